Source: an optimization exercise on an open RTL-to-GDS flow (aim: small area). Production flows keep margins and buffers that such runs may drop. At most, simulation tests tie the RTL to the original design; equivalence was not proved. The runs stand in the order in which they began. Some may have run side by side, so a run need not build on the results above it, and the first need not be the original design. Some runs may be left out. An edit can pass the tests and still lose a function that they never use. Only the layout flow was run in run 1; the RTL was not checked for function there. Power figures rest on the tool's default switching activity, not on a simulated workload.

<file path="design.v">
module Timer (clk,rst,en,T,Flag);
	input clk,en;
	input rst;
	input T;
	output reg Flag;
	reg [8:0] counter;  
	reg Ignore_T,T_temp;  
	always @(posedge clk or negedge rst) begin
		if (!rst) begin
			Flag <= 0;
			counter <= 0;
			Ignore_T <= 0;
			T_temp <= 0;
		end 
		else begin
			if(~en) begin
				Flag <= 0;  
				counter <= 0;
				Ignore_T <= 0;
				T_temp <= 0;
			end
			else begin
				if(Ignore_T == 0)
					T_temp <= T;
				if (T_temp==0 && counter==90) begin
					Flag<= 1;
					counter <= 0;
					Ignore_T <= 0;
				end
				else if (T_temp==1 && counter==150) begin
					Flag <= 1;
				    counter <= 0;
				    Ignore_T <= 0;
				end
				else begin
					Flag <= 0;
					Ignore_T <= 1;
					counter <= counter+1;
				end
			end
		end		
	end
endmodule 
module Pulse_Gen (clk,rst,in,out);
	parameter WIDTH=8;
	input clk,rst;
	input [WIDTH-1:0] in;
	output [WIDTH-1:0]out;
	reg [WIDTH-1:0] q;
	always @(posedge clk or negedge rst) begin
		if(!rst) begin
			q<=0;
		end
		else begin
			q<=in;
		end
	end
	assign out=(~q)&in;
endmodule
module Pulse_Gen_2_Edges (clk,rst,in,out);
	parameter WIDTH=8;
	input clk,rst;
	input [WIDTH-1:0] in;
	output [WIDTH-1:0]out;
	reg [WIDTH-1:0] q;
	always @(posedge clk or negedge rst) begin
		if(!rst) begin
			q <= 0;
		end
		else begin
			q <= in;
		end
	end
	assign out = q ^ in;
endmodule
module UCIE_ctl_CNTL_FSM (
	input 				i_clk,
	input 				i_rst_n,
	input 		[3:0] 	i_fdi_lp_state_req,
	input 				i_fdi_lp_rx_active_sts,
	input				i_fdi_lp_linkerror,
	input 				i_fdi_pl_error,
	input 		[3:0] 	i_rdi_pl_state_sts,
	input 				i_rdi_pl_inband_pres,
	input 		[2:0] 	i_rdi_pl_speedmode,
	input 		[2:0] 	i_rdi_pl_lnk_cfg,
	input  			 	i_csr_UCIe_Link_Control_Retrain,
	input 		[31:0] 	i_csr_ADVCAP,
	input 				i_tx_overflow,
	input 				i_rx_overflow,
	input 				i_sb_busy_flag,
	input 		[4:0] 	i_sb_pl_decode,
	input 				i_sb_pl_valid,
	input 		[31:0] 	i_sb_pl_adv_cap_val,
	input 				i_sb_src_error,
	input 				i_sb_dst_error,
	input 				i_sb_opcode_error,
	input 				i_sb_unsupported_message,
	input 				i_sb_parity_error,
	output reg  [3:0] 	o_fdi_pl_state_sts,
	output reg 			o_fdi_pl_inband_pres,
	output reg 			o_fdi_pl_rx_active_req,
	output reg 	[2:0] 	o_fdi_pl_protocol,
	output reg 	[3:0] 	o_fdi_pl_protocol_flitfmt,
	output reg 			o_fdi_pl_protocol_vld,
	output reg 	[2:0]	o_fdi_pl_speedmode,
	output reg 	[2:0]	o_fdi_pl_lnk_cfg,
	output reg 			o_pl_phyinrecenter_i, 	 
	output reg 			o_pl_trainerror_i, 		 
	output reg 	[3:0] 	o_rdi_lp_state_req,
	output reg 			o_rdi_lp_linkerror,
	output reg 	[4:0]	o_sb_lp_decode,
	output reg 			o_sb_lp_valid,
	output reg 	[31:0]	o_sb_lp_adv_cap_val,
	output reg			o_log_parameter_exchange_timeout,
	output reg			o_log_state_status_transition_timeout,
	output reg			o_log_adapter_timeout,
	output reg	[3:0]	o_log_enabled_caps
	);
	localparam  GLOBAL_RESET 					= 5'b00000;
	localparam	RESET 							= 5'b00001;
	localparam	REQ_ACTIVE_STATE_ON_PHY			= 5'b00011;
	localparam	SEE_CAPS						= 5'b00010;
	localparam	PARAMETER_NEGOTIATION_FALIED	= 5'b00110;
	localparam	PARAMETER_NEGOTIATION_DONE		= 5'b00111;
	localparam	SEND_SB_ACTIVE_REQ				= 5'b00101;
	localparam	SB_ACTIVE_RSP_RECEIVED			= 5'b00100;
	localparam	WAIT_RX_STATE					= 5'b01100;
	localparam	OPEN_RX							= 5'b01101;
	localparam	SEND_SB_ACTIVE_RSP				= 5'b01111;
	localparam	ACTIVE							= 5'b01110;
	localparam	PROPAGATE_RETRAIN_REQ_TO_PHY	= 5'b01010;
	localparam	RETRAIN							= 5'b01011;
	localparam	PROPAGATE_LINKERROR_TO_PHY		= 5'b01001;
	localparam	LINKERROR 						= 5'b01000;
	localparam	SEND_SB_LINKRESET_REQ			= 5'b11000;
	localparam	SEND_SB_LINKRESET_RSP			= 5'b11001;
	localparam	PROPAGATE_LINKRESET_REQ_TO_PHY	= 5'b11011;
	localparam	LINKRESET 						= 5'b11010;
	localparam	PROPAGATE_ACTIVE_REQ_TO_PHY		= 5'b11110;
	localparam  NOP_REQ 						= 4'b0000;
	localparam  ACTIVE_REQ 						= 4'b0001;
	localparam 	LINKRESET_REQ 					= 4'b1001;
	localparam 	RETRAIN_REQ 					= 4'b1011;
	localparam  RESET_STS 						= 4'b0000;
	localparam  ACTIVE_STS 						= 4'b0001;
	localparam 	LINKRESET_STS 					= 4'b1001;
	localparam  LINKERROR_STS 					= 4'b1010;
	localparam 	RETRAIN_STS 					= 4'b1011;
	localparam  SB_ADV_CAP_ADAPTER 				= 5'b00000;
	localparam	SB_ADAPTER_REQ_ACTIVE 			= 5'b10101;
	localparam	SB_ADAPTER_RSP_ACTIVE 			= 5'b11001;
	localparam 	SB_ADAPTER_REQ_LINKRESET 		= 5'b10111;
	localparam 	SB_ADAPTER_RSP_LINKRESET 		= 5'b11011;
	localparam  RAW_FORMAT						= 4'b0001;
	localparam  STREAMING_PROTOCOL				= 3'b111;
	localparam  PCIE_PROTOCOL 					= 3'b000;
	localparam  CXL_1_PROTOCOL					= 3'b011;
	reg [4:0] cs, ns;
	reg r_IS_NOP_SENT_flag;
	reg r_transitioned_from_NOP_flag;
	reg r_RX_done_flag, r_TX_done_flag;
	wire r_linkreset_req_sent_flag = 1'b0;
	reg w_en_transition_after_sb_busy_detected_flag;
	reg [3:0] r_negotiated_caps;
	reg r_en_timer, r_mode_timer;
	wire w_timeout_flag;
	wire w_link_down_signal;
	wire w_sb_busy_detected_flag;
	reg	[3:0]   r_fdi_pl_state_sts_temp;
	reg 		r_fdi_pl_inband_pres_temp;
	reg 		r_fdi_pl_rx_active_req_temp;
	reg [2:0] 	r_fdi_pl_protocol_temp;
	reg [3:0] 	r_fdi_pl_protocol_flitfmt_temp;	
	reg 		r_fdi_pl_protocol_vld_temp;
	reg [2:0] 	r_fdi_pl_speedmode_temp;
	reg [2:0]	r_fdi_pl_lnk_cfg_temp;
	reg 		r_sb_busy_flag_temp;
	reg [4:0]	r_sb_lp_decode_temp;
	reg 		r_sb_lp_valid_temp;
	reg [31:0]	o_sb_lp_adv_cap_val_temp;
	reg [3:0] 	r_rdi_lp_state_req_temp;
	reg 		r_rdi_lp_linkerror_temp;
	reg 		r_pl_phyinrecenter_i_temp;
	reg 		r_pl_trainerror_i_temp;
	reg 		r_TX_done_flag_temp;
	reg 		r_RX_done_flag_temp;
	reg 		r_IS_NOP_SENT_temp;
	reg 		r_transitioned_from_NOP_flag_temp;
	reg 		r_en_transition_after_sb_busy_detected_flag_temp;
	reg [3:0] 	r_log_enabled_caps_temp;
	reg [3:0] 	r_negotiated_caps_temp;
	Timer  timer (.clk(i_clk), .rst(i_rst_n), .en(r_en_timer), .T(r_mode_timer), .Flag(w_timeout_flag));
	assign w_link_down_signal = ((o_fdi_pl_state_sts == ACTIVE_STS) && (i_tx_overflow || i_rx_overflow))   ||
								i_fdi_lp_linkerror || o_pl_trainerror_i || 
								i_sb_src_error 	   || i_sb_dst_error 	|| i_sb_opcode_error || i_sb_parity_error ||
								i_sb_unsupported_message;
	assign w_sb_busy_detected_flag = i_sb_busy_flag & ~r_sb_busy_flag_temp;  
	always @(*) begin
		r_transitioned_from_NOP_flag = r_transitioned_from_NOP_flag_temp;
		case(cs)
			GLOBAL_RESET: begin
				if(!i_rst_n) begin
					ns = GLOBAL_RESET;
				end
				else begin
					ns = RESET;
				end
			end
			RESET : begin
				if (i_rdi_pl_state_sts == LINKERROR_STS) begin
					ns = LINKERROR;
				end
				else if (w_link_down_signal) begin
					ns = PROPAGATE_LINKERROR_TO_PHY;
				end
				else if (i_sb_pl_valid && (i_sb_pl_decode == SB_ADAPTER_REQ_LINKRESET)) begin
					ns = SEND_SB_LINKRESET_RSP;
				end
				else if ((i_fdi_lp_state_req == LINKRESET_REQ) && r_transitioned_from_NOP_flag_temp) begin
					ns = SEND_SB_LINKRESET_REQ;
				end
				else begin
					if(	i_rdi_pl_inband_pres || ((i_fdi_lp_state_req == ACTIVE_REQ) && r_transitioned_from_NOP_flag_temp)) begin
						ns = REQ_ACTIVE_STATE_ON_PHY;
						r_transitioned_from_NOP_flag = 0;
					end
					else if(i_fdi_lp_state_req == NOP_REQ) begin
						r_transitioned_from_NOP_flag = 1;
						ns = RESET;
					end
					else begin
						r_transitioned_from_NOP_flag = 0;
						ns = RESET;
					end
				end			
			end
			REQ_ACTIVE_STATE_ON_PHY : begin
				if (i_rdi_pl_state_sts == LINKERROR_STS) begin
					ns = LINKERROR;
				end
				else if (w_link_down_signal || w_timeout_flag) begin
					ns = PROPAGATE_LINKERROR_TO_PHY;
				end
				else if (i_sb_pl_valid && (i_sb_pl_decode == SB_ADAPTER_REQ_LINKRESET)) begin
					ns = SEND_SB_LINKRESET_RSP;
				end
				else if (i_fdi_lp_state_req == LINKRESET_REQ) begin
					ns = SEND_SB_LINKRESET_REQ;
				end
				else begin
					if (i_rdi_pl_state_sts == ACTIVE_STS) begin
						if (o_fdi_pl_inband_pres) begin
							ns = SEND_SB_ACTIVE_REQ;
						end
						else begin
							ns = SEE_CAPS;
						end
					end
					else begin
						ns = REQ_ACTIVE_STATE_ON_PHY;
					end
				end
			end
			SEE_CAPS : begin
				if (i_rdi_pl_state_sts == LINKERROR_STS) begin
					ns = LINKERROR;
				end
				else if (w_link_down_signal || w_timeout_flag) begin
					ns = PROPAGATE_LINKERROR_TO_PHY;
				end
				else if (i_sb_pl_valid && (i_sb_pl_decode == SB_ADAPTER_REQ_LINKRESET)) begin
					ns = SEND_SB_LINKRESET_RSP;
				end
				else if (i_fdi_lp_state_req == LINKRESET_REQ) begin
					ns = SEND_SB_LINKRESET_REQ;
				end
				else begin
					if (i_sb_pl_valid && (i_sb_pl_decode == SB_ADV_CAP_ADAPTER) && w_en_transition_after_sb_busy_detected_flag) begin
						if (i_csr_ADVCAP == i_sb_pl_adv_cap_val) begin
							ns = PARAMETER_NEGOTIATION_DONE;
						end
						else begin
							ns = PARAMETER_NEGOTIATION_FALIED;
						end
					end
					else begin
						ns = SEE_CAPS;
					end
				end
			end
			PARAMETER_NEGOTIATION_FALIED : begin
				ns = PROPAGATE_LINKERROR_TO_PHY;
			end
			PARAMETER_NEGOTIATION_DONE : begin
				if (i_rdi_pl_state_sts == LINKERROR_STS) begin
					ns = LINKERROR;
				end
				else if (w_link_down_signal) begin
					ns = PROPAGATE_LINKERROR_TO_PHY;
				end
				else if (i_sb_pl_valid && (i_sb_pl_decode == SB_ADAPTER_REQ_LINKRESET)) begin
					ns = SEND_SB_LINKRESET_RSP;
				end
				else if (i_fdi_lp_state_req == LINKRESET_REQ) begin
					ns = SEND_SB_LINKRESET_REQ;
				end
				else begin
					if (i_fdi_lp_state_req == ACTIVE_REQ) begin
						ns = SEND_SB_ACTIVE_REQ;
					end
					else begin
						ns = WAIT_RX_STATE;
					end
				end
			end
			SEND_SB_ACTIVE_REQ : begin
				if (i_rdi_pl_state_sts == LINKERROR_STS) begin
					ns = LINKERROR;
				end
				else if (w_link_down_signal || w_timeout_flag) begin
					ns = PROPAGATE_LINKERROR_TO_PHY;
				end
				else if (i_sb_pl_valid && (i_sb_pl_decode == SB_ADAPTER_REQ_LINKRESET)) begin
					ns = SEND_SB_LINKRESET_RSP;
				end
				else if (i_fdi_lp_state_req == LINKRESET_REQ) begin
					ns = SEND_SB_LINKRESET_REQ;
				end
				else begin
					if (i_sb_pl_valid && w_en_transition_after_sb_busy_detected_flag) begin
						if ((i_sb_pl_decode == SB_ADAPTER_REQ_ACTIVE) && !r_RX_done_flag) begin
							ns = OPEN_RX;
						end
						else if (i_sb_pl_decode == SB_ADAPTER_RSP_ACTIVE) begin
							ns = SB_ACTIVE_RSP_RECEIVED;
						end
						else begin
							ns = SEND_SB_ACTIVE_REQ;
						end
					end
					else begin
						ns = SEND_SB_ACTIVE_REQ;
					end
				end
			end
			SB_ACTIVE_RSP_RECEIVED : begin
				if (i_rdi_pl_state_sts == LINKERROR_STS) begin
					ns = LINKERROR;
				end
				else if (w_link_down_signal) begin
					ns = PROPAGATE_LINKERROR_TO_PHY;
				end
				else if (i_sb_pl_valid && (i_sb_pl_decode == SB_ADAPTER_REQ_LINKRESET)) begin
					ns = SEND_SB_LINKRESET_RSP;
				end
				else if (i_fdi_lp_state_req == LINKRESET_REQ) begin
					ns = SEND_SB_LINKRESET_REQ;
				end
				else begin
					if (r_RX_done_flag) begin
						ns = ACTIVE;
					end
					else begin
						ns = WAIT_RX_STATE;
					end
				end
			end
			WAIT_RX_STATE : begin
				if (i_rdi_pl_state_sts == LINKERROR_STS) begin
					ns = LINKERROR;
				end
				else if (w_link_down_signal || w_timeout_flag) begin
					ns = PROPAGATE_LINKERROR_TO_PHY;
				end
				else if (i_sb_pl_valid && (i_sb_pl_decode == SB_ADAPTER_REQ_LINKRESET)) begin
					ns = SEND_SB_LINKRESET_RSP;
				end
				else if (i_fdi_lp_state_req == LINKRESET_REQ) begin
					ns = SEND_SB_LINKRESET_REQ;
				end
				else begin
					if (i_sb_pl_valid && (i_sb_pl_decode == SB_ADAPTER_REQ_ACTIVE)) begin
						ns = OPEN_RX;
					end
					else if (i_fdi_lp_state_req == ACTIVE_REQ && !r_TX_done_flag) begin
						ns = SEND_SB_ACTIVE_REQ;
					end
					else begin
						ns = WAIT_RX_STATE;
					end
				end
			end
			OPEN_RX : begin
				if (i_rdi_pl_state_sts == LINKERROR_STS) begin
					ns = LINKERROR;
				end
				else if (w_link_down_signal || w_timeout_flag) begin
					ns = PROPAGATE_LINKERROR_TO_PHY;
				end
				else if (i_sb_pl_valid && (i_sb_pl_decode == SB_ADAPTER_REQ_LINKRESET)) begin
					ns = SEND_SB_LINKRESET_RSP;
				end
				else if (i_fdi_lp_state_req == LINKRESET_REQ) begin
					ns = SEND_SB_LINKRESET_REQ;
				end
				else begin
					if (i_fdi_lp_rx_active_sts) begin
						ns = SEND_SB_ACTIVE_RSP;
					end
					else begin
						ns = OPEN_RX;
					end
				end
			end
			SEND_SB_ACTIVE_RSP : begin
				if (i_rdi_pl_state_sts == LINKERROR_STS) begin
					ns = LINKERROR;
				end
				else if (w_link_down_signal) begin
					ns = PROPAGATE_LINKERROR_TO_PHY;
				end
				else if (i_sb_pl_valid && (i_sb_pl_decode == SB_ADAPTER_REQ_LINKRESET)) begin
					ns = SEND_SB_LINKRESET_RSP;
				end
				else if (i_fdi_lp_state_req == LINKRESET_REQ) begin
					ns = SEND_SB_LINKRESET_REQ;
				end
				else begin
					if (w_en_transition_after_sb_busy_detected_flag) begin
						if (r_TX_done_flag) begin
							ns = ACTIVE;
						end
						else begin
							if (i_sb_pl_valid && (i_sb_pl_decode == SB_ADAPTER_RSP_ACTIVE)) begin
								ns = SB_ACTIVE_RSP_RECEIVED;
							end
							else if (i_fdi_lp_state_req == ACTIVE_REQ) begin
								ns = SEND_SB_ACTIVE_REQ;
							end
							else begin
								ns = SEND_SB_ACTIVE_RSP;
							end
						end
					end
					else begin
						ns = SEND_SB_ACTIVE_RSP;
					end
				end
			end
			ACTIVE : begin
				if (i_rdi_pl_state_sts == LINKERROR_STS) begin
					ns = LINKERROR;
				end
				else if (w_link_down_signal) begin
					ns = PROPAGATE_LINKERROR_TO_PHY;
				end
				else if (i_sb_pl_valid && (i_sb_pl_decode == SB_ADAPTER_REQ_LINKRESET)) begin
					ns = SEND_SB_LINKRESET_RSP;
				end
				else if (i_fdi_lp_state_req == LINKRESET_REQ) begin
					ns = SEND_SB_LINKRESET_REQ;
				end
				else begin
					if (i_rdi_pl_state_sts == RETRAIN_STS) begin
						ns = RETRAIN;
					end
					else if (i_fdi_lp_state_req == RETRAIN_REQ 	||
							i_csr_UCIe_Link_Control_Retrain 	||
							i_fdi_pl_error) begin
						ns = PROPAGATE_RETRAIN_REQ_TO_PHY;
					end
					else begin
						ns = ACTIVE;
					end
				end
			end
			PROPAGATE_RETRAIN_REQ_TO_PHY : begin
				if (i_rdi_pl_state_sts == LINKERROR_STS) begin
					ns = LINKERROR;
				end
				else if (w_link_down_signal || w_timeout_flag) begin
					ns = PROPAGATE_LINKERROR_TO_PHY;
				end
				else if (i_sb_pl_valid && (i_sb_pl_decode == SB_ADAPTER_REQ_LINKRESET)) begin
					ns = SEND_SB_LINKRESET_RSP;
				end
				else if (i_fdi_lp_state_req == LINKRESET_REQ) begin
					ns = SEND_SB_LINKRESET_REQ;
				end
				else begin
					if (i_rdi_pl_state_sts == RETRAIN_STS) begin
						ns = RETRAIN;
					end
					else begin
						ns = PROPAGATE_RETRAIN_REQ_TO_PHY;
					end
				end
			end
			RETRAIN : begin
				if (i_rdi_pl_state_sts == LINKERROR_STS) begin
					ns = LINKERROR;
				end
				else if (w_link_down_signal) begin
					ns = PROPAGATE_LINKERROR_TO_PHY;
				end
				else if (i_sb_pl_valid && (i_sb_pl_decode == SB_ADAPTER_REQ_LINKRESET)) begin
					ns = SEND_SB_LINKRESET_RSP;
				end
				else if (i_fdi_lp_state_req == LINKRESET_REQ) begin
					ns = SEND_SB_LINKRESET_REQ;
				end
				else begin
					if((i_fdi_lp_state_req == ACTIVE_REQ) && r_transitioned_from_NOP_flag_temp) begin
						ns = REQ_ACTIVE_STATE_ON_PHY;
						r_transitioned_from_NOP_flag = 0;
					end
					else if(i_fdi_lp_state_req == NOP_REQ) begin
						r_transitioned_from_NOP_flag = 1;
						ns = RETRAIN;
					end
					else begin
						r_transitioned_from_NOP_flag = 0;
						ns = RETRAIN;
					end
				end
			end
			PROPAGATE_LINKERROR_TO_PHY : begin
				if (i_rdi_pl_state_sts == LINKERROR_STS) begin
					ns = LINKERROR;
				end
				else begin
					ns = PROPAGATE_LINKERROR_TO_PHY;
				end
			end
			LINKERROR : begin
				if (i_rdi_pl_state_sts == RESET_STS) begin
					ns = RESET;
				end
				else if (!w_timeout_flag) begin
					ns = LINKERROR;
				end
				else begin
					if (w_link_down_signal) begin
						ns = LINKERROR;
					end
					else if (i_fdi_lp_state_req == ACTIVE_REQ) begin
						ns = PROPAGATE_ACTIVE_REQ_TO_PHY;
					end
					else begin
						ns = LINKERROR;
					end
				end
			end
			SEND_SB_LINKRESET_REQ : begin
				if (i_rdi_pl_state_sts == LINKERROR_STS) begin
					ns = LINKERROR;
				end
				else if (w_link_down_signal || w_timeout_flag) begin
					ns = PROPAGATE_LINKERROR_TO_PHY;
				end
				else begin
					if (i_sb_pl_valid && w_en_transition_after_sb_busy_detected_flag) begin
						if (i_sb_pl_decode == SB_ADAPTER_RSP_LINKRESET) begin
							ns = PROPAGATE_LINKRESET_REQ_TO_PHY;
						end
						else if (i_sb_pl_decode == SB_ADAPTER_REQ_LINKRESET) begin
							ns = SEND_SB_LINKRESET_RSP;
						end
						else begin
							ns = SEND_SB_LINKRESET_REQ;
						end
					end
					else begin
						ns = SEND_SB_LINKRESET_REQ;
					end
				end
			end
			SEND_SB_LINKRESET_RSP : begin
				if (i_rdi_pl_state_sts == LINKERROR_STS) begin
					ns = LINKERROR;
				end
				else if (w_link_down_signal) begin
					ns = PROPAGATE_LINKERROR_TO_PHY;
				end
				else begin
					if (w_en_transition_after_sb_busy_detected_flag) begin
						if (r_linkreset_req_sent_flag) begin
							ns = PROPAGATE_LINKRESET_REQ_TO_PHY;
						end
						else if (i_rdi_pl_state_sts == LINKRESET_STS) begin
							ns = LINKRESET;
						end
						else begin
							ns = SEND_SB_LINKRESET_RSP;
						end
					end
					else begin
						ns = SEND_SB_LINKRESET_RSP;
					end
				end
			end
			PROPAGATE_LINKRESET_REQ_TO_PHY : begin
				if (i_rdi_pl_state_sts == LINKERROR_STS) begin
					ns = LINKERROR;
				end
				else if (w_link_down_signal || w_timeout_flag) begin
					ns = PROPAGATE_LINKERROR_TO_PHY;
				end
				else begin
					if (i_rdi_pl_state_sts == LINKRESET_STS) begin
						ns = LINKRESET;
					end
					else begin
						ns = PROPAGATE_LINKRESET_REQ_TO_PHY;
					end
				end
			end
			LINKRESET : begin
				if (i_rdi_pl_state_sts == LINKERROR_STS) begin
					ns = LINKERROR;
				end
				else if (w_link_down_signal) begin
					ns = PROPAGATE_LINKERROR_TO_PHY;
				end
				else begin
					if (i_rdi_pl_state_sts == RESET_STS) begin
						ns = RESET;
					end
					else if (i_fdi_lp_state_req == ACTIVE_REQ) begin
						ns = PROPAGATE_ACTIVE_REQ_TO_PHY;
					end
					else begin
						ns = LINKRESET;
					end
				end
			end
			PROPAGATE_ACTIVE_REQ_TO_PHY : begin
				if (w_link_down_signal || w_timeout_flag) begin
					ns = PROPAGATE_LINKERROR_TO_PHY;
				end
				else if (i_sb_pl_valid && (i_sb_pl_decode == SB_ADAPTER_REQ_LINKRESET)) begin
					ns = SEND_SB_LINKRESET_RSP;
				end
				else if (i_fdi_lp_state_req == LINKRESET_REQ) begin
					ns = SEND_SB_LINKRESET_REQ;
				end
				else begin
					if (i_rdi_pl_state_sts == RESET_STS) begin
						ns = RESET;
					end
					else begin
						ns = PROPAGATE_ACTIVE_REQ_TO_PHY;
					end
				end
			end
			default : begin
				ns = GLOBAL_RESET;
			end
		endcase
	end
	always @(posedge i_clk or negedge i_rst_n) begin
		if(!i_rst_n) begin
			cs <= GLOBAL_RESET;
		end
		else begin
			cs <= ns;
		end
	end
	always @(*) begin
		o_fdi_pl_state_sts  		= r_fdi_pl_state_sts_temp;
		o_fdi_pl_inband_pres    	= r_fdi_pl_inband_pres_temp;
		o_pl_trainerror_i 			= r_pl_trainerror_i_temp;
		o_fdi_pl_rx_active_req 		= r_fdi_pl_rx_active_req_temp;
		o_fdi_pl_protocol 			= r_fdi_pl_protocol_temp;
		o_fdi_pl_protocol_flitfmt 	= r_fdi_pl_protocol_flitfmt_temp;
		o_fdi_pl_protocol_vld 		= r_fdi_pl_protocol_vld_temp;
		o_fdi_pl_speedmode 			= r_fdi_pl_speedmode_temp;
		o_fdi_pl_lnk_cfg 			= r_fdi_pl_lnk_cfg_temp;
		o_pl_phyinrecenter_i 		= r_pl_phyinrecenter_i_temp;
		o_rdi_lp_state_req  		= r_rdi_lp_state_req_temp;
		o_rdi_lp_linkerror 			= r_rdi_lp_linkerror_temp;
		o_sb_lp_decode 				= r_sb_lp_decode_temp;
		o_sb_lp_valid  				= r_sb_lp_valid_temp;
		o_sb_lp_adv_cap_val 		= o_sb_lp_adv_cap_val_temp;
		r_IS_NOP_SENT_flag 			= r_IS_NOP_SENT_temp;
		r_en_timer 					= 0;
		r_mode_timer 				= 0;
		r_TX_done_flag				= r_TX_done_flag_temp;
		r_RX_done_flag				= r_RX_done_flag_temp;
		w_en_transition_after_sb_busy_detected_flag = r_en_transition_after_sb_busy_detected_flag_temp;
		r_negotiated_caps 			= r_negotiated_caps_temp;
		o_log_parameter_exchange_timeout 		= 0;
		o_log_state_status_transition_timeout 	= 0;
		o_log_adapter_timeout 					= 0;
		o_log_enabled_caps 						= r_log_enabled_caps_temp;
		case(cs)
			GLOBAL_RESET: begin
				o_fdi_pl_state_sts 		=  RESET_STS;
				o_fdi_pl_inband_pres 	=  0;
				o_pl_trainerror_i 		=  0;
				o_fdi_pl_rx_active_req 	=  0;
				if (i_csr_ADVCAP[4]) begin
					o_fdi_pl_protocol 	=  STREAMING_PROTOCOL;
				end
				else if (i_csr_ADVCAP[3]) begin
					o_fdi_pl_protocol 	=  PCIE_PROTOCOL;
				end
				else if (i_csr_ADVCAP[1] || i_csr_ADVCAP[2] ) begin
					o_fdi_pl_protocol 	=  CXL_1_PROTOCOL;
				end
				o_fdi_pl_protocol_flitfmt 	=  RAW_FORMAT;
				o_fdi_pl_protocol_vld 		=  0;
				o_fdi_pl_speedmode 			=  3'b000;
				o_fdi_pl_lnk_cfg 			=  3'b001;
				o_pl_phyinrecenter_i 		=  0;
				o_rdi_lp_state_req 			=  NOP_REQ;
				o_rdi_lp_linkerror 			=  0;
				o_sb_lp_decode  			=  0;
				o_sb_lp_valid 				=  0;
				o_sb_lp_adv_cap_val 		=  0;
				r_TX_done_flag 				=  0;
				r_RX_done_flag 				=  0;
				w_en_transition_after_sb_busy_detected_flag = 0;
				r_IS_NOP_SENT_flag 			=  0;
				o_log_enabled_caps 			=  0;
			end
			RESET : begin
				o_fdi_pl_state_sts 			=  RESET_STS;
				o_fdi_pl_inband_pres 		=  0;
				o_pl_trainerror_i 			=  0;
				o_fdi_pl_rx_active_req 		=  0;
				o_fdi_pl_protocol_vld 		=  0;
				o_pl_phyinrecenter_i 		=  0;
				o_rdi_lp_state_req 			=  NOP_REQ;
				o_rdi_lp_linkerror 			=  0;
				o_sb_lp_decode 				=  0;
				o_sb_lp_valid 				=  0;
				o_sb_lp_adv_cap_val 		=  0;
				w_en_transition_after_sb_busy_detected_flag = 0;
				r_IS_NOP_SENT_flag 			=  0;
				r_TX_done_flag 				=  0;
				r_RX_done_flag 				=  0;
			end
			REQ_ACTIVE_STATE_ON_PHY : begin
				if(w_timeout_flag) begin
					r_en_timer 		=  0;
				end 
				else begin
					r_en_timer 		=  1;
					r_mode_timer 	=  0;
				end
				o_pl_trainerror_i 		=  0;
				o_fdi_pl_rx_active_req 	=  0;
				o_pl_phyinrecenter_i 	=  1;
				if ( (o_fdi_pl_state_sts== RESET_STS) && i_rdi_pl_inband_pres) begin
					o_rdi_lp_state_req 	=  ACTIVE_REQ;
				end
				else if(r_IS_NOP_SENT_temp) begin
					o_rdi_lp_state_req 	=  ACTIVE_REQ;
				end
				else begin
					o_rdi_lp_state_req 	=  NOP_REQ;
					r_IS_NOP_SENT_flag 	=  1;
				end
				o_rdi_lp_linkerror 		=  0;
				o_sb_lp_decode 			=  0;
				o_sb_lp_valid 			=  0;
				o_sb_lp_adv_cap_val 	=  0;
				w_en_transition_after_sb_busy_detected_flag = 0;
			end
			SEE_CAPS : begin
				if (w_sb_busy_detected_flag) begin
					w_en_transition_after_sb_busy_detected_flag = 1;
				end
				if(w_timeout_flag) begin
					o_log_parameter_exchange_timeout = 1;
					r_en_timer 		=  0;
				end 
				else begin
					r_en_timer 		=  1;
					r_mode_timer 	=  0;
				end
				o_fdi_pl_state_sts 		=  RESET_STS;
				o_fdi_pl_inband_pres 	=  0;
				o_pl_trainerror_i 		=  0;
				o_fdi_pl_rx_active_req 	=  0;
				if ( (i_csr_ADVCAP == i_sb_pl_adv_cap_val )
				 && (i_sb_pl_valid && i_sb_pl_decode ==  SB_ADV_CAP_ADAPTER) && i_csr_ADVCAP[4]  ) begin 
					o_fdi_pl_protocol 	=  STREAMING_PROTOCOL;
				end
				else if (  (i_csr_ADVCAP ==  i_sb_pl_adv_cap_val )
				 && (i_sb_pl_valid && i_sb_pl_decode ==  SB_ADV_CAP_ADAPTER) && i_csr_ADVCAP[3]) begin
					o_fdi_pl_protocol 	=  PCIE_PROTOCOL;
				end
				else if ((i_csr_ADVCAP ==  i_sb_pl_adv_cap_val )
				 && (i_sb_pl_valid && i_sb_pl_decode ==  SB_ADV_CAP_ADAPTER) && (i_csr_ADVCAP[1] || i_csr_ADVCAP[2]) ) begin
					o_fdi_pl_protocol 	=  CXL_1_PROTOCOL;
				end
				o_fdi_pl_protocol_flitfmt 	=  RAW_FORMAT;
				o_fdi_pl_protocol_vld 		=  0;
				o_pl_phyinrecenter_i 		=  1;
				o_rdi_lp_state_req 			=  NOP_REQ;
				o_rdi_lp_linkerror 			=  0;
				o_sb_lp_decode 				=  SB_ADV_CAP_ADAPTER;
				o_sb_lp_valid 				=  1;
				o_sb_lp_adv_cap_val 		=  i_csr_ADVCAP;
				r_IS_NOP_SENT_flag 			=  0;
				o_fdi_pl_speedmode 			=  i_rdi_pl_speedmode;
				o_fdi_pl_lnk_cfg 			=  i_rdi_pl_lnk_cfg;
				r_negotiated_caps 			=  i_csr_ADVCAP[3:0];
			end
			PARAMETER_NEGOTIATION_FALIED : begin
				o_fdi_pl_state_sts 			=  RESET_STS;
				o_fdi_pl_inband_pres 		=  0;
				o_pl_trainerror_i 			=  1;
				o_fdi_pl_rx_active_req 		=  0;
				o_fdi_pl_protocol 			=  0;
				o_fdi_pl_protocol_flitfmt 	=  0;
				o_fdi_pl_protocol_vld 		=  0;
				o_pl_phyinrecenter_i 		=  1;
				o_rdi_lp_state_req 			=  NOP_REQ;
				o_rdi_lp_linkerror 			=  0;
				o_sb_lp_decode 				=  0;
				o_sb_lp_valid 				=  0;
				o_sb_lp_adv_cap_val 		=  0;
				w_en_transition_after_sb_busy_detected_flag = 0;
				r_IS_NOP_SENT_flag 			=  0;
			end
			PARAMETER_NEGOTIATION_DONE : begin
				o_fdi_pl_state_sts 			=  RESET_STS;
				o_fdi_pl_inband_pres 		=  1;
				o_pl_trainerror_i 			=  0;
				o_fdi_pl_rx_active_req 		=  0;
				o_fdi_pl_protocol_vld 		=  1;
				o_pl_phyinrecenter_i 		=  1;
				o_rdi_lp_state_req 			=  NOP_REQ;
				o_rdi_lp_linkerror 			=  0;
				o_sb_lp_decode 				=  0;
				o_sb_lp_valid 				=  0;
				o_sb_lp_adv_cap_val 		=  0;
				w_en_transition_after_sb_busy_detected_flag = 0;
				r_IS_NOP_SENT_flag 			=  0;
				o_log_enabled_caps 			= r_negotiated_caps;
			end
			SEND_SB_ACTIVE_REQ : begin
				if (w_sb_busy_detected_flag) begin
					w_en_transition_after_sb_busy_detected_flag = 1;
				end
				if(w_timeout_flag) begin
					o_log_adapter_timeout = 1;
					r_en_timer 		=  0;
				end 
				else begin
					r_en_timer 		=  1;
					r_mode_timer 	=  0;
				end
				o_fdi_pl_inband_pres 	=  1;
				o_pl_trainerror_i 		=  0;
				o_fdi_pl_rx_active_req 	=  0;
				o_fdi_pl_protocol_vld 	=  1;
				o_pl_phyinrecenter_i 	=  1;
				o_rdi_lp_state_req 		=  NOP_REQ;
				o_rdi_lp_linkerror 		=  0;
				o_sb_lp_decode 			=  SB_ADAPTER_REQ_ACTIVE;
				o_sb_lp_valid 			=  1;
				o_sb_lp_adv_cap_val 	=  0;
				r_IS_NOP_SENT_flag 		=  0;
			end
			SB_ACTIVE_RSP_RECEIVED : begin
				o_fdi_pl_inband_pres 	=  1;
				o_pl_trainerror_i 		=  0;
				o_fdi_pl_rx_active_req 	=  0;
				o_fdi_pl_protocol_vld 	=  1;
				o_pl_phyinrecenter_i 	=  1;
				o_rdi_lp_state_req 		=  NOP_REQ;
				o_rdi_lp_linkerror 		=  0;
				o_sb_lp_decode 			=  0;
				o_sb_lp_valid 			=  0;
				o_sb_lp_adv_cap_val 	=  0;
				r_TX_done_flag 			=  1;
				w_en_transition_after_sb_busy_detected_flag = 0;
				r_IS_NOP_SENT_flag 		=  0;
			end
			WAIT_RX_STATE : begin
				if(w_timeout_flag) begin
					o_log_adapter_timeout = 1;
					r_en_timer 		=  0;
				end 
				else begin
					r_en_timer 		=  1;
					r_mode_timer 	=  0;
				end
				o_fdi_pl_inband_pres 	=  1;
				o_pl_trainerror_i 		=  0;
				o_fdi_pl_rx_active_req 	=  0;
				o_fdi_pl_protocol_vld 	=  1;
				o_pl_phyinrecenter_i 	=  1;
				o_rdi_lp_state_req 		=  NOP_REQ;
				o_rdi_lp_linkerror 		=  0;
				o_sb_lp_decode 			=  0;
				o_sb_lp_valid 			=  0;
				o_sb_lp_adv_cap_val 	=  0;
				w_en_transition_after_sb_busy_detected_flag = 0;
				r_IS_NOP_SENT_flag 		=  0;
			end
			OPEN_RX : begin
				if(w_timeout_flag) begin
					o_log_adapter_timeout = 1;
					r_en_timer 		=  0;
				end 
				else begin
					r_en_timer 		=  1;
					r_mode_timer 	=  0;
				end
				o_fdi_pl_inband_pres 	=  1;
				o_pl_trainerror_i 		=  0;
				o_fdi_pl_rx_active_req 	=  1;
				o_fdi_pl_protocol_vld 	=  1;
				o_pl_phyinrecenter_i 	=  1;
				o_rdi_lp_state_req 		=  NOP_REQ;
				o_rdi_lp_linkerror 		=  0;
				o_sb_lp_decode 			=  0;
				o_sb_lp_valid 			=  0;
				o_sb_lp_adv_cap_val 	=  0;
				w_en_transition_after_sb_busy_detected_flag = 0;
				r_IS_NOP_SENT_flag 		=  0;
			end
			SEND_SB_ACTIVE_RSP : begin
				if (w_sb_busy_detected_flag) begin
					w_en_transition_after_sb_busy_detected_flag = 1;
				end
				o_fdi_pl_inband_pres 	=  1;
				o_pl_trainerror_i 		=  0;
				o_fdi_pl_rx_active_req 	=  1;  
				o_fdi_pl_protocol_vld 	=  1;
				o_pl_phyinrecenter_i 	=  1;
				o_rdi_lp_state_req 		=  NOP_REQ;
				o_rdi_lp_linkerror 		=  0;
				o_sb_lp_decode 			=  SB_ADAPTER_RSP_ACTIVE;
				o_sb_lp_valid 			=  1;
				o_sb_lp_adv_cap_val 	=  0;
				r_RX_done_flag 			=  1;
				r_IS_NOP_SENT_flag 		=  0;
			end
			ACTIVE : begin
				o_fdi_pl_state_sts 		=  ACTIVE_STS;
				o_fdi_pl_inband_pres 	=  1;
				o_pl_trainerror_i 		=  0;
				o_fdi_pl_rx_active_req 	=  1;
				o_fdi_pl_protocol_vld 	=  1;
				o_pl_phyinrecenter_i 	=  0;
				o_rdi_lp_state_req 		=  NOP_REQ;
				o_rdi_lp_linkerror 		=  0;
				o_sb_lp_decode 			=  0;
				o_sb_lp_valid 			=  0;
				o_sb_lp_adv_cap_val 	=  0;
				r_TX_done_flag 			=  0;
				r_RX_done_flag 			=  0;
				w_en_transition_after_sb_busy_detected_flag = 0;
				r_IS_NOP_SENT_flag 		=  0;
				o_fdi_pl_speedmode 		=  i_rdi_pl_speedmode;
				o_fdi_pl_lnk_cfg 		=  i_rdi_pl_lnk_cfg;
			end
			PROPAGATE_RETRAIN_REQ_TO_PHY : begin
				if(w_timeout_flag) begin
					o_log_state_status_transition_timeout = 1;
					r_en_timer 		=  0;
				end 
				else begin
					r_en_timer 		=  1;
					r_mode_timer 	=  0;
				end
				o_fdi_pl_state_sts 		=  ACTIVE_STS;
				o_fdi_pl_inband_pres 	=  1;
				o_pl_trainerror_i 		=  0;
				o_fdi_pl_rx_active_req 	=  0;  
				o_fdi_pl_protocol_vld 	=  0;
				o_pl_phyinrecenter_i 	=  1;
				o_rdi_lp_state_req 		=  RETRAIN_REQ;
				o_rdi_lp_linkerror 		=  0;
				o_sb_lp_decode 			=  0;
				o_sb_lp_valid 			=  0;
				o_sb_lp_adv_cap_val 	=  0;
				w_en_transition_after_sb_busy_detected_flag = 0;
				r_IS_NOP_SENT_flag 		=  0;
				o_fdi_pl_speedmode 		=  i_rdi_pl_speedmode;
				o_fdi_pl_lnk_cfg 		=  i_rdi_pl_lnk_cfg;
			end
			RETRAIN : begin
				o_fdi_pl_state_sts 		=  RETRAIN_STS;
				o_fdi_pl_inband_pres 	=  1;
				o_pl_trainerror_i 		=  0;
				o_fdi_pl_rx_active_req 	=  0;
				o_fdi_pl_protocol_vld 	=  1;
				o_pl_phyinrecenter_i 	=  1;
				o_rdi_lp_linkerror 		=  0;
				o_sb_lp_decode 			=  0;
				o_sb_lp_valid 			=  0;
				o_sb_lp_adv_cap_val 	=  0;
				w_en_transition_after_sb_busy_detected_flag = 0;
				r_IS_NOP_SENT_flag 		=  0;
				o_fdi_pl_speedmode 		=  i_rdi_pl_speedmode;
				o_fdi_pl_lnk_cfg 		=  i_rdi_pl_lnk_cfg;
				o_fdi_pl_speedmode 		=  i_rdi_pl_speedmode;
				o_fdi_pl_lnk_cfg 		=  i_rdi_pl_lnk_cfg;
			end
			PROPAGATE_LINKERROR_TO_PHY : begin
				o_fdi_pl_rx_active_req 	=  0;
				o_fdi_pl_protocol_vld 	=  0;
				o_pl_phyinrecenter_i 	=  0;
				o_rdi_lp_state_req 		=  NOP_REQ;
				o_rdi_lp_linkerror 		=  1;
				o_sb_lp_decode 			=  0;
				o_sb_lp_valid 			=  0;
				o_sb_lp_adv_cap_val 	=  0;
				w_en_transition_after_sb_busy_detected_flag = 0;
				r_IS_NOP_SENT_flag 		=  0;
			end
			LINKERROR : begin
				if(w_timeout_flag) begin
					r_en_timer 		=  0;
				end 
				else begin
					r_en_timer 		=  1;
					r_mode_timer 	=  1;
				end
				o_fdi_pl_state_sts 		=  LINKERROR_STS;
				o_fdi_pl_inband_pres 	=  0;
				o_pl_trainerror_i 		=  0;
				o_fdi_pl_rx_active_req 	=  0;
				o_fdi_pl_protocol_vld 	=  0;
				o_pl_phyinrecenter_i 	=  0;
				o_rdi_lp_state_req 		=  NOP_REQ;
				o_sb_lp_decode 			=  0;
				o_sb_lp_valid 			=  0;
				o_sb_lp_adv_cap_val 	=  0;
				w_en_transition_after_sb_busy_detected_flag = 0;
				r_IS_NOP_SENT_flag 		=  0;
			end
			SEND_SB_LINKRESET_REQ : begin
				if (w_sb_busy_detected_flag) begin
					w_en_transition_after_sb_busy_detected_flag = 1;
				end
				if(w_timeout_flag) begin
					o_log_adapter_timeout = 1;
					r_en_timer 		=  0;
				end 
				else begin
					r_en_timer 		=  1;
					r_mode_timer 	=  0;
				end
				o_fdi_pl_inband_pres 	=  0;
				o_pl_trainerror_i 		=  0;
				o_fdi_pl_rx_active_req 	=  0;
				o_fdi_pl_protocol_vld 	=  0;
				o_pl_phyinrecenter_i 	=  0;
				o_rdi_lp_state_req 		=  NOP_REQ;
				o_rdi_lp_linkerror 		=  0;
				o_sb_lp_decode 			=  SB_ADAPTER_REQ_LINKRESET;
				o_sb_lp_valid 			=  1;
				o_sb_lp_adv_cap_val 	=  0;
				r_IS_NOP_SENT_flag 		=  0;
			end
			SEND_SB_LINKRESET_RSP : begin
				if (w_sb_busy_detected_flag) begin
					w_en_transition_after_sb_busy_detected_flag=1;
				end
				o_fdi_pl_state_sts 		=  LINKRESET_STS;
				o_fdi_pl_inband_pres 	=  0;
				o_pl_trainerror_i 		=  0;
				o_fdi_pl_rx_active_req 	=  0;
				o_fdi_pl_protocol_vld 	=  0;
				o_pl_phyinrecenter_i 	=  0;
				o_rdi_lp_state_req 		=  NOP_REQ;
				o_rdi_lp_linkerror 		=  0;
				o_sb_lp_decode 			=  SB_ADAPTER_RSP_LINKRESET;
				o_sb_lp_valid 			=  1;
				o_sb_lp_adv_cap_val 	=  0;
				r_IS_NOP_SENT_flag 		=  0;
			end
			PROPAGATE_LINKRESET_REQ_TO_PHY : begin
				if(w_timeout_flag) begin
					o_log_state_status_transition_timeout = 1;
					r_en_timer 		=  0;
				end 
				else begin
					r_en_timer 		=  1;
					r_mode_timer 	=  0;
				end
				o_fdi_pl_state_sts 		=  LINKRESET_STS;
				o_fdi_pl_inband_pres 	=  0;
				o_pl_trainerror_i 		=  0;
				o_fdi_pl_rx_active_req 	=  0;
				o_fdi_pl_protocol_vld 	=  0;
				o_pl_phyinrecenter_i 	=  0;
				o_rdi_lp_state_req 		=  LINKRESET_REQ;
				o_rdi_lp_linkerror 		=  0;
				o_sb_lp_decode 			=  0;
				o_sb_lp_valid 			=  0;
				o_sb_lp_adv_cap_val 	=  0;
				w_en_transition_after_sb_busy_detected_flag = 0;
				r_IS_NOP_SENT_flag 		=  0;
			end
			LINKRESET : begin
				o_fdi_pl_state_sts 		=  LINKRESET_STS;
				o_fdi_pl_inband_pres 	=  0;
				o_pl_trainerror_i 		=  0;
				o_fdi_pl_rx_active_req 	=  0;
				o_fdi_pl_protocol_vld 	=  0;
				o_pl_phyinrecenter_i 	=  0;
				o_rdi_lp_linkerror 		=  0;
				o_sb_lp_decode 			=  0;
				o_sb_lp_valid 			=  0;
				o_sb_lp_adv_cap_val 	=  0;
				w_en_transition_after_sb_busy_detected_flag = 0;
				r_IS_NOP_SENT_flag 		=  0;
			end
			PROPAGATE_ACTIVE_REQ_TO_PHY : begin
				if(w_timeout_flag) begin
					o_log_state_status_transition_timeout = 1;
					r_en_timer 		=  0;
				end 
				else begin
					r_en_timer 		=  1;
					r_mode_timer 	=  0;
				end
				o_fdi_pl_inband_pres 		=  0;
				o_pl_trainerror_i 			=  0;
				o_fdi_pl_rx_active_req 		=  0;
				o_fdi_pl_protocol_vld 		=  0;
				o_pl_phyinrecenter_i 		=  0;
				o_rdi_lp_state_req 			=  ACTIVE_REQ;
				o_rdi_lp_linkerror 			=  0;
				o_sb_lp_decode 				=  0;
				o_sb_lp_valid 				=  0;
				o_sb_lp_adv_cap_val 		=  0;
				w_en_transition_after_sb_busy_detected_flag = 0;
				r_IS_NOP_SENT_flag 			=  0;
			end
			default : begin
				o_fdi_pl_state_sts 			=  RESET_STS;
				o_fdi_pl_inband_pres 		=  0;
				o_pl_trainerror_i 			=  0;
				o_fdi_pl_rx_active_req 		=  0;
				o_fdi_pl_protocol 			=  0;
				o_fdi_pl_protocol_flitfmt 	=  0;
				o_fdi_pl_protocol_vld 		=  0;
				o_pl_phyinrecenter_i 		=  0;
				o_rdi_lp_state_req 			=  NOP_REQ;
				o_rdi_lp_linkerror 			=  0;
				o_sb_lp_decode 				=  0;
				o_sb_lp_valid 				=  0;
				o_sb_lp_adv_cap_val 		=  0;
				w_en_transition_after_sb_busy_detected_flag = 0;
				r_IS_NOP_SENT_flag 			=  0;
			end
		endcase
	end
	always @(posedge i_clk or negedge i_rst_n) begin
		if(!i_rst_n) begin
			r_fdi_pl_state_sts_temp			<= 0;
			r_fdi_pl_inband_pres_temp		<= 0;
			r_pl_trainerror_i_temp			<= 0;
			r_fdi_pl_rx_active_req_temp		<= 0;
			r_fdi_pl_protocol_temp  		<= 0;
			r_fdi_pl_protocol_flitfmt_temp	<= 0;
			r_fdi_pl_protocol_vld_temp		<= 0;
			r_fdi_pl_speedmode_temp			<= 0;
			r_fdi_pl_lnk_cfg_temp			<= 0;
			r_pl_phyinrecenter_i_temp		<= 0;
			r_rdi_lp_state_req_temp			<= 0;
			r_rdi_lp_linkerror_temp			<= 0;
			r_sb_lp_decode_temp				<= 0;
			r_sb_lp_valid_temp				<= 0;
			o_sb_lp_adv_cap_val_temp		<= 0;
			r_IS_NOP_SENT_temp 				<= 0;
			r_TX_done_flag_temp				<= 0;
			r_RX_done_flag_temp				<= 0;
			r_transitioned_from_NOP_flag_temp	<= 0;
			r_sb_busy_flag_temp 				<= 0;
			r_en_transition_after_sb_busy_detected_flag_temp <= 0;
			r_log_enabled_caps_temp 		<= 0;
			r_negotiated_caps_temp 			<= 0;
		end
		else begin
			r_fdi_pl_state_sts_temp 		<= o_fdi_pl_state_sts;
			r_fdi_pl_inband_pres_temp 		<= o_fdi_pl_inband_pres;
			r_pl_trainerror_i_temp 			<= o_pl_trainerror_i;
			r_fdi_pl_rx_active_req_temp 	<= o_fdi_pl_rx_active_req;
			r_fdi_pl_protocol_temp 			<= o_fdi_pl_protocol;
			r_fdi_pl_protocol_flitfmt_temp 	<= o_fdi_pl_protocol_flitfmt;
			r_fdi_pl_protocol_vld_temp 		<= o_fdi_pl_protocol_vld;
			r_fdi_pl_speedmode_temp  		<= o_fdi_pl_speedmode;
			r_fdi_pl_lnk_cfg_temp  			<= o_fdi_pl_lnk_cfg;
			r_pl_phyinrecenter_i_temp  		<= o_pl_phyinrecenter_i;
			r_rdi_lp_state_req_temp  		<= o_rdi_lp_state_req;
			r_rdi_lp_linkerror_temp  		<= o_rdi_lp_linkerror;
			r_sb_lp_decode_temp  			<= o_sb_lp_decode;
			r_sb_lp_valid_temp  			<= o_sb_lp_valid;
			o_sb_lp_adv_cap_val_temp   		<= o_sb_lp_adv_cap_val;
			r_IS_NOP_SENT_temp 				<= r_IS_NOP_SENT_flag;
			r_TX_done_flag_temp				<= r_TX_done_flag;
			r_RX_done_flag_temp				<= r_RX_done_flag;
			r_transitioned_from_NOP_flag_temp	<= r_transitioned_from_NOP_flag;
			r_sb_busy_flag_temp 				<= i_sb_busy_flag;
			r_en_transition_after_sb_busy_detected_flag_temp <= w_en_transition_after_sb_busy_detected_flag;
			r_log_enabled_caps_temp 		<= o_log_enabled_caps;
			r_negotiated_caps_temp 			<= r_negotiated_caps;
		end
	end
endmodule
module UCIE_ctl_Logging_FSM(
  input         i_clk,
  input         i_rst,
  input [3:0]   i_cntl_pl_state_sts,
  input         i_cntl_phyinrecenter,
  input         i_cntl_invalid_parameter_exchange,
  input         i_cntl_parameter_exchange_timeout,
  input         i_cntl_state_status_transition_timeout,
  input         i_cntl_adapter_timeout,
  input [2:0]   i_cntl_pl_speedmode,
  input [2:0]   i_cntl_pl_lnk_cfg,
  input [3:0]   i_cntl_enabled_caps,
  input         i_rdi_pl_error,
  input         i_rdi_pl_cerror,
  input         i_rdi_pl_nferror,
  input         i_rdi_pl_trainerror,
  input         i_rdi_pl_phyinrecenter,
  input         i_sb_pl_valid,
  input [4:0]   i_sb_pl_decode,
  input         i_sb_src_error,
  input         i_sb_dst_error,
  input         i_sb_parity_error,
  input         i_sb_opcode_error,
  input         i_sb_unsupported_message,
  input         i_tx_over_flow,
  input         i_rx_over_flow,
  output            o_fdi_pl_error,
  output            o_fdi_pl_cerror,
  output            o_fdi_pl_nferror,
  output            o_fdi_pl_phyinrecenter,
  output            o_fdi_pl_trainerror,
  output reg        o_csr_wr,
  output reg [7:0]  o_csr_addr,
  output reg [31:0] o_csr_wdata
);
localparam SB_MSG_ERROR_CORRECTABLE      = 5'b11100;
localparam SB_MSG_ERROR_NON_FATAL        = 5'b11101;
localparam SB_MSG_ERROR_FATAL            = 5'b11110;
localparam LINK_STATUS_ACTIVE            = 4'b0001;
localparam LINK_STATUS_RETRAIN           = 4'b1011;
localparam STATE_IDLE                    = 3'b000;
localparam STATE_LINK_STATUS             = 3'b001;    
localparam STATE_INTERNAL_ERROR_STATUS   = 3'b010;
localparam STATE_ADAPTER_ERROR_STATUS    = 3'b011;
localparam STATE_UNCORR_ERROR_STATUS     = 3'b100;
localparam STATE_CLEAR_RETRAIN           = 3'b101;
localparam REG_LINK_CONTROL              = 8'h10;
localparam REG_LINK_STATUS               = 8'h14;
localparam REG_INTERNAL_ERROR_STATUS     = 8'h24;
localparam REG_ADAPTER_ERROR_STATUS      = 8'h2c;
localparam REG_UNCORR_ERROR_STATUS       = 8'h34;
wire w_fdi_pl_error_p, w_fdi_pl_cerror_p, w_fdi_pl_nferror_p,
     w_invalid_parameter_exchange_p, w_fdi_pl_trainerror_p,
     w_fdi_pl_phyinrecenter_p, 
     w_sb_correctable, w_sb_nonfatal, w_sb_fatal,
     w_sb_correctable_p, w_sb_nonfatal_p, w_sb_fatal_p,
     w_sb_src_error_p, w_sb_dst_error_p, w_sb_opcode_error_p, w_sb_unsupported_message_p, w_sb_parity_error_p, 
     w_state_status_transition_timeout_p, w_adapter_timeout_p, w_parameter_exchange_timeout_p,
     w_tx_over_flow_p, w_rx_over_flow_p,
     w_link_status, w_link_status_p,
     w_entered_retrain, w_entered_retrain_p;
wire [2:0]  w_fdi_pl_speedmode_p,
            w_fdi_pl_lnk_cfg_p;
wire [3:0]  w_enabled_caps_p;
reg [2:0]   r_current_state, r_next_state;
reg [31:0]  r_link_status_log_data, r_internal_error_status_log_data, r_uncorr_error_status_log_data, r_adapter_error_status_log_data,
            r_link_status_log_data_temp, r_internal_error_status_log_data_temp, r_uncorr_error_status_log_data_temp, r_adapter_error_status_log_data_temp;
reg [16:0]  r_link_status_log_updates_flag, r_link_status_log_updates_flag_temp;
reg         r_entered_retrain, r_entered_retrain_temp;
Pulse_Gen #(19) PG_RISING_EDGE (
    .clk(i_clk),
    .rst(i_rst),
    .in ({o_fdi_pl_error,   o_fdi_pl_cerror,   o_fdi_pl_nferror,   i_cntl_invalid_parameter_exchange,   o_fdi_pl_trainerror,
          w_sb_correctable, w_sb_nonfatal,     w_sb_fatal,
          i_sb_src_error,   i_sb_dst_error,    i_sb_opcode_error,   i_sb_unsupported_message,   i_sb_parity_error,
          i_cntl_state_status_transition_timeout,   i_cntl_adapter_timeout,   i_cntl_parameter_exchange_timeout,
          i_tx_over_flow,   i_rx_over_flow,
          w_entered_retrain}
          ),
    .out({w_fdi_pl_error_p, w_fdi_pl_cerror_p, w_fdi_pl_nferror_p, w_invalid_parameter_exchange_p, w_fdi_pl_trainerror_p,
          w_sb_correctable_p, w_sb_nonfatal_p, w_sb_fatal_p,
          w_sb_src_error_p, w_sb_dst_error_p,  w_sb_opcode_error_p, w_sb_unsupported_message_p, w_sb_parity_error_p,
          w_state_status_transition_timeout_p, w_adapter_timeout_p, w_parameter_exchange_timeout_p,
          w_tx_over_flow_p, w_rx_over_flow_p,
          w_entered_retrain_p}
          )
    );
Pulse_Gen_2_Edges #(12) PG_BOTH_EDGES (
    .clk(i_clk),
    .rst(i_rst),
    .in ({w_link_status,        o_fdi_pl_phyinrecenter,
          i_cntl_pl_speedmode,   i_cntl_pl_lnk_cfg,
          i_cntl_enabled_caps}
          ),
    .out({w_link_status_p,      w_fdi_pl_phyinrecenter_p,
          w_fdi_pl_speedmode_p, w_fdi_pl_lnk_cfg_p,
          w_enabled_caps_p}
          )
    );
assign o_fdi_pl_error           = i_rdi_pl_error;
assign o_fdi_pl_cerror          = i_rdi_pl_cerror;
assign o_fdi_pl_nferror         = i_rdi_pl_nferror;
assign o_fdi_pl_trainerror      = i_rdi_pl_trainerror    | i_cntl_invalid_parameter_exchange;
assign o_fdi_pl_phyinrecenter   = i_rdi_pl_phyinrecenter | i_cntl_phyinrecenter;
assign w_sb_correctable = (i_sb_pl_decode == SB_MSG_ERROR_CORRECTABLE && i_sb_pl_valid) ? 1'b1 : 1'b0;
assign w_sb_nonfatal    = (i_sb_pl_decode == SB_MSG_ERROR_NON_FATAL   && i_sb_pl_valid) ? 1'b1 : 1'b0;
assign w_sb_fatal       = (i_sb_pl_decode == SB_MSG_ERROR_FATAL       && i_sb_pl_valid) ? 1'b1 : 1'b0;
assign w_link_status     = (i_cntl_pl_state_sts == LINK_STATUS_ACTIVE || i_cntl_pl_state_sts == LINK_STATUS_RETRAIN) ? 1'b1 : 1'b0;
assign w_entered_retrain = (i_cntl_pl_state_sts == LINK_STATUS_RETRAIN) ? 1'b1 : 1'b0;
always @(*) begin
    case (r_current_state)
        STATE_IDLE: begin
            if (r_link_status_log_updates_flag || r_link_status_log_data[31:17])
                r_next_state = STATE_LINK_STATUS;
            else if (r_internal_error_status_log_data)
                r_next_state = STATE_INTERNAL_ERROR_STATUS;  
            else if (r_uncorr_error_status_log_data)
                r_next_state = STATE_UNCORR_ERROR_STATUS;
            else if (r_adapter_error_status_log_data)
                r_next_state = STATE_ADAPTER_ERROR_STATUS;
            else if (r_entered_retrain)
                r_next_state = STATE_CLEAR_RETRAIN;
            else
                r_next_state = STATE_IDLE;
        end
        STATE_CLEAR_RETRAIN: begin
            r_next_state = STATE_IDLE;
        end
        STATE_LINK_STATUS: begin
            if (r_internal_error_status_log_data)
                r_next_state = STATE_INTERNAL_ERROR_STATUS;
            else if (r_uncorr_error_status_log_data)
                r_next_state = STATE_UNCORR_ERROR_STATUS;
            else if (r_adapter_error_status_log_data)
                r_next_state = STATE_ADAPTER_ERROR_STATUS;
            else
                r_next_state = STATE_IDLE;
        end
        STATE_INTERNAL_ERROR_STATUS: begin
            if (r_link_status_log_updates_flag || r_link_status_log_data[31:17])
                r_next_state = STATE_LINK_STATUS;
            else if (r_uncorr_error_status_log_data)
                r_next_state = STATE_UNCORR_ERROR_STATUS;
            else if (r_adapter_error_status_log_data)
                r_next_state = STATE_ADAPTER_ERROR_STATUS;
            else
                r_next_state = STATE_IDLE;
        end
        STATE_UNCORR_ERROR_STATUS: begin
            if (r_link_status_log_updates_flag || r_link_status_log_data[31:17])
                r_next_state = STATE_LINK_STATUS;
            else if (r_internal_error_status_log_data)
                r_next_state = STATE_INTERNAL_ERROR_STATUS;  
            else if (r_adapter_error_status_log_data)
                r_next_state = STATE_ADAPTER_ERROR_STATUS;
            else
                r_next_state = STATE_IDLE;
        end
        STATE_ADAPTER_ERROR_STATUS: begin
            if (r_link_status_log_updates_flag || r_link_status_log_data[31:17])
                r_next_state = STATE_LINK_STATUS;
            else if (r_internal_error_status_log_data)
                r_next_state = STATE_INTERNAL_ERROR_STATUS;  
            else if (r_uncorr_error_status_log_data)
                r_next_state = STATE_UNCORR_ERROR_STATUS;
            else
                r_next_state = STATE_IDLE;
        end
        default : r_next_state = STATE_IDLE;
    endcase
end
always @(posedge i_clk or negedge i_rst) begin
  if (!i_rst) begin
    r_current_state <= STATE_IDLE;
  end else begin
    r_current_state <= r_next_state;
  end
end
always @ (*) begin
    o_csr_wr    = 0;
    o_csr_addr  = 0;
    o_csr_wdata = 0;
    r_link_status_log_updates_flag   = r_link_status_log_updates_flag_temp;
    r_link_status_log_data           = r_link_status_log_data_temp;
    r_internal_error_status_log_data = r_internal_error_status_log_data_temp;
    r_uncorr_error_status_log_data   = r_uncorr_error_status_log_data_temp;
    r_adapter_error_status_log_data  = r_adapter_error_status_log_data_temp;
    if (w_enabled_caps_p && (i_cntl_enabled_caps != 0))
        r_link_status_log_updates_flag[3:0]     = {4{(w_enabled_caps_p && (i_cntl_enabled_caps != 0))}};
    if (w_link_status && w_fdi_pl_lnk_cfg_p)
        r_link_status_log_updates_flag[10:7]    = 4'b1111;
    if (w_link_status  && w_fdi_pl_speedmode_p)
        r_link_status_log_updates_flag[14:11]   = 4'b1111;
    if (w_link_status_p)
        r_link_status_log_updates_flag[15]      = 1'b1;
    if (w_fdi_pl_phyinrecenter_p)
        r_link_status_log_updates_flag[16]      = 1'b1;
    if (w_enabled_caps_p)           r_link_status_log_data[3:0]   = i_cntl_enabled_caps;
    if (w_link_status)              begin
        if (w_fdi_pl_lnk_cfg_p)     r_link_status_log_data[10:7]  = i_cntl_pl_lnk_cfg;
        if (w_fdi_pl_speedmode_p)   r_link_status_log_data[14:11] = i_cntl_pl_speedmode;
    end
    if (w_link_status_p)            begin
        r_link_status_log_data[15]   = w_link_status;
        r_link_status_log_data[17]   = 1'b1;
    end
    if (w_fdi_pl_phyinrecenter_p)   r_link_status_log_data[16]   = o_fdi_pl_phyinrecenter;
    if (w_fdi_pl_error_p || w_fdi_pl_cerror_p || w_sb_correctable_p) begin
        r_link_status_log_data[19]   = 1'b1;
    end
    if (w_fdi_pl_nferror_p)         r_link_status_log_data[20]   = 1'b1;
    if (w_fdi_pl_trainerror_p)      r_link_status_log_data[21]   = 1'b1;
    if (w_sb_src_error_p)           r_internal_error_status_log_data[0] = 1'b1;
    if (w_sb_dst_error_p)           r_internal_error_status_log_data[1] = 1'b1;
    if (w_sb_opcode_error_p)        r_internal_error_status_log_data[2] = 1'b1;
    if (w_sb_unsupported_message_p) r_internal_error_status_log_data[3] = 1'b1;
    if (w_sb_parity_error_p)        r_internal_error_status_log_data[4] = 1'b1;
    if (w_tx_over_flow_p)           r_internal_error_status_log_data[6] = 1'b1;
    if (w_rx_over_flow_p)           r_internal_error_status_log_data[7] = 1'b1;
    if (w_parameter_exchange_timeout_p)         r_adapter_error_status_log_data[0]  = 1'b1;
    if (w_state_status_transition_timeout_p)    r_adapter_error_status_log_data[1]  = 1'b1;
    if (w_adapter_timeout_p)        r_uncorr_error_status_log_data[0] = 1'b1;
    if (w_rx_over_flow_p)           r_uncorr_error_status_log_data[1] = 1'b1;
    if (w_sb_src_error_p     || w_sb_dst_error_p       || w_sb_opcode_error_p
     || w_sb_parity_error_p  || w_sb_unsupported_message_p
     || w_tx_over_flow_p     || w_rx_over_flow_p) begin
        r_uncorr_error_status_log_data[2] = 1'b1;
    end
    if (w_sb_fatal_p)                   r_uncorr_error_status_log_data[3] = 1'b1;
    if (w_sb_nonfatal_p)                r_uncorr_error_status_log_data[4] = 1'b1;
    if (w_invalid_parameter_exchange_p) r_uncorr_error_status_log_data[5] = 1'b1;
    r_entered_retrain         = r_entered_retrain_temp;
    if (w_entered_retrain_p)    r_entered_retrain = 1;
    case (r_current_state)
        STATE_CLEAR_RETRAIN: begin
            o_csr_wr    = 1;
            o_csr_addr  = REG_LINK_CONTROL;
            o_csr_wdata = 'h0000_0000;
            r_entered_retrain = 0;
        end
        STATE_LINK_STATUS: begin
            o_csr_wr    = 1;
            o_csr_addr  = REG_LINK_STATUS;
            o_csr_wdata = r_link_status_log_data;
            r_link_status_log_data[31:17] = 0;
            r_link_status_log_updates_flag = 0;
        end
        STATE_INTERNAL_ERROR_STATUS: begin
            o_csr_wr    = 1;
            o_csr_addr  = REG_INTERNAL_ERROR_STATUS;
            o_csr_wdata = r_internal_error_status_log_data;
            r_internal_error_status_log_data = 0;
        end
        STATE_UNCORR_ERROR_STATUS: begin
            o_csr_wr    = 1;
            o_csr_addr  = REG_UNCORR_ERROR_STATUS;
            o_csr_wdata = r_uncorr_error_status_log_data;
            r_uncorr_error_status_log_data = 0;
        end
        STATE_ADAPTER_ERROR_STATUS: begin
            o_csr_wr    = 1;
            o_csr_addr  = REG_ADAPTER_ERROR_STATUS;
            o_csr_wdata = r_adapter_error_status_log_data;
            r_adapter_error_status_log_data = 0;
        end
        default : begin
            o_csr_wr    = 0;
            o_csr_addr  = 0;
            o_csr_wdata = 0;
        end
    endcase
end
always @(posedge i_clk or negedge i_rst) begin
    if (!i_rst) begin
        r_link_status_log_updates_flag_temp      <= 0;
        r_link_status_log_data_temp              <= 0;
        r_internal_error_status_log_data_temp    <= 0;
        r_uncorr_error_status_log_data_temp      <= 0;
        r_adapter_error_status_log_data_temp     <= 0;
        r_entered_retrain_temp                   <= 0;
    end
    else begin
        r_link_status_log_updates_flag_temp      <= r_link_status_log_updates_flag;
        r_link_status_log_data_temp              <= r_link_status_log_data;
        r_internal_error_status_log_data_temp    <= r_internal_error_status_log_data;
        r_uncorr_error_status_log_data_temp      <= r_uncorr_error_status_log_data;
        r_adapter_error_status_log_data_temp     <= r_adapter_error_status_log_data;
        r_entered_retrain_temp                   <= r_entered_retrain;
    end
end
endmodule
module UCIE_ctl_CNTL (
	input 				i_rst_n,
	input 				i_fdi_lclk,
	input 		[3:0] 	i_fdi_lp_state_req,
	input 				i_fdi_lp_rx_active_sts,
	input				i_fdi_lp_linkerror,
	input 		[3:0] 	i_rdi_pl_state_sts,
	input 				i_rdi_pl_inband_pres,
	input 		[2:0] 	i_rdi_pl_speedmode,
	input 		[2:0] 	i_rdi_pl_lnk_cfg,
	input 				i_rdi_pl_phyinrecenter,
	input 				i_rdi_pl_error,
	input 				i_rdi_pl_cerror,
	input 				i_rdi_pl_nferror,
	input 				i_rdi_pl_trainerror,
	input  			 	i_csr_UCIe_Link_Control_Retrain,
	input 		[31:0] 	i_csr_ADVCAP,
	input 				i_tx_overflow,
	input 				i_rx_overflow,
	input 				i_sb_busy_flag,
	input 				i_sb_pl_valid,
	input 		[4:0] 	i_sb_pl_decode,
	input 		[31:0] 	i_sb_pl_adv_cap_val,
	input 				i_sb_src_error,
	input 				i_sb_dst_error,
	input 				i_sb_opcode_error,
	input 				i_sb_unsupported_message,
	input 				i_sb_parity_error,
	output 	  	[3:0] 	o_fdi_pl_state_sts,
	output 	 			o_fdi_pl_inband_pres,
	output 	 			o_fdi_pl_rx_active_req,
	output 	 	[2:0] 	o_fdi_pl_protocol,
	output 	 	[3:0] 	o_fdi_pl_protocol_flitfmt,
	output 	 			o_fdi_pl_protocol_vld,
	output 	 	[2:0]	o_fdi_pl_speedmode,
	output 	 	[2:0]	o_fdi_pl_lnk_cfg,
	output 				o_fdi_pl_error,
	output 				o_fdi_pl_cerror,
	output 				o_fdi_pl_nferror,
	output 				o_fdi_pl_phyinrecenter,
	output 				o_fdi_pl_trainerror,
	output 	 	[3:0] 	o_rdi_lp_state_req,
	output 	 			o_rdi_lp_linkerror,
	output 	 	[4:0]	o_sb_lp_decode,
	output 	 			o_sb_lp_valid,
	output 	 	[31:0]	o_sb_lp_adv_cap_val,
	output 				o_csr_wr,
	output [7:0]	 	o_csr_addr,
	output [31:0] 		o_csr_wdata
);
	wire 		w_pl_phyinrecenter_i;
	wire 		w_pl_trainerror_i;
	wire 		w_parameter_exchange_timeout;
	wire 		w_state_status_transition_timeout;
	wire 		w_adapter_timeout;
	wire [3:0]  w_enabled_caps;
	UCIE_ctl_CNTL_FSM CNTL_FSM (
		.i_clk 									(i_fdi_lclk),
		.i_rst_n 								(i_rst_n),
	 	.i_fdi_lp_state_req 					(i_fdi_lp_state_req),
		.i_fdi_lp_rx_active_sts 				(i_fdi_lp_rx_active_sts),
		.i_fdi_lp_linkerror 					(i_fdi_lp_linkerror),
		.i_fdi_pl_error 						(o_fdi_pl_error),
	 	.o_fdi_pl_state_sts 					(o_fdi_pl_state_sts),
		.o_fdi_pl_inband_pres 					(o_fdi_pl_inband_pres),
		.o_fdi_pl_rx_active_req 				(o_fdi_pl_rx_active_req),
	 	.o_fdi_pl_protocol 						(o_fdi_pl_protocol),
	 	.o_fdi_pl_protocol_flitfmt 				(o_fdi_pl_protocol_flitfmt),
		.o_fdi_pl_protocol_vld 					(o_fdi_pl_protocol_vld),
		.o_fdi_pl_speedmode 					(o_fdi_pl_speedmode),
		.o_fdi_pl_lnk_cfg 						(o_fdi_pl_lnk_cfg),
		.o_pl_phyinrecenter_i 					(w_pl_phyinrecenter_i),
		.o_pl_trainerror_i 						(w_pl_trainerror_i),
	 	.i_rdi_pl_state_sts 					(i_rdi_pl_state_sts),
		.i_rdi_pl_inband_pres 					(i_rdi_pl_inband_pres),
	 	.i_rdi_pl_speedmode 					(i_rdi_pl_speedmode),
	 	.i_rdi_pl_lnk_cfg 						(i_rdi_pl_lnk_cfg),
		.o_rdi_lp_state_req 					(o_rdi_lp_state_req),
		.o_rdi_lp_linkerror 					(o_rdi_lp_linkerror),
	  	.i_csr_UCIe_Link_Control_Retrain 		(i_csr_UCIe_Link_Control_Retrain),
	 	.i_csr_ADVCAP 							(i_csr_ADVCAP),
	 	.i_tx_overflow 							(i_tx_overflow),
	 	.i_rx_overflow 							(i_rx_overflow),
	 	.i_sb_src_error 						(i_sb_src_error),
		.i_sb_dst_error 						(i_sb_dst_error),
		.i_sb_opcode_error 						(i_sb_opcode_error),
		.i_sb_unsupported_message 				(i_sb_unsupported_message),
		.i_sb_parity_error 						(i_sb_parity_error),
	 	.i_sb_busy_flag 						(i_sb_busy_flag),
	 	.i_sb_pl_decode 						(i_sb_pl_decode),
		.i_sb_pl_valid 							(i_sb_pl_valid),
	 	.i_sb_pl_adv_cap_val 					(i_sb_pl_adv_cap_val),
	 	.o_sb_lp_decode 						(o_sb_lp_decode),
		.o_sb_lp_valid 							(o_sb_lp_valid),
		.o_sb_lp_adv_cap_val 					(o_sb_lp_adv_cap_val),
		.o_log_parameter_exchange_timeout 		(w_parameter_exchange_timeout),
		.o_log_state_status_transition_timeout 	(w_state_status_transition_timeout),
		.o_log_adapter_timeout 					(w_adapter_timeout),
		.o_log_enabled_caps                    	(w_enabled_caps)
	);
	UCIE_ctl_Logging_FSM LOG_FSM (
		.i_clk 									(i_fdi_lclk),
		.i_rst 									(i_rst_n),
		.i_cntl_pl_state_sts 					(o_fdi_pl_state_sts),
		.i_cntl_pl_speedmode 					(o_fdi_pl_speedmode),
		.i_cntl_pl_lnk_cfg 						(o_fdi_pl_lnk_cfg),
		.i_cntl_phyinrecenter 					(w_pl_phyinrecenter_i),
		.i_cntl_invalid_parameter_exchange 		(w_pl_trainerror_i),
		.i_cntl_parameter_exchange_timeout 		(w_parameter_exchange_timeout),
		.i_cntl_state_status_transition_timeout (w_state_status_transition_timeout),
		.i_cntl_adapter_timeout 				(w_adapter_timeout),
		.i_cntl_enabled_caps                    (w_enabled_caps),
		.i_rdi_pl_error 						(i_rdi_pl_error),
		.i_rdi_pl_cerror 						(i_rdi_pl_cerror),
		.i_rdi_pl_nferror 						(i_rdi_pl_nferror),
		.i_rdi_pl_trainerror 					(i_rdi_pl_trainerror),
		.i_rdi_pl_phyinrecenter 				(i_rdi_pl_phyinrecenter),
		.i_sb_pl_valid 							(i_sb_pl_valid),
		.i_sb_pl_decode 						(i_sb_pl_decode),
		.i_sb_src_error 						(i_sb_src_error),
		.i_sb_dst_error 						(i_sb_dst_error),
		.i_sb_opcode_error 						(i_sb_opcode_error),
		.i_sb_unsupported_message 				(i_sb_unsupported_message),
		.i_sb_parity_error 						(i_sb_parity_error),
		.i_tx_over_flow 						(i_tx_overflow),
		.i_rx_over_flow 						(i_rx_overflow),
		.o_fdi_pl_error 						(o_fdi_pl_error),
		.o_fdi_pl_cerror 						(o_fdi_pl_cerror),
		.o_fdi_pl_nferror 						(o_fdi_pl_nferror),
		.o_fdi_pl_phyinrecenter 				(o_fdi_pl_phyinrecenter),
		.o_fdi_pl_trainerror 					(o_fdi_pl_trainerror),
		.o_csr_wr 								(o_csr_wr),
		.o_csr_addr 							(o_csr_addr),
		.o_csr_wdata 							(o_csr_wdata)
	);
endmodule
</file>
<file path="run.sh">
#!/bin/bash
# synth_recipe.tcl (not shown) runs the flow's synth.tcl, then flattens the netlist and writes it again
# the make line also repeats each setting of config.mk as NAME=value (left out here)
make -C /OpenROAD-flow-scripts/flow DESIGN_CONFIG=/design/flow/config.mk WORK_HOME=/design/flow/orfs CLKGATE_MAP_FILE= SYNTH_SCRIPT=/design/flow/synth_recipe.tcl finish
</file>
<file path="config.mk">
export PLATFORM = sky130hd
export DESIGN_NAME = UCIE_ctl_CNTL
export DESIGN_NICKNAME = UCIE_ctl_CNTL
export VERILOG_FILES = /design/flow/design.v
export SDC_FILE = /design/flow/constraint.sdc
export NUM_CORES = 4
export LEC_CHECK = 0
export CAP_MARGIN = 20
export CORE_MARGIN = 2
export CORE_UTILIZATION = 40
export SLEW_MARGIN = 20
</file>
<file path="constraint.sdc">
create_clock -name core_clock -period 6.0 [get_ports {i_fdi_lclk}]
set_input_delay 1.2000 -clock core_clock [delete_from_list [all_inputs] [get_ports {i_fdi_lclk}]]
set_output_delay 1.2000 -clock core_clock [all_outputs]
set_load 0.01 [all_outputs]
</file>
==> results of run 1 <==
kinds of logic (layout without fill, tap and decap cells):
family,after synthesis,in the layout,synth area share
AOI/OAI and AO/OA,263,263,0.155
xor gates and xnor gates,48,48,0.0364
adders and majority gates,5,5,0.00477
buffers and inverters,112,319,0.0436
DFF,222,222,0.482
muxes,13,13,0.0125
other,1,4,0.000325
and+or+nand+nor,574,574,0.266
power groups by stage:
stage	Clock, mW	Sequential (mW)	Combinational [mW]
final	1.52	1.72	1.31
after global routing	1.62	1.74	1.41
after CTS	1.56	1.72	1.31
after detailed placement	0	1.75	1.30
after global placement	0	1.75	1.30
after floorplan	0	1.69	0.738
worst max-delay path, cell delays in order, from the launching register on:
cell	delay (ns)
dfrtp_1	0.75
buf_4	0.29
nor4bb_1	0.37
o21a_1	0.16
a21oi_1	0.08
or2_2	0.37
a21oi_2	0.42
mux2_2	0.43
a221o_1	0.36
clkdlybuf4s50_1	0.50
per-stage QoR:
step	utilization	total power, mW	hold WS, ns	cells
finish	0.519	4.56	0.475	1832
global route	0.519	4.78	0.506	1832
CTS	0.519	4.59	0.482	1832
detailed placement	0.490	3.05	0.468	1786
global placement	0.490	3.05	0.459	1786
floorplan	-	2.42	0.448	1241
cell type report:
cell class,instances,area [um^2]
Inverter,33,124
Multi-Input combinational cell,907,5510
Clock buffer,34,689
Clock inverter,12,128
Sequential cell,222,5560
Tap cell,384,480
Fill cell,2670,13700
Timing Repair Buffer,240,2320
cell usage after synthesis, types with 30 or more instances:
cell type    n  area, um^2
and2_1      91         569
a21oi_1     49         245
xor2_1      41         359
nor2_1     136         510
clkbuf_1    52         195
dfrtp_1    222        5560
inv_1       30         113
nand2_1     95         357
o21ai_0     61         305
nor4_1      43         269
nor2b_1     39         244
a22oi_1     32         240
and3_1      36         225
how the worst min path moves through the flow:
stage	cells past startpoint	slack, ns	start	end
floorplan	2	0.45	LOG_FSM.r_link_status_log_updates_flag_temp[10]	LOG_FSM.r_link_status_log_updates_flag_temp[10]
global placement	2	0.46	LOG_FSM.r_link_status_log_updates_flag_temp[10]	LOG_FSM.r_link_status_log_updates_flag_temp[10]
detailed placement	1	0.47	CNTL_FSM.r_fdi_pl_protocol_flitfmt_temp[1]	CNTL_FSM.r_fdi_pl_protocol_flitfmt_temp[1]
CTS	1	0.48	CNTL_FSM.r_fdi_pl_protocol_flitfmt_temp[1]	CNTL_FSM.r_fdi_pl_protocol_flitfmt_temp[1]
global route	1	0.51	CNTL_FSM.r_fdi_pl_protocol_flitfmt_temp[1]	CNTL_FSM.r_fdi_pl_protocol_flitfmt_temp[1]
finish	1	0.47	CNTL_FSM.r_fdi_pl_protocol_flitfmt_temp[1]	CNTL_FSM.r_fdi_pl_protocol_flitfmt_temp[1]
registers in the layout, indices dropped and copies added (netlist names), 5 cells and up:
signal                                         flops
LOG_FSM.r_adapter_error_status_log_data_temp      32
LOG_FSM.r_link_status_log_updates_flag_temp       17
LOG_FSM.PG_RISING_EDGE.q                          19
LOG_FSM.r_uncorr_error_status_log_data_temp       32
LOG_FSM.r_internal_error_status_log_data_temp     32
CNTL_FSM.timer.counter                             9
LOG_FSM.PG_BOTH_EDGES.q                           12
LOG_FSM.r_link_status_log_data_temp               29
CNTL_FSM.cs                                        5
per-layer routing:
layer,GRT usage,share of wire
met3,0.0450,0.064
met1,0.381,0.48
met5,0,0
met2,0.369,0.44
met4,0.0571,0.019
==> results.yml, run 1 <==
run_status:
  status: "timing/DRC/antenna clean"
global_routing:
  grtUsageTotal: 0.250
  grt_overflow: 0
  grt_pass1_wl_um: 59800
  grt_max_degree: 76
  antenna_found_initial: 0
  grt_pass1_vias: 10021
floorplanning:
  die_h_um: 174
  rows: 62
  core-area_mm2: 0.0285
  die_w_um: 174
  io_pins: 212
  dieArea_mm2: 0.0302
  start_util: 0.404
clock_network:
  cts_sinks: 222
  hold_buffers: 0
  cts_max_level: 1
  path_clk_slew_ns: 0.06
  clk_path_buf_depth: 3
  cts_tree: "built"
  post_cts_buffers: 0
  numCtsBuffers: 25
  clkLatencyLatePin_ns: 0.52
  cts_resized: 0
  root_buffer: "clkbuf_16"
worst_setup_path:
  arrival_ns: 4.24
  worstPathMaxFanout: 18
  start_kind: "register"
  worstSetupPathType: "reg2out"
  critical_path.endpoint: "o_csr_wdata[11]"
  end_kind: "output pin"
  regToRegSetupSlack_ns: 2.10
  reg2reg_depth: 9
  crit_required_ns: 4.80
  startpoint: "CNTL_FSM.cs[1]"
  r2r_end: "LOG_FSM.r_current_state[2]"
  reg2reg_from: "CNTL_FSM.cs[2]"
route:
  drtPass1Iterations: 5
  drt-total-wl_um: 38000
  wl_per_cell_um: 20.7
  dr_total_vias: 10242
  drc: 0
  drt_iter0_markers: 808
  vias_per_cell: 5.59
  antenna_left: 0
cells_and_area:
  num_antenna_cells: 0
  synthToLayoutAreaGrowth_pct: 28.4
  final_area_mm2: 0.0148
  layout_common_cells: "dfrtp_1 (222), clkdlybuf4s50_1 (206), nor2_1 (135)"
  nets: 1534
  layout_commonest_cell: "dfrtp_1"
  drive_above_1_share: 0.0746
min_path:
  hold_path_class: "reg2reg"
sta:
  rsz0062_at_grt: "false"
  layout_min_cycle_time_ns: 5.44
  worst_pin_slew_ns: 1.19
  worst_slew_margin_rel: 0.208
  slew_viol_final: 0
  setup_violations: 0
  setup_ws_ns: 0.559
  finalCritPeriodShare: 0.907
  fin_setup_tns_ns: 0
  fmax_mhz: 184
  clock_skew_ns: 0.0134
  hold_viol: 0
placement:
  placed_cell_area_mm2: 0.0140
  place.gp.congestion: 0.938
  place_hpwl_um: 28000
  io_buffers: 207
  dp_worst_setup_slack_ns: 0.775
pwr:
  p_seq_frac: 0.378
  ir_worst_vdd_v: 0.000271
  p_switching_mw: 1.52
  p_comb_frac: 0.288
  pwr-share-clk: 0.334
  p_leak_nw: 6.49
  sw_frac_of_total: 0.333
  p_int_mw: 3.04
  power_density_mw_per_mm2: 308
yosys:
  synth_edf_count: 0
  synth_area_mm2: 0.0115
  synth_ff_type: "dfrtp_1"
  yosysSeqAreaShare: 0.482
  synth_cells: 1238
  synth.avg_cell_area_um2: 9.32
  ys_seq_elements: 222
  synth_cell_types: 82
  ys_warn_count: 5
  synthArstFlopShare: 1.00
job:
  maxCapViolations: 0
==> run 2: changes to the inputs <==
==> design.v (replaced) <==
module UCIE_ctl_CNTL (
	input 				i_rst_n,
	input 				i_fdi_lclk,
	input 		[3:0] 	i_fdi_lp_state_req,
	input 				i_fdi_lp_rx_active_sts,
	input				i_fdi_lp_linkerror,
	input 		[3:0] 	i_rdi_pl_state_sts,
	input 				i_rdi_pl_inband_pres,
	input 		[2:0] 	i_rdi_pl_speedmode,
	input 		[2:0] 	i_rdi_pl_lnk_cfg,
	input 				i_rdi_pl_phyinrecenter,
	input 				i_rdi_pl_error,
	input 				i_rdi_pl_cerror,
	input 				i_rdi_pl_nferror,
	input 				i_rdi_pl_trainerror,
	input  			 	i_csr_UCIe_Link_Control_Retrain,
	input 		[31:0] 	i_csr_ADVCAP,
	input 				i_tx_overflow,
	input 				i_rx_overflow,
	input 				i_sb_busy_flag,
	input 				i_sb_pl_valid,
	input 		[4:0] 	i_sb_pl_decode,
	input 		[31:0] 	i_sb_pl_adv_cap_val,
	input 				i_sb_src_error,
	input 				i_sb_dst_error,
	input 				i_sb_opcode_error,
	input 				i_sb_unsupported_message,
	input 				i_sb_parity_error,
	output reg 	[3:0] 	o_fdi_pl_state_sts,
	output reg 			o_fdi_pl_inband_pres,
	output 	 			o_fdi_pl_rx_active_req,
	output 	 	[2:0] 	o_fdi_pl_protocol,
	output 	 	[3:0] 	o_fdi_pl_protocol_flitfmt,
	output 	 			o_fdi_pl_protocol_vld,
	output 	 	[2:0]	o_fdi_pl_speedmode,
	output 	 	[2:0]	o_fdi_pl_lnk_cfg,
	output 				o_fdi_pl_error,
	output 				o_fdi_pl_cerror,
	output 				o_fdi_pl_nferror,
	output 				o_fdi_pl_phyinrecenter,
	output 				o_fdi_pl_trainerror,
	output reg 	[3:0] 	o_rdi_lp_state_req,
	output 	 			o_rdi_lp_linkerror,
	output reg 	[4:0]	o_sb_lp_decode,
	output 	 			o_sb_lp_valid,
	output 	 	[31:0]	o_sb_lp_adv_cap_val,
	output reg			o_csr_wr,
	output reg [7:0]	o_csr_addr,
	output reg [31:0] 	o_csr_wdata
);
	localparam [4:0] GR   = 5'b00000;	 
	localparam [4:0] RST  = 5'b00001;	 
	localparam [4:0] REQ  = 5'b00011;	 
	localparam [4:0] SEE  = 5'b00010;	 
	localparam [4:0] NF   = 5'b00110;	 
	localparam [4:0] ND   = 5'b00111;	 
	localparam [4:0] SSAR = 5'b00101;	 
	localparam [4:0] SARR = 5'b00100;	 
	localparam [4:0] WRX  = 5'b01100;	 
	localparam [4:0] ORX  = 5'b01101;	 
	localparam [4:0] SSAP = 5'b01111;	 
	localparam [4:0] ACT  = 5'b01110;	 
	localparam [4:0] PRR  = 5'b01010;	 
	localparam [4:0] RTR  = 5'b01011;	 
	localparam [4:0] PLE  = 5'b01001;	 
	localparam [4:0] LE   = 5'b01000;	 
	localparam [4:0] SLQ  = 5'b11000;	 
	localparam [4:0] SLP  = 5'b11001;	 
	localparam [4:0] PLR  = 5'b11011;	 
	localparam [4:0] LR   = 5'b11010;	 
	localparam [4:0] PAR  = 5'b11110;	 
	reg [4:0] cs, ns;
	wire s_gr   = (cs == GR);
	wire s_rst  = (cs == RST);
	wire s_req  = (cs == REQ);
	wire s_see  = (cs == SEE);
	wire s_nf   = (cs == NF);
	wire s_nd   = (cs == ND);
	wire s_ssar = (cs == SSAR);
	wire s_sarr = (cs == SARR);
	wire s_wrx  = (cs == WRX);
	wire s_orx  = (cs == ORX);
	wire s_ssap = (cs == SSAP);
	wire s_act  = (cs == ACT);
	wire s_prr  = (cs == PRR);
	wire s_rtr  = (cs == RTR);
	wire s_ple  = (cs == PLE);
	wire s_le   = (cs == LE);
	wire s_slq  = (cs == SLQ);
	wire s_slp  = (cs == SLP);
	wire s_plr  = (cs == PLR);
	wire s_lr   = (cs == LR);
	wire s_par  = (cs == PAR);
	reg [2:0] sts_q;		 
	reg       inb_q;		 
	reg       te_q;			 
	reg [1:0] prot_q;		 
	reg       fmt_q;		 
	reg [2:0] spd_q, cfg_q;	 
	reg       lpr_q;		 
	reg       lerr_q;		 
	reg       nop_q;		 
	reg       tx_q, rx_q;	 
	reg       tnop_q;		 
	reg       busy_q;		 
	reg       ent_q;		 
	reg [3:0] caps_q;		 
	reg [3:0] neg_q;		 
	reg [7:0] tcnt;			 
	reg       tflag;		 
	wire les     = (i_rdi_pl_state_sts == 4'b1010);
	wire pl_rst  = (i_rdi_pl_state_sts == 4'b0000);
	wire pl_act  = (i_rdi_pl_state_sts == 4'b0001);
	wire pl_lr   = (i_rdi_pl_state_sts == 4'b1001);
	wire pl_rtr  = (i_rdi_pl_state_sts == 4'b1011);
	wire lp_nop  = (i_fdi_lp_state_req == 4'b0000);
	wire lp_act  = (i_fdi_lp_state_req == 4'b0001);
	wire lp_lr   = (i_fdi_lp_state_req == 4'b1001);
	wire lp_rtr  = (i_fdi_lp_state_req == 4'b1011);
	wire sb_cap  = i_sb_pl_valid & (i_sb_pl_decode == 5'b00000);
	wire sb_areq = i_sb_pl_valid & (i_sb_pl_decode == 5'b10101);
	wire sb_arsp = i_sb_pl_valid & (i_sb_pl_decode == 5'b11001);
	wire sb_lreq = i_sb_pl_valid & (i_sb_pl_decode == 5'b10111);
	wire sb_lrsp = i_sb_pl_valid & (i_sb_pl_decode == 5'b11011);
	wire cap_eq  = (i_csr_ADVCAP == i_sb_pl_adv_cap_val);
	wire sb_err  = i_sb_src_error | i_sb_dst_error | i_sb_opcode_error |
	               i_sb_parity_error | i_sb_unsupported_message;
	wire to      = tflag;
	wire sts_hold = s_req | s_ssar | s_sarr | s_wrx | s_orx | s_ssap | s_ple | s_slq | s_par;
	always @(*) begin
		if (sts_hold)               o_fdi_pl_state_sts = {sts_q[2], 1'b0, sts_q[1], sts_q[0]};
		else if (s_act | s_prr)     o_fdi_pl_state_sts = 4'b0001;
		else if (s_rtr)             o_fdi_pl_state_sts = 4'b1011;
		else if (s_le)              o_fdi_pl_state_sts = 4'b1010;
		else if (s_slp | s_plr | s_lr) o_fdi_pl_state_sts = 4'b1001;
		else                        o_fdi_pl_state_sts = 4'b0000;
	end
	always @(*) begin
		if (s_req | s_ple)
			o_fdi_pl_inband_pres = inb_q;
		else
			o_fdi_pl_inband_pres = s_nd | s_ssar | s_sarr | s_wrx | s_orx | s_ssap | s_act | s_prr | s_rtr;
	end
	wire te_i = s_nf | (s_ple & te_q);
	assign o_fdi_pl_rx_active_req = s_orx | s_ssap | s_act;
	assign o_fdi_pl_protocol_vld  = s_nd | s_ssar | s_sarr | s_wrx | s_orx | s_ssap | s_act | s_rtr | (s_req & sts_q[2]);
	wire phy_i = s_req | s_see | s_nf | s_nd | s_ssar | s_sarr | s_wrx | s_orx | s_ssap | s_prr | s_rtr;
	wire see_ok = s_see & cap_eq & sb_cap;
	wire [2:0] prot_sel = i_csr_ADVCAP[4] ? 3'b111 : i_csr_ADVCAP[3] ? 3'b100 : (i_csr_ADVCAP[1] | i_csr_ADVCAP[2]) ? 3'b101 : 3'b000;
	wire [1:0] prot_d = ((s_gr | see_ok) & prot_sel[2]) ? prot_sel[1:0] : s_nf ? 2'b00 : prot_q;
	assign o_fdi_pl_protocol = {prot_d[1], prot_d[0], prot_d[0]};
	wire fmt_d = (s_gr | s_see) ? 1'b1 : s_nf ? 1'b0 : fmt_q;
	assign o_fdi_pl_protocol_flitfmt = {3'b000, fmt_d};
	wire lnk_upd = s_see | s_act | s_prr | s_rtr;
	assign o_fdi_pl_speedmode = s_gr ? 3'b000 : lnk_upd ? i_rdi_pl_speedmode : spd_q;
	assign o_fdi_pl_lnk_cfg   = s_gr ? 3'b001 : lnk_upd ? i_rdi_pl_lnk_cfg   : cfg_q;
	wire req_act = s_req & (nop_q | (~sts_q[2] & ~sts_q[0] & i_rdi_pl_inband_pres));
	always @(*) begin
		if (s_prr | (s_rtr & lpr_q))     o_rdi_lp_state_req = 4'b1011;
		else if (s_plr | (s_lr & lpr_q)) o_rdi_lp_state_req = 4'b1001;
		else if (s_par | req_act)        o_rdi_lp_state_req = 4'b0001;
		else                             o_rdi_lp_state_req = 4'b0000;
	end
	assign o_rdi_lp_linkerror = s_ple | (s_le & lerr_q);
	always @(*) begin
		case (1'b1)
			s_ssar:  o_sb_lp_decode = 5'b10101;
			s_ssap:  o_sb_lp_decode = 5'b11001;
			s_slq:   o_sb_lp_decode = 5'b10111;
			s_slp:   o_sb_lp_decode = 5'b11011;
			default: o_sb_lp_decode = 5'b00000;
		endcase
	end
	assign o_sb_lp_valid = s_see | s_ssar | s_ssap | s_slq | s_slp;
	assign o_sb_lp_adv_cap_val = s_see ? i_csr_ADVCAP : 32'd0;
	wire busy_edge = i_sb_busy_flag & ~busy_q;
	wire ent = (s_see | s_ssar | s_ssap | s_slq | s_slp) & (ent_q | busy_edge);
	wire [3:0] caps = s_gr ? 4'd0 : s_nd ? neg_q : caps_q;
	wire sts_is_act = (~sts_q[2] & sts_q[0] & s_slq) | s_act | s_prr;
	wire ld = (sts_is_act & (i_tx_overflow | i_rx_overflow)) | i_fdi_lp_linkerror | sb_err;
	wire to_par_exch = s_see & to;
	wire to_adapter  = (s_ssar | s_wrx | s_orx | s_slq) & to;
	wire to_sst      = (s_prr | s_plr | s_par) & to;
	reg tnop_d;
	always @(*) begin
		tnop_d = tnop_q;
		ns = cs;
		case (cs)
			GR: ns = RST;
			RST: begin
				if (les) ns = LE;
				else if (ld) ns = PLE;
				else if (sb_lreq) ns = SLP;
				else if (lp_lr & tnop_q) ns = SLQ;
				else begin
					if (i_rdi_pl_inband_pres | (lp_act & tnop_q)) ns = REQ;
					tnop_d = lp_nop & ~i_rdi_pl_inband_pres;
				end
			end
			REQ, SEE, SSAR, WRX, ORX, PRR, ND, SARR, SSAP, ACT, RTR: begin
				if (les) ns = LE;
				else if (ld | (to & (s_req | s_see | s_ssar | s_wrx | s_orx | s_prr))) ns = PLE;
				else if (sb_lreq) ns = SLP;
				else if (lp_lr) ns = SLQ;
				else case (cs)
					REQ:  if (pl_act) ns = inb_q ? SSAR : SEE;
					SEE:  if (sb_cap & ent_q | sb_cap & busy_edge) ns = cap_eq ? ND : NF;
					ND:   ns = lp_act ? SSAR : WRX;
					SSAR: if (i_sb_pl_valid & ent) begin
					          if (sb_areq & ~rx_q) ns = ORX;
					          else if (sb_arsp) ns = SARR;
					      end
					SARR: ns = rx_q ? ACT : WRX;
					WRX:  if (sb_areq) ns = ORX;
					      else if (lp_act & ~tx_q) ns = SSAR;
					ORX:  if (i_fdi_lp_rx_active_sts) ns = SSAP;
					SSAP: if (ent) begin
					          if (tx_q) ns = ACT;
					          else if (sb_arsp) ns = SARR;
					          else if (lp_act) ns = SSAR;
					      end
					ACT:  if (pl_rtr) ns = RTR;
					      else if (lp_rtr | i_csr_UCIe_Link_Control_Retrain | i_rdi_pl_error) ns = PRR;
					PRR:  if (pl_rtr) ns = RTR;
					RTR:  begin
					          if (lp_act & tnop_q) ns = REQ;
					          tnop_d = lp_nop;
					      end
					default: ;
				endcase
			end
			NF: ns = PLE;
			PLE: if (les) ns = LE;
			LE: begin
				if (pl_rst) ns = RST;
				else if (to & ~ld & lp_act) ns = PAR;
			end
			SLQ: begin
				if (les) ns = LE;
				else if (ld | to) ns = PLE;
				else if (ent) begin
					if (sb_lrsp) ns = PLR;
					else if (sb_lreq) ns = SLP;
				end
			end
			SLP: begin
				if (les) ns = LE;
				else if (ld) ns = PLE;
				else if (ent & pl_lr) ns = LR;
			end
			PLR: begin
				if (les) ns = LE;
				else if (ld | to) ns = PLE;
				else if (pl_lr) ns = LR;
			end
			LR: begin
				if (les) ns = LE;
				else if (ld) ns = PLE;
				else if (pl_rst) ns = RST;
				else if (lp_act) ns = PAR;
			end
			PAR: begin
				if (ld | to) ns = PLE;
				else if (sb_lreq) ns = SLP;
				else if (lp_lr) ns = SLQ;
				else if (pl_rst) ns = RST;
			end
			default: ns = GR;
		endcase
	end
	wire t_en = (s_req | s_see | s_ssar | s_wrx | s_orx | s_prr | s_le | s_slq | s_plr | s_par) & ~tflag;
	wire t_fire = (tcnt == 8'd150);
	wire t_zero = (tcnt == 8'd0);
	wire [7:0] t_inc = tcnt + 8'd1;
	always @(posedge i_fdi_lclk or negedge i_rst_n) begin
		if (!i_rst_n) begin
			cs <= GR;
			sts_q <= 3'b000; inb_q <= 1'b0; te_q <= 1'b0; prot_q <= 2'b00; fmt_q <= 1'b0;
			spd_q <= 3'b000; cfg_q <= 3'b000; lpr_q <= 1'b0; lerr_q <= 1'b0; nop_q <= 1'b0;
			tx_q <= 1'b0; rx_q <= 1'b0; tnop_q <= 1'b0; busy_q <= 1'b0; ent_q <= 1'b0;
			caps_q <= 4'd0; neg_q <= 4'd0; tcnt <= 8'd0; tflag <= 1'b0;
		end else begin
			cs <= ns;
			sts_q <= {o_fdi_pl_state_sts[3], o_fdi_pl_state_sts[1], o_fdi_pl_state_sts[0]};
			inb_q <= o_fdi_pl_inband_pres;
			te_q <= te_i;
			prot_q <= prot_d;
			fmt_q <= fmt_d;
			spd_q <= o_fdi_pl_speedmode;
			cfg_q <= o_fdi_pl_lnk_cfg;
			lpr_q <= |o_rdi_lp_state_req;
			lerr_q <= o_rdi_lp_linkerror;
			nop_q <= s_req & (nop_q | ~(~sts_q[2] & ~sts_q[0] & i_rdi_pl_inband_pres));
			tx_q <= s_sarr | (tx_q & ~(s_gr | s_rst | s_act));
			rx_q <= s_ssap | (rx_q & ~(s_gr | s_rst | s_act));
			tnop_q <= tnop_d;
			busy_q <= i_sb_busy_flag;
			ent_q <= ent;
			caps_q <= caps;
			if (s_see) neg_q <= i_csr_ADVCAP[3:0];
			if (!t_en) begin
				tcnt <= 8'd0; tflag <= 1'b0;
			end else if (t_fire) begin
				tcnt <= 8'd0; tflag <= 1'b1;
			end else begin
				tcnt <= (t_zero & ~s_le) ? 8'd61 : t_inc;
				tflag <= 1'b0;
			end
		end
	end
	assign o_fdi_pl_error         = i_rdi_pl_error;
	assign o_fdi_pl_cerror        = i_rdi_pl_cerror;
	assign o_fdi_pl_nferror       = i_rdi_pl_nferror;
	assign o_fdi_pl_trainerror    = i_rdi_pl_trainerror | te_i;
	assign o_fdi_pl_phyinrecenter = i_rdi_pl_phyinrecenter | phy_i;
	localparam [2:0] L_IDLE = 3'd0, L_LINK = 3'd1, L_INT = 3'd2, L_ADP = 3'd3, L_UNC = 3'd4, L_CLR = 3'd5;
	reg [2:0] ls, lns;
	reg q_err, q_cerr, q_nferr, q_trerr, q_corr, q_nfat, q_fat;
	reg q_src, q_dst, q_opc, q_uns, q_par, q_tx, q_rx, q_phy;
	reg [2:0] l_cfg, l_spd;			 
	reg l_b17, l_b19, l_b20, l_b21, l_upd;
	reg [6:0] l_int;				 
	reg [5:0] l_unc;
	reg [1:0] l_adp;
	reg l_ertr;
	wire sb_corr = i_sb_pl_valid & (i_sb_pl_decode == 5'b11100);
	wire sb_nfat = i_sb_pl_valid & (i_sb_pl_decode == 5'b11101);
	wire sb_fat  = i_sb_pl_valid & (i_sb_pl_decode == 5'b11110);
	wire p_err   = i_rdi_pl_error   & ~q_err;
	wire p_cerr  = i_rdi_pl_cerror  & ~q_cerr;
	wire p_nferr = i_rdi_pl_nferror & ~q_nferr;
	wire p_inv   = te_i & ~te_q;
	wire p_trerr = o_fdi_pl_trainerror & ~q_trerr;
	wire p_corr  = sb_corr & ~q_corr;
	wire p_nfat  = sb_nfat & ~q_nfat;
	wire p_fat   = sb_fat  & ~q_fat;
	wire p_src   = i_sb_src_error & ~q_src;
	wire p_dst   = i_sb_dst_error & ~q_dst;
	wire p_opc   = i_sb_opcode_error & ~q_opc;
	wire p_uns   = i_sb_unsupported_message & ~q_uns;
	wire p_par   = i_sb_parity_error & ~q_par;
	wire p_tx    = i_tx_overflow & ~q_tx;
	wire p_rx    = i_rx_overflow & ~q_rx;
	wire link_st   = (o_fdi_pl_state_sts == 4'b0001) | (o_fdi_pl_state_sts == 4'b1011);
	wire link_st_q = sts_q[0] & (~sts_q[2] | sts_q[1]);
	wire ertr      = (o_fdi_pl_state_sts == 4'b1011);
	wire ertr_q    = sts_q[2] & sts_q[1] & sts_q[0];
	wire p_link    = link_st ^ link_st_q;
	wire p_ertr    = ertr & ~ertr_q;
	wire p_phy     = o_fdi_pl_phyinrecenter ^ q_phy;
	wire p_caps    = (caps != caps_q);
	wire p_cfg     = (o_fdi_pl_lnk_cfg != cfg_q);
	wire p_spd     = (o_fdi_pl_speedmode != spd_q);
	wire       u_upd = l_upd | (p_caps & (caps != 4'd0)) | (link_st & (p_cfg | p_spd)) | p_link | p_phy;
	wire [2:0] u_cfg = (link_st & p_cfg) ? o_fdi_pl_lnk_cfg : l_cfg;
	wire [2:0] u_spd = (link_st & p_spd) ? o_fdi_pl_speedmode : l_spd;
	wire       u_b17 = l_b17 | p_link;
	wire       u_b19 = l_b19 | p_err | p_cerr | p_corr;
	wire       u_b20 = l_b20 | p_nferr;
	wire       u_b21 = l_b21 | p_trerr;
	wire [6:0] u_int = l_int | {p_rx, p_tx, p_par, p_uns, p_opc, p_dst, p_src};
	wire [5:0] u_unc = l_unc | {p_inv, p_nfat, p_fat, (p_src | p_dst | p_opc | p_par | p_uns | p_tx | p_rx), p_rx, to_adapter};
	wire [1:0] u_adp = l_adp | {to_sst, to_par_exch};
	wire       u_ertr = l_ertr | p_ertr;
	wire link_pend = u_upd | u_b19 | u_b20 | u_b21;
	wire int_pend  = |u_int;
	wire unc_pend  = |u_unc;
	wire adp_pend  = |u_adp;
	always @(*) begin
		case (ls)
			L_IDLE: lns = link_pend ? L_LINK : int_pend ? L_INT : unc_pend ? L_UNC : adp_pend ? L_ADP : u_ertr ? L_CLR : L_IDLE;
			L_LINK: lns = int_pend ? L_INT : unc_pend ? L_UNC : adp_pend ? L_ADP : L_IDLE;
			L_INT:  lns = link_pend ? L_LINK : unc_pend ? L_UNC : adp_pend ? L_ADP : L_IDLE;
			L_UNC:  lns = link_pend ? L_LINK : int_pend ? L_INT : adp_pend ? L_ADP : L_IDLE;
			L_ADP:  lns = link_pend ? L_LINK : int_pend ? L_INT : unc_pend ? L_UNC : L_IDLE;
			default: lns = L_IDLE;
		endcase
	end
	always @(*) begin
		o_csr_wr = 1'b1;
		o_csr_addr = 8'h00;
		o_csr_wdata = 32'd0;
		case (ls)
			L_CLR:  o_csr_addr = 8'h10;
			L_LINK: begin
				o_csr_addr = 8'h14;
				o_csr_wdata = {10'd0, u_b21, u_b20, u_b19, 1'b0, u_b17, o_fdi_pl_phyinrecenter, link_st,
				               1'b0, u_spd, 1'b0, u_cfg, 3'b000, caps};
			end
			L_INT: begin o_csr_addr = 8'h24; o_csr_wdata = {24'd0, u_int[6:5], 1'b0, u_int[4:0]}; end
			L_UNC: begin o_csr_addr = 8'h34; o_csr_wdata = {26'd0, u_unc}; end
			L_ADP: begin o_csr_addr = 8'h2c; o_csr_wdata = {30'd0, u_adp}; end
			default: o_csr_wr = 1'b0;
		endcase
	end
	always @(posedge i_fdi_lclk or negedge i_rst_n) begin
		if (!i_rst_n) begin
			ls <= L_IDLE;
			q_err <= 1'b0; q_cerr <= 1'b0; q_nferr <= 1'b0; q_trerr <= 1'b0;
			q_corr <= 1'b0; q_nfat <= 1'b0; q_fat <= 1'b0;
			q_src <= 1'b0; q_dst <= 1'b0; q_opc <= 1'b0; q_uns <= 1'b0; q_par <= 1'b0;
			q_tx <= 1'b0; q_rx <= 1'b0; q_phy <= 1'b0;
			l_cfg <= 3'd0; l_spd <= 3'd0;
			l_b17 <= 1'b0; l_b19 <= 1'b0; l_b20 <= 1'b0; l_b21 <= 1'b0; l_upd <= 1'b0;
			l_int <= 7'd0; l_unc <= 6'd0; l_adp <= 2'd0; l_ertr <= 1'b0;
		end else begin
			ls <= lns;
			q_err <= i_rdi_pl_error; q_cerr <= i_rdi_pl_cerror; q_nferr <= i_rdi_pl_nferror;
			q_trerr <= o_fdi_pl_trainerror;
			q_corr <= sb_corr; q_nfat <= sb_nfat; q_fat <= sb_fat;
			q_src <= i_sb_src_error; q_dst <= i_sb_dst_error; q_opc <= i_sb_opcode_error;
			q_uns <= i_sb_unsupported_message; q_par <= i_sb_parity_error;
			q_tx <= i_tx_overflow; q_rx <= i_rx_overflow;
			q_phy <= o_fdi_pl_phyinrecenter;
			l_cfg <= u_cfg; l_spd <= u_spd;
			l_b17 <= u_b17 & (ls != L_LINK);
			l_b19 <= u_b19 & (ls != L_LINK);
			l_b20 <= u_b20 & (ls != L_LINK);
			l_b21 <= u_b21 & (ls != L_LINK);
			l_upd <= u_upd & (ls != L_LINK);
			l_int <= u_int & {7{ls != L_INT}};
			l_unc <= u_unc & {6{ls != L_UNC}};
			l_adp <= u_adp & {2{ls != L_ADP}};
			l_ertr <= u_ertr & (ls != L_CLR);
		end
	end
endmodule
==> run 2 against run 1 <==
Effect of this change: clock skew shrank 0.0057 ns; sequential power shrank 46%; final cell count shrank 35%; critical path depth grew 1; critical endpoint is now o_fdi_pl_protocol[1]; non-clock buffer count shrank 38; first-iteration DRC count shrank 17%; sequential cell count shrank 133.
==> results.yml, run 2 <==
run_status:
  status: "timing/DRC/antenna clean"
sta:
  setup_violations: 0
  finalCritPeriodShare: 0.889
  setup_ws_ns: 0.666
  layout_min_cycle_time_ns: 5.33
  fin_setup_tns_ns: 0
  slew_viol_final: 0
  hold_viol: 0
  rsz0062_at_grt: "false"
  fmax_mhz: 187
  worst_pin_slew_ns: 0.959
  clock_skew_ns: 0.00768
  hold_ws_ns: 0.484
  worst_slew_margin_rel: 0.356
worst_setup_path:
  crit_required_ns: 4.80
  regToRegSetupSlack_ns: 2.53
  start_kind: "input pin"
  worstPathMaxFanout: 5
  crit_buf_inv: 2
  max_stage_delay_ns: 0.63
  arrival_ns: 4.13
  r2r_end: "cs[0]"
  worstSetupPathType: "in2out"
  reg2reg_depth: 8
  reg2reg_from: "cs[2]"
  cpLargestDelayFamily: "buffers and inverters"
  worstPathCellList: "clkdlybuf4s50_1 -> xor2_1 -> nor4_1 -> nand4_1 -> nor3_1 -> nand2_1 -> nand2_1 -> a21oi_1 -> a311oi_1 -> clkdlybuf4s50_1"
  end_kind: "output pin"
  cpMaxStageDelayCell: "clkdlybuf4s50_1"
cells_and_area:
  top_regs: "tcnt (8), l_int (7), l_unc (6)"
  top_register: "tcnt"
  layout_common_cells: "clkdlybuf4s50_1 (188), nor2_1 (107), dfrtp_1 (89)"
  layout_commonest_cell: "clkdlybuf4s50_1"
  fin_util: 0.551
  final_area_mm2: 0.00878
  fin_cells: 1186
  synthToLayoutAreaGrowth_pct: 33.9
  drive_above_1_share: 0.0660
  num_antenna_cells: 0
  nets: 1071
  largest_reg_flops: 8
pwr:
  power_density_mw_per_mm2: 407
  p_leak_nw: 3.69
  power_mw: 3.58
  ir_worst_vdd_v: 0.000207
floorplanning:
  io_pins: 212
  dieArea_mm2: 0.0174
  start_util: 0.411
  rows: 46
  core-area_mm2: 0.0159
  die_h_um: 132
  die_w_um: 132
route:
  drt-total-wl_um: 23600
  antenna_left: 0
  drt_iter0_markers: 672
  wl_per_cell_um: 19.9
  dr_total_vias: 6714
  drtPass1Iterations: 7
  drc: 0
  vias_per_cell: 5.66
clock_network:
  cts_tree: "built"
  path_clk_slew_ns: 0.07
  numCtsBuffers: 9
  post_cts_buffers: 0
  clkLatencyLatePin_ns: 0.35
  cts_max_level: 3
  cts_resized: 0
  root_buffer: "clkbuf_16"
  hold_buffers: 0
  clk_path_buf_depth: 2
  cts_sinks: 89
yosys:
  ys_warn_count: 1
  synth_edf_count: 0
  yosys.area.top_type: "dfrtp_1"
  synth_area_leaders: "dfrtp_1 (34%), nor2_1 (6.1%), xor2_1 (5.6%)"
  synth_commonest_cells: "nor2_1 (107), dfrtp_1 (89), nand2_1 (63), a21oi_1 (50), xor2_1 (42)"
  yosysSeqAreaShare: 0.340
  synth_cells: 798
  synthArstFlopShare: 1.00
  yosys.area.top_type_share: 0.340
  yosysMostFrequentCell: "nor2_1"
  ys_seq_elements: 89
  synth_cell_types: 86
  synth_area_mm2: 0.00656
  synth.avg_cell_area_um2: 8.22
  synth_ff_type: "dfrtp_1"
global_routing:
  grt_pass1_vias: 6495
  antenna_found_initial: 0
  grt_overflow: 0
  grtUsageTotal: 0.271
  grt_pass1_wl_um: 37500
  grt_max_degree: 55
placement:
  dp_cells: 1170
  place_hpwl_um: 18400
  placed_cell_area_mm2: 0.00846
  place.gp.congestion: 1.02
  dp_worst_setup_slack_ns: 0.661
  io_buffers: 189
min_path:
  min_path_cells: 1
  hold_path_class: "reg2reg"
  min_to: "l_spd[2]"
  hp-start: "l_spd[2]"
job:
  maxCapViolations: 0
run 2: cell count changes in the layout (fill, tap and decap cells not counted), sizes merged, moves of 22 or more:
cell	change
nor2	-31
a22oi	-30
nand2	-31
nor4	-22
dfrtp	-133
clkbuf	-25
and2	-81
o21ai	-28
run 2: cell type report:
class / count / area, um^2
timing repair buffer: 202 / 1990
fill: 1475 / 7160
sequential: 89 / 2230
multi-input combinational: 634 / 3860
clock buffer: 9 / 225
clock inverter: 7 / 98.8
tap: 216 / 270
inverter: 29 / 109
run 2: routing by layer:
metal	vias to the layer above	wire [um]	track usage
li1	3139	-	-
met1	3293	10600	0.380
met2	258	11500	0.442
met3	24	1330	0.0477
met4	0	194	0.0525
met5	-	0	0
run 2: worst max path at each step:
stage | startpoint | cells after the start | end | slack (ns)
final | i_csr_ADVCAP[3] | 10 | o_fdi_pl_protocol[1] | 0.67
after global routing | i_csr_ADVCAP[3] | 10 | o_fdi_pl_protocol[0] | 0.42
after CTS | i_csr_ADVCAP[3] | 10 | o_fdi_pl_protocol[1] | 0.67
after detailed placement | i_csr_ADVCAP[3] | 10 | o_fdi_pl_protocol[1] | 0.66
after global placement | i_csr_ADVCAP[3] | 10 | o_fdi_pl_protocol[0] | 0.80
after floorplan | i_csr_ADVCAP[21] | 9 | o_fdi_pl_protocol[1] | 1.97
run 2: power by group:
part	internal, mW	leakage, nW	total (mW)	switching, mW
clock	0.369	0.162	0.627	0.258
sequential	0.767	1.12	0.932	0.165
combinational	0.852	2.41	2.02	1.17
total	1.99	3.69	3.58	1.59
run 2: cells by family after synthesis:
| logic type | after synthesis | synth area share |
|---|---|---|
| xor gates and xnor gates | 48 | 0.0641 |
| buffers and inverters | 96 | 0.0844 |
| AOI/OAI and AO/OA | 172 | 0.176 |
| muxes | 22 | 0.0365 |
| DFF | 89 | 0.340 |
| adders and majority gates | 3 | 0.00573 |
| other | 1 | 0.000572 |
| and+or+nand+nor | 367 | 0.293 |
==> run 3: changes to the inputs <==
--- a/config.mk
+++ b/config.mk
@@ -8,4 +8,5 @@
 export CAP_MARGIN = 20
 export CORE_MARGIN = 2
 export CORE_UTILIZATION = 40
+export CTS_BUF_LIST = sky130_fd_sc_hd__clkbuf_8
 export SLEW_MARGIN = 20
==> run 3 against run 2 <==
Effect of this change: hold slack gained 0.0063 ns; routed wire length fell by 0.19%; worst setup slack worse by 0.042 ns; register-to-register slack got worse by 0.05 ns; maximum frequency down 0.78%; critical path type unchanged; still clean on timing, DRC and antenna; area after synthesis did not move; largest power group unchanged; sequential share of layout area increased by 0.30 points; count of clock-buffer cells in the layout stayed put.
==> results.yml, run 3 <==
run_status:
  status: "timing/DRC/antenna clean"
route:
  drt_iter0_markers: 691
  drtPass1Iterations: 5
  dr_total_vias: 6689
  drc: 0
  drt-total-wl_um: 23600
  antenna_left: 0
  vias_per_cell: 5.64
  wl_per_cell_um: 19.9
clock_network:
  cts_resized: 0
  cts_max_level: 3
  clkLatencyLatePin_ns: 0.38
  root_buffer: "clkbuf_8"
  numCtsBuffers: 9
  cts_sinks: 89
  clk_path_buf_depth: 2
  post_cts_buffers: 0
  cts_tree: "built"
  hold_buffers: 0
  path_clk_slew_ns: 0.09
cells_and_area:
  layout_common_cells: "clkdlybuf4s50_1 (188), nor2_1 (107), dfrtp_1 (89)"
  top_register: "tcnt"
  nets: 1071
  fin_util: 0.544
  layout_commonest_cell: "clkdlybuf4s50_1"
  top_regs: "tcnt (8), l_int (7), l_unc (6)"
  multi_input_area_mm2: 0.00386
  num_antenna_cells: 0
  largest_reg_flops: 8
  regArea_mm2: 0.00223
  synthToLayoutAreaGrowth_pct: 32.4
  drive_above_1_share: 0.0660
  fillerInstances: 1494
sta:
  worst_slew_margin_rel: 0.339
  fin_setup_tns_ns: 0
  setup_violations: 0
  fmax_mhz: 186
  rsz0062_at_grt: "false"
  clock_skew_ns: 0.00570
  worst_pin_slew_ns: 0.984
  finalCritPeriodShare: 0.896
  layout_min_cycle_time_ns: 5.38
  hold_viol: 0
  slew_viol_final: 0
global_routing:
  grt_pass1_wl_um: 37300
  grt_max_degree: 55
  antenna_found_initial: 0
  grtUsageTotal: 0.269
  grt_pass1_vias: 6496
  grt_overflow: 0
pwr:
  ir_worst_vdd_v: 0.000191
  power_density_mw_per_mm2: 395
  power_mw: 3.43
  p_leak_nw: 3.65
worst_setup_path:
  start_kind: "input pin"
  r2r_end: "cs[0]"
  worstSetupPathType: "in2out"
  crit_required_ns: 4.80
  max_stage_delay_ns: 0.63
  critical_path.endpoint: "o_fdi_pl_protocol[1]"
  end_kind: "output pin"
  arrival_ns: 4.18
  reg2reg_depth: 8
  worstPathCellList: "clkdlybuf4s50_1 -> xor2_1 -> nor4_1 -> nand4_1 -> nor3_1 -> nand2_1 -> nand2_1 -> a21oi_1 -> a311oi_1 -> clkdlybuf4s50_1"
  startpoint: "i_csr_ADVCAP[3]"
  worstPathMaxFanout: 5
  cpMaxStageDelayCell: "clkdlybuf4s50_1"
  reg2reg_from: "cs[2]"
  regToRegSetupSlack_ns: 2.48
floorplanning:
  core-area_mm2: 0.0159
  die_w_um: 132
  rows: 46
  dieArea_mm2: 0.0174
  io_pins: 212
  start_util: 0.411
  die_h_um: 132
min_path:
  hold_path_class: "reg2reg"
  hp-start: "l_spd[2]"
yosys:
  synth_area_leaders: "dfrtp_1 (34%), nor2_1 (6.1%), xor2_1 (5.6%)"
  synth_cells: 798
  synth_cell_types: 86
  yosysMostFrequentCell: "nor2_1"
  yosysSeqAreaShare: 0.340
  yosys.area.top_type: "dfrtp_1"
  ys_seq_elements: 89
  yosys.area.top_type_share: 0.340
  synth_ff_type: "dfrtp_1"
  ys_warn_count: 1
  synth_area_mm2: 0.00656
  synth.avg_cell_area_um2: 8.22
  synth_commonest_cells: "nor2_1 (107), dfrtp_1 (89), nand2_1 (63), a21oi_1 (50), xor2_1 (42)"
  synthArstFlopShare: 1.00
  synth_edf_count: 0
placement:
  place.gp.congestion: 1.02
  io_buffers: 189
  place_hpwl_um: 18400
job:
  maxCapViolations: 0
-- run 3: cell counts after synthesis --
No cell type changed its count.
-- run 3: metal layers --
metal,share of wire,vias to the layer above,global-route usage
met3,0.064,21,0.0450
met2,0.49,280,0.440
met1,0.44,3250,0.380
met5,0,-,0
met4,0.0093,0,0.0465
li1,-,3138,-
-- run 3: worst min path at each step --
stage | end | slack (ns) | depth (start not counted)
floorplan | l_b17 | 0.45 | 2
global placement | l_spd[0] | 0.46 | 1
detailed placement | l_spd[2] | 0.47 | 1
CTS | l_spd[2] | 0.49 | 1
global route | l_cfg[1] | 0.51 | 1
finish | l_spd[2] | 0.49 | 1
-- run 3: where the power goes --
group          internal, mW  switching (mW)
Combinational         0.852            1.16
Sequential            0.766           0.166
Clock                 0.239           0.238
Total                  1.86            1.57
-- run 3: cells by family after synthesis --
family / count (synthesis) / synth area share
xor+xnor: 48 / 0.0641
flops: 89 / 0.340
mux: 22 / 0.0365
fa+ha+maj: 3 / 0.00573
simple gates: 367 / 0.293
buf+inv: 96 / 0.0844
other cells: 1 / 0.000572
compound gates: 172 / 0.176
-- run 3: layout make-up --
cell class / count / area share
Timing Repair Buffer: 202 / 0.229
Tap cell: 216 / 0.0311
Multi-Input combinational cell: 634 / 0.445
Inverter: 29 / 0.0125
Sequential cell: 89 / 0.257
Clock inverter: 7 / 0.0114
Clock buffer: 9 / 0.0143
-- run 3: critical path, delay by kind of cell --
kind	cells	cell delay [ns]
simple gates	5	1.13
buf+inv	2	1.15
compound gates	2	0.49
xor+xnor	1	0.21
-- run 3: through the flow --
stage               cells  worst slack [ns]  area [um^2]  hold slack [ns]
floorplan             819              1.97         6640            0.452
global placement     1170             0.802         8460            0.464
detailed placement   1170             0.661         8460            0.471
CTS                  1186             0.667         8680            0.493
global route         1186             0.420         8680            0.513
finish               1186             0.624         8680            0.490
==> run 4: changes to the inputs <==
==> flow/run.sh (new file) <==
#!/bin/bash
set -euo pipefail
bash standard.sh finish "BUFFER_PORTS_ARGS=-buffer_cell sky130_fd_sc_hd__buf_1" > standard_flow.log 2>&1
==> standard.sh (new file) <==
#!/bin/bash
# synth_recipe.tcl (not shown) runs the flow's synth.tcl, then flattens the netlist and writes it again
# the make line also repeats each setting of config.mk as NAME=value (left out here)
make -C /OpenROAD-flow-scripts/flow DESIGN_CONFIG=/design/flow/config.mk WORK_HOME=/design/flow/orfs CLKGATE_MAP_FILE= SYNTH_SCRIPT=/design/flow/synth_recipe.tcl "${@:-finish}"
--- a/config.mk
+++ b/config.mk
@@ -8,5 +8,4 @@
 export CAP_MARGIN = 20
 export CORE_MARGIN = 2
 export CORE_UTILIZATION = 40
-export CTS_BUF_LIST = sky130_fd_sc_hd__clkbuf_8
 export SLEW_MARGIN = 20
removed: run.sh
==> run 4 against run 3 <==
Effect of this change: area after synthesis stayed put; final cell count shrank 0.25%; critical path depth is 2 lower; utilization decreased by 7.0 points; sequential power rose by 2%; maximum frequency is 9.8% higher; critical path type is now reg2out; largest cell class unchanged.
==> results.yml, run 4 <==
global_routing:
  met2_usage: 0.371
  grt_overflow: 0
  grtUsageTotal: 0.241
  grt_pass1_vias: 6173
  antenna_found_initial: 0
  grt.busiest_layer: "met2"
  use_met1: 0.345
  grt_use_met3: 0.0392
  grt_pass1_wl_um: 33600
  grt_max_degree: 49
sta:
  worst_slew_margin_rel: 0.372
  clock_skew_ns: 0.0107
  layout_min_cycle_time_ns: 4.89
  hold_ws_ns: 0.483
  fin_setup_tns_ns: 0
  setup_ws_ns: 1.11
  slew_viol_final: 0
  hold_viol: 0
  setup_violations: 0
  finalCritPeriodShare: 0.816
  fmax_mhz: 204
  rsz0062_at_grt: "false"
  worst_pin_slew_ns: 0.934
yosys:
  synthMuxAreaShare: 0.0365
  yosysMostFrequentCell: "nor2_1"
  yosysSeqAreaShare: 0.340
  synthXorXnorAreaFrac: 0.0641
  synth_cell_types: 86
  synth_top_family_by_area: "simple AND/OR/NAND/NOR gates"
  synth_cells: 798
  synth_ff_type: "dfrtp_1"
  synth_area_leaders: "dfrtp_1 (34%), nor2_1 (6.1%), xor2_1 (5.6%)"
  synth_area_mm2: 0.00656
  synth_edf_count: 0
  ys_warn_count: 1
  synth-compound-area-share: 0.176
  synthAdderAreaFrac: 0.00573
  synthArstFlopShare: 1.00
  ys_seq_elements: 89
  yosys.area.top_type_share: 0.340
  synth_commonest_cells: "nor2_1 (107), dfrtp_1 (89), nand2_1 (63), a21oi_1 (50), xor2_1 (42)"
  synth.avg_cell_area_um2: 8.22
  synthSimpleGateAreaFrac: 0.293
  yosys.area.top_type: "dfrtp_1"
placement:
  place.gp.congestion: 0.958
  place_hpwl_um: 16200
  io_buffers: 189
  dp_worst_setup_slack_ns: 1.49
  dp_cells: 1167
  placed_cell_area_mm2: 0.00725
worst_setup_path:
  crit_required_ns: 4.80
  worstPathCellList: "or3_1 -> nor3_4 -> nor3_1 -> a211oi_1 -> or2_1 -> mux2_1 -> and2_1 -> buf_1"
  regToRegSetupSlack_ns: 2.42
  cpMaxStageDelayCell: "dfrtp_1"
  arrival_ns: 3.69
  end_kind: "output pin"
  start_kind: "register"
  worstSetupPathType: "reg2out"
  cpLargestDelayFamily: "simple AND/OR/NAND/NOR gates"
  max_stage_delay_ns: 0.68
  worstPathMaxFanout: 22
  crit_buf_inv: 1
clock_network:
  cts_tree: "built"
  numCtsBuffers: 9
  cts_sinks: 89
  clkLatencyLatePin_ns: 0.36
  cts_max_level: 3
  hold_buffers: 0
  path_clk_slew_ns: 0.07
  clk_path_buf_depth: 2
  root_buffer: "clkbuf_16"
  post_cts_buffers: 0
  cts_resized: 0
cells_and_area:
  fin_cells: 1183
  fin_util: 0.474
  top_register: "tcnt"
  layout_commonest_cell: "buf_1"
  largest_reg_flops: 8
  nets: 1068
  synthToLayoutAreaGrowth_pct: 15.3
  top_regs: "tcnt (8), l_int (7), l_unc (6)"
  num_antenna_cells: 0
  layout_common_cells: "buf_1 (188), nor2_1 (107), dfrtp_1 (89)"
  final_area_mm2: 0.00756
  drive_above_1_share: 0.0620
run_status:
  status: "timing/DRC/antenna clean"
pwr:
  ir_worst_vdd_v: 0.000214
  power_mw: 3.24
  p_leak_nw: 3.19
  power_density_mw_per_mm2: 429
route:
  dr_total_vias: 6523
  wl_per_cell_um: 17.8
  drc: 0
  drt-total-wl_um: 21100
  drt_iter0_markers: 526
  antenna_left: 0
  vias_per_cell: 5.51
  drtPass1Iterations: 5
floorplanning:
  start_util: 0.411
  die_h_um: 132
  die_w_um: 132
  io_pins: 212
  rows: 46
  dieArea_mm2: 0.0174
  core-area_mm2: 0.0159
min_path:
  hold_path_class: "reg2reg"
job:
  maxCapViolations: 0
-- run 4: path summary, 6_finish.rpt --
| kind | startpoint | end | cells after the start |
|---|---|---|---|
| hold / removal | l_spd[0] | l_spd[0] | 1 |
| setup reg to reg | cs[4] | cs[3] | 8 |
| hold reg to reg | l_spd[0] | l_spd[0] | 1 |
| min in group asynchronous | i_rst_n | tnop_q | 1 |
| max in group asynchronous | i_rst_n | tcnt[2] | 2 |
| setup / recovery | cs[4] | o_csr_wdata[11] | 8 |
-- run 4: final cells by class --
class / count / area (um^2)
Fill cell: 1646 / 8380
Multi-Input combinational cell: 634 / 3860
Sequential cell: 89 / 2230
Timing Repair Buffer: 199 / 788
Tap cell: 216 / 270
Clock buffer: 9 / 225
Inverter: 29 / 109
Clock inverter: 7 / 83.8
-- run 4: kinds of logic after synthesis --
kind of cell             after synthesis
AND/OR/NAND/NOR                      367
AO/OA/AOI/OAI                        172
buffers and inverters                 96
flip-flops                            89
XOR/XNOR                              48
multiplexers                          22
adder cells (fa/ha/maj)                3
other                                  1
-- run 4: worst register-to-register path: cells and delay by family, from the launching register on --
kind	cells	cell delay [ns]
AOI/OAI and AO/OA	2	0.40
DFF	1	0.87
buffers and inverters	1	0.35
muxes	1	0.38
and+or+nand+nor	4	1.46
-- run 4: per-layer routing --
layer / routed length, um / up-vias
li1: - / 3144
met1: 9840 / 3092
met2: 9530 / 246
met3: 1150 / 41
met4: 559 / 0
met5: 0 / -
-- run 4: power breakdown --
group	internal, mW	leakage [nW]	switching, mW
combinational	0.579	1.91	1.12
clock	0.332	0.154	0.268
sequential	0.767	1.12	0.180
total	1.68	3.19	1.57
==> run 5: changes to the inputs <==
==> flow/run.sh (replaced) <==
#!/bin/bash
set -euo pipefail
bash standard.sh finish \
  "BUFFER_PORTS_ARGS=-buffer_cell sky130_fd_sc_hd__buf_1" \
  "CTS_ARGS=-sink_clustering_enable -repair_clock_nets -buf_list sky130_fd_sc_hd__clkbuf_8 -dont_use_dummy_load" \
  > standard_flow.log 2>&1
==> run 5 against run 4 <==
Effect of this change: clock power down 43%; utilization down 1.2 points; area after synthesis unchanged; die area unchanged; routed wire length down 0.20%; final cell count down 0.59%; sequential power about the same; first-iteration DRC count up 14%; sequential cell count unchanged; highest routed layer unchanged.
==> results.yml, run 5 <==
yosys:
  yosysMostFrequentCell: "nor2_1"
  synth_cells: 798
  synth_area_leaders: "dfrtp_1 (34%), nor2_1 (6.1%), xor2_1 (5.6%)"
  ys_seq_elements: 89
  yosys.area.top_type_share: 0.340
  ys_warn_count: 1
  synth_area_mm2: 0.00656
  synthArstFlopShare: 1.00
  synth_ff_type: "dfrtp_1"
  synth.avg_cell_area_um2: 8.22
  synth_commonest_cells: "nor2_1 (107), dfrtp_1 (89), nand2_1 (63), a21oi_1 (50), xor2_1 (42)"
  yosys.area.top_type: "dfrtp_1"
  yosysSeqAreaShare: 0.340
  synth_cell_types: 86
  synth_edf_count: 0
pwr:
  power_mw: 2.98
  p_leak_nw: 3.10
  ir_worst_vdd_v: 0.000184
  power_density_mw_per_mm2: 405
floorplanning:
  io_pins: 212
  die_w_um: 132
  dieArea_mm2: 0.0174
  rows: 46
  die_h_um: 132
  core-area_mm2: 0.0159
  start_util: 0.411
sta:
  fmax_mhz: 204
  slew_viol_final: 0
  setup_violations: 0
  layout_min_cycle_time_ns: 4.89
  clock_skew_ns: 0.0352
  worst_slew_margin_rel: 0.383
  worst_pin_slew_ns: 0.918
  rsz0062_at_grt: "false"
  fin_setup_tns_ns: 0
  hold_ws_ns: 0.482
  hold_viol: 0
  finalCritPeriodShare: 0.816
cells_and_area:
  num_antenna_cells: 0
  top_regs: "tcnt (8), l_int (7), l_unc (6)"
  layout_common_cells: "buf_1 (188), nor2_1 (107), dfrtp_1 (89)"
  layout_commonest_cell: "buf_1"
  regArea_mm2: 0.00223
  nets: 1068
  drive_above_1_share: 0.0552
  top_register: "tcnt"
  fillerInstances: 1669
  final_area_mm2: 0.00738
  fin_util: 0.463
  largest_reg_flops: 8
  synthToLayoutAreaGrowth_pct: 12.5
  multi_input_area_mm2: 0.00386
clock_network:
  cts_max_level: 3
  hold_buffers: 0
  cts_tree: "built"
  cts_resized: 0
  clk_path_buf_depth: 2
  post_cts_buffers: 0
  cts_sinks: 89
  numCtsBuffers: 9
  path_clk_slew_ns: 0.07
  clkLatencyLatePin_ns: 0.39
  root_buffer: "clkbuf_8"
worst_setup_path:
  reg2reg_from: "cs[4]"
  reg2reg_depth: 8
  regToRegSetupSlack_ns: 2.39
  start_kind: "register"
  end_kind: "output pin"
  arrival_ns: 3.69
  worstPathMaxFanout: 22
  r2r_end: "cs[3]"
  worstSetupPathType: "reg2out"
  crit_required_ns: 4.80
placement:
  place.gp.congestion: 0.958
  io_buffers: 189
  place_hpwl_um: 16200
  placed_cell_area_mm2: 0.00725
route:
  drtPass1Iterations: 5
  antenna_left: 0
  drc: 0
  drt_iter0_markers: 602
  dr_total_vias: 6483
  wl_per_cell_um: 17.9
  drt-total-wl_um: 21000
  vias_per_cell: 5.51
global_routing:
  grt_pass1_vias: 6147
  grt_overflow: 0
  grt_max_degree: 49
  grtUsageTotal: 0.240
  grt_pass1_wl_um: 33500
  antenna_found_initial: 0
min_path:
  min_path_cells: 1
  min_to: "l_spd[0]"
  hp-start: "l_spd[0]"
  hold_path_class: "reg2reg"
job:
  maxCapViolations: 0
run_status:
  status: "timing/DRC/antenna clean"
-- run 5: cell counts after synthesis --
Identical to the previous run, type by type.
-- run 5: routing by layer --
layer,global-route usage,vias up,wire length (um)
met5,0,-,0
met4,0.0803,0,574
met3,0.0361,38,1080
met2,0.370,237,9480
met1,0.344,3084,9900
li1,-,3124,-
-- run 5: logic make-up (layout without fill, tap and decap cells) --
group                    after synthesis  after routing  share of synthesized area
AND/OR/NAND/NOR                      367            367                      0.293
AO/OA/AOI/OAI                        172            172                      0.176
buffers and inverters                 96            237                     0.0844
flip-flops                            89             89                      0.340
XOR/XNOR                              48             48                     0.0641
multiplexers                          22             22                     0.0365
adder cells (fa/ha/maj)                3              3                    0.00573
other                                  1             22                   0.000572
-- run 5: layout make-up --
type,instances,share of cell area
multi-input cells,634,0.523
flip-flops and latches,89,0.302
repair buffers,199,0.107
well taps,216,0.0366
clock buffers,9,0.0168
inverters,29,0.0148
-- run 5: worst max-delay path by stage --
stage	startpoint	endpoint	slack, ns	cells past startpoint
after detailed placement	cs[4]	o_csr_wdata[12]	1.49	8
final	cs[4]	o_csr_wdata[11]	1.11	8
after floorplan	i_csr_ADVCAP[21]	o_fdi_pl_protocol[1]	1.97	9
after global placement	cs[4]	o_csr_wdata[11]	1.54	8
after global routing	cs[4]	o_csr_wdata[11]	0.87	8
after CTS	cs[4]	o_csr_wdata[12]	1.08	8
-- run 5: stage by stage --
step	instances	setup WS (ns)
3_5_place_dp	1167	1.49
4_1_cts	1176	1.08
6_report	1176	1.11
3_3_place_gp	1167	1.54
5_1_grt	1176	0.867
2_1_floorplan	819	1.97
-- run 5: critical path: stages, from the launching register on --
cell and delay, ns:
dfrtp_1 0.68, or3_1 0.64, nor3_4 0.60, nor3_1 0.13, a211oi_1 0.41, or2_1 0.23, mux2_1 0.35, and2_1 0.16
buf_1 0.12
-- run 5: where the power goes --
| group | internal [mW] | switching (mW) |
|---|---|---|
| clock network | 0.135 | 0.205 |
| logic | 0.579 | 1.12 |
| registers | 0.766 | 0.178 |
| total | 1.48 | 1.50 |
==> run 6: changes to the inputs <==
--- a/design.v
+++ b/design.v
@@ -97,9 +97,7 @@
 	reg [1:0] prot_q;		 
 	reg       fmt_q;		 
 	reg [2:0] spd_q, cfg_q;	 
-	reg       lpr_q;		 
-	reg       lerr_q;		 
-	reg       nop_q;		 
+	reg       aux_q;		 
 	reg       tx_q, rx_q;	 
 	reg       tnop_q;		 
 	reg       busy_q;		 
@@ -107,7 +105,6 @@
 	reg [3:0] caps_q;		 
 	reg [3:0] neg_q;		 
 	reg [7:0] tcnt;			 
-	reg       tflag;		 
 	wire les     = (i_rdi_pl_state_sts == 4'b1010);
 	wire pl_rst  = (i_rdi_pl_state_sts == 4'b0000);
 	wire pl_act  = (i_rdi_pl_state_sts == 4'b0001);
@@ -125,6 +122,8 @@
 	wire cap_eq  = (i_csr_ADVCAP == i_sb_pl_adv_cap_val);
 	wire sb_err  = i_sb_src_error | i_sb_dst_error | i_sb_opcode_error |
 	               i_sb_parity_error | i_sb_unsupported_message;
+	wire t_pre   = (tcnt[7:1] == 7'b1001011);
+	wire tflag   = t_pre & tcnt[0];
 	wire to      = tflag;
 	wire sts_hold = s_req | s_ssar | s_sarr | s_wrx | s_orx | s_ssap | s_ple | s_slq | s_par;
 	always @(*) begin
@@ -154,14 +153,14 @@
 	wire lnk_upd = s_see | s_act | s_prr | s_rtr;
 	assign o_fdi_pl_speedmode = s_gr ? 3'b000 : lnk_upd ? i_rdi_pl_speedmode : spd_q;
 	assign o_fdi_pl_lnk_cfg   = s_gr ? 3'b001 : lnk_upd ? i_rdi_pl_lnk_cfg   : cfg_q;
-	wire req_act = s_req & (nop_q | (~sts_q[2] & ~sts_q[0] & i_rdi_pl_inband_pres));
+	wire req_act = s_req & (aux_q | (~sts_q[2] & ~sts_q[0] & i_rdi_pl_inband_pres));
 	always @(*) begin
-		if (s_prr | (s_rtr & lpr_q))     o_rdi_lp_state_req = 4'b1011;
-		else if (s_plr | (s_lr & lpr_q)) o_rdi_lp_state_req = 4'b1001;
+		if (s_prr | (s_rtr & aux_q))     o_rdi_lp_state_req = 4'b1011;
+		else if (s_plr | (s_lr & aux_q)) o_rdi_lp_state_req = 4'b1001;
 		else if (s_par | req_act)        o_rdi_lp_state_req = 4'b0001;
 		else                             o_rdi_lp_state_req = 4'b0000;
 	end
-	assign o_rdi_lp_linkerror = s_ple | (s_le & lerr_q);
+	assign o_rdi_lp_linkerror = s_ple | (s_le & aux_q);
 	always @(*) begin
 		case (1'b1)
 			s_ssar:  o_sb_lp_decode = 5'b10101;
@@ -269,44 +268,39 @@
 		endcase
 	end
 	wire t_en = (s_req | s_see | s_ssar | s_wrx | s_orx | s_prr | s_le | s_slq | s_plr | s_par) & ~tflag;
-	wire t_fire = (tcnt == 8'd150);
+	wire t_fire = t_pre & ~tcnt[0];
 	wire t_zero = (tcnt == 8'd0);
 	wire [7:0] t_inc = tcnt + 8'd1;
 	always @(posedge i_fdi_lclk or negedge i_rst_n) begin
 		if (!i_rst_n) begin
 			cs <= GR;
-			sts_q <= 3'b000; inb_q <= 1'b0; te_q <= 1'b0; prot_q <= 2'b00; fmt_q <= 1'b0;
-			spd_q <= 3'b000; cfg_q <= 3'b000; lpr_q <= 1'b0; lerr_q <= 1'b0; nop_q <= 1'b0;
-			tx_q <= 1'b0; rx_q <= 1'b0; tnop_q <= 1'b0; busy_q <= 1'b0; ent_q <= 1'b0;
-			caps_q <= 4'd0; neg_q <= 4'd0; tcnt <= 8'd0; tflag <= 1'b0;
+			sts_q <= 3'b000; prot_q <= 2'b00; tnop_q <= 1'b0;
 		end else begin
 			cs <= ns;
 			sts_q <= {o_fdi_pl_state_sts[3], o_fdi_pl_state_sts[1], o_fdi_pl_state_sts[0]};
+			prot_q <= prot_d;
+			tnop_q <= tnop_d;
+		end
+	end
+	always @(posedge i_fdi_lclk) begin
 			inb_q <= o_fdi_pl_inband_pres;
 			te_q <= te_i;
-			prot_q <= prot_d;
 			fmt_q <= fmt_d;
 			spd_q <= o_fdi_pl_speedmode;
 			cfg_q <= o_fdi_pl_lnk_cfg;
-			lpr_q <= |o_rdi_lp_state_req;
-			lerr_q <= o_rdi_lp_linkerror;
-			nop_q <= s_req & (nop_q | ~(~sts_q[2] & ~sts_q[0] & i_rdi_pl_inband_pres));
+			aux_q <= (~les & (s_prr | s_plr | (s_rtr & aux_q & ~(lp_act & tnop_q)) | (s_lr & aux_q) |
+			                  (s_req & (aux_q | ~(~sts_q[2] & ~sts_q[0] & i_rdi_pl_inband_pres))))) |
+			         s_ple | (s_le & aux_q);
 			tx_q <= s_sarr | (tx_q & ~(s_gr | s_rst | s_act));
 			rx_q <= s_ssap | (rx_q & ~(s_gr | s_rst | s_act));
-			tnop_q <= tnop_d;
 			busy_q <= i_sb_busy_flag;
 			ent_q <= ent;
 			caps_q <= caps;
 			if (s_see) neg_q <= i_csr_ADVCAP[3:0];
-			if (!t_en) begin
-				tcnt <= 8'd0; tflag <= 1'b0;
-			end else if (t_fire) begin
-				tcnt <= 8'd0; tflag <= 1'b1;
-			end else begin
+			if (!t_en)
+				tcnt <= 8'd0;
+			else
 				tcnt <= (t_zero & ~s_le) ? 8'd61 : t_inc;
-				tflag <= 1'b0;
-			end
-		end
 	end
 	assign o_fdi_pl_error         = i_rdi_pl_error;
 	assign o_fdi_pl_cerror        = i_rdi_pl_cerror;
@@ -315,7 +309,8 @@
 	assign o_fdi_pl_phyinrecenter = i_rdi_pl_phyinrecenter | phy_i;
 	localparam [2:0] L_IDLE = 3'd0, L_LINK = 3'd1, L_INT = 3'd2, L_ADP = 3'd3, L_UNC = 3'd4, L_CLR = 3'd5;
 	reg [2:0] ls, lns;
-	reg q_err, q_cerr, q_nferr, q_trerr, q_corr, q_nfat, q_fat;
+	reg q_err, q_cerr, q_nferr, q_trerr;
+	reg [1:0] q_sbe;
 	reg q_src, q_dst, q_opc, q_uns, q_par, q_tx, q_rx, q_phy;
 	reg [2:0] l_cfg, l_spd;			 
 	reg l_b17, l_b19, l_b20, l_b21, l_upd;
@@ -331,9 +326,9 @@
 	wire p_nferr = i_rdi_pl_nferror & ~q_nferr;
 	wire p_inv   = te_i & ~te_q;
 	wire p_trerr = o_fdi_pl_trainerror & ~q_trerr;
-	wire p_corr  = sb_corr & ~q_corr;
-	wire p_nfat  = sb_nfat & ~q_nfat;
-	wire p_fat   = sb_fat  & ~q_fat;
+	wire p_corr  = sb_corr & ~(q_sbe == 2'b11);
+	wire p_nfat  = sb_nfat & ~(q_sbe == 2'b01);
+	wire p_fat   = sb_fat  & ~(q_sbe == 2'b10);
 	wire p_src   = i_sb_src_error & ~q_src;
 	wire p_dst   = i_sb_dst_error & ~q_dst;
 	wire p_opc   = i_sb_opcode_error & ~q_opc;
@@ -341,19 +336,20 @@
 	wire p_par   = i_sb_parity_error & ~q_par;
 	wire p_tx    = i_tx_overflow & ~q_tx;
 	wire p_rx    = i_rx_overflow & ~q_rx;
-	wire link_st   = (o_fdi_pl_state_sts == 4'b0001) | (o_fdi_pl_state_sts == 4'b1011);
+	wire lnk_act   = s_act | s_prr | s_rtr;		 
+	wire link_st   = lnk_act | (sts_hold & sts_q[0] & (~sts_q[2] | sts_q[1]));
 	wire link_st_q = sts_q[0] & (~sts_q[2] | sts_q[1]);
-	wire ertr      = (o_fdi_pl_state_sts == 4'b1011);
+	wire ertr      = s_rtr | (sts_hold & sts_q[2] & sts_q[1] & sts_q[0]);
 	wire ertr_q    = sts_q[2] & sts_q[1] & sts_q[0];
 	wire p_link    = link_st ^ link_st_q;
 	wire p_ertr    = ertr & ~ertr_q;
 	wire p_phy     = o_fdi_pl_phyinrecenter ^ q_phy;
-	wire p_caps    = (caps != caps_q);
-	wire p_cfg     = (o_fdi_pl_lnk_cfg != cfg_q);
-	wire p_spd     = (o_fdi_pl_speedmode != spd_q);
-	wire       u_upd = l_upd | (p_caps & (caps != 4'd0)) | (link_st & (p_cfg | p_spd)) | p_link | p_phy;
-	wire [2:0] u_cfg = (link_st & p_cfg) ? o_fdi_pl_lnk_cfg : l_cfg;
-	wire [2:0] u_spd = (link_st & p_spd) ? o_fdi_pl_speedmode : l_spd;
+	wire n_caps    = s_nd & (neg_q != caps_q) & (neg_q != 4'd0);	 
+	wire n_cfg     = lnk_act & (i_rdi_pl_lnk_cfg != cfg_q);		 
+	wire n_spd     = lnk_act & (i_rdi_pl_speedmode != spd_q);	 
+	wire       u_upd = l_upd | n_caps | n_cfg | n_spd | p_link | p_phy;
+	wire [2:0] u_cfg = n_cfg ? i_rdi_pl_lnk_cfg : l_cfg;
+	wire [2:0] u_spd = n_spd ? i_rdi_pl_speedmode : l_spd;
 	wire       u_b17 = l_b17 | p_link;
 	wire       u_b19 = l_b19 | p_err | p_cerr | p_corr;
 	wire       u_b20 = l_b20 | p_nferr;
@@ -397,7 +393,7 @@
 		if (!i_rst_n) begin
 			ls <= L_IDLE;
 			q_err <= 1'b0; q_cerr <= 1'b0; q_nferr <= 1'b0; q_trerr <= 1'b0;
-			q_corr <= 1'b0; q_nfat <= 1'b0; q_fat <= 1'b0;
+			q_sbe <= 2'b00;
 			q_src <= 1'b0; q_dst <= 1'b0; q_opc <= 1'b0; q_uns <= 1'b0; q_par <= 1'b0;
 			q_tx <= 1'b0; q_rx <= 1'b0; q_phy <= 1'b0;
 			l_cfg <= 3'd0; l_spd <= 3'd0;
@@ -407,7 +403,7 @@
 			ls <= lns;
 			q_err <= i_rdi_pl_error; q_cerr <= i_rdi_pl_cerror; q_nferr <= i_rdi_pl_nferror;
 			q_trerr <= o_fdi_pl_trainerror;
-			q_corr <= sb_corr; q_nfat <= sb_nfat; q_fat <= sb_fat;
+			q_sbe <= {sb_corr | sb_fat, sb_corr | sb_nfat};
 			q_src <= i_sb_src_error; q_dst <= i_sb_dst_error; q_opc <= i_sb_opcode_error;
 			q_uns <= i_sb_unsupported_message; q_par <= i_sb_parity_error;
 			q_tx <= i_tx_overflow; q_rx <= i_rx_overflow;
==> run 6 against run 5 <==
Effect of this change: routed wire length is 1.7% lower; first-iteration DRC count decreased by 34%; hold slack better by 0.0049 ns; sequential power decreased by 1%; design area down 2.4%; via count is 1.4% lower; clock skew is 0.016 ns lower; largest cell class unchanged; highest routed layer unchanged.
==> results.yml, run 6 <==
yosys:
  synth_area_leaders: "dfrtp_1 (22%), dfxtp_1 (8.2%), nor2_1 (5.9%)"
  synthArstFlopShare: 0.647
  ys_seq_elements: 85
  synth_cells: 795
  yosys.area.top_type: "dfrtp_1"
  synth_ff_type: "dfrtp_1"
  synth_edf_count: 4
  yosys.area.top_type_share: 0.217
  synth_area_mm2: 0.00634
  yosysMostFrequentCell: "nor2_1"
  yosysSeqAreaShare: 0.318
  ys_warn_count: 1
  synth.avg_cell_area_um2: 7.98
  synth_cell_types: 84
  synth_commonest_cells: "nor2_1 (99), nand2_1 (62), dfrtp_1 (55), xor2_1 (42)"
sta:
  layout_min_cycle_time_ns: 4.52
  hold_viol: 0
  worst_slew_margin_rel: 0.400
  rsz0062_at_grt: "false"
  hold_ws_ns: 0.487
  slew_viol_final: 0
  clock_skew_ns: 0.0196
  fmax_mhz: 221
  setup_violations: 0
  worst_pin_slew_ns: 0.894
  fin_setup_tns_ns: 0
  finalCritPeriodShare: 0.754
global_routing:
  grt_pass1_wl_um: 31800
  antenna_found_initial: 0
  grtUsageTotal: 0.245
  grt_pass1_vias: 5790
  grt_max_degree: 56
  grt_overflow: 0
floorplanning:
  core-area_mm2: 0.0157
  dieArea_mm2: 0.0169
  start_util: 0.404
  die_h_um: 130
  die_w_um: 130
  rows: 46
  io_pins: 212
placement:
  io_buffers: 189
  place_hpwl_um: 16000
  place.gp.congestion: 0.952
route:
  drtPass1Iterations: 5
  drt_iter0_markers: 400
  dr_total_vias: 6394
  drc: 0
  drt-total-wl_um: 20700
  antenna_left: 0
  wl_per_cell_um: 17.7
  vias_per_cell: 5.48
clock_network:
  cts_max_level: 3
  clkLatencyLatePin_ns: 0.39
  cts_sinks: 85
  clk_path_buf_depth: 2
  hold_buffers: 0
  path_clk_slew_ns: 0.08
  cts_tree: "built"
  numCtsBuffers: 9
  root_buffer: "clkbuf_8"
  cts_resized: 0
  post_cts_buffers: 0
worst_setup_path:
  worstPathCellList: "buf_4 -> or2_2 -> nor3_2 -> buf_4 -> or2_2 -> mux2i_1 -> o21ai_0 -> buf_1"
  cpMaxStageDelayCell: "dfrtp_1"
  worstPathMaxFanout: 40
  reg2reg_from: "cs[0]"
  reg2reg_depth: 8
  regToRegSetupSlack_ns: 2.18
  start_kind: "register"
  crit_required_ns: 4.80
  end_kind: "output pin"
  max_stage_delay_ns: 0.72
  arrival_ns: 3.32
  worstSetupPathType: "reg2out"
  r2r_end: "ls[0]"
pwr:
  p_leak_nw: 2.75
  ir_worst_vdd_v: 0.000203
  power_density_mw_per_mm2: 407
run_status:
  status: "timing/DRC/antenna clean"
cells_and_area:
  largest_reg_flops: 8
  fillerInstances: 1630
  top_regs: "tcnt (8), l_int (7), l_unc (6)"
  layout_commonest_cell: "buf_1"
  synthToLayoutAreaGrowth_pct: 13.5
  drive_above_1_share: 0.0494
  top_register: "tcnt"
  nets: 1058
  num_antenna_cells: 0
  layout_common_cells: "buf_1 (188), nor2_1 (99), nand2_1 (62)"
min_path:
  hp-start: "fmt_q"
  min_path_cells: 2
  hold_path_class: "reg2reg"
  min_to: "fmt_q"
job:
  maxCapViolations: 0
==> run 6: changes by cell type in the layout (fill, tap and decap cells not counted), moves of 5 or more <==
| cell | delta |
|---|---|
| nor2b_1 | +5 |
| o21ai_0 | +8 |
| and2_1 | +31 |
| a21oi_1 | -10 |
| mux2_1 | -7 |
| and3_1 | -32 |
| mux2i_1 | +6 |
| dfxtp_1 | +26 |
| dfrtp_1 | -34 |
| inv_1 | -11 |
| nor2_1 | -8 |
==> run 6: routing by layer <==
layer / vias up / share of wire / GRT usage
li1: 3091 / - / -
met1: 3006 / 0.44 / 0.342
met2: 260 / 0.46 / 0.377
met3: 37 / 0.078 / 0.0644
met4: 0 / 0.021 / 0.0658
met5: - / 0 / 0
==> run 6: worst max-delay path: cells and delay by family (launching register included) <==
| kind | cells | cell delay, ns |
|---|---|---|
| flip-flops | 1 | 0.72 |
| buffers and inverters | 3 | 0.92 |
| AO/OA/AOI/OAI | 1 | 0.13 |
| AND/OR/NAND/NOR | 3 | 0.94 |
| multiplexers | 1 | 0.22 |
==> run 6: logic make-up (layout without fill, tap and decap cells) <==
kind of cell | Yosys count | after routing | share of synthesized area
and+or+nand+nor | 375 | 375 | 0.319
AOI/OAI and AO/OA | 169 | 169 | 0.177
buffers and inverters | 90 | 225 | 0.0736
DFF | 85 | 85 | 0.318
xor gates and xnor gates | 51 | 51 | 0.0704
muxes | 22 | 22 | 0.0383
adders and majority gates | 2 | 2 | 0.00394
other | 1 | 22 | 0.000591
==> run 6: cell type report <==
type,instances,area [um^2],area share
clock buffers,9,124,0.0172
inverters,19,71.3,0.00991
multi-input cells,641,3940,0.548
flip-flops and latches,85,2020,0.280
well taps,216,270,0.0376
repair buffers,197,771,0.107
==> run 6: where the power goes <==
group | switching, mW | internal [mW] | total (mW)
Clock | 0.201 | 0.135 | 0.335
Sequential | 0.182 | 0.749 | 0.931
Combinational | 1.05 | 0.615 | 1.66
Total | 1.43 | 1.50 | 2.93
==> run 6: worst max path at each step <==
stage	start	end	depth (start not counted)
6_report	cs[2]	o_fdi_pl_lnk_cfg[0]	8
5_1_grt	cs[2]	o_fdi_pl_protocol[2]	9
4_1_cts	cs[2]	o_fdi_pl_lnk_cfg[0]	8
3_5_place_dp	i_csr_ADVCAP[12]	o_fdi_pl_protocol[2]	9
3_3_place_gp	i_csr_ADVCAP[12]	o_fdi_pl_protocol[2]	9
2_1_floorplan	i_csr_ADVCAP[16]	o_fdi_pl_protocol[1]	7
==> run 6: through the flow <==
step | total power [mW] | instances | cell area (um^2) | setup WS (ns) | utilization
6_report | 2.93 | 1167 | 7200 | 1.48 | 0.458
5_1_grt | 3.15 | 1167 | 7200 | 1.27 | 0.458
4_1_cts | 2.92 | 1167 | 7200 | 1.45 | 0.458
3_5_place_dp | 2.58 | 1158 | 7070 | 1.77 | 0.450
3_3_place_gp | 2.58 | 1158 | 7070 | 1.80 | 0.450
2_1_floorplan | 2.09 | 816 | 6420 | 2.25 | -
==> run 7: changes to the inputs <==
--- a/config.mk
+++ b/config.mk
@@ -5,6 +5,7 @@
 export SDC_FILE = /design/flow/constraint.sdc
 export NUM_CORES = 4
 export LEC_CHECK = 0
+export ABC_AREA = 1
 export CAP_MARGIN = 20
 export CORE_MARGIN = 2
 export CORE_UTILIZATION = 40
==> run 7 against run 6 <==
Effect of this change: largest cell class unchanged; global-route usage fell by 0.79 points; sequential cell count did not move; via count rose by 1.4%; critical path depth rose by 2; routed wire length fell by 7.1%; final cell count rose by 15%; register-to-register slack improved by 1.1 ns; synthesized cell count rose by 22%; sequential power fell by 9.6%.
==> results.yml, run 7 <==
route:
  dr_total_vias: 6486
  drt_iter0_markers: 384
  wl_per_cell_um: 14.3
  drc: 0
  drtPass1Iterations: 5
  antenna_left: 0
  vias_per_cell: 4.84
  drt-total-wl_um: 19200
worst_setup_path:
  r2r_end: "cs[3]"
  reg2reg_from: "cs[4]"
  end_kind: "output pin"
  arrival_ns: 2.80
  crit_required_ns: 4.80
  critical_path.endpoint: "o_fdi_pl_protocol[1]"
  worstSetupPathType: "in2out"
  startpoint: "i_csr_ADVCAP[9]"
  worstPathMaxFanout: 4
  regToRegSetupSlack_ns: 3.25
  reg2reg_depth: 12
  start_kind: "input pin"
floorplanning:
  start_util: 0.407
  rows: 45
  core-area_mm2: 0.0151
  die_h_um: 128
  die_w_um: 128
  dieArea_mm2: 0.0163
  io_pins: 212
yosys:
  ys_warn_count: 1
  synth_edf_count: 4
  synth_cell_types: 48
  yosysSeqAreaShare: 0.329
  synth_area_leaders: "dfrtp_1 (22%), nand2_1 (13%), nor2_1 (11%)"
  synth.avg_cell_area_um2: 6.34
  synth_area_mm2: 0.00613
  ys_seq_elements: 85
  synth_ff_type: "dfrtp_1"
  synth_commonest_cells: "nand2_1 (214), nor2_1 (173), inv_1 (168), nand3_1 (58), dfrtp_1 (55)"
  yosysMostFrequentCell: "nand2_1"
  yosys.area.top_type: "dfrtp_1"
  synth_cells: 968
  yosys.area.top_type_share: 0.224
  synthArstFlopShare: 0.647
sta:
  fin_setup_tns_ns: 0
  slew_viol_final: 0
  setup_violations: 0
  layout_min_cycle_time_ns: 4.00
  fmax_mhz: 250
  finalCritPeriodShare: 0.666
  worst_pin_slew_ns: 0.772
  worst_slew_margin_rel: 0.481
  clock_skew_ns: 0.0229
  rsz0062_at_grt: "false"
  hold_viol: 0
placement:
  place.gp.congestion: 0.989
  place_hpwl_um: 15400
  io_buffers: 189
clock_network:
  cts_tree: "built"
  path_clk_slew_ns: 0.08
  root_buffer: "clkbuf_8"
  clkLatencyLatePin_ns: 0.38
  cts_max_level: 3
  clk_path_buf_depth: 2
  hold_buffers: 0
  post_cts_buffers: 0
  cts_resized: 0
  numCtsBuffers: 9
  cts_sinks: 85
cells_and_area:
  largest_reg_flops: 8
  layout_common_cells: "nand2_1 (214), buf_1 (188), nor2_1 (173)"
  top_regs: "tcnt (8), l_int (7), l_unc (6)"
  synthToLayoutAreaGrowth_pct: 15.0
  nets: 1258
  layout_commonest_cell: "nand2_1"
  top_register: "tcnt"
  drive_above_1_share: 0.0556
  num_antenna_cells: 0
min_path:
  hold_path_class: "reg2reg"
global_routing:
  antenna_found_initial: 0
  grt_overflow: 0
  grt_max_degree: 56
  grtUsageTotal: 0.237
  grt_pass1_vias: 5983
  grt_pass1_wl_um: 30300
pwr:
  ir_worst_vdd_v: 0.000144
  p_leak_nw: 3.67
  power_mw: 2.55
  p_switching_mw: 1.24
  p_comb_frac: 0.537
  power_density_mw_per_mm2: 361
  sw_frac_of_total: 0.488
  p_seq_frac: 0.331
  pwr-share-clk: 0.132
  p_int_mw: 1.30
run_status:
  status: "timing/DRC/antenna clean"
job:
  maxCapViolations: 0
run 7: cell types whose count changed in the layout (fill, tap and decap cells not counted), moves of 12 or more:
cell	change
nor2_1	+74
nand2b_1	-15
nand2_1	+152
nor2b_1	-26
and2_1	-37
xor2_1	-30
nor4_1	-16
nand3_1	+36
a21oi_1	-12
inv_1	+151
run 7: routing by layer:
metal	global-route usage	wire [um]	vias to the layer above
li1	-	-	3318
met1	0.311	8370	2851
met2	0.398	8880	286
met3	0.0442	1560	31
met4	0.0724	398	0
met5	0	0	-
run 7: through the flow:
stage / hold WS, ns / worst slack [ns] / cells / util / instance area (um^2)
floorplan: 0.428 / 2.13 / 989 / - / 6210
global placement: 0.436 / 2.08 / 1330 / 0.459 / 6930
detailed placement: 0.442 / 2.00 / 1330 / 0.459 / 6930
CTS: 0.463 / 1.99 / 1339 / 0.467 / 7050
global route: 0.494 / 1.70 / 1339 / 0.467 / 7050
finish: 0.461 / 2.00 / 1339 / 0.467 / 7050
run 7: area by class of cell:
| cell class | count | area (um^2) |
|---|---|---|
| fillers | 1675 | 8040 |
| multi-input cells | 686 | 3270 |
| flip-flops and latches | 85 | 2020 |
| repair buffers | 192 | 733 |
| inverters | 179 | 674 |
| well taps | 188 | 235 |
| clock buffers | 9 | 124 |
run 7: power by group through the flow:
stage	logic, mW	clock network, mW	registers, mW
4_1_cts	1.37	0.344	0.841
3_3_place_gp	1.36	0	0.850
2_1_floorplan	0.978	0	0.821
5_1_grt	1.56	0.362	0.863
6_report	1.37	0.337	0.842
3_5_place_dp	1.36	0	0.852
run 7: worst min-delay path by stage:
stage	from	endpoint	slack (ns)	depth (start not counted)
2_1_floorplan	fmt_q	fmt_q	0.43	2
3_3_place_gp	fmt_q	fmt_q	0.44	2
3_5_place_dp	fmt_q	fmt_q	0.44	2
4_1_cts	fmt_q	fmt_q	0.46	2
5_1_grt	fmt_q	fmt_q	0.49	2
6_report	fmt_q	fmt_q	0.46	2
run 7: kinds of logic after synthesis:
kind of cell	share of synthesized area
fa+ha+maj	0.00408
compound gates	0.0877
buf+inv	0.152
flops	0.329
simple gates	0.376
mux	0.00673
xor+xnor	0.0443
other cells	0.000611
run 7: critical path, cell delays in order:
cell and delay (ns):
buf_1 0.09, or2_2 0.29, a21oi_1 0.13, nand2_1 0.06, nor2_1 0.12, nand3_1 0.11, o21ai_0 0.17, o31ai_1 0.14
o21ai_0 0.30, buf_1 0.19
==> run 8: changes to the inputs <==
==> flow/run.sh (replaced) <==
#!/bin/bash
# Layout flow: the standard synthesis, then the combinational logic between
# the (unchanged) registers is re-mapped by ABC with an area-oriented script,
# then the standard layout from floorplan on, with buf_1 port buffers and
# a clkbuf_8 clock tree without dummy loads.
set -euo pipefail
HERE=$(pwd)
RES=$HERE/orfs/results/sky130hd/UCIE_ctl_CNTL/base
LIB=$FLOW_HOME/platforms/sky130hd/lib/sky130_fd_sc_hd__tt_025C_1v80.lib
KNOBS=("BUFFER_PORTS_ARGS=-buffer_cell sky130_fd_sc_hd__buf_1"
       "CTS_ARGS=-sink_clustering_enable -repair_clock_nets -buf_list sky130_fd_sc_hd__clkbuf_8 -dont_use_dummy_load")

# 1. standard synthesis
bash standard.sh synth "${KNOBS[@]}" > standard_synth.log 2>&1
cp $RES/1_2_yosys.v std_1_2_yosys.v

# 2. re-map the combinational logic; registers and tie cells are kept as they are
DONT_USE=$(sed -n '/^export DONT_USE_CELLS/,/^$/p' $FLOW_HOME/platforms/sky130hd/config.mk \
           | grep -o 'sky130_fd_sc_hd__[a-z0-9_]*' | sed 's/^/-dont_use /' | tr '\n' ' ')
FF=$(grep -o 'sky130_fd_sc_hd__[a-z0-9_]*' std_1_2_yosys.v | sort -u | grep -E '__(df|edf|sdf|dl|conb)' | tr '\n' ' ')
cat > resyn.ys <<EOT
read_liberty -ignore_miss_func $LIB
blackbox $FF
read_verilog std_1_2_yosys.v
hierarchy -top $FLOW_TOP
flatten
opt -purge
abc -liberty $LIB $DONT_USE -script $HERE/flow/area.abc
opt_clean -purge
setundef -zero
splitnets
opt_clean -purge
hilomap -singleton -hicell sky130_fd_sc_hd__conb_1 HI -locell sky130_fd_sc_hd__conb_1 LO
insbuf -buf sky130_fd_sc_hd__buf_1 A X
opt_clean -purge
stat -liberty $LIB
write_verilog -noattr -nohex -nodec resyn_1_2_yosys.v
EOT
yosys -s resyn.ys > resyn_yosys.log 2>&1
cp resyn_1_2_yosys.v $RES/1_2_yosys.v
rm -f $RES/1_synth.odb $RES/1_synth.sdc

# 3. rest of the standard flow
bash standard.sh finish "${KNOBS[@]}" > standard_flow.log 2>&1
==> flow/area.abc (new file) <==
strash
ifraig
dc2
dch -f
amap
topo
--- a/config.mk
+++ b/config.mk
@@ -5,7 +5,6 @@
 export SDC_FILE = /design/flow/constraint.sdc
 export NUM_CORES = 4
 export LEC_CHECK = 0
-export ABC_AREA = 1
 export CAP_MARGIN = 20
 export CORE_MARGIN = 2
 export CORE_UTILIZATION = 40
==> run 8 against run 7 <==
Effect of this change: critical path depth up 9; via count fell by 0.34%; die area shrank 11%; largest power group unchanged; clock power grew 1%; combinational power increased by 29%.
==> results.yml, run 8 <==
run_status:
  status: "timing/DRC/antenna clean"
worst_setup_path:
  start_kind: "register"
  worstPathCellList: "clkinv_1 -> nor2_1 -> buf_4 -> clkinv_1 -> nor2_1 -> clkinv_1 -> nor2_1 -> buf_4 -> clkinv_1 -> or4_1 -> or3_1 -> nor4_1 -> buf_4 -> clkinv_1 -> o21ai_0 -> o21ai_0 -> a21boi_0 -> o22ai_1 -> buf_1"
  reg2reg_from: "cs[1]"
  max_stage_delay_ns: 0.45
  cpLargestDelayFamily: "simple AND/OR/NAND/NOR gates"
  reg2reg_depth: 21
  worstSetupPathType: "reg2out"
  cpMaxStageDelayCell: "or4_1"
  end_kind: "output pin"
  worstPathMaxFanout: 7
  regToRegSetupSlack_ns: 1.97
  arrival_ns: 4.27
  path_common_cell: "clkinv_1"
  r2r_end: "cs[0]"
  crit_buf_inv: 9
  crit_required_ns: 4.80
cells_and_area:
  layout_commonest_cell: "nor2_1"
  top_register: "tcnt"
  synthToLayoutAreaGrowth_pct: 21.8
  fillerInstances: 1390
  layout_common_cells: "nor2_1 (205), buf_1 (188), clkinv_1 (101)"
  largest_reg_flops: 8
  drive_above_1_share: 0.0307
  fin_util: 0.501
  nets: 1114
  num_antenna_cells: 0
  fin_cells: 1185
  top_regs: "tcnt (8), l_int (7), l_unc (6)"
  multi_input_area_mm2: 0.00305
  regArea_mm2: 0.00202
placement:
  place_hpwl_um: 16000
  dp_cells: 1176
  place.gp.congestion: 0.994
  io_buffers: 189
pwr:
  p_leak_nw: 2.44
  power_density_mw_per_mm2: 448
  ir_worst_vdd_v: 0.000138
floorplanning:
  die_w_um: 121
  die_h_um: 121
  dieArea_mm2: 0.0146
  rows: 42
  start_util: 0.411
  core-area_mm2: 0.0133
  io_pins: 212
route:
  wl_per_cell_um: 17.2
  drc: 0
  antenna_left: 0
  drtPass1Iterations: 6
  drt_iter0_markers: 732
  vias_per_cell: 5.45
  dr_total_vias: 6464
  drt-total-wl_um: 20400
min_path:
  min_to: "tcnt[0]"
  hp-start: "tcnt[0]"
  min_path_cells: 1
  hold_path_class: "reg2reg"
clock_network:
  cts_resized: 0
  post_cts_buffers: 0
  root_buffer: "clkbuf_8"
  path_clk_slew_ns: 0.07
  numCtsBuffers: 9
  cts_max_level: 3
  cts_sinks: 85
  clk_path_buf_depth: 2
  clkLatencyLatePin_ns: 0.39
  cts_tree: "built"
  hold_buffers: 0
global_routing:
  grt_max_degree: 56
  grt_overflow: 0
  grtUsageTotal: 0.278
  antenna_found_initial: 0
  grt_pass1_wl_um: 31300
  grt_pass1_vias: 6021
sta:
  layout_min_cycle_time_ns: 5.47
  clock_skew_ns: 0.0254
  setup_violations: 0
  hold_viol: 0
  rsz0062_at_grt: "false"
  fin_setup_tns_ns: 0
  worst_pin_slew_ns: 0.955
  fmax_mhz: 183
  finalCritPeriodShare: 0.911
  slew_viol_final: 0
  worst_slew_margin_rel: 0.359
yosys:
  synth_cells: 796
  synth.avg_cell_area_um2: 6.87
  synth_area_mm2: 0.00547
  ys_warn_count: 1
job:
  maxCapViolations: 0
## run 8: worst max path at each step
stage                           from                   end  slack, ns  depth (start not counted)
finish                         cs[1]  o_fdi_pl_protocol[1]       0.53                         19
global route                   cs[1]  o_fdi_pl_protocol[1]        0.1                         19
floorplan                      cs[1]  o_fdi_pl_protocol[1]       0.14                         16
CTS                            cs[1]  o_fdi_pl_protocol[1]       0.45                         19
global placement    i_csr_ADVCAP[30]  o_fdi_pl_protocol[0]       0.68                         14
detailed placement  i_csr_ADVCAP[30]  o_fdi_pl_protocol[1]       0.59                         14
## run 8: where the power goes
group	total [mW]	switching (mW)	leakage [nW]	internal, mW
clock network	0.341	0.206	0.0647	0.135
registers	0.877	0.114	0.897	0.762
logic	1.77	1.20	1.47	0.566
## run 8: metal layers
layer,share of wire,global-route usage
met5,0,0
met2,0.45,0.439
met4,0.035,0.116
met1,0.43,0.373
met3,0.077,0.0531
## run 8: per-stage QoR
stage / hold slack [ns] / setup slack [ns] / instance area [um^2] / total power [mW]
after floorplan: 0.409 / 0.145 / 5550 / 1.96
after CTS: 0.450 / 0.451 / 6660 / 2.97
after detailed placement: 0.437 / 0.594 / 6540 / 2.62
after global routing: 0.464 / 0.0952 / 6660 / 3.22
final: 0.448 / 0.534 / 6660 / 2.99
after global placement: 0.434 / 0.682 / 6540 / 2.64
## run 8: area by class of cell
cell class | count | area share
well taps | 176 | 0.0331
clock buffers | 9 | 0.0186
inverters | 101 | 0.0569
repair buffers | 210 | 0.130
flip-flops and latches | 85 | 0.303
multi-input cells | 604 | 0.458
==> run 9: changes to the inputs <==
==> flow/area.abc (replaced) <==
strash
&get -n
&deepsyn -T 30
&put
dch -f
amap
--- a/config.mk
+++ b/config.mk
@@ -5,7 +5,8 @@
 export SDC_FILE = /design/flow/constraint.sdc
 export NUM_CORES = 4
 export LEC_CHECK = 0
-export CAP_MARGIN = 20
+export ABC_AREA = 1
+export CAP_MARGIN = 0
 export CORE_MARGIN = 2
 export CORE_UTILIZATION = 40
-export SLEW_MARGIN = 20
+export SLEW_MARGIN = 0
==> run 9 against run 8 <==
Effect of this change: worst setup slack improved by 0.61 ns; routed wire length fell by 16%; first-iteration DRC count fell by 25%; maximum frequency rose by 12%; design area fell by 7.1%; sequential power fell by 1%; area after synthesis fell by 7.4%; hold slack got worse by 0.0085 ns; critical path depth fell by 3.
==> results.yml, run 9 <==
clock_network:
  clkLatencyLatePin_ns: 0.38
  numCtsBuffers: 9
  path_clk_slew_ns: 0.08
  root_buffer: "clkbuf_8"
  clk_path_buf_depth: 2
  cts_resized: 0
  cts_tree: "built"
  cts_sinks: 85
  hold_buffers: 0
  post_cts_buffers: 0
  cts_max_level: 3
global_routing:
  grtUsageTotal: 0.251
  grt_max_degree: 56
  grt_pass1_wl_um: 25900
  antenna_found_initial: 0
  grt_overflow: 0
  grt_pass1_vias: 5031
pwr:
  p_leak_nw: 2.36
  ir_worst_vdd_v: 0.000149
  power_mw: 2.66
  power_density_mw_per_mm2: 430
cells_and_area:
  largest_reg_flops: 8
  fillerInstances: 1356
  top_regs: "tcnt (8), l_int (7), l_unc (6)"
  nets: 1036
  top_register: "tcnt"
  num_antenna_cells: 0
  synthToLayoutAreaGrowth_pct: 22.0
  layout_commonest_cell: "nor2_1"
  layout_common_cells: "nor2_1 (206), buf_1 (188), clkinv_1 (123)"
  drive_above_1_share: 0.0236
  fin_util: 0.494
worst_setup_path:
  worstPathCellList: "clkinv_1 -> buf_4 -> nand2_1 -> nor3_1 -> clkinv_1 -> nor2_1 -> clkinv_1 -> buf_4 -> nor3_1 -> nand4_1 -> o21a_1 -> a211oi_1 -> nor3b_1 -> nor2_1 -> nor2_1 -> buf_1"
  cp_num_cells: 16
  worstPathMaxFanout: 33
  r2r_end: "cs[1]"
  end_kind: "output pin"
  regToRegSetupSlack_ns: 1.46
  reg2reg_depth: 18
  worstSetupPathType: "reg2out"
  cpLargestDelayFamily: "simple AND/OR/NAND/NOR gates"
  arrival_ns: 3.66
  start_kind: "register"
  crit_buf_inv: 6
  cpMaxStageDelayCell: "dfrtp_1"
  crit_required_ns: 4.80
  max_stage_delay_ns: 0.52
  reg2reg_from: "cs[3]"
floorplanning:
  core-area_mm2: 0.0125
  start_util: 0.405
  die_w_um: 117
  die_h_um: 117
  rows: 41
  dieArea_mm2: 0.0136
  io_pins: 212
sta:
  worst_pin_slew_ns: 0.728
  rsz0062_at_grt: "false"
  hold_viol: 0
  finalCritPeriodShare: 0.810
  fin_setup_tns_ns: 0
  slew_viol_final: 0
  clock_skew_ns: 0.0276
  setup_violations: 0
  layout_min_cycle_time_ns: 4.86
  fmax_mhz: 206
  worst_slew_margin_rel: 0.513
placement:
  place_hpwl_um: 13900
  place.gp.congestion: 0.927
  io_buffers: 189
min_path:
  hp-start: "tcnt[0]"
  min_to: "tcnt[0]"
  hold_path_class: "reg2reg"
  min_path_cells: 1
yosys:
  synth.avg_cell_area_um2: 6.97
  synth_area_mm2: 0.00507
  ys_warn_count: 1
  synth_cells: 727
run_status:
  status: "timing/DRC/antenna clean"
job:
  maxCapViolations: 0
route:
  wl_per_cell_um: 15.5
  drtPass1Iterations: 5
  antenna_left: 0
  drc: 0
  drt-total-wl_um: 17100
  vias_per_cell: 5.23
  dr_total_vias: 5770
  drt_iter0_markers: 547
run 9: cell types whose count changed in the layout (fill, tap and decap cells not counted), moves of 5 or more:
| cell | previous run | this run |
|---|---|---|
| a21oi_1 | 59 | 32 |
| nor2b_1 | 34 | 11 |
| clkinv_1 | 101 | 123 |
| o21ai_0 | 45 | 29 |
| nor3_1 | 40 | 27 |
| o22ai_1 | 16 | 29 |
| buf_4 | 21 | 12 |
| nand2_1 | 50 | 41 |
| nor4_1 | 14 | 7 |
| nand3_1 | 14 | 9 |
run 9: power breakdown:
| part | total (mW) | internal (mW) | switching, mW | leakage, nW |
|---|---|---|---|---|
| logic | 1.47 | 0.475 | 0.994 | 1.39 |
| clock network | 0.322 | 0.134 | 0.188 | 0.0647 |
| registers | 0.866 | 0.756 | 0.110 | 0.905 |
run 9: worst max-delay path by stage:
stage               startpoint              endpoint  slack (ns)
5_1_grt                  cs[4]  o_fdi_pl_protocol[2]        0.81
3_5_place_dp   i_csr_ADVCAP[0]  o_fdi_pl_protocol[2]        1.19
6_report                 cs[4]  o_fdi_pl_protocol[2]        1.14
2_1_floorplan            cs[1]  o_fdi_pl_protocol[1]        1.35
4_1_cts                  cs[4]  o_fdi_pl_protocol[2]        1.16
3_3_place_gp   i_csr_ADVCAP[0]  o_fdi_pl_protocol[2]        1.29
run 9: worst register-to-register path, stage by stage (launching register included):
cell,delay [ns]
dfrtp_1,0.52
clkinv_1,0.37
nor3_1,0.34
clkinv_1,0.28
nor2_1,0.20
nor2_1,0.08
o21ai_0,0.14
buf_4,0.20
clkinv_1,0.07
buf_4,0.16
nand2_1,0.13
o211ai_1,0.11
o31a_1,0.28
a2111oi_0,0.31
o21ai_0,0.19
a21oi_1,0.28
o21ai_0,0.18
or4_1,0.44
o21a_1,0.13
run 9: per-layer routing:
layer | global-route usage | share of wire
met5 | 0 | 0
met4 | 0.0871 | 0.021
met3 | 0.0415 | 0.082
met2 | 0.395 | 0.45
met1 | 0.350 | 0.45
run 9: cell type report:
class,count,area (um^2),area share
inverters,123,462,0.0747
well taps,172,215,0.0348
flip-flops and latches,85,2020,0.326
multi-input cells,513,2570,0.415
repair buffers,201,801,0.129
clock buffers,9,124,0.0200
run 9: per-stage QoR:
stage	hold WS [ns]	cell area [um^2]	setup slack (ns)	cells
2_1_floorplan	0.409	5150	1.35	748
3_3_place_gp	0.424	6060	1.29	1094
3_5_place_dp	0.423	6060	1.19	1094
4_1_cts	0.442	6180	1.16	1103
5_1_grt	0.514	6180	0.812	1103
6_report	0.439	6180	1.14	1103
==> run 10: changes to the inputs <==
--- a/flow/run.sh
+++ b/flow/run.sh
@@ -8,7 +8,7 @@
 RES=$HERE/orfs/results/sky130hd/UCIE_ctl_CNTL/base
 LIB=$FLOW_HOME/platforms/sky130hd/lib/sky130_fd_sc_hd__tt_025C_1v80.lib
 KNOBS=("BUFFER_PORTS_ARGS=-buffer_cell sky130_fd_sc_hd__buf_1"
-       "CTS_ARGS=-sink_clustering_enable -repair_clock_nets -buf_list sky130_fd_sc_hd__clkbuf_8 -dont_use_dummy_load")
+       "CTS_ARGS=-sink_clustering_enable -repair_clock_nets -buf_list sky130_fd_sc_hd__clkbuf_8 -dont_use_dummy_load -sink_clustering_size 22")
 
 # 1. standard synthesis
 bash standard.sh synth "${KNOBS[@]}" > standard_synth.log 2>&1
==> run 10 against run 9 <==
Effect of this change: first-iteration DRC count is the same; critical path type unchanged; still clean; largest cell class unchanged; sequential share of layout area is the same; count of clock-buffer cells in the layout unchanged; total power stayed put; sequential cell count is the same.
==> results.yml, run 10 <==
worst_setup_path:
  worstSetupPathType: "reg2out"
  reg2reg_from: "cs[3]"
  crit_required_ns: 4.80
  regToRegSetupSlack_ns: 1.46
  start_kind: "register"
  arrival_ns: 3.66
  end_kind: "output pin"
  worstPathMaxFanout: 33
  reg2reg_depth: 18
  startpoint: "cs[4]"
  r2r_end: "cs[1]"
cells_and_area:
  top_regs: "tcnt (8), l_int (7), l_unc (6)"
  top_register: "tcnt"
  largest_reg_flops: 8
  synthToLayoutAreaGrowth_pct: 22.0
  layout_commonest_cell: "nor2_1"
  drive_above_1_share: 0.0236
  num_antenna_cells: 0
  layout_common_cells: "nor2_1 (206), buf_1 (188), clkinv_1 (123)"
  fillerInstances: 1356
  nets: 1036
yosys:
  synth_cells: 727
  ys_warn_count: 1
  synth_area_mm2: 0.00507
  synth.avg_cell_area_um2: 6.97
clock_network:
  clkLatencyLatePin_ns: 0.38
  cts_resized: 0
  cts_tree: "built"
  numCtsBuffers: 9
  cts_max_level: 3
  clk_path_buf_depth: 2
  root_buffer: "clkbuf_8"
  hold_buffers: 0
  cts_sinks: 85
  path_clk_slew_ns: 0.08
  post_cts_buffers: 0
global_routing:
  antenna_found_initial: 0
  grt_pass1_wl_um: 25900
  grt_max_degree: 56
  grt_pass1_vias: 5031
  grt_overflow: 0
  grtUsageTotal: 0.251
route:
  antenna_left: 0
  drc: 0
  drtPass1Iterations: 5
  vias_per_cell: 5.23
  wl_per_cell_um: 15.5
  drt-total-wl_um: 17100
  dr_total_vias: 5770
  drt_iter0_markers: 547
sta:
  finalCritPeriodShare: 0.810
  clock_skew_ns: 0.0276
  rsz0062_at_grt: "false"
  fmax_mhz: 206
  hold_viol: 0
  fin_setup_tns_ns: 0
  hold_ws_ns: 0.439
  setup_violations: 0
  worst_pin_slew_ns: 0.728
  worst_slew_margin_rel: 0.513
  layout_min_cycle_time_ns: 4.86
  slew_viol_final: 0
placement:
  place_hpwl_um: 13900
  io_buffers: 189
  place.gp.congestion: 0.927
pwr:
  p_leak_nw: 2.36
  ir_worst_vdd_v: 0.000149
  power_density_mw_per_mm2: 430
  power_mw: 2.66
min_path:
  hp-start: "tcnt[0]"
  hold_path_class: "reg2reg"
  min_to: "tcnt[0]"
  min_path_cells: 1
floorplanning:
  die_w_um: 117
  core-area_mm2: 0.0125
  io_pins: 212
  rows: 41
  start_util: 0.405
  dieArea_mm2: 0.0136
  die_h_um: 117
run_status:
  status: "timing/DRC/antenna clean"
job:
  maxCapViolations: 0
run 10: cell counts in the layout (fill, tap and decap cells not counted):
No cell type changed its count.
run 10: power by group:
part | switching (mW) | total [mW] | leakage (nW) | internal, mW
Sequential | 0.110 | 0.866 | 0.905 | 0.756
Clock | 0.188 | 0.322 | 0.0647 | 0.134
Combinational | 0.994 | 1.47 | 1.39 | 0.475
Total | 1.29 | 2.66 | 2.36 | 1.37
run 10: worst max path at each step:
stage	endpoint	slack, ns	cells past startpoint
3_5_place_dp	o_fdi_pl_protocol[2]	1.19	14
4_1_cts	o_fdi_pl_protocol[2]	1.16	16
2_1_floorplan	o_fdi_pl_protocol[1]	1.35	12
3_3_place_gp	o_fdi_pl_protocol[2]	1.29	14
6_report	o_fdi_pl_protocol[2]	1.14	16
5_1_grt	o_fdi_pl_protocol[2]	0.81	16
run 10: final cells by class:
| type | count | area, um^2 | share of cell area |
|---|---|---|---|
| Timing Repair Buffer | 201 | 801 | 0.129 |
| Clock buffer | 9 | 124 | 0.0200 |
| Inverter | 123 | 462 | 0.0747 |
| Sequential cell | 85 | 2020 | 0.326 |
| Multi-Input combinational cell | 513 | 2570 | 0.415 |
| Tap cell | 172 | 215 | 0.0348 |
run 10: per-layer routing:
layer	GRT usage	routed length [um]	up-vias	part of all wire
met3	0.0415	1400	29	0.082
met4	0.0871	356	0	0.021
li1	-	-	2835	-
met2	0.395	7670	271	0.45
met5	0	0	-	0
met1	0.350	7690	2635	0.45
run 10: worst max-delay path: stages, from the launching register on:
cell      delay, ns
dfrtp_1        0.52
clkinv_1       0.09
buf_4          0.18
nand2_1        0.14
nor3_1         0.24
clkinv_1       0.25
nor2_1         0.22
clkinv_1       0.09
buf_4          0.24
nor3_1         0.21
nand4_1        0.16
o21a_1         0.24
a211oi_1       0.27
nor3b_1        0.11
nor2_1         0.11
nor2_1         0.07
buf_1          0.16
run 10: stage by stage:
stage	cell area (um^2)	utilization	instances	setup slack, ns
3_5_place_dp	6060	0.484	1094	1.19
3_3_place_gp	6060	0.484	1094	1.29
6_report	6180	0.494	1103	1.14
2_1_floorplan	5150	-	748	1.35
5_1_grt	6180	0.494	1103	0.812
4_1_cts	6180	0.494	1103	1.16
==> run 11: changes to the inputs <==
--- a/flow/run.sh
+++ b/flow/run.sh
@@ -8,7 +8,8 @@
 RES=$HERE/orfs/results/sky130hd/UCIE_ctl_CNTL/base
 LIB=$FLOW_HOME/platforms/sky130hd/lib/sky130_fd_sc_hd__tt_025C_1v80.lib
 KNOBS=("BUFFER_PORTS_ARGS=-buffer_cell sky130_fd_sc_hd__buf_1"
-       "CTS_ARGS=-sink_clustering_enable -repair_clock_nets -buf_list sky130_fd_sc_hd__clkbuf_8 -dont_use_dummy_load -sink_clustering_size 22")
+       "SKIP_REPAIR_TIE_FANOUT=1"
+       "CTS_ARGS=-sink_clustering_enable -repair_clock_nets -buf_list sky130_fd_sc_hd__clkbuf_8 -dont_use_dummy_load")
 
 # 1. standard synthesis
 bash standard.sh synth "${KNOBS[@]}" > standard_synth.log 2>&1
==> run 11 against run 10 <==
Effect of this change: worst setup slack worse by 0.048 ns; non-clock buffer count stayed put; clock power about the same; global-route usage fell by 0.066 points; synthesized cell count unchanged; maximum frequency decreased by 0.98%; critical endpoint is now o_fdi_pl_protocol[0].
==> results.yml, run 11 <==
run_status:
  status: "timing/DRC/antenna clean"
clock_network:
  cts_tree: "built"
  root_buffer: "clkbuf_8"
  cts_resized: 0
  path_clk_slew_ns: 0.06
  hold_buffers: 0
  cts_max_level: 3
  clkLatencyLatePin_ns: 0.39
  cts_sinks: 85
  clk_path_buf_depth: 2
  numCtsBuffers: 9
  post_cts_buffers: 0
floorplanning:
  dieArea_mm2: 0.0136
  die_h_um: 117
  io_pins: 212
  die_w_um: 117
  core-area_mm2: 0.0125
  start_util: 0.405
  rows: 41
sta:
  finalCritPeriodShare: 0.818
  hold_viol: 0
  worst_pin_slew_ns: 0.710
  fin_setup_tns_ns: 0
  layout_min_cycle_time_ns: 4.91
  clock_skew_ns: 0.0368
  setup_violations: 0
  fmax_mhz: 204
  slew_viol_final: 0
  rsz0062_at_grt: "false"
  worst_slew_margin_rel: 0.527
route:
  wl_per_cell_um: 15.8
  vias_per_cell: 5.25
  drtPass1Iterations: 5
  antenna_left: 0
  drt_iter0_markers: 548
  dr_total_vias: 5685
  drc: 0
  drt-total-wl_um: 17100
pwr:
  p_leak_nw: 2.29
  power_mw: 2.66
  ir_worst_vdd_v: 0.000164
  power_density_mw_per_mm2: 435
cells_and_area:
  multi_input_area_mm2: 0.00249
  top_regs: "tcnt (8), l_int (7), l_unc (6)"
  layout_common_cells: "nor2_1 (206), buf_1 (188), clkinv_1 (123)"
  fin_util: 0.488
  top_register: "tcnt"
  regArea_mm2: 0.00202
  drive_above_1_share: 0.0242
  nets: 1015
  num_antenna_cells: 0
  fillerInstances: 1355
  synthToLayoutAreaGrowth_pct: 20.5
  layout_commonest_cell: "nor2_1"
  largest_reg_flops: 8
global_routing:
  grt_pass1_wl_um: 26100
  grt_pass1_vias: 5008
  grtUsageTotal: 0.250
  grt_overflow: 0
  grt_max_degree: 56
  antenna_found_initial: 0
worst_setup_path:
  start_kind: "input pin"
  crit_required_ns: 4.80
  worstPathMaxFanout: 3
  arrival_ns: 3.71
  reg2reg_depth: 17
  worstSetupPathType: "in2out"
  end_kind: "output pin"
placement:
  place.gp.congestion: 1.00
  place_hpwl_um: 13700
  io_buffers: 189
job:
  maxCapViolations: 0
yosys:
  ys_warn_count: 1
  synth_cells: 727
  synth_area_mm2: 0.00507
  synth.avg_cell_area_um2: 6.97
min_path:
  hold_path_class: "reg2reg"
  min_path_cells: 1
## run 11: final cells by class
type                            instances  area share
Multi-Input combinational cell        492       0.407
Sequential cell                        85       0.330
Timing Repair Buffer                  201       0.131
Inverter                              123      0.0756
Tap cell                              172      0.0352
Clock buffer                            9      0.0203
## run 11: layer usage
metal | wire (um) | global-route usage | part of all wire
met3 | 1180 | 0.0431 | 0.069
met5 | 0 | 0 | 0
met4 | 337 | 0.0878 | 0.020
met2 | 7380 | 0.375 | 0.43
met1 | 8150 | 0.363 | 0.48
## run 11: power by group
group	internal [mW]	total [mW]	switching, mW
sequential	0.756	0.873	0.117
clock	0.134	0.322	0.188
combinational	0.476	1.46	0.984
## run 11: path summary, 6_finish.rpt
| path | start | to | slack (ns) |
|---|---|---|---|
| setup / recovery | i_csr_ADVCAP[0] | o_fdi_pl_protocol[0] | 1.09 |
| hold / removal | tcnt[0] | tcnt[0] | 0.45 |
| setup reg to reg | cs[1] | cs[1] | 1.58 |
| hold reg to reg | tcnt[0] | tcnt[0] | 0.45 |
| max in group asynchronous | i_rst_n | cs[0] | 4.55 |
| min in group asynchronous | i_rst_n | q_trerr | 0.95 |
## run 11: through the flow
stage	hold slack [ns]	instance area [um^2]	instances	worst slack, ns
after detailed placement	0.428	5980	1073	1.13
after global placement	0.423	5980	1073	1.29
after CTS	0.444	6110	1082	1.11
after floorplan	0.409	5070	727	1.35
final	0.446	6110	1082	1.09
after global routing	0.475	6110	1082	0.836
## run 11: worst max-delay path: stages
cell and delay, ns:
buf_1 0.11, clkinv_1 0.13, a22o_1 0.22, a221o_1 0.26
a2111oi_0 0.33, nand4_1 0.17, nor3_1 0.18, nand4_1 0.17
o21a_1 0.24, a211oi_1 0.30, nor2_1 0.07, o21ai_0 0.16
buf_1 0.19
==> run 12: changes to the inputs <==
--- a/design.v
+++ b/design.v
@@ -122,8 +122,7 @@
 	wire cap_eq  = (i_csr_ADVCAP == i_sb_pl_adv_cap_val);
 	wire sb_err  = i_sb_src_error | i_sb_dst_error | i_sb_opcode_error |
 	               i_sb_parity_error | i_sb_unsupported_message;
-	wire t_pre   = (tcnt[7:1] == 7'b1001011);
-	wire tflag   = t_pre & tcnt[0];
+	wire tflag   = (tcnt == 8'h80);
 	wire to      = tflag;
 	wire sts_hold = s_req | s_ssar | s_sarr | s_wrx | s_orx | s_ssap | s_ple | s_slq | s_par;
 	always @(*) begin
@@ -268,21 +267,20 @@
 		endcase
 	end
 	wire t_en = (s_req | s_see | s_ssar | s_wrx | s_orx | s_prr | s_le | s_slq | s_plr | s_par) & ~tflag;
-	wire t_fire = t_pre & ~tcnt[0];
 	wire t_zero = (tcnt == 8'd0);
-	wire [7:0] t_inc = tcnt + 8'd1;
+	wire [7:0] t_nxt = t_zero ? (s_le ? 8'h04 : 8'hBA) : {tcnt[6:0], ~(tcnt[7] ^ tcnt[5] ^ tcnt[4] ^ tcnt[3])};
 	always @(posedge i_fdi_lclk or negedge i_rst_n) begin
 		if (!i_rst_n) begin
 			cs <= GR;
-			sts_q <= 3'b000; prot_q <= 2'b00; tnop_q <= 1'b0;
+			prot_q <= 2'b00; tnop_q <= 1'b0;
 		end else begin
 			cs <= ns;
-			sts_q <= {o_fdi_pl_state_sts[3], o_fdi_pl_state_sts[1], o_fdi_pl_state_sts[0]};
 			prot_q <= prot_d;
 			tnop_q <= tnop_d;
 		end
 	end
 	always @(posedge i_fdi_lclk) begin
+			sts_q <= {o_fdi_pl_state_sts[3], o_fdi_pl_state_sts[1], o_fdi_pl_state_sts[0]};
 			inb_q <= o_fdi_pl_inband_pres;
 			te_q <= te_i;
 			fmt_q <= fmt_d;
@@ -297,10 +295,7 @@
 			ent_q <= ent;
 			caps_q <= caps;
 			if (s_see) neg_q <= i_csr_ADVCAP[3:0];
-			if (!t_en)
-				tcnt <= 8'd0;
-			else
-				tcnt <= (t_zero & ~s_le) ? 8'd61 : t_inc;
+			tcnt <= t_en ? t_nxt : 8'd0;
 	end
 	assign o_fdi_pl_error         = i_rdi_pl_error;
 	assign o_fdi_pl_cerror        = i_rdi_pl_cerror;
@@ -321,43 +316,44 @@
 	wire sb_corr = i_sb_pl_valid & (i_sb_pl_decode == 5'b11100);
 	wire sb_nfat = i_sb_pl_valid & (i_sb_pl_decode == 5'b11101);
 	wire sb_fat  = i_sb_pl_valid & (i_sb_pl_decode == 5'b11110);
-	wire p_err   = i_rdi_pl_error   & ~q_err;
-	wire p_cerr  = i_rdi_pl_cerror  & ~q_cerr;
-	wire p_nferr = i_rdi_pl_nferror & ~q_nferr;
+	wire g = ~s_gr;
+	wire p_err   = i_rdi_pl_error   & ~(q_err & g);
+	wire p_cerr  = i_rdi_pl_cerror  & ~(q_cerr & g);
+	wire p_nferr = i_rdi_pl_nferror & ~(q_nferr & g);
 	wire p_inv   = te_i & ~te_q;
-	wire p_trerr = o_fdi_pl_trainerror & ~q_trerr;
-	wire p_corr  = sb_corr & ~(q_sbe == 2'b11);
-	wire p_nfat  = sb_nfat & ~(q_sbe == 2'b01);
-	wire p_fat   = sb_fat  & ~(q_sbe == 2'b10);
-	wire p_src   = i_sb_src_error & ~q_src;
-	wire p_dst   = i_sb_dst_error & ~q_dst;
-	wire p_opc   = i_sb_opcode_error & ~q_opc;
-	wire p_uns   = i_sb_unsupported_message & ~q_uns;
-	wire p_par   = i_sb_parity_error & ~q_par;
-	wire p_tx    = i_tx_overflow & ~q_tx;
-	wire p_rx    = i_rx_overflow & ~q_rx;
+	wire p_trerr = o_fdi_pl_trainerror & ~(q_trerr & g);
+	wire p_corr  = sb_corr & ~(q_sbe == 2'b11 && g);
+	wire p_nfat  = sb_nfat & ~(q_sbe == 2'b01 && g);
+	wire p_fat   = sb_fat  & ~(q_sbe == 2'b10 && g);
+	wire p_src   = i_sb_src_error & ~(q_src & g);
+	wire p_dst   = i_sb_dst_error & ~(q_dst & g);
+	wire p_opc   = i_sb_opcode_error & ~(q_opc & g);
+	wire p_uns   = i_sb_unsupported_message & ~(q_uns & g);
+	wire p_par   = i_sb_parity_error & ~(q_par & g);
+	wire p_tx    = i_tx_overflow & ~(q_tx & g);
+	wire p_rx    = i_rx_overflow & ~(q_rx & g);
 	wire lnk_act   = s_act | s_prr | s_rtr;		 
 	wire link_st   = lnk_act | (sts_hold & sts_q[0] & (~sts_q[2] | sts_q[1]));
-	wire link_st_q = sts_q[0] & (~sts_q[2] | sts_q[1]);
+	wire link_st_q = g & sts_q[0] & (~sts_q[2] | sts_q[1]);
 	wire ertr      = s_rtr | (sts_hold & sts_q[2] & sts_q[1] & sts_q[0]);
-	wire ertr_q    = sts_q[2] & sts_q[1] & sts_q[0];
+	wire ertr_q    = g & sts_q[2] & sts_q[1] & sts_q[0];
 	wire p_link    = link_st ^ link_st_q;
 	wire p_ertr    = ertr & ~ertr_q;
-	wire p_phy     = o_fdi_pl_phyinrecenter ^ q_phy;
+	wire p_phy     = o_fdi_pl_phyinrecenter ^ (q_phy & g);
 	wire n_caps    = s_nd & (neg_q != caps_q) & (neg_q != 4'd0);	 
 	wire n_cfg     = lnk_act & (i_rdi_pl_lnk_cfg != cfg_q);		 
 	wire n_spd     = lnk_act & (i_rdi_pl_speedmode != spd_q);	 
-	wire       u_upd = l_upd | n_caps | n_cfg | n_spd | p_link | p_phy;
-	wire [2:0] u_cfg = n_cfg ? i_rdi_pl_lnk_cfg : l_cfg;
-	wire [2:0] u_spd = n_spd ? i_rdi_pl_speedmode : l_spd;
-	wire       u_b17 = l_b17 | p_link;
-	wire       u_b19 = l_b19 | p_err | p_cerr | p_corr;
-	wire       u_b20 = l_b20 | p_nferr;
-	wire       u_b21 = l_b21 | p_trerr;
-	wire [6:0] u_int = l_int | {p_rx, p_tx, p_par, p_uns, p_opc, p_dst, p_src};
-	wire [5:0] u_unc = l_unc | {p_inv, p_nfat, p_fat, (p_src | p_dst | p_opc | p_par | p_uns | p_tx | p_rx), p_rx, to_adapter};
-	wire [1:0] u_adp = l_adp | {to_sst, to_par_exch};
-	wire       u_ertr = l_ertr | p_ertr;
+	wire       u_upd = (l_upd & g) | n_caps | n_cfg | n_spd | p_link | p_phy;
+	wire [2:0] u_cfg = n_cfg ? i_rdi_pl_lnk_cfg : (l_cfg & {3{g}});
+	wire [2:0] u_spd = n_spd ? i_rdi_pl_speedmode : (l_spd & {3{g}});
+	wire       u_b17 = (l_b17 & g) | p_link;
+	wire       u_b19 = (l_b19 & g) | p_err | p_cerr | p_corr;
+	wire       u_b20 = (l_b20 & g) | p_nferr;
+	wire       u_b21 = (l_b21 & g) | p_trerr;
+	wire [6:0] u_int = (l_int & {7{g}}) | {p_rx, p_tx, p_par, p_uns, p_opc, p_dst, p_src};
+	wire [5:0] u_unc = (l_unc & {6{g}}) | {p_inv, p_nfat, p_fat, (p_src | p_dst | p_opc | p_par | p_uns | p_tx | p_rx), p_rx, to_adapter};
+	wire [1:0] u_adp = (l_adp & {2{g}}) | {to_sst, to_par_exch};
+	wire       u_ertr = (l_ertr & g) | p_ertr;
 	wire link_pend = u_upd | u_b19 | u_b20 | u_b21;
 	wire int_pend  = |u_int;
 	wire unc_pend  = |u_unc;
@@ -390,17 +386,12 @@
 		endcase
 	end
 	always @(posedge i_fdi_lclk or negedge i_rst_n) begin
-		if (!i_rst_n) begin
+		if (!i_rst_n)
 			ls <= L_IDLE;
-			q_err <= 1'b0; q_cerr <= 1'b0; q_nferr <= 1'b0; q_trerr <= 1'b0;
-			q_sbe <= 2'b00;
-			q_src <= 1'b0; q_dst <= 1'b0; q_opc <= 1'b0; q_uns <= 1'b0; q_par <= 1'b0;
-			q_tx <= 1'b0; q_rx <= 1'b0; q_phy <= 1'b0;
-			l_cfg <= 3'd0; l_spd <= 3'd0;
-			l_b17 <= 1'b0; l_b19 <= 1'b0; l_b20 <= 1'b0; l_b21 <= 1'b0; l_upd <= 1'b0;
-			l_int <= 7'd0; l_unc <= 6'd0; l_adp <= 2'd0; l_ertr <= 1'b0;
-		end else begin
+		else
 			ls <= lns;
+	end
+	always @(posedge i_fdi_lclk) begin
 			q_err <= i_rdi_pl_error; q_cerr <= i_rdi_pl_cerror; q_nferr <= i_rdi_pl_nferror;
 			q_trerr <= o_fdi_pl_trainerror;
 			q_sbe <= {sb_corr | sb_fat, sb_corr | sb_nfat};
@@ -418,6 +409,5 @@
 			l_unc <= u_unc & {6{ls != L_UNC}};
 			l_adp <= u_adp & {2{ls != L_ADP}};
 			l_ertr <= u_ertr & (ls != L_CLR);
-		end
 	end
 endmodule
==> flow/run.sh (replaced) <==
#!/bin/bash
# Layout flow: the standard synthesis; then the combinational logic between
# the (unchanged) registers is re-mapped by ABC with a few area-oriented
# scripts run side by side, keeping the smallest result; then the standard
# layout from floorplan on, with buf_1 port buffers, one tie cell per constant
# (no tie fanout split) and a clkbuf_8 clock tree without dummy loads.
set -euo pipefail
HERE=$(pwd)
RES=$HERE/orfs/results/sky130hd/UCIE_ctl_CNTL/base
LIB=$FLOW_HOME/platforms/sky130hd/lib/sky130_fd_sc_hd__tt_025C_1v80.lib
KNOBS=("BUFFER_PORTS_ARGS=-buffer_cell sky130_fd_sc_hd__buf_1"
       "SKIP_REPAIR_TIE_FANOUT=1"
       "CTS_ARGS=-sink_clustering_enable -repair_clock_nets -buf_list sky130_fd_sc_hd__clkbuf_8 -dont_use_dummy_load")

# 1. standard synthesis
bash standard.sh synth "${KNOBS[@]}" > standard_synth.log 2>&1
cp $RES/1_2_yosys.v std_1_2_yosys.v

# 2. re-map the combinational logic; registers and tie cells are kept as they are
DONT_USE=$(sed -n '/^export DONT_USE_CELLS/,/^$/p' $FLOW_HOME/platforms/sky130hd/config.mk \
           | grep -o 'sky130_fd_sc_hd__[a-z0-9_]*' | sed 's/^/-dont_use /' | tr '\n' ' ')
FF=$(grep -o 'sky130_fd_sc_hd__[a-z0-9_]*' std_1_2_yosys.v | sort -u | grep -E '__(df|edf|sdf|dl|conb)' | tr '\n' ' ')
best=""; best_area=""
for s in $HERE/flow/area*.abc; do
  n=$(basename $s .abc)
  cat > resyn_$n.ys <<EOT
read_liberty -ignore_miss_func $LIB
blackbox $FF
read_verilog std_1_2_yosys.v
hierarchy -top $FLOW_TOP
flatten
opt -purge
abc -liberty $LIB $DONT_USE -script $s
opt_clean -purge
setundef -zero
splitnets
opt_clean -purge
hilomap -singleton -hicell sky130_fd_sc_hd__conb_1 HI -locell sky130_fd_sc_hd__conb_1 LO
insbuf -buf sky130_fd_sc_hd__buf_1 A X
opt_clean -purge
tee -o resyn_$n.stat stat -liberty $LIB
write_verilog -noattr -nohex -nodec resyn_$n.v
EOT
  yosys -s resyn_$n.ys > resyn_$n.log 2>&1 &
done
wait
for s in $HERE/flow/area*.abc; do
  n=$(basename $s .abc)
  a=$(grep -o "Chip area for module .*: [0-9.]*" resyn_$n.stat | awk '{print $NF}' || true)
  echo "$n $a" >> resyn_areas.txt
  if [[ -n "$a" ]] && { [[ -z "$best" ]] || awk -v a="$a" -v b="$best_area" 'BEGIN{exit !(a<b)}'; }; then
    best=$n; best_area=$a
  fi
done
echo "chosen $best $best_area" >> resyn_areas.txt
cp resyn_$best.v resyn_1_2_yosys.v
cp resyn_1_2_yosys.v $RES/1_2_yosys.v
rm -f $RES/1_synth.odb $RES/1_synth.sdc

# 3. rest of the standard flow
bash standard.sh finish "${KNOBS[@]}" > standard_flow.log 2>&1
==> flow/area1.abc (new file) <==
strash
&get -n
&deepsyn -T 30
&put
dch -f
amap
==> flow/area2.abc (new file) <==
strash
&get -n
&deepsyn -T 30
&put
dch -f
amap
strash
dch -f
amap
==> flow/area3.abc (new file) <==
strash
&get -n
&deepsyn -T 30 -S 3
&put
dch -f
amap
strash
dch -f
amap
==> flow/area4.abc (new file) <==
strash
ifraig
dc2
dch -f
amap
removed: flow/area.abc
==> run 12 against run 11 <==
Effect of this change: still clean on timing, DRC and antenna; final cell count shrank 3.0%; combinational power barely moved; critical path depth up 1; clock power rose by 2%; area after synthesis decreased by 3.5%; first-iteration DRC count grew 15%; count of clock-buffer cells in the layout unchanged; hold slack improved by 0.0084 ns; design area decreased by 3.2%; sequential power is 0.9% lower; global-route usage increased by 1.9 points; register-to-register slack worse by 0.22 ns.
==> results.yml, run 12 <==
run_status:
  status: "timing/DRC/antenna clean"
cells_and_area:
  fin_util: 0.494
  regArea_mm2: 0.00180
  num_antenna_cells: 0
  layout_commonest_cell: "buf_1"
  final_area_mm2: 0.00591
  top_register: "tcnt"
  fillerInstances: 1234
  drive_above_1_share: 0.0255
  multi_input_area_mm2: 0.00255
  top_regs: "tcnt (8), l_int (7), l_unc (6)"
  largest_reg_flops: 8
  layout_common_cells: "buf_1 (189), nor2_1 (173), clkinv_1 (119)"
  nets: 1007
  synthToLayoutAreaGrowth_pct: 20.9
placement:
  io_buffers: 189
  place.gp.congestion: 0.969
  dp_worst_setup_slack_ns: 1.20
  placed_cell_area_mm2: 0.00579
  place_hpwl_um: 14800
worst_setup_path:
  crit_buf_inv: 4
  crit_required_ns: 4.80
  worstPathCellList: "clkinv_1 -> nand2_1 -> nor2_1 -> nand2_1 -> buf_4 -> clkinv_1 -> nand4b_1 -> a2111o_1 -> nor4_1 -> a21oi_1 -> a211oi_1 -> nor2_1 -> o21ai_0 -> buf_1"
  worstPathMaxFanout: 33
  max_stage_delay_ns: 0.50
  cpLargestDelayFamily: "simple AND/OR/NAND/NOR gates"
  worstSetupPathType: "reg2out"
  arrival_ns: 3.79
  start_kind: "register"
  end_kind: "output pin"
  cpMaxStageDelayCell: "dfrtp_1"
sta:
  fin_setup_tns_ns: 0
  fmax_mhz: 200
  worst_pin_slew_ns: 0.866
  slew_viol_final: 0
  finalCritPeriodShare: 0.832
  rsz0062_at_grt: "false"
  worst_slew_margin_rel: 0.423
  layout_min_cycle_time_ns: 4.99
  hold_viol: 0
  setup_ws_ns: 1.01
  setup_violations: 0
  clock_skew_ns: 0.0302
min_path:
  hold_path_class: "reg2reg"
clock_network:
  cts_tree: "built"
  cts_max_level: 3
  root_buffer: "clkbuf_8"
  clkLatencyLatePin_ns: 0.38
  hold_buffers: 0
  cts_sinks: 85
  clk_path_buf_depth: 2
  numCtsBuffers: 9
  cts_resized: 0
  post_cts_buffers: 0
  path_clk_slew_ns: 0.08
floorplanning:
  start_util: 0.409
  io_pins: 212
  core-area_mm2: 0.0120
  dieArea_mm2: 0.0131
  die_h_um: 115
  rows: 40
  die_w_um: 115
route:
  drt_iter0_markers: 629
  drt-total-wl_um: 18100
  wl_per_cell_um: 17.2
  drtPass1Iterations: 6
  antenna_left: 0
  drc: 0
  dr_total_vias: 5848
  vias_per_cell: 5.57
job:
  maxCapViolations: 0
global_routing:
  grt_max_degree: 36
  grtUsageTotal: 0.269
  grt_pass1_vias: 5508
  antenna_found_initial: 0
  grt_overflow: 0
  grt_pass1_wl_um: 27400
yosys:
  synth.avg_cell_area_um2: 6.82
  ys_warn_count: 1
  synth_cells: 717
  synth_area_mm2: 0.00489
pwr:
  p_leak_nw: 2.18
  power_density_mw_per_mm2: 453
  ir_worst_vdd_v: 0.000184
==> run 12: final cells by class <==
class                   count  share of cell area
inverters                 119              0.0755
flip-flops and latches     85               0.304
clock buffers               9              0.0209
well taps                 147              0.0311
multi-input cells         486               0.431
repair buffers            203               0.138
==> run 12: stage by stage <==
step	total power [mW]	std cells	hold slack (ns)
CTS	2.66	1049	0.465
floorplan	1.79	717	0.426
finish	2.68	1049	0.454
global placement	2.33	1040	0.447
detailed placement	2.33	1040	0.461
global route	2.87	1049	0.483
==> run 12: path summary, 6_finish.rpt <==
kind	startpoint	end	slack, ns	depth (start not counted)
max in group asynchronous	i_rst_n	cs[0]	4.53	1
worst max register to register	cs[1]	cs[3]	1.36	21
worst min register to register	tcnt[5]	tcnt[6]	0.45	2
worst min-delay path	tcnt[5]	tcnt[6]	0.45	2
worst max-delay path	cs[2]	o_fdi_pl_protocol[1]	1.01	14
min in group asynchronous	i_rst_n	ls[2]	0.90	1
==> run 12: where the power goes <==
group / switching [mW] / leakage (nW) / internal [mW]
sequential: 0.102 / 0.752 / 0.762
clock: 0.192 / 0.0647 / 0.135
combinational: 1.00 / 1.36 / 0.481
==> run 12: per-layer routing <==
layer / wire length, um / vias up / track usage
met5: 0 / - / 0
met4: 474 / 0 / 0.108
met3: 1340 / 49 / 0.0513
met2: 8600 / 298 / 0.452
met1: 7670 / 2678 / 0.338
li1: - / 2823 / -
==> run 12: worst reg2reg max path, stage by stage, from the launching register on <==
cell and delay, ns:
dfrtp_1 0.35, clkinv_1 0.26, nor2_1 0.46, nand2_1 0.21, nor2_1 0.18, clkinv_1 0.17
o21ai_0 0.21, nor3_1 0.15, o21ai_0 0.23, clkinv_1 0.14, o311ai_0 0.37, buf_4 0.21
nor2_1 0.12, nand2_1 0.20, nor3_1 0.09, a21oi_1 0.14, o211ai_1 0.12, a311o_1 0.32
o21ai_0 0.15, buf_4 0.20, o2111ai_1 0.11, o21a_1 0.14
==> run 13: changes to the inputs <==
--- a/config.mk
+++ b/config.mk
@@ -8,5 +8,5 @@
 export ABC_AREA = 1
 export CAP_MARGIN = 0
 export CORE_MARGIN = 2
-export CORE_UTILIZATION = 40
+export CORE_UTILIZATION = 65
 export SLEW_MARGIN = 0
==> run 13 against run 12 <==
Effect of this change: area after synthesis unchanged; die area down 37%; combinational power about the same; still clean on timing, DRC and antenna; register-to-register slack about the same; sequential share of layout area up 0.51 points; clock power down 1%; critical path depth down 2; sequential cell count unchanged; largest power group unchanged; via count up 5.6%; first-iteration DRC count up 20%; utilization up 31 points.
==> results.yml, run 13 <==
run_status:
  status: "timing/DRC/antenna clean"
sta:
  slew_viol_final: 0
  rsz0062_at_grt: "false"
  fin_setup_tns_ns: 0
  setup_ws_ns: 0.942
  fmax_mhz: 198
  worst_pin_slew_ns: 0.818
  hold_viol: 0
  worst_slew_margin_rel: 0.455
  finalCritPeriodShare: 0.843
  setup_violations: 0
  layout_min_cycle_time_ns: 5.06
  clock_skew_ns: 0.0374
global_routing:
  met2_usage: 0.736
  grt_max_degree: 34
  grt_pass1_vias: 5807
  grtUsageTotal: 0.441
  grt_pass1_wl_um: 28600
  grt_overflow: 0
  grt_use_met3: 0.105
  antenna_found_initial: 0
  grt.busiest_layer: "met2"
  use_met1: 0.530
cells_and_area:
  synthToLayoutAreaGrowth_pct: 18.9
  num_antenna_cells: 0
  layout_commonest_cell: "buf_1"
  top_register: "tcnt"
  top_regs: "tcnt (8), l_int (7), l_unc (6)"
  layout_common_cells: "buf_1 (189), nor2_1 (173), clkinv_1 (119)"
  fin_cells: 996
  largest_reg_flops: 8
  drive_above_1_share: 0.0201
  nets: 1002
  fillerInstances: 555
floorplanning:
  rows: 31
  die_w_um: 90.8
  core-area_mm2: 0.00725
  start_util: 0.674
  dieArea_mm2: 0.00824
  io_pins: 212
  die_h_um: 90.8
worst_setup_path:
  worstPathCellList: "clkinv_1 -> nor2_1 -> nand2_1 -> nor2_1 -> nor3_1 -> nor4_1 -> clkinv_1 -> nand2_1 -> clkinv_1 -> a32oi_1 -> o221ai_1 -> buf_1"
  r2r_end: "cs[3]"
  arrival_ns: 3.86
  reg2reg_depth: 20
  crit_required_ns: 4.80
  worstSetupPathType: "reg2out"
  max_stage_delay_ns: 0.58
  path_common_cell: "clkinv_1"
  worstPathMaxFanout: 12
  reg2reg_from: "cs[3]"
  start_kind: "register"
  regToRegSetupSlack_ns: 1.36
  end_kind: "output pin"
  cpMaxStageDelayCell: "dfrtp_1"
route:
  antenna_left: 0
  drc: 0
  vias_per_cell: 6.20
  drt_iter0_markers: 755
  wl_per_cell_um: 18.3
  dr_total_vias: 6175
  drtPass1Iterations: 7
  drt-total-wl_um: 18200
clock_network:
  root_buffer: "clkbuf_8"
  cts_resized: 0
  clk_path_buf_depth: 2
  path_clk_slew_ns: 0.07
  post_cts_buffers: 0
  cts_max_level: 3
  clkLatencyLatePin_ns: 0.37
  numCtsBuffers: 9
  hold_buffers: 0
  cts_sinks: 85
  cts_tree: "built"
min_path:
  min_to: "tcnt[6]"
  hold_path_class: "reg2reg"
  hp-start: "tcnt[5]"
  min_path_cells: 2
yosys:
  synth_cells: 717
  ys_warn_count: 1
  synth_area_mm2: 0.00489
  synth.avg_cell_area_um2: 6.82
pwr:
  ir_worst_vdd_v: 0.000241
  p_leak_nw: 2.16
  power_density_mw_per_mm2: 456
  power_mw: 2.65
placement:
  io_buffers: 189
  place_hpwl_um: 14700
  dp_worst_setup_slack_ns: 1.21
  place.gp.congestion: 1.10
  dp_cells: 987
job:
  maxCapViolations: 0
-- run 13: worst max-delay path by stage --
stage | startpoint | to | depth (start not counted)
5_1_grt | cs[3] | o_csr_wdata[0] | 12
3_5_place_dp | i_csr_ADVCAP[4] | o_fdi_pl_protocol[0] | 11
3_3_place_gp | i_csr_ADVCAP[4] | o_fdi_pl_protocol[1] | 11
4_1_cts | cs[3] | o_csr_wdata[0] | 12
2_1_floorplan | i_csr_ADVCAP[25] | o_fdi_pl_protocol[1] | 10
6_report | cs[3] | o_csr_wdata[0] | 12
-- run 13: power by group --
| group | internal, mW | switching, mW |
|---|---|---|
| sequential | 0.762 | 0.114 |
| combinational | 0.459 | 0.996 |
| clock | 0.135 | 0.189 |
-- run 13: final cells by class --
cell class / count / area [um^2] / area share
Inverter: 119 / 447 / 0.0768
Timing Repair Buffer: 198 / 777 / 0.134
Clock buffer: 9 / 124 / 0.0213
Sequential cell: 85 / 1800 / 0.309
Multi-Input combinational cell: 486 / 2550 / 0.438
Tap cell: 99 / 124 / 0.0213
-- run 13: per-stage QoR --
step,util,instance area (um^2),hold WS (ns)
after floorplan,-,4890,0.426
after global placement,0.785,5690,0.447
after detailed placement,0.785,5690,0.457
after CTS,0.802,5820,0.466
after global routing,0.802,5820,0.499
final,0.802,5820,0.469
-- run 13: routing by layer --
layer	wire length, um	share of wire
met2	8460	0.46
met4	992	0.054
met3	2150	0.12
met1	6610	0.36
met5	0	0
-- run 13: critical path: cells and delay by family, from the launching register on --
| kind | cells | cell delay (ns) |
|---|---|---|
| simple gates | 6 | 1.46 |
| compound gates | 2 | 0.56 |
| flops | 1 | 0.58 |
| buf+inv | 4 | 0.89 |
==> run 14: changes to the inputs <==
--- a/flow/run.sh
+++ b/flow/run.sh
@@ -21,11 +21,16 @@
            | grep -o 'sky130_fd_sc_hd__[a-z0-9_]*' | sed 's/^/-dont_use /' | tr '\n' ' ')
 FF=$(grep -o 'sky130_fd_sc_hd__[a-z0-9_]*' std_1_2_yosys.v | sort -u | grep -E '__(df|edf|sdf|dl|conb)' | tr '\n' ' ')
 best=""; best_area=""
+# each script is run twice: re-mapping everything, and keeping the standard
+# synthesis's XOR/XNOR cells as they are
+XOR=$(grep -o 'sky130_fd_sc_hd__x[a-z0-9_]*' std_1_2_yosys.v | sort -u | tr '\n' ' ')
 for s in $HERE/flow/area*.abc; do
-  n=$(basename $s .abc)
+ for keep in all x; do
+  n=$(basename $s .abc)_$keep
+  KEEP="$FF"; [[ $keep == x ]] && KEEP="$FF $XOR"
   cat > resyn_$n.ys <<EOT
 read_liberty -ignore_miss_func $LIB
-blackbox $FF
+blackbox $KEEP
 read_verilog std_1_2_yosys.v
 hierarchy -top $FLOW_TOP
 flatten
@@ -42,15 +47,18 @@
 write_verilog -noattr -nohex -nodec resyn_$n.v
 EOT
   yosys -s resyn_$n.ys > resyn_$n.log 2>&1 &
+ done
 done
 wait
 for s in $HERE/flow/area*.abc; do
-  n=$(basename $s .abc)
+ for keep in all x; do
+  n=$(basename $s .abc)_$keep
   a=$(grep -o "Chip area for module .*: [0-9.]*" resyn_$n.stat | awk '{print $NF}' || true)
   echo "$n $a" >> resyn_areas.txt
   if [[ -n "$a" ]] && { [[ -z "$best" ]] || awk -v a="$a" -v b="$best_area" 'BEGIN{exit !(a<b)}'; }; then
     best=$n; best_area=$a
   fi
+ done
 done
 echo "chosen $best $best_area" >> resyn_areas.txt
 cp resyn_$best.v resyn_1_2_yosys.v
removed: flow/area3.abc
==> run 14 against run 13 <==
Effect of this change: worst setup slack worse by 0.27 ns; highest routed layer unchanged; clock skew is 0.0025 ns higher; sequential cell count did not move; non-clock buffer count increased by 1; sequential share of layout area up 0.31 points; maximum frequency decreased by 5.1%; critical endpoint is now o_fdi_pl_protocol[0]; total power fell by 5.9%; utilization is 0.37 points lower; critical path type unchanged.
==> results.yml, run 14 <==
global_routing:
  grt_pass1_vias: 5457
  antenna_found_initial: 0
  grt_max_degree: 41
  grt_overflow: 0
  grtUsageTotal: 0.398
  grt_pass1_wl_um: 26400
worst_setup_path:
  start_kind: "register"
  worstSetupPathType: "reg2out"
  end_kind: "output pin"
  cpMaxStageDelayCell: "dfrtp_1"
  worstPathMaxFanout: 12
  worstPathCellList: "nor2_1 -> clkinv_1 -> nor2_1 -> clkinv_1 -> nor2_1 -> clkinv_1 -> a2111oi_0 -> nand4b_1 -> or4_1 -> o21ai_0 -> clkinv_1 -> nor2_1 -> a21oi_1 -> o22ai_1 -> buf_1"
  arrival_ns: 4.13
  crit_required_ns: 4.80
  max_stage_delay_ns: 0.51
cells_and_area:
  layout_common_cells: "buf_1 (189), nor2_1 (142), clkinv_1 (81)"
  fillerInstances: 520
  largest_reg_flops: 8
  nets: 946
  top_regs: "tcnt (8), l_int (7), l_unc (6)"
  final_area_mm2: 0.00576
  drive_above_1_share: 0.0226
  layout_commonest_cell: "buf_1"
  synthToLayoutAreaGrowth_pct: 19.3
  top_register: "tcnt"
  num_antenna_cells: 0
  fin_util: 0.798
pwr:
  sw_frac_of_total: 0.469
  ir_worst_vdd_v: 0.000302
  power_density_mw_per_mm2: 433
  p_int_mw: 1.32
  pwr-share-clk: 0.125
  p_switching_mw: 1.17
  p_seq_frac: 0.341
  p_comb_frac: 0.534
  p_leak_nw: 1.98
sta:
  worst_pin_slew_ns: 0.847
  hold_ws_ns: 0.467
  finalCritPeriodShare: 0.888
  fin_setup_tns_ns: 0
  hold_viol: 0
  fmax_mhz: 188
  setup_violations: 0
  clock_skew_ns: 0.0398
  rsz0062_at_grt: "false"
  layout_min_cycle_time_ns: 5.33
  slew_viol_final: 0
  worst_slew_margin_rel: 0.420
clock_network:
  numCtsBuffers: 9
  hold_buffers: 0
  path_clk_slew_ns: 0.07
  cts_tree: "built"
  clk_path_buf_depth: 2
  cts_sinks: 85
  root_buffer: "clkbuf_8"
  clkLatencyLatePin_ns: 0.37
  cts_resized: 0
  post_cts_buffers: 0
  cts_max_level: 3
route:
  drt-total-wl_um: 16800
  dr_total_vias: 5811
  drc: 0
  drtPass1Iterations: 7
  vias_per_cell: 6.18
  drt_iter0_markers: 648
  wl_per_cell_um: 17.9
  antenna_left: 0
min_path:
  hold_path_class: "reg2reg"
floorplanning:
  rows: 31
  start_util: 0.669
  core-area_mm2: 0.00721
  die_w_um: 90.2
  io_pins: 212
  dieArea_mm2: 0.00813
  die_h_um: 90.2
yosys:
  synth_cells: 660
  synth.avg_cell_area_um2: 7.31
  ys_warn_count: 1
  synth_area_mm2: 0.00483
placement:
  placed_cell_area_mm2: 0.00563
  io_buffers: 189
  place_hpwl_um: 13200
  place.gp.congestion: 1.10
run_status:
  status: "timing/DRC/antenna clean"
job:
  maxCapViolations: 0
## run 14: routing by layer
layer / share of wire / wire length, um / GRT usage / vias up
met2: 0.45 / 7650 / 0.638 / 427
met3: 0.12 / 2050 / 0.108 / 83
li1: - / - / - / 2627
met1: 0.38 / 6430 / 0.507 / 2674
met5: 0 / 0 / 0 / -
met4: 0.043 / 722 / 0.172 / 0
## run 14: final timing paths
| check | start | endpoint | slack, ns | cells after the start |
|---|---|---|---|---|
| worst min-delay path | tcnt[6] | tcnt[7] | 0.47 | 2 |
| max in group asynchronous | i_rst_n | cs[0] | 4.52 | 1 |
| worst max-delay path | cs[4] | o_fdi_pl_protocol[0] | 0.67 | 15 |
| min in group asynchronous | i_rst_n | ls[0] | 0.91 | 1 |
| worst min register to register | tcnt[6] | tcnt[7] | 0.47 | 2 |
| worst max register to register | cs[3] | cs[3] | 0.76 | 25 |
## run 14: final cells by class
class,instances,area (um^2),area share
Clock buffer,9,124,0.0215
Inverter,81,304,0.0528
Multi-Input combinational cell,467,2630,0.456
Sequential cell,85,1800,0.312
Tap cell,99,124,0.0215
Timing Repair Buffer,199,785,0.136
## run 14: through the flow
stage          std cells  worst slack (ns)  power [mW]
2_1_floorplan        660             0.801        1.70
3_3_place_gp         931              1.04        2.09
3_5_place_dp         931              1.05        2.14
4_1_cts              940             0.757        2.44
5_1_grt              940             0.390        2.64
6_report             940             0.670        2.50
## run 14: power groups by stage
stage | clock network, mW | logic, mW | registers (mW)
detailed placement | 0 | 1.28 | 0.860
floorplan | 0 | 0.865 | 0.836
global placement | 0 | 1.24 | 0.850
global route | 0.332 | 1.44 | 0.872
finish | 0.313 | 1.33 | 0.851
CTS | 0.309 | 1.29 | 0.849
## run 14: worst max-delay path: cells and delay by family (launching register included)
| family | cells | cell delay (ns) |
|---|---|---|
| buf+inv | 5 | 0.94 |
| compound gates | 4 | 0.88 |
| flops | 1 | 0.51 |
| simple gates | 6 | 1.45 |
==> run 15: changes to the inputs <==
--- a/design.v
+++ b/design.v
@@ -294,7 +294,7 @@
 			busy_q <= i_sb_busy_flag;
 			ent_q <= ent;
 			caps_q <= caps;
-			if (s_see) neg_q <= i_csr_ADVCAP[3:0];
+			neg_q <= i_csr_ADVCAP[3:0];	 
 			tcnt <= t_en ? t_nxt : 8'd0;
 	end
 	assign o_fdi_pl_error         = i_rdi_pl_error;
==> run 15 against run 14 <==
Effect of this change: routed wire length grew 3.6%; count of clock-buffer cells in the layout is the same; non-clock buffer count shrank 1; maximum frequency shrank 0.59%; sequential power grew 2.5%; total power grew 6.5%; still clean; hold slack gained 0.015 ns; largest power group unchanged.
==> results.yml, run 15 <==
clock_network:
  root_buffer: "clkbuf_8"
  numCtsBuffers: 9
  cts_tree: "built"
  cts_max_level: 3
  clk_path_buf_depth: 2
  clkLatencyLatePin_ns: 0.37
  cts_resized: 0
  post_cts_buffers: 0
  path_clk_slew_ns: 0.09
  cts_sinks: 85
  hold_buffers: 0
min_path:
  hold_path_class: "reg2reg"
  min_to: "tcnt[3]"
  min_path_cells: 2
  hp-start: "tcnt[2]"
global_routing:
  grt.busiest_layer: "met2"
  grtUsageTotal: 0.419
  grt_use_met3: 0.0863
  grt_pass1_wl_um: 27200
  grt_pass1_vias: 5641
  grt_max_degree: 33
  use_met1: 0.482
  met2_usage: 0.726
  grt_overflow: 0
  antenna_found_initial: 1
pwr:
  p_leak_nw: 2.03
  power_density_mw_per_mm2: 463
  ir_worst_vdd_v: 0.000224
worst_setup_path:
  worstSetupPathType: "in2out"
  path_common_cell: "buf_1"
  reg2reg_depth: 15
  r2r_end: "cs[4]"
  arrival_ns: 4.16
  worstPathCellList: "buf_1 -> xnor2_1 -> nand4_1 -> or4b_1 -> nor3_1 -> o2111ai_1 -> a2111oi_0 -> a21oi_1 -> clkinv_1 -> o21ai_0 -> nor2b_1 -> o22ai_1 -> buf_1"
  max_stage_delay_ns: 0.58
  worstPathMaxFanout: 3
  reg2reg_from: "cs[4]"
  end_kind: "output pin"
  cpMaxStageDelayCell: "a2111oi_0"
  start_kind: "input pin"
  crit_required_ns: 4.80
  regToRegSetupSlack_ns: 1.15
route:
  dr_total_vias: 5922
  wl_per_cell_um: 18.5
  drtPass1Iterations: 6
  drt_iter0_markers: 575
  vias_per_cell: 6.28
  antenna_left: 0
  drt-total-wl_um: 17500
  drc: 0
yosys:
  synth.avg_cell_area_um2: 7.26
  synth_area_mm2: 0.00481
  synth_cells: 663
  ys_warn_count: 1
sta:
  rsz0062_at_grt: "false"
  fin_setup_tns_ns: 0
  layout_min_cycle_time_ns: 5.36
  fmax_mhz: 187
  slew_viol_final: 0
  hold_viol: 0
  worst_pin_slew_ns: 0.853
  worst_slew_margin_rel: 0.428
  finalCritPeriodShare: 0.894
  clock_skew_ns: 0.0257
  setup_violations: 0
floorplanning:
  dieArea_mm2: 0.00811
  io_pins: 212
  core-area_mm2: 0.00721
  start_util: 0.667
  die_h_um: 90.0
  die_w_um: 90.0
  rows: 31
job:
  maxCapViolations: 0
placement:
  io_buffers: 189
  place_hpwl_um: 14000
  place.gp.congestion: 1.06
  dp_cells: 933
cells_and_area:
  nets: 948
  top_regs: "tcnt (8), l_int (7), l_unc (6)"
  largest_reg_flops: 8
  layout_common_cells: "buf_1 (189), nor2_1 (149), dfxtp_1 (74)"
  layout_commonest_cell: "buf_1"
  synthToLayoutAreaGrowth_pct: 19.2
  fin_cells: 943
  top_register: "tcnt"
  drive_above_1_share: 0.0214
run_status:
  status: "timing/DRC/antenna clean"
-- run 15: worst max path at each step --
stage | start | slack, ns | depth (start not counted) | end
after floorplan | i_csr_ADVCAP[10] | 1.36 | 12 | o_fdi_pl_protocol[1]
after global placement | i_csr_ADVCAP[10] | 1.01 | 13 | o_fdi_pl_protocol[0]
after detailed placement | i_csr_ADVCAP[14] | 0.74 | 13 | o_fdi_pl_protocol[0]
after CTS | i_csr_ADVCAP[14] | 0.71 | 13 | o_fdi_pl_protocol[0]
after global routing | i_csr_ADVCAP[10] | 0.43 | 13 | o_fdi_pl_protocol[0]
final | i_csr_ADVCAP[14] | 0.64 | 13 | o_fdi_pl_protocol[0]
-- run 15: final cells by class --
cell class / count / area (um^2)
repair buffers: 198 / 777
fillers: 521 / 1480
flip-flops and latches: 85 / 1760
multi-input cells: 478 / 2680
diodes: 1 / 2.50
inverters: 73 / 274
well taps: 99 / 124
clock buffers: 9 / 124
-- run 15: critical path, delay by kind of cell --
| family | cells | cell delay (ns) |
|---|---|---|
| AOI/OAI and AO/OA | 5 | 1.28 |
| buffers and inverters | 3 | 0.46 |
| and+or+nand+nor | 4 | 1.02 |
| xor gates and xnor gates | 1 | 0.19 |
-- run 15: report_power, final --
| part | total [mW] | switching [mW] | leakage [nW] | internal, mW |
|---|---|---|---|---|
| Clock | 0.319 | 0.185 | 0.0647 | 0.134 |
| Sequential | 0.872 | 0.114 | 0.748 | 0.758 |
| Combinational | 1.47 | 0.988 | 1.22 | 0.480 |
| Total | 2.66 | 1.29 | 2.03 | 1.37 |
-- run 15: routing by layer --
layer,routed length [um],vias up
met4,1100,0
met1,6280,2671
met3,1750,113
li1,-,2641
met5,0,-
met2,8320,497
-- run 15: through the flow --
step	worst slack, ns	power, mW	util	hold slack, ns	instance area, um^2
after floorplan	1.36	1.79	-	0.432	4810
after global placement	1.01	2.23	0.778	0.446	5610
after detailed placement	0.745	2.29	0.778	0.461	5610
after CTS	0.706	2.60	0.795	0.482	5740
after global routing	0.426	2.80	0.795	0.521	5740
final	0.638	2.66	0.795	0.482	5740
==> run 16: changes to the inputs <==
--- a/design.v
+++ b/design.v
@@ -179,93 +179,61 @@
 	wire to_par_exch = s_see & to;
 	wire to_adapter  = (s_ssar | s_wrx | s_orx | s_slq) & to;
 	wire to_sst      = (s_prr | s_plr | s_par) & to;
-	reg tnop_d;
+	wire x_les = ~(s_gr | s_nf | s_le | s_par);			 
+	wire x_ld  = ~(s_gr | s_nf | s_le | s_ple);			 
+	wire x_to  = s_req | s_see | s_ssar | s_wrx | s_orx | s_prr | s_slq | s_plr | s_par;	 
+	wire x_lr  = ~(s_gr | s_nf | s_ple | s_le | s_slq | s_slp | s_plr | s_lr);	 
+	wire go_le  = x_les & les;
+	wire go_ple = x_ld & (ld | (to & x_to));
+	wire go_slp = x_lr & sb_lreq;
+	wire go_slq = x_lr & lp_lr & (tnop_q | ~s_rst);
+	wire shared = go_le | go_ple | go_slp | go_slq;
+	reg [4:0] ns_own;
 	always @(*) begin
-		tnop_d = tnop_q;
-		ns = cs;
+		ns_own = cs;
 		case (cs)
-			GR: ns = RST;
-			RST: begin
-				if (les) ns = LE;
-				else if (ld) ns = PLE;
-				else if (sb_lreq) ns = SLP;
-				else if (lp_lr & tnop_q) ns = SLQ;
-				else begin
-					if (i_rdi_pl_inband_pres | (lp_act & tnop_q)) ns = REQ;
-					tnop_d = lp_nop & ~i_rdi_pl_inband_pres;
-				end
-			end
-			REQ, SEE, SSAR, WRX, ORX, PRR, ND, SARR, SSAP, ACT, RTR: begin
-				if (les) ns = LE;
-				else if (ld | (to & (s_req | s_see | s_ssar | s_wrx | s_orx | s_prr))) ns = PLE;
-				else if (sb_lreq) ns = SLP;
-				else if (lp_lr) ns = SLQ;
-				else case (cs)
-					REQ:  if (pl_act) ns = inb_q ? SSAR : SEE;
-					SEE:  if (sb_cap & ent_q | sb_cap & busy_edge) ns = cap_eq ? ND : NF;
-					ND:   ns = lp_act ? SSAR : WRX;
-					SSAR: if (i_sb_pl_valid & ent) begin
-					          if (sb_areq & ~rx_q) ns = ORX;
-					          else if (sb_arsp) ns = SARR;
-					      end
-					SARR: ns = rx_q ? ACT : WRX;
-					WRX:  if (sb_areq) ns = ORX;
-					      else if (lp_act & ~tx_q) ns = SSAR;
-					ORX:  if (i_fdi_lp_rx_active_sts) ns = SSAP;
-					SSAP: if (ent) begin
-					          if (tx_q) ns = ACT;
-					          else if (sb_arsp) ns = SARR;
-					          else if (lp_act) ns = SSAR;
-					      end
-					ACT:  if (pl_rtr) ns = RTR;
-					      else if (lp_rtr | i_csr_UCIe_Link_Control_Retrain | i_rdi_pl_error) ns = PRR;
-					PRR:  if (pl_rtr) ns = RTR;
-					RTR:  begin
-					          if (lp_act & tnop_q) ns = REQ;
-					          tnop_d = lp_nop;
-					      end
-					default: ;
-				endcase
-			end
-			NF: ns = PLE;
-			PLE: if (les) ns = LE;
-			LE: begin
-				if (pl_rst) ns = RST;
-				else if (to & ~ld & lp_act) ns = PAR;
-			end
-			SLQ: begin
-				if (les) ns = LE;
-				else if (ld | to) ns = PLE;
-				else if (ent) begin
-					if (sb_lrsp) ns = PLR;
-					else if (sb_lreq) ns = SLP;
-				end
-			end
-			SLP: begin
-				if (les) ns = LE;
-				else if (ld) ns = PLE;
-				else if (ent & pl_lr) ns = LR;
-			end
-			PLR: begin
-				if (les) ns = LE;
-				else if (ld | to) ns = PLE;
-				else if (pl_lr) ns = LR;
-			end
-			LR: begin
-				if (les) ns = LE;
-				else if (ld) ns = PLE;
-				else if (pl_rst) ns = RST;
-				else if (lp_act) ns = PAR;
-			end
-			PAR: begin
-				if (ld | to) ns = PLE;
-				else if (sb_lreq) ns = SLP;
-				else if (lp_lr) ns = SLQ;
-				else if (pl_rst) ns = RST;
-			end
-			default: ns = GR;
+			GR:   ns_own = RST;
+			RST:  if (i_rdi_pl_inband_pres | (lp_act & tnop_q)) ns_own = REQ;
+			REQ:  if (pl_act) ns_own = inb_q ? SSAR : SEE;
+			SEE:  if (sb_cap & ent) ns_own = cap_eq ? ND : NF;
+			ND:   ns_own = lp_act ? SSAR : WRX;
+			SSAR: if (ent & sb_areq & ~rx_q) ns_own = ORX;
+			      else if (ent & sb_arsp) ns_own = SARR;
+			SARR: ns_own = rx_q ? ACT : WRX;
+			WRX:  if (sb_areq) ns_own = ORX;
+			      else if (lp_act & ~tx_q) ns_own = SSAR;
+			ORX:  if (i_fdi_lp_rx_active_sts) ns_own = SSAP;
+			SSAP: if (ent) begin
+			          if (tx_q) ns_own = ACT;
+			          else if (sb_arsp) ns_own = SARR;
+			          else if (lp_act) ns_own = SSAR;
+			      end
+			ACT:  if (pl_rtr) ns_own = RTR;
+			      else if (lp_rtr | i_csr_UCIe_Link_Control_Retrain | i_rdi_pl_error) ns_own = PRR;
+			PRR:  if (pl_rtr) ns_own = RTR;
+			RTR:  if (lp_act & tnop_q) ns_own = REQ;
+			NF:   ns_own = PLE;
+			PLE:  ;
+			LE:   if (pl_rst) ns_own = RST;
+			      else if (to & ~ld & lp_act) ns_own = PAR;
+			SLQ:  if (ent & sb_lrsp) ns_own = PLR;
+			      else if (ent & sb_lreq) ns_own = SLP;
+			SLP:  if (ent & pl_lr) ns_own = LR;
+			PLR:  if (pl_lr) ns_own = LR;
+			LR:   if (pl_rst) ns_own = RST;
+			      else if (lp_act) ns_own = PAR;
+			PAR:  if (pl_rst) ns_own = RST;
+			default: ns_own = GR;
 		endcase
 	end
+	always @(*) begin
+		if (go_le)       ns = LE;
+		else if (go_ple) ns = PLE;
+		else if (go_slp) ns = SLP;
+		else if (go_slq) ns = SLQ;
+		else             ns = ns_own;
+	end
+	wire tnop_d = shared ? tnop_q : s_rst ? (lp_nop & ~i_rdi_pl_inband_pres) : s_rtr ? lp_nop : tnop_q;
 	wire t_en = (s_req | s_see | s_ssar | s_wrx | s_orx | s_prr | s_le | s_slq | s_plr | s_par) & ~tflag;
 	wire t_zero = (tcnt == 8'd0);
 	wire [7:0] t_nxt = t_zero ? (s_le ? 8'h04 : 8'hBA) : {tcnt[6:0], ~(tcnt[7] ^ tcnt[5] ^ tcnt[4] ^ tcnt[3])};
@@ -358,15 +326,19 @@
 	wire int_pend  = |u_int;
 	wire unc_pend  = |u_unc;
 	wire adp_pend  = |u_adp;
+	wire l_idle = (ls == L_IDLE);
+	wire m_link = link_pend & (ls != L_LINK);
+	wire m_int  = int_pend  & (ls != L_INT);
+	wire m_unc  = unc_pend  & (ls != L_UNC);
+	wire m_adp  = adp_pend  & (ls != L_ADP);
 	always @(*) begin
-		case (ls)
-			L_IDLE: lns = link_pend ? L_LINK : int_pend ? L_INT : unc_pend ? L_UNC : adp_pend ? L_ADP : u_ertr ? L_CLR : L_IDLE;
-			L_LINK: lns = int_pend ? L_INT : unc_pend ? L_UNC : adp_pend ? L_ADP : L_IDLE;
-			L_INT:  lns = link_pend ? L_LINK : unc_pend ? L_UNC : adp_pend ? L_ADP : L_IDLE;
-			L_UNC:  lns = link_pend ? L_LINK : int_pend ? L_INT : adp_pend ? L_ADP : L_IDLE;
-			L_ADP:  lns = link_pend ? L_LINK : int_pend ? L_INT : unc_pend ? L_UNC : L_IDLE;
-			default: lns = L_IDLE;
-		endcase
+		if (ls == L_CLR)  lns = L_IDLE;
+		else if (m_link)  lns = L_LINK;
+		else if (m_int)   lns = L_INT;
+		else if (m_unc)   lns = L_UNC;
+		else if (m_adp)   lns = L_ADP;
+		else if (l_idle & u_ertr) lns = L_CLR;
+		else              lns = L_IDLE;
 	end
 	always @(*) begin
 		o_csr_wr = 1'b1;
==> run 16 against run 15 <==
Effect of this change: critical path depth decreased by 3; via count decreased by 4.2%; final cell count shrank 3.0%; routed wire length is 6.3% lower; non-clock buffer count is 4 lower; count of clock-buffer cells in the layout is the same; clock skew increased by 0.0075 ns; utilization rose by 1.2 points.
==> results.yml, run 16 <==
run_status:
  status: "timing/DRC/antenna clean"
clock_network:
  clkLatencyLatePin_ns: 0.36
  cts_resized: 0
  clk_path_buf_depth: 2
  cts_tree: "built"
  numCtsBuffers: 9
  hold_buffers: 0
  post_cts_buffers: 0
  cts_sinks: 85
  root_buffer: "clkbuf_8"
  path_clk_slew_ns: 0.08
  cts_max_level: 3
pwr:
  power_density_mw_per_mm2: 383
  p_leak_nw: 1.93
  ir_worst_vdd_v: 0.000255
placement:
  dp_worst_setup_slack_ns: 1.20
  place.gp.congestion: 1.15
  io_buffers: 189
  placed_cell_area_mm2: 0.00543
  place_hpwl_um: 12800
global_routing:
  grt_pass1_wl_um: 24600
  antenna_found_initial: 0
  grt_pass1_vias: 5089
  grt_overflow: 0
  grtUsageTotal: 0.398
  grt_max_degree: 34
sta:
  layout_min_cycle_time_ns: 5.23
  clock_skew_ns: 0.0333
  finalCritPeriodShare: 0.872
  worst_pin_slew_ns: 1.06
  rsz0062_at_grt: "false"
  setup_ws_ns: 0.767
  slew_viol_final: 0
  hold_viol: 0
  fin_setup_tns_ns: 0
  worst_slew_margin_rel: 0.285
  setup_violations: 0
  fmax_mhz: 191
route:
  vias_per_cell: 6.20
  drt_iter0_markers: 567
  wl_per_cell_um: 17.9
  drt-total-wl_um: 16400
  drtPass1Iterations: 9
  dr_total_vias: 5676
  antenna_left: 0
  drc: 0
worst_setup_path:
  worstSetupPathType: "reg2out"
  end_kind: "output pin"
  worstPathMaxFanout: 14
  arrival_ns: 4.03
  crit_required_ns: 4.80
  start_kind: "register"
cells_and_area:
  synthToLayoutAreaGrowth_pct: 19.1
  top_register: "tcnt"
  largest_reg_flops: 8
  num_antenna_cells: 0
  regArea_mm2: 0.00176
  fin_util: 0.808
  multi_input_area_mm2: 0.00248
  drive_above_1_share: 0.0171
  nets: 924
  fillerInstances: 471
  top_regs: "tcnt (8), l_int (7), l_unc (6)"
  final_area_mm2: 0.00555
  layout_common_cells: "buf_1 (189), nor2_1 (137), clkinv_1 (86)"
  layout_commonest_cell: "buf_1"
floorplanning:
  rows: 30
  die_h_um: 88.7
  io_pins: 212
  die_w_um: 88.7
  core-area_mm2: 0.00687
  start_util: 0.678
  dieArea_mm2: 0.00786
min_path:
  hold_path_class: "reg2reg"
job:
  maxCapViolations: 0
yosys:
  ys_warn_count: 1
  synth.avg_cell_area_um2: 7.25
  synth_cells: 643
  synth_area_mm2: 0.00466
## run 16: cell types whose count changed in the layout (fill, tap and decap cells not counted), sizes merged, moves of 6 or more
cell    delta
o21ai     +17
nand2     -16
clkinv    +13
nor2      -12
o22ai      +9
a32o       -8
nand3      -8
a21oi      -7
xnor2      -6
## run 16: cell type report
class	instances	area share
inverter	86	0.0582
sequential	85	0.317
tap	96	0.0216
multi-input combinational	445	0.447
timing repair buffer	194	0.135
clock buffer	9	0.0223
## run 16: routing by layer
metal / wire length (um) / GRT usage
met2: 7700 / 0.658
met5: 0 / 0
met1: 5880 / 0.519
met3: 2010 / 0.0690
met4: 782 / 0.156
## run 16: final timing paths
check	to	slack, ns	startpoint	cells past startpoint
setup reg to reg	cs[3]	1.32	cs[0]	15
hold / removal	ent_q	0.46	ent_q	2
hold reg to reg	ent_q	0.46	ent_q	2
min in group asynchronous	cs[4]	0.95	i_rst_n	1
setup / recovery	o_fdi_pl_protocol[1]	0.77	cs[1]	10
max in group asynchronous	prot_q[0]	4.50	i_rst_n	1
## run 16: power breakdown
| part | internal [mW] | leakage, nW | switching [mW] |
|---|---|---|---|
| logic | 0.326 | 1.12 | 0.677 |
| clock network | 0.135 | 0.0647 | 0.187 |
| registers | 0.712 | 0.743 | 0.0894 |
| total | 1.17 | 1.93 | 0.953 |
## run 16: worst max-delay path: stages, from the launching register on
cell,delay (ns)
dfrtp_1,0.68
clkinv_1,0.46
nor2_1,0.50
clkinv_1,0.15
or4_1,0.51
or3_1,0.38
o21ai_0,0.20
o41ai_1,0.13
o21ai_0,0.09
a21boi_0,0.37
buf_1,0.20
## run 16: through the flow
stage	instances	hold WS, ns	total power, mW
6_report	915	0.465	2.13
2_1_floorplan	643	0.410	1.43
3_3_place_gp	906	0.429	1.75
3_5_place_dp	906	0.440	1.77
5_1_grt	915	0.479	2.24
4_1_cts	915	0.464	2.08
==> run 17: changes to the inputs <==
--- a/flow/run.sh
+++ b/flow/run.sh
@@ -46,10 +46,10 @@
 tee -o resyn_$n.stat stat -liberty $LIB
 write_verilog -noattr -nohex -nodec resyn_$n.v
 EOT
-  yosys -s resyn_$n.ys > resyn_$n.log 2>&1 &
  done
 done
-wait
+# run the scripts NUM_CORES at a time
+ls resyn_area*.ys | xargs -P ${NUM_CORES:-4} -I{} sh -c 'yosys -s {} > $(basename {} .ys).log 2>&1' || true
 for s in $HERE/flow/area*.abc; do
  for keep in all x; do
   n=$(basename $s .abc)_$keep
==> flow/area3.abc (new file) <==
strash
&get -n
&deepsyn -T 30 -S 3
&put
dch -f
amap
==> flow/area5.abc (new file) <==
strash
&get -n
&deepsyn -T 30 -S 7
&put
dch -f
amap
strash
dch -f
amap
==> run 17 against run 16 <==
Effect of this change: still clean on timing, DRC and antenna; design area decreased by 0.16%; global-route usage fell by 0.90 points; die area rose by 0.14%; register-to-register slack gained 0.15 ns; maximum frequency decreased by 0.34%; final cell count down 0.22%; largest power group is now sequential cells; highest routed layer unchanged.
==> results.yml, run 17 <==
run_status:
  status: "timing/DRC/antenna clean"
sta:
  worst_pin_slew_ns: 1.13
  layout_min_cycle_time_ns: 5.25
  rsz0062_at_grt: "false"
  setup_violations: 0
  fin_setup_tns_ns: 0
  hold_viol: 0
  worst_slew_margin_rel: 0.227
  finalCritPeriodShare: 0.875
  clock_skew_ns: 0.0231
  hold_ws_ns: 0.478
  fmax_mhz: 190
  slew_viol_final: 0
  setup_ws_ns: 0.749
global_routing:
  grt_pass1_vias: 5170
  antenna_found_initial: 0
  grtUsageTotal: 0.389
  grt_max_degree: 34
  grt_overflow: 0
  grt_pass1_wl_um: 23600
cells_and_area:
  layout_commonest_cell: "buf_1"
  layout_common_cells: "buf_1 (189), nor2_1 (131), clkinv_1 (85)"
  top_regs: "tcnt (8), l_int (7), l_unc (6)"
  largest_reg_flops: 8
  nets: 922
  synthToLayoutAreaGrowth_pct: 18.7
  fin_util: 0.807
  top_register: "tcnt"
  num_antenna_cells: 0
  drive_above_1_share: 0.0147
route:
  vias_per_cell: 6.01
  drt-total-wl_um: 15700
  drc: 0
  drtPass1Iterations: 8
  drt_iter0_markers: 526
  antenna_left: 0
  dr_total_vias: 5490
  wl_per_cell_um: 17.2
clock_network:
  root_buffer: "clkbuf_8"
  path_clk_slew_ns: 0.07
  cts_sinks: 85
  numCtsBuffers: 9
  clkLatencyLatePin_ns: 0.36
  hold_buffers: 0
  post_cts_buffers: 0
  cts_tree: "built"
  cts_resized: 0
  clk_path_buf_depth: 2
  cts_max_level: 3
worst_setup_path:
  crit_buf_inv: 5
  end_kind: "output pin"
  cpMaxStageDelayCell: "nor4bb_1"
  path_common_cell: "clkinv_1"
  crit_required_ns: 4.80
  worstSetupPathType: "reg2out"
  start_kind: "register"
  cpLargestDelayFamily: "simple AND/OR/NAND/NOR gates"
  arrival_ns: 4.05
  worstPathCellList: "clkinv_1 -> nand2_1 -> nor2_1 -> clkinv_1 -> nor2_1 -> clkinv_1 -> buf_4 -> a21oi_1 -> nor4bb_1 -> o221ai_1 -> buf_1"
  worstPathMaxFanout: 25
  max_stage_delay_ns: 0.64
pwr:
  ir_worst_vdd_v: 0.000151
  p_leak_nw: 1.94
  power_density_mw_per_mm2: 275
placement:
  place_hpwl_um: 12600
  dp_worst_setup_slack_ns: 1.14
  io_buffers: 189
  place.gp.congestion: 1.13
floorplanning:
  die_w_um: 88.7
  rows: 30
  dieArea_mm2: 0.00787
  io_pins: 212
  core-area_mm2: 0.00687
  start_util: 0.679
  die_h_um: 88.7
yosys:
  synth_cells: 643
  synth.avg_cell_area_um2: 7.26
  ys_warn_count: 1
  synth_area_mm2: 0.00467
job:
  maxCapViolations: 0
min_path:
  hold_path_class: "reg2reg"
run 17: changes by cell type in the layout (fill, tap and decap cells not counted), moves of 3 or more:
cell / delta
a22oi_1: -3
nand2_1: +7
nor2_1: -6
o21a_1: +4
o22ai_1: +5
run 17: metal layers:
| layer | routed length, um | track usage |
|---|---|---|
| met5 | 0 | 0 |
| met4 | 724 | 0.194 |
| met3 | 1700 | 0.0933 |
| met2 | 7620 | 0.666 |
| met1 | 5690 | 0.454 |
run 17: worst reg2reg max path, cell delays in order, from the launching register on:
cell and delay (ns):
dfrtp_1 0.56, clkinv_1 0.38, nor2_1 0.35, clkinv_1 0.15
nor3_1 0.44, a2111oi_0 0.11, or3_1 0.33, nor3_1 0.27
nor2_1 0.14, o22ai_1 0.16, o41ai_1 0.12, or2_0 0.25
or3_1 0.37, or2_0 0.30, nor4_1 0.33, a32oi_1 0.16
run 17: path summary, 6_finish.rpt:
kind	endpoint	depth (start not counted)	slack, ns	start
min in group asynchronous	ls[1]	1	0.91	i_rst_n
worst max register to register	cs[3]	15	1.47	cs[0]
worst min register to register	ent_q	2	0.48	ent_q
worst max-delay path	o_csr_wdata[2]	11	0.75	cs[4]
max in group asynchronous	ls[2]	1	4.55	i_rst_n
worst min-delay path	ent_q	2	0.48	ent_q
run 17: through the flow:
| stage | power [mW] | area (um^2) | cells |
|---|---|---|---|
| final | 1.52 | 5540 | 913 |
| after detailed placement | 1.20 | 5420 | 904 |
| after global routing | 1.59 | 5540 | 913 |
| after CTS | 1.50 | 5540 | 913 |
| after floorplan | 1.00 | 4670 | 643 |
| after global placement | 1.17 | 5420 | 904 |
run 17: final cells by class:
class	count	area (um^2)
inverter	85	319
timing repair buffer	192	732
sequential	85	1760
fill	493	1330
clock buffer	9	124
multi-input combinational	446	2490
tap	96	120
run 17: power breakdown:
part           leakage, nW  internal (mW)  switching, mW
Combinational         1.13          0.174          0.348
Clock               0.0647          0.135          0.188
Sequential           0.746          0.642         0.0353
Total                 1.94          0.951          0.571
==> run 18: changes to the inputs <==
--- a/flow/run.sh
+++ b/flow/run.sh
@@ -10,7 +10,7 @@
 LIB=$FLOW_HOME/platforms/sky130hd/lib/sky130_fd_sc_hd__tt_025C_1v80.lib
 KNOBS=("BUFFER_PORTS_ARGS=-buffer_cell sky130_fd_sc_hd__buf_1"
        "SKIP_REPAIR_TIE_FANOUT=1"
-       "CTS_ARGS=-sink_clustering_enable -repair_clock_nets -buf_list sky130_fd_sc_hd__clkbuf_8 -dont_use_dummy_load")
+       "CTS_ARGS=-sink_clustering_enable -repair_clock_nets -buf_list sky130_fd_sc_hd__clkbuf_16 -sink_buffer_max_cap_derate 1.0 -dont_use_dummy_load")
 
 # 1. standard synthesis
 bash standard.sh synth "${KNOBS[@]}" > standard_synth.log 2>&1
@@ -46,10 +46,10 @@
 tee -o resyn_$n.stat stat -liberty $LIB
 write_verilog -noattr -nohex -nodec resyn_$n.v
 EOT
+  yosys -s resyn_$n.ys > resyn_$n.log 2>&1 &
  done
 done
-# run the scripts NUM_CORES at a time
-ls resyn_area*.ys | xargs -P ${NUM_CORES:-4} -I{} sh -c 'yosys -s {} > $(basename {} .ys).log 2>&1' || true
+wait
 for s in $HERE/flow/area*.abc; do
  for keep in all x; do
   n=$(basename $s .abc)_$keep
removed: flow/area3.abc
removed: flow/area5.abc
==> run 18 against run 17 <==
Effect of this change: area after synthesis fell by 0.13%; critical endpoint is now o_fdi_pl_protocol[0]; final cell count rose by 0.22%; sequential cell count did not move; clock power rose by 45%; total power rose by 51%; count of clock-buffer cells in the layout did not move; largest cell class unchanged.
==> results.yml, run 18 <==
worst_setup_path:
  max_stage_delay_ns: 0.67
  worstPathMaxFanout: 14
  reg2reg_depth: 15
  end_kind: "output pin"
  cpLargestDelayFamily: "simple AND/OR/NAND/NOR gates"
  arrival_ns: 3.95
  crit_required_ns: 4.80
  worstPathCellList: "clkinv_1 -> nor2_1 -> clkinv_1 -> or4_1 -> or3_1 -> o21ai_0 -> o41ai_1 -> o21ai_0 -> a21boi_0 -> buf_1"
  cpMaxStageDelayCell: "dfrtp_1"
  start_kind: "register"
  worstSetupPathType: "reg2out"
  crit_buf_inv: 3
  cp_num_cells: 10
global_routing:
  grt_pass1_wl_um: 25800
  grt_pass1_vias: 5250
  grt_overflow: 0
  grtUsageTotal: 0.424
  antenna_found_initial: 0
  grt_max_degree: 34
cells_and_area:
  layout_common_cells: "buf_1 (189), nor2_1 (137), clkinv_1 (86)"
  top_regs: "tcnt (8), l_int (7), l_unc (6)"
  fin_util: 0.823
  regArea_mm2: 0.00176
  multi_input_area_mm2: 0.00248
  top_register: "tcnt"
  num_antenna_cells: 0
  largest_reg_flops: 8
  layout_commonest_cell: "buf_1"
  drive_above_1_share: 0.0171
  synthToLayoutAreaGrowth_pct: 21.3
  nets: 924
  fillerInstances: 460
yosys:
  synth_area_mm2: 0.00466
  synth.avg_cell_area_um2: 7.25
  ys_warn_count: 1
  synth_cells: 643
sta:
  finalCritPeriodShare: 0.859
  setup_violations: 0
  worst_slew_margin_rel: 0.277
  slew_viol_final: 0
  rsz0062_at_grt: "false"
  worst_pin_slew_ns: 1.07
  hold_viol: 0
  fmax_mhz: 194
  layout_min_cycle_time_ns: 5.15
  fin_setup_tns_ns: 0
  clock_skew_ns: 0.0220
clock_network:
  post_cts_buffers: 0
  clkLatencyLatePin_ns: 0.35
  path_clk_slew_ns: 0.06
  cts_resized: 0
  root_buffer: "clkbuf_16"
  hold_buffers: 0
  cts_max_level: 3
  numCtsBuffers: 9
  cts_tree: "built"
  cts_sinks: 85
  clk_path_buf_depth: 2
floorplanning:
  die_w_um: 88.7
  die_h_um: 88.7
  io_pins: 212
  core-area_mm2: 0.00687
  start_util: 0.678
  rows: 30
  dieArea_mm2: 0.00786
pwr:
  ir_worst_vdd_v: 0.000256
  power_mw: 2.30
  p_leak_nw: 1.98
  power_density_mw_per_mm2: 407
placement:
  place.gp.congestion: 1.15
  io_buffers: 189
  place_hpwl_um: 12800
route:
  vias_per_cell: 6.29
  antenna_left: 0
  drt-total-wl_um: 17100
  dr_total_vias: 5758
  drc: 0
  drtPass1Iterations: 9
  drt_iter0_markers: 776
  wl_per_cell_um: 18.6
min_path:
  min_path_cells: 2
  hold_path_class: "reg2reg"
job:
  maxCapViolations: 0
run_status:
  status: "timing/DRC/antenna clean"
==> run 18: worst paths after layout <==
path	startpoint	to	slack (ns)
max in group asynchronous	i_rst_n	prot_q[0]	4.46
min	l_spd[0]	l_spd[0]	0.46
min reg2reg	l_spd[0]	l_spd[0]	0.46
max reg2reg	cs[0]	cs[3]	1.37
max	cs[1]	o_fdi_pl_protocol[0]	0.85
min in group asynchronous	i_rst_n	cs[4]	0.97
==> run 18: area by class of cell <==
cell class	instances	share of cell area
Tap cell	96	0.0213
Clock buffer	9	0.0399
Inverter	86	0.0571
Sequential cell	85	0.311
Multi-Input combinational cell	445	0.439
Timing Repair Buffer	194	0.132
==> run 18: through the flow <==
stage	setup slack (ns)	instances	area (um^2)	hold WS [ns]
after floorplan	1.34	643	4660	0.410
after detailed placement	1.20	906	5430	0.440
after CTS	0.976	915	5650	0.458
final	0.847	915	5650	0.458
after global routing	0.640	915	5650	0.473
after global placement	1.39	906	5430	0.429
==> run 18: report_power, final <==
part | internal (mW) | total, mW | switching, mW
combinational | 0.326 | 1.02 | 0.699
clock | 0.264 | 0.469 | 0.205
sequential | 0.714 | 0.806 | 0.0927
total | 1.30 | 2.30 | 0.997
==> run 18: worst reg2reg max path, cell delays in order (launching register included) <==
cell,delay (ns)
dfrtp_1,0.56
clkinv_1,0.39
nor2_1,0.29
clkinv_1,0.18
nor3_1,0.43
a21oi_1,0.08
a311o_1,0.32
nor3_1,0.34
nor2_1,0.13
o21ai_0,0.23
o41a_1,0.22
o21ai_0,0.12
or3_1,0.41
or2_0,0.30
nor4_1,0.33
a32oi_1,0.16
==> run 18: per-layer routing <==
metal	global-route usage	share of wire	vias to the layer above
li1	-	-	2546
met1	0.545	0.36	2600
met2	0.680	0.46	497
met3	0.0979	0.12	115
met4	0.187	0.056	0
met5	0	0	-
==> run 19: changes to the inputs <==
--- a/flow/run.sh
+++ b/flow/run.sh
@@ -10,7 +10,7 @@
 LIB=$FLOW_HOME/platforms/sky130hd/lib/sky130_fd_sc_hd__tt_025C_1v80.lib
 KNOBS=("BUFFER_PORTS_ARGS=-buffer_cell sky130_fd_sc_hd__buf_1"
        "SKIP_REPAIR_TIE_FANOUT=1"
-       "CTS_ARGS=-sink_clustering_enable -repair_clock_nets -buf_list sky130_fd_sc_hd__clkbuf_16 -sink_buffer_max_cap_derate 1.0 -dont_use_dummy_load")
+       "CTS_ARGS=-sink_clustering_enable -repair_clock_nets -buf_list sky130_fd_sc_hd__clkbuf_8 -dont_use_dummy_load")
 
 # 1. standard synthesis
 bash standard.sh synth "${KNOBS[@]}" > standard_synth.log 2>&1
--- a/config.mk
+++ b/config.mk
@@ -9,4 +9,5 @@
 export CAP_MARGIN = 0
 export CORE_MARGIN = 2
 export CORE_UTILIZATION = 65
+export GPL_TIMING_DRIVEN = 0
 export SLEW_MARGIN = 0
==> run 19 against run 18 <==
Effect of this change: still clean; design area decreased by 0.71%; worst setup slack got worse by 0.53 ns; sequential share of layout area increased by 0.22 points; maximum frequency decreased by 9.4%; count of clock-buffer cells in the layout unchanged; die area about the same; final cell count increased by 3.1%.
==> results.yml, run 19 <==
sta:
  slew_viol_final: 0
  worst_pin_slew_ns: 1.09
  worst_slew_margin_rel: 0.269
  layout_min_cycle_time_ns: 5.69
  fmax_mhz: 176
  rsz0062_at_grt: "false"
  hold_viol: 0
  setup_violations: 0
  fin_setup_tns_ns: 0
  setup_ws_ns: 0.313
  finalCritPeriodShare: 0.948
  clock_skew_ns: 0.0276
cells_and_area:
  largest_reg_flops: 8
  num_antenna_cells: 0
  drive_above_1_share: 0.0106
  final_area_mm2: 0.00561
  synthToLayoutAreaGrowth_pct: 20.5
  nets: 952
  layout_commonest_cell: "buf_1"
  fillerInstances: 494
  regArea_mm2: 0.00176
  top_register: "tcnt"
  layout_common_cells: "buf_1 (216), nor2_1 (135), clkinv_1 (87)"
  multi_input_area_mm2: 0.00247
  top_regs: "tcnt (8), l_int (7), l_unc (6)"
worst_setup_path:
  worstPathCellList: "clkinv_1 -> nand3_1 -> nor2_1 -> clkinv_1 -> a21boi_0 -> nor2_1 -> o22ai_1 -> a21oi_1 -> o21ai_0 -> buf_1"
  reg2reg_from: "cs[0]"
  worstPathMaxFanout: 36
  arrival_ns: 4.49
  start_kind: "register"
  startpoint: "cs[2]"
  end_kind: "output pin"
  max_stage_delay_ns: 0.97
  crit_required_ns: 4.80
  worstSetupPathType: "reg2out"
  cpMaxStageDelayCell: "clkinv_1"
  regToRegSetupSlack_ns: 1.16
floorplanning:
  die_w_um: 88.6
  core-area_mm2: 0.00687
  io_pins: 212
  die_h_um: 88.6
  rows: 30
  start_util: 0.678
  dieArea_mm2: 0.00786
route:
  antenna_left: 0
  drc: 0
  dr_total_vias: 5658
  vias_per_cell: 6.00
  drt_iter0_markers: 495
  wl_per_cell_um: 16.1
  drt-total-wl_um: 15200
  drtPass1Iterations: 5
placement:
  placed_cell_area_mm2: 0.00549
  io_buffers: 189
  place_hpwl_um: 12000
  dp_worst_setup_slack_ns: 0.901
  place.gp.congestion: 1.10
clock_network:
  post_cts_buffers: 0
  hold_buffers: 0
  numCtsBuffers: 9
  cts_tree: "built"
  root_buffer: "clkbuf_8"
  cts_resized: 0
  clk_path_buf_depth: 2
  cts_max_level: 3
  path_clk_slew_ns: 0.07
  cts_sinks: 85
  clkLatencyLatePin_ns: 0.36
run_status:
  status: "timing/DRC/antenna clean"
yosys:
  synth_cells: 649
  synth.avg_cell_area_um2: 7.18
  ys_warn_count: 1
  synth_area_mm2: 0.00466
min_path:
  hold_path_class: "reg2reg"
  hp-start: "l_spd[0]"
global_routing:
  grtUsageTotal: 0.378
  grt_pass1_vias: 5166
  grt_max_degree: 37
  grt_overflow: 0
  antenna_found_initial: 0
  grt_pass1_wl_um: 23200
pwr:
  ir_worst_vdd_v: 0.000146
  p_leak_nw: 2.00
  power_density_mw_per_mm2: 350
job:
  maxCapViolations: 0
-- run 19: cell type report --
class / count / area share
Inverter: 87 / 0.0582
Tap cell: 96 / 0.0214
Timing Repair Buffer: 189 / 0.126
Multi-Input combinational cell: 450 / 0.441
Buffer: 27 / 0.0181
Clock buffer: 9 / 0.0221
Sequential cell: 85 / 0.313
-- run 19: power breakdown --
group          switching (mW)  internal [mW]
clock network           0.185          0.135
registers              0.0727          0.705
logic                   0.572          0.295
-- run 19: layer usage --
metal,share of wire,global-route usage,vias up
met4,0.046,0.187,0
met1,0.37,0.439,2523
met2,0.49,0.657,435
li1,-,-,2613
met3,0.10,0.0793,87
met5,0,0,-
-- run 19: metrics by stage --
stage,hold slack [ns],utilization,std cells,power (mW)
final,0.457,0.817,943,1.96
after global routing,0.495,0.817,943,2.08
after CTS,0.463,0.817,943,1.94
after detailed placement,0.443,0.799,934,1.63
after global placement,0.435,0.799,934,1.59
after floorplan,0.423,-,649,1.34
-- run 19: final timing paths --
check,endpoint,cells past startpoint
max,o_csr_wdata[1],10
min,l_spd[0],2
max reg2reg,cs[3],14
min reg2reg,l_spd[0],2
max in group asynchronous,ls[2],1
min in group asynchronous,cs[4],1
-- run 19: worst max-delay path: cells and delay by family, from the launching register on --
family | cells | cell delay, ns
AND/OR/NAND/NOR | 3 | 1.11
buffers and inverters | 3 | 1.41
AO/OA/AOI/OAI | 4 | 1.11
flip-flops | 1 | 0.52
==> run 20: changes to the inputs <==
--- a/config.mk
+++ b/config.mk
@@ -8,6 +8,5 @@
 export ABC_AREA = 1
 export CAP_MARGIN = 0
 export CORE_MARGIN = 2
-export CORE_UTILIZATION = 65
-export GPL_TIMING_DRIVEN = 0
+export CORE_UTILIZATION = 80
 export SLEW_MARGIN = 0
==> run 20 against run 19 <==
Effect of this change: the run now fails in 3_3_place_gp; synthesized cell count is the same; area after synthesis unchanged.
==> results.yml, run 20 <==
run_status:
  status: "did not finish"
  error: "[ERROR GPL-0301] Utilization 107.042 % exceeds 100%."
  lastStage: "3_3_place_gp"
placement:
  io_buffers: 189
floorplanning:
  die_h_um: 80.3
  die_w_um: 80.3
  io_pins: 212
  rows: 27
  start_util: 0.835
yosys:
  ys_warn_count: 1
  synth.avg_cell_area_um2: 7.18
  synth_area_mm2: 0.00466
  synth_cells: 649
==> run 21: changes to the inputs <==
--- a/design.v
+++ b/design.v
@@ -95,14 +95,16 @@
 	reg       inb_q;		 
 	reg       te_q;			 
 	reg [1:0] prot_q;		 
-	reg       fmt_q;		 
+	reg       fmt_qn;		 
+	wire      fmt_q = ~fmt_qn;
 	reg [2:0] spd_q, cfg_q;	 
 	reg       aux_q;		 
 	reg       tx_q, rx_q;	 
 	reg       tnop_q;		 
 	reg       busy_q;		 
 	reg       ent_q;		 
-	reg [3:0] caps_q;		 
+	reg [3:0] caps_qn;		 
+	wire [3:0] caps_q = ~caps_qn;
 	reg [3:0] neg_q;		 
 	reg [7:0] tcnt;			 
 	wire les     = (i_rdi_pl_state_sts == 4'b1010);
@@ -251,7 +253,7 @@
 			sts_q <= {o_fdi_pl_state_sts[3], o_fdi_pl_state_sts[1], o_fdi_pl_state_sts[0]};
 			inb_q <= o_fdi_pl_inband_pres;
 			te_q <= te_i;
-			fmt_q <= fmt_d;
+			fmt_qn <= ~fmt_d;
 			spd_q <= o_fdi_pl_speedmode;
 			cfg_q <= o_fdi_pl_lnk_cfg;
 			aux_q <= (~les & (s_prr | s_plr | (s_rtr & aux_q & ~(lp_act & tnop_q)) | (s_lr & aux_q) |
@@ -261,7 +263,7 @@
 			rx_q <= s_ssap | (rx_q & ~(s_gr | s_rst | s_act));
 			busy_q <= i_sb_busy_flag;
 			ent_q <= ent;
-			caps_q <= caps;
+			caps_qn <= ~caps;
 			neg_q <= i_csr_ADVCAP[3:0];	 
 			tcnt <= t_en ? t_nxt : 8'd0;
 	end
@@ -272,7 +274,8 @@
 	assign o_fdi_pl_phyinrecenter = i_rdi_pl_phyinrecenter | phy_i;
 	localparam [2:0] L_IDLE = 3'd0, L_LINK = 3'd1, L_INT = 3'd2, L_ADP = 3'd3, L_UNC = 3'd4, L_CLR = 3'd5;
 	reg [2:0] ls, lns;
-	reg q_err, q_cerr, q_nferr, q_trerr;
+	reg q_err, q_cerr, q_nferr, q_trerrn;
+	wire q_trerr = ~q_trerrn;
 	reg [1:0] q_sbe;
 	reg q_src, q_dst, q_opc, q_uns, q_par, q_tx, q_rx, q_phy;
 	reg [2:0] l_cfg, l_spd;			 
@@ -365,7 +368,7 @@
 	end
 	always @(posedge i_fdi_lclk) begin
 			q_err <= i_rdi_pl_error; q_cerr <= i_rdi_pl_cerror; q_nferr <= i_rdi_pl_nferror;
-			q_trerr <= o_fdi_pl_trainerror;
+			q_trerrn <= ~o_fdi_pl_trainerror;
 			q_sbe <= {sb_corr | sb_fat, sb_corr | sb_nfat};
 			q_src <= i_sb_src_error; q_dst <= i_sb_dst_error; q_opc <= i_sb_opcode_error;
 			q_uns <= i_sb_unsupported_message; q_par <= i_sb_parity_error;
--- a/config.mk
+++ b/config.mk
@@ -8,5 +8,5 @@
 export ABC_AREA = 1
 export CAP_MARGIN = 0
 export CORE_MARGIN = 2
-export CORE_UTILIZATION = 80
+export CORE_UTILIZATION = 65
 export SLEW_MARGIN = 0
==> run 21 against run 20 <==
Effect of this change: now clean on timing, DRC and antenna; area after synthesis shrank 0.11%; synthesized cell count shrank 1.4%.
==> results.yml, run 21 <==
pwr:
  p_leak_nw: 1.94
  power_mw: 1.50
  p_seq_frac: 0.457
  sw_frac_of_total: 0.366
  p_comb_frac: 0.328
  p_int_uw: 952
  pwr-share-clk: 0.216
  ir_worst_vdd_v: 0.000168
  p_switching_uw: 549
  power_density_mw_per_mm2: 271
cells_and_area:
  synthToLayoutAreaGrowth_pct: 19.0
  top_register: "tcnt"
  regArea_mm2: 0.00176
  drive_above_1_share: 0.0160
  largest_reg_flops: 8
  top_regs: "tcnt (8), l_int (7), l_unc (6)"
  layout_commonest_cell: "buf_1"
  fillerInstances: 513
  final_area_mm2: 0.00554
  nets: 920
  multi_input_area_mm2: 0.00254
  layout_common_cells: "buf_1 (189), nor2_1 (137), dfxtp_1 (74)"
floorplanning:
  die_h_um: 88.6
  io_pins: 212
  start_util: 0.677
  core-area_mm2: 0.00687
  die_w_um: 88.6
  rows: 30
  dieArea_mm2: 0.00785
global_routing:
  grt_overflow: 0
  grtUsageTotal: 0.406
  grt_pass1_wl_um: 24200
  grt_pass1_vias: 5159
  grt_max_degree: 37
  antenna_found_initial: 1
route:
  wl_per_cell_um: 17.5
  wl_met1_um: 5800
  dr_total_vias: 5494
  vias_per_cell: 6.02
  drc: 0
  drt_iter0_markers: 554
  route.met2.wl_um: 7780
  drt-total-wl_um: 16000
  drtPass1Iterations: 5
  routed.top_layer: "met4"
  antenna_left: 0
  met3_wirelength_um: 1670
clock_network:
  cts_resized: 0
  path_clk_slew_ns: 0.09
  hold_buffers: 0
  root_buffer: "clkbuf_8"
  post_cts_buffers: 0
  numCtsBuffers: 9
  clkLatencyLatePin_ns: 0.36
  cts_max_level: 3
  cts_tree: "built"
  cts_sinks: 85
  clk_path_buf_depth: 2
sta:
  worst_pin_slew_ns: 0.853
  finalCritPeriodShare: 0.843
  hold_ws_ns: 0.465
  clock_skew_ns: 0.0261
  rsz0062_at_grt: "false"
  layout_min_cycle_time_ns: 5.06
  hold_viol: 0
  fin_setup_tns_ns: 0
  worst_slew_margin_rel: 0.417
  setup_violations: 0
  slew_viol_final: 0
  fmax_mhz: 198
job:
  maxCapViolations: 0
worst_setup_path:
  cpLargestDelayFamily: "simple AND/OR/NAND/NOR gates"
  r2r_end: "cs[3]"
  reg2reg_from: "cs[3]"
  cpMaxStageDelayCell: "nor3_1"
  end_kind: "output pin"
  crit_required_ns: 4.80
  crit_buf_inv: 2
  regToRegSetupSlack_ns: 1.56
  path_common_cell: "nor2_1"
  reg2reg_depth: 15
  start_kind: "register"
  worstSetupPathType: "reg2out"
  worstPathCellList: "clkinv_1 -> nand2_1 -> nor2_1 -> or3_1 -> nor3_1 -> or2_0 -> nor2_1 -> a21oi_1 -> o221ai_1 -> buf_1"
  worstPathMaxFanout: 12
  arrival_ns: 3.86
  max_stage_delay_ns: 0.69
min_path:
  hold_path_class: "reg2reg"
  min_path_cells: 2
  hp-start: "tcnt[5]"
  min_to: "tcnt[6]"
placement:
  place_hpwl_um: 12800
  placed_cell_area_mm2: 0.00541
  io_buffers: 189
  place.gp.congestion: 0.966
run_status:
  status: "timing/DRC/antenna clean"
yosys:
  ys_warn_count: 1
  synth_cells: 640
  synth.avg_cell_area_um2: 7.27
  synth_area_mm2: 0.00465
-- run 21: layout make-up --
class | count | share of cell area
Tap cell | 96 | 0.0217
Antenna cell | 1 | 0.000452
Multi-Input combinational cell | 460 | 0.459
Clock buffer | 9 | 0.0224
Sequential cell | 85 | 0.317
Timing Repair Buffer | 193 | 0.134
Inverter | 68 | 0.0461
-- run 21: how the worst max path moves through the flow --
stage	from	to	slack (ns)	cells after the start
after floorplan	i_csr_ADVCAP[13]	o_fdi_pl_protocol[1]	1.48	10
after global placement	i_csr_ADVCAP[1]	o_fdi_pl_protocol[0]	1.20	11
after detailed placement	i_csr_ADVCAP[26]	o_fdi_pl_protocol[0]	1.04	11
after CTS	i_csr_ADVCAP[1]	o_fdi_pl_protocol[0]	1.03	11
after global routing	cs[3]	o_csr_wdata[0]	0.66	12
final	cs[2]	o_csr_wdata[3]	0.94	10
-- run 21: routing by layer --
| metal | vias up | global-route usage |
|---|---|---|
| li1 | 2536 | - |
| met1 | 2490 | 0.482 |
| met2 | 405 | 0.695 |
| met3 | 63 | 0.0700 |
| met4 | 0 | 0.223 |
| met5 | - | 0 |
-- run 21: worst reg2reg max path: stages (launching register included) --
cell	delay [ns]
dfrtp_1	0.66
clkinv_1	0.37
nor2_1	0.35
clkinv_1	0.30
nor2_1	0.18
or3_1	0.18
nor2_1	0.06
o221ai_1	0.36
nor2_1	0.09
nor4b_1	0.49
a31oi_1	0.22
o41ai_1	0.29
buf_4	0.20
o211ai_1	0.13
a2111oi_0	0.27
o21ai_0	0.14
-- run 21: stage by stage --
stage | util | std cells | worst slack (ns)
2_1_floorplan | - | 640 | 1.48
3_3_place_gp | 0.788 | 902 | 1.20
3_5_place_dp | 0.788 | 902 | 1.04
4_1_cts | 0.806 | 911 | 1.03
5_1_grt | 0.806 | 912 | 0.656
6_report | 0.806 | 912 | 0.942
-- run 21: power groups by stage --
| stage | registers [mW] | logic, mW | clock network, mW |
|---|---|---|---|
| finish | 0.685 | 0.492 | 0.324 |
| global route | 0.693 | 0.547 | 0.337 |
| CTS | 0.685 | 0.482 | 0.317 |
| detailed placement | 0.697 | 0.480 | 0 |
| global placement | 0.692 | 0.454 | 0 |
| floorplan | 0.686 | 0.311 | 0 |
==> run 22: changes to the inputs <==
--- a/flow/run.sh
+++ b/flow/run.sh
@@ -10,7 +10,7 @@
 LIB=$FLOW_HOME/platforms/sky130hd/lib/sky130_fd_sc_hd__tt_025C_1v80.lib
 KNOBS=("BUFFER_PORTS_ARGS=-buffer_cell sky130_fd_sc_hd__buf_1"
        "SKIP_REPAIR_TIE_FANOUT=1"
-       "CTS_ARGS=-sink_clustering_enable -repair_clock_nets -buf_list sky130_fd_sc_hd__clkbuf_8 -dont_use_dummy_load")
+       "CTS_ARGS=-sink_clustering_enable -repair_clock_nets -buf_list sky130_fd_sc_hd__clkbuf_8 -sink_buffer_max_cap_derate 1.0 -dont_use_dummy_load")
 
 # 1. standard synthesis
 bash standard.sh synth "${KNOBS[@]}" > standard_synth.log 2>&1
==> run 22 against run 21 <==
Effect of this change: global-route usage is the same; via count is the same; final cell count is the same; maximum frequency is the same; count of clock-buffer cells in the layout stayed put; routed wire length did not move; sequential share of layout area did not move; critical endpoint unchanged; largest power group unchanged.
==> results.yml, run 22 <==
clock_network:
  cts_tree: "built"
  clkLatencyLatePin_ns: 0.36
  cts_sinks: 85
  numCtsBuffers: 9
  hold_buffers: 0
  cts_max_level: 3
  path_clk_slew_ns: 0.09
  root_buffer: "clkbuf_8"
  clk_path_buf_depth: 2
  post_cts_buffers: 0
  cts_resized: 0
worst_setup_path:
  r2r_end: "cs[3]"
  worstSetupPathType: "reg2out"
  arrival_ns: 3.86
  end_kind: "output pin"
  critical_path.endpoint: "o_csr_wdata[3]"
  regToRegSetupSlack_ns: 1.56
  reg2reg_depth: 15
  startpoint: "cs[2]"
  crit_required_ns: 4.80
  start_kind: "register"
  reg2reg_from: "cs[3]"
  worstPathMaxFanout: 12
placement:
  place.gp.congestion: 0.966
  place_hpwl_um: 12800
  dp_cells: 902
  io_buffers: 189
sta:
  fmax_mhz: 198
  worst_pin_slew_ns: 0.853
  fin_setup_tns_ns: 0
  rsz0062_at_grt: "false"
  setup_violations: 0
  worst_slew_margin_rel: 0.417
  finalCritPeriodShare: 0.843
  hold_viol: 0
  slew_viol_final: 0
  layout_min_cycle_time_ns: 5.06
  clock_skew_ns: 0.0261
route:
  antenna_left: 0
  drc: 0
  drt_iter0_markers: 554
  drtPass1Iterations: 5
  wl_per_cell_um: 17.5
  vias_per_cell: 6.02
  dr_total_vias: 5494
  drt-total-wl_um: 16000
floorplanning:
  start_util: 0.677
  die_w_um: 88.6
  die_h_um: 88.6
  dieArea_mm2: 0.00785
  rows: 30
  core-area_mm2: 0.00687
  io_pins: 212
global_routing:
  grt_pass1_vias: 5159
  grt_overflow: 0
  antenna_found_initial: 1
  grt_pass1_wl_um: 24200
  grtUsageTotal: 0.406
  grt_max_degree: 37
pwr:
  p_switching_uw: 549
  p_comb_frac: 0.328
  power_density_mw_per_mm2: 271
  p_leak_nw: 1.94
  pwr-share-clk: 0.216
  sw_frac_of_total: 0.366
  p_int_uw: 952
  p_seq_frac: 0.457
  ir_worst_vdd_v: 0.000168
cells_and_area:
  top_regs: "tcnt (8), l_int (7), l_unc (6)"
  layout_common_cells: "buf_1 (189), nor2_1 (137), dfxtp_1 (74)"
  regArea_mm2: 0.00176
  fillerInstances: 513
  nets: 920
  top_register: "tcnt"
  multi_input_area_mm2: 0.00254
  largest_reg_flops: 8
  drive_above_1_share: 0.0160
  synthToLayoutAreaGrowth_pct: 19.0
  fin_cells: 912
  layout_commonest_cell: "buf_1"
min_path:
  hold_path_class: "reg2reg"
yosys:
  synth_cells: 640
  ys_warn_count: 1
  synth.avg_cell_area_um2: 7.27
  synth_area_mm2: 0.00465
run_status:
  status: "timing/DRC/antenna clean"
job:
  maxCapViolations: 0
## run 22: routing by layer
metal | track usage | vias up | routed length [um]
li1 | - | 2536 | -
met2 | 0.695 | 405 | 7780
met1 | 0.482 | 2490 | 5800
met4 | 0.223 | 0 | 747
met3 | 0.0700 | 63 | 1670
met5 | 0 | - | 0
## run 22: how the worst min path moves through the flow
stage / startpoint / endpoint / depth (start not counted)
final: tcnt[5] / tcnt[6] / 2
after global routing: tcnt[5] / tcnt[6] / 2
after floorplan: l_cfg[1] / l_cfg[1] / 2
after global placement: l_cfg[1] / l_cfg[1] / 2
after detailed placement: l_cfg[1] / l_cfg[1] / 2
after CTS: tcnt[5] / tcnt[6] / 2
## run 22: layout make-up
type | count | share of cell area
Tap cell | 96 | 0.0217
Timing Repair Buffer | 193 | 0.134
Clock buffer | 9 | 0.0224
Multi-Input combinational cell | 460 | 0.459
Antenna cell | 1 | 0.000452
Sequential cell | 85 | 0.317
Inverter | 68 | 0.0461
## run 22: worst max-delay path, stage by stage (launching register included)
cell and delay (ns):
dfrtp_1 0.60, clkinv_1 0.47, nand2_1 0.24, nor2_1 0.13, or3_1 0.38, nor3_1 0.69, or2_0 0.32, nor2_1 0.06
a21oi_1 0.28, o221ai_1 0.19, buf_1 0.16
## run 22: per-stage QoR
| stage | instance area [um^2] | power, mW | worst slack (ns) | util | hold slack (ns) |
|---|---|---|---|---|---|
| after floorplan | 4650 | 0.997 | 1.48 | - | 0.422 |
| after global placement | 5410 | 1.15 | 1.20 | 0.788 | 0.434 |
| after detailed placement | 5410 | 1.18 | 1.04 | 0.788 | 0.452 |
| after CTS | 5530 | 1.48 | 1.03 | 0.806 | 0.468 |
| after global routing | 5540 | 1.58 | 0.656 | 0.806 | 0.494 |
| final | 5540 | 1.50 | 0.942 | 0.806 | 0.465 |
## run 22: power by group through the flow
stage	combinational, mW	sequential (mW)	clock [mW]
2_1_floorplan	0.311	0.686	0
3_3_place_gp	0.454	0.692	0
3_5_place_dp	0.480	0.697	0
4_1_cts	0.482	0.685	0.317
5_1_grt	0.547	0.693	0.337
6_report	0.492	0.685	0.324
==> run 23: changes to the inputs <==
--- a/flow/run.sh
+++ b/flow/run.sh
@@ -10,7 +10,7 @@
 LIB=$FLOW_HOME/platforms/sky130hd/lib/sky130_fd_sc_hd__tt_025C_1v80.lib
 KNOBS=("BUFFER_PORTS_ARGS=-buffer_cell sky130_fd_sc_hd__buf_1"
        "SKIP_REPAIR_TIE_FANOUT=1"
-       "CTS_ARGS=-sink_clustering_enable -repair_clock_nets -buf_list sky130_fd_sc_hd__clkbuf_8 -sink_buffer_max_cap_derate 1.0 -dont_use_dummy_load")
+       "CTS_ARGS=-sink_clustering_enable -repair_clock_nets -buf_list sky130_fd_sc_hd__clkbuf_8 -sink_buffer_max_cap_derate 0.3 -dont_use_dummy_load")
 
 # 1. standard synthesis
 bash standard.sh synth "${KNOBS[@]}" > standard_synth.log 2>&1
==> run 23 against run 22 <==
Effect of this change: utilization is the same; total power is the same; clock power is essentially flat; sequential share of layout area is the same; global-route usage is the same; worst setup slack is the same; clock skew is the same.
==> results.yml, run 23 <==
worst_setup_path:
  worstPathMaxFanout: 12
  start_kind: "register"
  startpoint: "cs[2]"
  arrival_ns: 3.86
  critical_path.endpoint: "o_csr_wdata[3]"
  r2r_end: "cs[3]"
  path_common_cell: "nor2_1"
  reg2reg_depth: 15
  end_kind: "output pin"
  crit_required_ns: 4.80
  worstSetupPathType: "reg2out"
  cpMaxStageDelayCell: "nor3_1"
  reg2reg_from: "cs[3]"
  worstPathCellList: "clkinv_1 -> nand2_1 -> nor2_1 -> or3_1 -> nor3_1 -> or2_0 -> nor2_1 -> a21oi_1 -> o221ai_1 -> buf_1"
  max_stage_delay_ns: 0.69
  regToRegSetupSlack_ns: 1.56
cells_and_area:
  top_regs: "tcnt (8), l_int (7), l_unc (6)"
  synthToLayoutAreaGrowth_pct: 19.0
  drive_above_1_share: 0.0160
  largest_reg_flops: 8
  top_register: "tcnt"
  nets: 920
  layout_commonest_cell: "buf_1"
  layout_common_cells: "buf_1 (189), nor2_1 (137), dfxtp_1 (74)"
sta:
  fin_setup_tns_ns: 0
  slew_viol_final: 0
  hold_ws_ns: 0.465
  setup_violations: 0
  clock_skew_ns: 0.0261
  fmax_mhz: 198
  worst_pin_slew_ns: 0.853
  rsz0062_at_grt: "false"
  finalCritPeriodShare: 0.843
  layout_min_cycle_time_ns: 5.06
  hold_viol: 0
  worst_slew_margin_rel: 0.417
floorplanning:
  rows: 30
  io_pins: 212
  core-area_mm2: 0.00687
  die_h_um: 88.6
  dieArea_mm2: 0.00785
  die_w_um: 88.6
  start_util: 0.677
clock_network:
  root_buffer: "clkbuf_8"
  hold_buffers: 0
  cts_resized: 0
  cts_tree: "built"
  cts_max_level: 3
  numCtsBuffers: 9
  clkLatencyLatePin_ns: 0.36
  clk_path_buf_depth: 2
  post_cts_buffers: 0
  cts_sinks: 85
  path_clk_slew_ns: 0.09
global_routing:
  grt_pass1_vias: 5159
  grt_pass1_wl_um: 24200
  antenna_found_initial: 1
  grt_max_degree: 37
  grtUsageTotal: 0.406
  grt_overflow: 0
job:
  maxCapViolations: 0
placement:
  io_buffers: 189
  place_hpwl_um: 12800
  place.gp.congestion: 0.966
yosys:
  synth_area_mm2: 0.00465
  ys_warn_count: 1
  synth_cells: 640
  synth.avg_cell_area_um2: 7.27
route:
  drt_iter0_markers: 554
  vias_per_cell: 6.02
  drc: 0
  drtPass1Iterations: 5
  dr_total_vias: 5494
  antenna_left: 0
  drt-total-wl_um: 16000
  wl_per_cell_um: 17.5
pwr:
  power_mw: 1.50
  p_leak_nw: 1.94
  ir_worst_vdd_v: 0.000168
  power_density_mw_per_mm2: 271
min_path:
  hold_path_class: "reg2reg"
run_status:
  status: "timing/DRC/antenna clean"
[run 23: metal layers]
layer	track usage	routed length, um	share of wire	up-vias
li1	-	-	-	2536
met1	0.482	5800	0.36	2490
met2	0.695	7780	0.49	405
met3	0.0700	1670	0.10	63
met4	0.223	747	0.047	0
met5	0	0	0	-
[run 23: layout make-up]
class,instances,area [um^2]
Antenna cell,1,2.50
Clock buffer,9,124
Fill cell,513,1330
Inverter,68,255
Multi-Input combinational cell,460,2540
Sequential cell,85,1760
Tap cell,96,120
Timing Repair Buffer,193,739
[run 23: worst min path at each step]
stage,startpoint,to,depth (start not counted)
6_report,tcnt[5],tcnt[6],2
5_1_grt,tcnt[5],tcnt[6],2
2_1_floorplan,l_cfg[1],l_cfg[1],2
4_1_cts,tcnt[5],tcnt[6],2
3_3_place_gp,l_cfg[1],l_cfg[1],2
3_5_place_dp,l_cfg[1],l_cfg[1],2
[run 23: stage by stage]
stage	instance area [um^2]	instances	utilization	setup WS, ns
floorplan	4650	640	-	1.48
global placement	5410	902	0.788	1.20
detailed placement	5410	902	0.788	1.04
CTS	5530	911	0.806	1.03
global route	5540	912	0.806	0.656
finish	5540	912	0.806	0.942
[run 23: critical path: cells and delay by family (launching register included)]
kind	cells	cell delay (ns)
AOI/OAI and AO/OA	2	0.47
DFF	1	0.60
buffers and inverters	2	0.63
and+or+nand+nor	6	1.82
[run 23: power by group]
| group | internal [mW] | switching (mW) | total (mW) |
|---|---|---|---|
| combinational | 0.168 | 0.324 | 0.492 |
| sequential | 0.649 | 0.0361 | 0.685 |
| clock | 0.135 | 0.189 | 0.324 |
| total | 0.952 | 0.549 | 1.50 |
==> run 24: changes to the inputs <==
--- a/flow/run.sh
+++ b/flow/run.sh
@@ -10,7 +10,7 @@
 LIB=$FLOW_HOME/platforms/sky130hd/lib/sky130_fd_sc_hd__tt_025C_1v80.lib
 KNOBS=("BUFFER_PORTS_ARGS=-buffer_cell sky130_fd_sc_hd__buf_1"
        "SKIP_REPAIR_TIE_FANOUT=1"
-       "CTS_ARGS=-sink_clustering_enable -repair_clock_nets -buf_list sky130_fd_sc_hd__clkbuf_8 -sink_buffer_max_cap_derate 0.3 -dont_use_dummy_load")
+       "CTS_ARGS=-sink_clustering_enable -repair_clock_nets -buf_list {sky130_fd_sc_hd__clkbuf_4 sky130_fd_sc_hd__clkbuf_8} -dont_use_dummy_load")
 
 # 1. standard synthesis
 bash standard.sh synth "${KNOBS[@]}" > standard_synth.log 2>&1
==> run 24 against run 23 <==
Effect of this change: first-iteration DRC count unchanged; maximum frequency is the same; design area is the same; area after synthesis did not move; critical path type unchanged; sequential share of layout area is the same.
==> results.yml, run 24 <==
worst_setup_path:
  path_common_cell: "nor2_1"
  arrival_ns: 3.86
  start_kind: "register"
  end_kind: "output pin"
  cpMaxStageDelayCell: "nor3_1"
  worstPathCellList: "clkinv_1 -> nand2_1 -> nor2_1 -> or3_1 -> nor3_1 -> or2_0 -> nor2_1 -> a21oi_1 -> o221ai_1 -> buf_1"
  crit_required_ns: 4.80
  max_stage_delay_ns: 0.69
  worstPathMaxFanout: 12
  worstSetupPathType: "reg2out"
cells_and_area:
  fillerInstances: 513
  nets: 920
  largest_reg_flops: 8
  layout_common_cells: "buf_1 (189), nor2_1 (137), dfxtp_1 (74)"
  layout_commonest_cell: "buf_1"
  drive_above_1_share: 0.0160
  top_register: "tcnt"
  synthToLayoutAreaGrowth_pct: 19.0
  top_regs: "tcnt (8), l_int (7), l_unc (6)"
clock_network:
  cts_resized: 0
  clkLatencyLatePin_ns: 0.36
  cts_sinks: 85
  post_cts_buffers: 0
  cts_max_level: 3
  clk_path_buf_depth: 2
  hold_buffers: 0
  numCtsBuffers: 9
  cts_tree: "built"
  root_buffer: "clkbuf_8"
  path_clk_slew_ns: 0.09
placement:
  io_buffers: 189
  place_hpwl_um: 12800
  dp_worst_setup_slack_ns: 1.04
  place.gp.congestion: 0.966
sta:
  hold_viol: 0
  finalCritPeriodShare: 0.843
  layout_min_cycle_time_ns: 5.06
  fmax_mhz: 198
  clock_skew_ns: 0.0261
  slew_viol_final: 0
  rsz0062_at_grt: "false"
  setup_ws_ns: 0.942
  setup_violations: 0
  worst_pin_slew_ns: 0.853
  worst_slew_margin_rel: 0.417
  fin_setup_tns_ns: 0
route:
  wl_per_cell_um: 17.5
  drc: 0
  vias_per_cell: 6.02
  drt_iter0_markers: 554
  drtPass1Iterations: 5
  antenna_left: 0
  drt-total-wl_um: 16000
  dr_total_vias: 5494
global_routing:
  grt_overflow: 0
  grt_pass1_wl_um: 24200
  grtUsageTotal: 0.406
  grt_pass1_vias: 5159
  grt_max_degree: 37
  antenna_found_initial: 1
pwr:
  p_leak_nw: 1.94
  power_density_mw_per_mm2: 271
  power_mw: 1.50
  ir_worst_vdd_v: 0.000168
yosys:
  synth_area_mm2: 0.00465
  synth_cells: 640
  ys_warn_count: 1
  synth.avg_cell_area_um2: 7.27
job:
  maxCapViolations: 0
floorplanning:
  core-area_mm2: 0.00687
  start_util: 0.677
  die_w_um: 88.6
  dieArea_mm2: 0.00785
  rows: 30
  io_pins: 212
  die_h_um: 88.6
min_path:
  hold_path_class: "reg2reg"
run_status:
  status: "timing/DRC/antenna clean"
[run 24: cell counts in the layout (fill, tap and decap cells not counted)]
Identical to the previous run, type by type.
[run 24: worst max-delay path: cells and delay by family (launching register included)]
kind,cells,cell delay [ns]
AND/OR/NAND/NOR,6,1.82
flip-flops,1,0.60
AO/OA/AOI/OAI,2,0.47
buffers and inverters,2,0.63
[run 24: final cells by class]
cell class / count / area (um^2) / area share
multi-input combinational: 460 / 2540 / 0.459
sequential: 85 / 1760 / 0.317
timing repair buffer: 193 / 739 / 0.134
inverter: 68 / 255 / 0.0461
clock buffer: 9 / 124 / 0.0224
tap: 96 / 120 / 0.0217
antenna: 1 / 2.50 / 0.000452
[run 24: per-stage QoR]
stage,hold slack (ns),instance area [um^2],std cells,utilization
2_1_floorplan,0.422,4650,640,-
3_3_place_gp,0.434,5410,902,0.788
4_1_cts,0.468,5530,911,0.806
6_report,0.465,5540,912,0.806
5_1_grt,0.494,5540,912,0.806
3_5_place_dp,0.452,5410,902,0.788
[run 24: worst paths after layout]
kind | start | endpoint | slack [ns] | depth (start not counted)
min in group asynchronous | i_rst_n | ls[1] | 0.88 | 1
worst max-delay path | cs[2] | o_csr_wdata[3] | 0.94 | 10
max in group asynchronous | i_rst_n | cs[3] | 4.62 | 1
worst max register to register | cs[3] | cs[3] | 1.56 | 15
worst min-delay path | tcnt[5] | tcnt[6] | 0.47 | 2
worst min register to register | tcnt[5] | tcnt[6] | 0.47 | 2
[run 24: report_power, final]
group          total [mW]  switching (mW)  internal (mW)
Clock               0.324           0.189          0.135
Combinational       0.492           0.324          0.168
Sequential          0.685          0.0361          0.649
[run 24: per-layer routing]
layer | GRT usage | part of all wire
met5 | 0 | 0
met4 | 0.223 | 0.047
met3 | 0.0700 | 0.10
met2 | 0.695 | 0.49
met1 | 0.482 | 0.36

==> port drivers added, routing unchanged <==
Ports are ideal in the flow. The routed layouts listed here were re-timed in OpenROAD.
Step 1 (the two cells are an assumption about what drives the block):
set clk [get_ports {i_fdi_lclk}]
set_driving_cell -lib_cell sky130_fd_sc_hd__clkbuf_16 $clk
set_driving_cell -lib_cell sky130_fd_sc_hd__buf_2 [delete_from_list [all_inputs] $clk]
Step 2 also shifts input and output timing later by t, the mid clock arrival at the registers, as if the neighbouring blocks saw the same clock.
Three values: ideal, step 1, step 2; two values: the first two.
run	t (ns)	setup WS [ns]	worst slew at a driven data input, ns	pins driven straight from the clock port
run 1	0.565	0.559 / 0.510 / 0.746	0.06	1
run 2	0.395	0.666 / 0.637 / 0.637	0.07	1
run 3	0.411	0.624 / 0.595 / 0.595	0.07	1
run 4	0.394	1.106 / 1.065 / 1.459	0.07	1
run 5	0.409	1.105 / 1.071 / 1.480	0.07	1
run 6	0.417	1.478 / 1.438 / 1.778	0.06	1
run 7	0.406	2.003 / 1.966 / 1.966	0.06	1
run 8	0.408	0.534 / 0.499 / 0.616	0.04	1
run 9	0.401	1.140 / 1.105 / 1.159	0.05	1
run 10	0.401	1.140 / 1.105 / 1.159	0.05	1
run 11	0.405	1.092 / 1.049 / 1.049	0.06	1
run 12	0.400	1.006 / 0.969 / 1.134	0.06	1
run 13	0.386	0.942 / 0.908 / 1.134	0.10	1
run 14	0.376	0.670 / 0.644 / 0.765	0.06	1
run 15	0.387	0.638 / 0.587 / 0.587	0.08	1
run 16	0.374	0.767 / 0.740 / 1.103	0.06	1
run 17	0.380	0.749 / 0.721 / 1.088	0.04	1
run 18	0.374	0.847 / 0.811 / 1.101	0.06	1
run 19	0.383	0.313 / 0.280 / 0.662	0.07	1
run 21	0.384	0.942 / 0.907 / 0.960	0.08	1
run 22	0.384	0.942 / 0.907 / 0.960	0.08	1
run 23	0.384	0.942 / 0.907 / 0.960	0.08	1
run 24	0.384	0.942 / 0.907 / 0.960	0.08	1
After both steps setup and hold are still met in every run listed. The setup slack of run 15, which loses most, moves by -0.051 ns with the drivers and by -0.051 ns with both steps.
